Context: an optimization exercise on an open-source flow, tuned for small area and a short achievable clock period. The choices shown serve that exercise and are no tape-out recipe. Function was checked by simulation only, so behaviour that the tests miss may differ from the original. Runs are listed by start time; runs that overlapped did not see each other's results, and the first one shown may already differ from the original design. Some runs may be left out. An edit can pass the tests and still lose a function that they never use. Power is estimated from default activity; no workload was simulated.

==> flow/design.v <==
`timescale 1ns / 1ps
module FA (
  input  X,   
  input  Y,   
  input  C,   
  output F,   
  output G,   
  output P    
);
  assign F = X ^ Y ^ C;
  assign G = X & Y;
  assign P = X + Y;
endmodule
`timescale 1ns / 1ps
module CLA4 (
  input  G3,   
  input  G2,   
  input  G1,   
  input  G0,   
  input  P3,   
  input  P2,   
  input  P1,   
  input  P0,   
  output C3,   
  output C2,   
  output C1,   
  output C0,   
  input  Cin   
);
  assign C0 = G0 + (P0 & Cin);
  assign C1 = G1 + (P1 & G0) + (P1 & P0 & Cin);
  assign C2 = G2 + (P2 & G1) + (P2 & P1 & G0) + (P2 & P1 & P0 & Cin);
  assign C3 = G3 + (P3 & G2) + (P3 & P2 & G1) + (P3 & P2 & P1 & G0) + (P3 & P3 & P1 & P0 & Cin);
endmodule
`timescale 1ns / 1ps
module Adder4 (
  input  [3:0] X,      
  input  [3:0] Y,      
  input        Cin,    
  output       Cout,   
  output [3:0] F,      
  output       Gm,
  output       Pm,
  output       C2
);
  wire [3:0] G, P, C;
  FA L3 (
    .X(X[3]),
    .Y(Y[3]),
    .C(C[2]),
    .F(F[3]),
    .G(G[3]),
    .P(P[3])
  );
  FA L2 (
    .X(X[2]),
    .Y(Y[2]),
    .C(C[1]),
    .F(F[2]),
    .G(G[2]),
    .P(P[2])
  );
  FA L1 (
    .X(X[1]),
    .Y(Y[1]),
    .C(C[0]),
    .F(F[1]),
    .G(G[1]),
    .P(P[1])
  );
  FA L0 (
    .X(X[0]),
    .Y(Y[0]),
    .C(Cin),
    .F(F[0]),
    .G(G[0]),
    .P(P[0])
  );
  CLA4 CLA (
    .G3(G[3]),
    .G2(G[2]),
    .G1(G[1]),
    .G0(G[0]),
    .P3(P[3]),
    .P2(P[2]),
    .P1(P[1]),
    .P0(P[0]),
    .C3(C[3]),
    .C2(C[2]),
    .C1(C[1]),
    .C0(C[0]),
    .Cin(Cin)
  );
  assign Cout = C[3];
  assign C2   = C[2];
  assign Gm   = G[3] + (P[3] & G[2]) + (P[3] & P[2] & G[1]) + (P[3] & P[2] & P[1] & G[0]);
  assign Pm   = P[3] & P[2] & P[1] & P[0];
endmodule
`timescale 1ns / 1ps
module Adder16 (
  input  [15:0] A,
  input  [15:0] B,
  input         Cin,
  output [15:0] F,
  output        Px,
  output        Gx,
  output        C14
);
  wire C15, C11, C7, C3;
  wire Pm3, Pm2, Pm1, Pm0;
  wire Gm3, Gm2, Gm1, Gm0;
  Adder4 U3 (
    .X(A[15:12]),
    .Y(B[15:12]),
    .Cin(C11),
    .Cout(),
    .F(F[15:12]),
    .Gm(Gm3),
    .Pm(Pm3),
    .C2(C14)
  );
  Adder4 U2 (
    .X(A[11:8]),
    .Y(B[11:8]),
    .Cin(C7),
    .Cout(),
    .F(F[11:8]),
    .Gm(Gm2),
    .Pm(Pm2),
    .C2()
  );
  Adder4 U1 (
    .X(A[7:4]),
    .Y(B[7:4]),
    .Cin(C3),
    .Cout(),
    .F(F[7:4]),
    .Gm(Gm1),
    .Pm(Pm1),
    .C2()
  );
  Adder4 U0 (
    .X(A[3:0]),
    .Y(B[3:0]),
    .Cin(Cin),
    .Cout(),
    .F(F[3:0]),
    .Gm(Gm0),
    .Pm(Pm0),
    .C2()
  );
  assign C3  = Gm0 + (Pm0 & Cin);
  assign C7  = Gm1 + (Pm1 & Gm0) + (Pm1 & Pm0 & Cin);
  assign C11 = Gm2 + (Pm2 & Gm1) + (Pm2 & Pm1 & Gm0) + (Pm2 & Pm1 & Pm0 & Cin);
  assign Px  = Pm3 & Pm2 & Pm1 & Pm0;
  assign Gx  = Gm3 + (Pm3 & Gm2) + (Pm3 & Pm2 & Gm1) + (Pm3 & Pm2 & Pm1 & Gm0);
endmodule
`timescale 1ns / 1ps
module Adder32 (
  input  [31:0] A,      
  input  [31:0] B,      
  output [31:0] F,      
  input         Cin,    
  output        Cout,   
  output        OF,     
  output        SF,     
  output        ZF,     
  output        CF      
);
  wire Gx1, Gx0, Px1, Px0;
  wire C15, C31, C30;
  Adder16 LW (
    .A(A[15:0]),
    .B(B[15:0]),
    .Cin(Cin),
    .F(F[15:0]),
    .Px(Px0),
    .Gx(Gx0),
    .C14()
  );
  Adder16 HW (
    .A(A[31:16]),
    .B(B[31:16]),
    .Cin(C15),
    .F(F[31:16]),
    .Px(Px1),
    .Gx(Gx1),
    .C14(C30)
  );
  assign C15  = Gx0 + (Px0 & Cin);
  assign C31  = Gx1 + (Px1 & Gx0) + (Px1 & Px0 & Cin);
  assign Cout = C31;
  assign OF   = C31 ^ C30;
  assign SF   = F[31];
  assign ZF   = ~|F;
  assign CF   = Cout ^ Cin;
endmodule
`timescale 1ns / 1ps
module BEXT (
  input         datain,     
  output [31:0] dataout     
);
  assign dataout = {32{datain}};
endmodule
`timescale 1ns / 1ps
module MUX1X2 (
    input X1, X0,
    input S,
    output wire Y
);
    assign Y = S ? X1 : X0;
endmodule
`timescale 1ns / 1ps
module MUX32X2 (
    input [31: 0] X1, X0,
    input S,
    output wire [31: 0] Y
);
    assign Y = S ? X1 : X0;
endmodule
`timescale 1ns / 1ps
module MUX32X4 (
    input [31: 0] X3, X2, X1, X0,
    input [1: 0] S,
    output wire [31: 0] Y
);
    assign Y = S == 2'b11 ? X3 :
               S == 2'b10 ? X2 :
               S == 2'b01 ? X1 :
                            X0;
endmodule
`timescale 1ns / 1ps
module MUX3X2 (
    input [2:0] X1, X0,
    input S,
    output wire [2:0] Y
);
    assign Y = S ? X1 : X0;
endmodule
`timescale 1ns / 1ps
module ALUCTR (
  input  [2:0] ALUctr,  
  output       SUBctr,  
  output [1:0] OPctr,   
  output       OVctr,   
  output       SIGctr   
);
  assign SUBctr  = ALUctr[2];
  assign OVctr   = !ALUctr[1] & ALUctr[0];
  assign SIGctr  = ALUctr[0];
  assign OPctr[1] = ALUctr[2] & ALUctr[1];
  assign OPctr[0] = !ALUctr[2] & ALUctr[1] & !ALUctr[0];
endmodule
`timescale 1ns / 1ps
module ALU (
    input [31: 0] A, B,
    input [2: 0] ALUctr,
    output wire [31: 0] Result,
    output wire Overflow, Z
);
    wire SUBctr, OVctr, SIGctr;
    wire [1: 0] OPctr;
    ALUCTR aluctr (
        .ALUctr(ALUctr),
        .SUBctr(SUBctr),
        .OVctr(OVctr),
        .SIGctr(SIGctr),
        .OPctr(OPctr)
    );
    wire [31: 0] ext_SUBctr;
    BEXT bext1 (
        .datain(SUBctr),
        .dataout(ext_SUBctr)
    );
    wire [31: 0] realB;
    assign realB = B ^ ext_SUBctr;
    wire [31: 0] F;
    wire OF, SF, CF;
    wire __ignore_for_adder__;
    Adder32 adder (
        .A(A),
        .B(realB),
        .F(F),
        .Cin(SUBctr),
        .Cout(__ignore_for_adder__),
        .ZF(Z),
        .OF(OF),
        .SF(SF),
        .CF(CF)
    );
    assign Overflow = OVctr & OF;
    wire [31: 0] orresult;
    assign orresult = A | B;
    wire SFxorOF;
    assign SFxorOF = SF ^ OF;
    wire x1;
    MUX1X2 mux1 (
        .X1(SFxorOF),
        .X0(CF),
        .S(SIGctr),
        .Y(x1)
    );
    wire [31: 0] _32h0, _32h1;
    assign _32h0 = 32'h0;
    assign _32h1 = 32'h1;
    wire [31: 0] out2;
    MUX32X2 mux2 (
        .X1(_32h1),
        .X0(_32h0),
        .S(x1),
        .Y(out2)
    );
    wire [31: 0] __ignore_for_mux3__;
    MUX32X4 mux3 (
        .X3(__ignore_for_mux3__),
        .X2(out2),
        .X1(orresult),
        .X0(F),
        .S(OPctr),
        .Y(Result)
    );
endmodule
`timescale 1ns / 1ps
module PC (
  input         Clk,    
  input         Clrn,   
  input  [31:0] PCin,   
  output [31:0] PCout   
);
  reg [31:0] PC;
  always @(negedge Clk) begin
    if (!Clrn) PC <= 32'h00000000;
    else PC <= PCin;
  end
  assign PCout = PC;
endmodule
`timescale 1ns / 1ps
module Ext (
  input  [15:0] imm16,   
  input         ExtOp,   
  output [31:0] Extout   
);
  assign Extout = ExtOp ? {{16{imm16[15]}}, imm16} : {16'h0000, imm16};
endmodule
`timescale 1ns / 1ps
module ControlUnit_main (
  input  [5:0] OP,      
  output       RegWr,   
  output       ALUSrc,  
  output       RegDst,  
  output       MemtoReg,  
  output       MemWr,   
  output       Branch,  
  output       Jump,    
  output       ExtOp,   
  output [2:0] ALUop,   
  output       R_type   
);
  wire ori   = !OP[5] & !OP[4] & OP[3] & OP[2] & !OP[1] & OP[0];    
  wire addiu = !OP[5] & !OP[4] & OP[3] & !OP[2] & !OP[1] & OP[0];   
  wire lw    = OP[5] & !OP[4] & !OP[3] & !OP[2] & OP[1] & OP[0];    
  wire sw    = OP[5] & !OP[4] & OP[3] & !OP[2] & OP[1] & OP[0];     
  wire beq   = !OP[5] & !OP[4] & !OP[3] & OP[2] & !OP[1] & !OP[0];  
  wire jump  = !OP[5] & !OP[4] & !OP[3] & !OP[2] & OP[1] & !OP[0];  
  assign RegWr    = R_type | ori | addiu | lw;
  assign ALUSrc   = ori | addiu | lw | sw;
  assign RegDst   = R_type;
  assign MemtoReg = lw;
  assign MemWr    = sw;
  assign Branch   = beq;
  assign Jump     = jump;
  assign ExtOp    = addiu | lw | sw;
  assign ALUop[0] = R_type;
  assign ALUop[1] = ori;
  assign ALUop[2] = beq;
  assign R_type   = !OP[5] & !OP[4] & !OP[3] & !OP[2] & !OP[1] & !OP[0];
endmodule
`timescale 1ns / 1ps
module ControlUnit_ALU (
  input  [5:0] func,    
  output [2:0] ALUctr   
);
  assign ALUctr[2] = !func[2] & func[1];
  assign ALUctr[1] = func[3] & !func[2] & func[1];
  assign ALUctr[0] = !func[3] & !func[2] & !func[0] | !func[2] & func[1] & !func[0];
endmodule
`timescale 1ns / 1ps
module ControlUnit (
  input  [5:0] OP,     
  input  [5:0] func,   
  output       RegWr,  
  output       ALUSrc,  
  output       RegDst,  
  output       MemtoReg,  
  output       MemWr,  
  output       Branch,  
  output       Jump,   
  output       ExtOp,  
  output [2:0] ALUctr  
);
  wire [2:0] ALUop;    
  wire [2:0] ALUop_R;  
  wire R_type;         
  ControlUnit_main U1 (  
    .OP(OP),
    .RegWr(RegWr),
    .ALUSrc(ALUSrc),
    .RegDst(RegDst),
    .MemtoReg(MemtoReg),
    .MemWr(MemWr),
    .Branch(Branch),
    .Jump(Jump),
    .ExtOp(ExtOp),
    .ALUop(ALUop),
    .R_type(R_type)
  );
  ControlUnit_ALU U2 (  
    .func(func),
    .ALUctr(ALUop_R)
  );
  MUX3X2 U3 (  
    .X1(ALUop_R),
    .X0(ALUop),
    .S(R_type),
    .Y(ALUctr)
  );
endmodule
`timescale 1ns / 1ps
module RegFiles (
  input        CLK,     
  input  [31:0] busW,   
  input        WE,      
  input  [4:0]  Rw,     
  input  [4:0]  Ra,     
  input  [4:0]  Rb,     
  output [31:0] busA,   
  output [31:0] busB    
);
  reg [31:0] RegFiles[31:0];  
  always @(negedge CLK) begin
    if (WE && Rw != 5'b00000) RegFiles[Rw] <= busW;  
  end
  assign busA = (Ra == 5'b00000) ? 32'h00000000 : RegFiles[Ra];
  assign busB = (Rb == 5'b00000) ? 32'h00000000 : RegFiles[Rb];
endmodule
`timescale 1ns / 1ps
module DetUnit (
    input  [4:0] E_Rs,      
    input  [4:0] E_Rt,      
    input        E_ALUSrc,  
    input  [4:0] M_Rw,      
    input  [4:0] W_Rw,      
    input        M_RegWr,   
    input        W_RegWr,   
    output [1:0] ALUSrcA,   
    output [1:0] ALUSrcB    
);
    wire C1A = M_RegWr && (M_Rw == E_Rs);
    wire C1B = M_RegWr && (M_Rw == E_Rt);
    wire C2A = W_RegWr && (W_Rw == E_Rs);
    wire C2B = W_RegWr && (W_Rw == E_Rt);
    assign ALUSrcA = C1A ? 2'b01 : C2A ? 2'b10 : 2'b00;
    assign ALUSrcB = E_ALUSrc ? 2'b11 : C1B ? 2'b01 : C2B ? 2'b10 : 2'b00;
endmodule
`timescale 1ns / 1ps
module DetUnit_load (
    input       E_MemtoReg,  
    input [4:0] Rs,          
    input [4:0] Rt,          
    input [4:0] E_Rt,        
    output      load_use     
);
    assign load_use = E_MemtoReg && ((E_Rt == Rs) || (E_Rt == Rt));
endmodule
`timescale 1ns / 1ps
module DetUnit_MEM (
    input  [4:0] M_Rt,      
    input  [4:0] W_Rw,      
    input        W_RegWr,   
    input        M_MemWr,   
    output       forward_busB  
);
    assign forward_busB = M_MemWr && W_RegWr && (W_Rw == M_Rt) && (W_Rw != 5'd0);
endmodule
`timescale 1ns / 1ps
module STAGE_IF (
    input              Clk,                     
    input              Clrn,                    
    input              stall,                   
    input              MEM_PCSrc,               
    input      [31:0]  MEM_Btarg_or_Jtarg,      
    input      [31:0]  IF_imem_data,            
    output reg [31:0]  IFout_PC,                
    output reg [31:0]  IFout_PC4,               
    output reg [31:0]  IFout_Inst               
);
    wire [31:0] pcin;
    wire [31:0] next_pc;
    MUX32X2 mux_pcin (
        .X1(MEM_Btarg_or_Jtarg),
        .X0(IFout_PC4),
        .S(MEM_PCSrc),
        .Y(next_pc)
    );
    assign pcin = stall ? IFout_PC : next_pc;
    wire [31:0] pc_wire;
    PC pc (
        .Clk(Clk),
        .Clrn(Clrn),
        .PCin(pcin),
        .PCout(pc_wire)
    );
    wire [31:0] inst_data;
    assign inst_data = IF_imem_data;
    always @(posedge Clk or negedge Clrn) begin
        if (!Clrn) begin
            IFout_PC  <= 32'd0;
            IFout_PC4 <= 32'd4;
            IFout_Inst<= 32'd0;
        end else if (!stall) begin
            IFout_PC  <= pc_wire;
            IFout_PC4 <= pc_wire + 32'd4;
            IFout_Inst<= inst_data;
        end
    end
endmodule
`timescale 1ns / 1ps
module REG_IF_ID (
    input Clk,                         
    input Clrn,                        
    input stall,                       
    input MEM_PCSrc,                   
    input [31:0] IF_PC4,               
    input [31:0] IF_PC,                
    input [31:0] IF_Inst,              
    output reg [31:0] ID_PC4,          
    output reg [31:0] ID_PC,           
    output reg [31:0] ID_Inst          
);
    always @(negedge Clk) begin
        if (!Clrn || MEM_PCSrc) begin
            ID_PC4  <= 32'h0;
            ID_PC   <= 32'h0;
            ID_Inst <= 32'h0;
        end
        else if (!stall) begin
            ID_PC4  <= IF_PC4;
            ID_PC   <= IF_PC;
            ID_Inst <= IF_Inst;
        end
    end
endmodule
`timescale 1ns / 1ps
module STAGE_ID (
    input              Clk,                     
    input      [31:0]  IDin_PC4,                
    input      [31:0]  IDin_PC,                 
    input      [31:0]  IDin_Inst,               
    input              WR_RegWE,                
    input      [4:0]   WR_Rw,                   
    input      [31:0]  WR_RegDin,               
    output     [31:0]  IDout_PC4,               
    output     [31:0]  IDout_Jtarg,             
    output     [31:0]  IDout_busA,              
    output     [31:0]  IDout_busB,              
    output     [4:0]   IDout_Rs,                
    output     [4:0]   IDout_Rt,                
    output     [4:0]   IDout_Rd,                
    output     [5:0]   IDout_func,              
    output     [15:0]  IDout_immd,              
    output             IDout_RegWr,             
    output             IDout_ALUSrc,            
    output             IDout_RegDst,            
    output             IDout_MemtoReg,          
    output             IDout_MemWr,             
    output             IDout_Branch,            
    output             IDout_Jump,              
    output             IDout_ExtOp,             
    output             IDout_R_type,            
    output     [2:0]   IDout_ALUop              
);
    wire [4:0]  ID_Rt     = IDin_Inst[20:16];
    wire [4:0]  ID_Rd     = IDin_Inst[15:11];
    wire [15:0] ID_imm16  = IDin_Inst[15:0];
    wire [5:0]  ID_func   = IDin_Inst[5:0];
    wire [5:0]  id_op     = IDin_Inst[31:26];
    wire [4:0]  id_rs     = IDin_Inst[25:21];
    ControlUnit cu (
        .OP(id_op),
        .func(ID_func),
        .RegWr(IDout_RegWr),
        .ALUSrc(IDout_ALUSrc),
        .RegDst(IDout_RegDst),
        .MemtoReg(IDout_MemtoReg),
        .MemWr(IDout_MemWr),
        .Branch(IDout_Branch),
        .Jump(IDout_Jump),
        .ExtOp(IDout_ExtOp),
        .ALUctr(IDout_ALUop)
    );
    assign IDout_R_type = id_op == 6'b000000;
    RegFiles regfiles (
        .CLK(Clk),
        .busW(WR_RegDin),
        .WE(WR_RegWE),
        .Rw(WR_Rw),
        .Ra(id_rs),
        .Rb(ID_Rt),
        .busA(IDout_busA),
        .busB(IDout_busB)
    );
    assign IDout_PC4   = IDin_PC4;
    assign IDout_Rs    = id_rs;
    assign IDout_Rt    = ID_Rt;
    assign IDout_Rd    = ID_Rd;
    assign IDout_func  = ID_func;
    assign IDout_immd  = ID_imm16;
    assign IDout_Jtarg = { IDin_PC4[31:28], IDin_Inst[25:0], 2'b00 };
endmodule
`timescale 1ns / 1ps
module REG_ID_EX (
    input Clk,                                     
    input Clrn,                                    
    input bubble,                                  
    input MEM_PCSrc,                               
    input [31:0] ID_PC4,                          
    input [31:0] ID_Jtarg,                        
    input [31:0] ID_busA,                         
    input [31:0] ID_busB,                         
    input [4:0] ID_Rs,                            
    input [4:0] ID_Rt,                            
    input [4:0] ID_Rd,                            
    input [5:0] ID_func,                          
    input [15:0] ID_immd,                         
    input ID_RegWr,                               
    input ID_ALUSrc,                              
    input ID_RegDst,                              
    input ID_MemtoReg,                            
    input ID_MemWr,                               
    input ID_Branch,                              
    input ID_Jump,                                
    input ID_ExtOp,                               
    input [2:0] ID_ALUop,                         
    input ID_R_type,                              
    output reg [31:0] EX_PC4,                     
    output reg [31:0] EX_Jtarg,                   
    output reg [31:0] EX_busA,                    
    output reg [31:0] EX_busB,                    
    output reg [4:0] EX_Rs,                       
    output reg [4:0] EX_Rt,                       
    output reg [4:0] EX_Rd,                       
    output reg [5:0] EX_func,                     
    output reg [15:0] EX_immd,                    
    output reg EX_RegWr,                          
    output reg EX_ALUSrc,                         
    output reg EX_RegDst,                         
    output reg EX_MemtoReg,                       
    output reg EX_MemWr,                          
    output reg EX_Branch,                         
    output reg EX_Jump,                           
    output reg EX_ExtOp,                          
    output reg [2:0] EX_ALUop,                    
    output reg EX_R_type                          
);
    always @(negedge Clk) begin
        if (!Clrn || MEM_PCSrc) begin
            EX_PC4     <= 32'h0;
            EX_Jtarg   <= 32'h0;
            EX_busA    <= 32'h0;
            EX_busB    <= 32'h0;
            EX_Rs      <= 5'h0;
            EX_Rt      <= 5'h0;
            EX_Rd      <= 5'h0;
            EX_func    <= 6'h0;
            EX_immd    <= 16'h0;
            EX_ALUop   <= 3'h0;
            EX_RegWr   <= 1'b0;
            EX_ALUSrc  <= 1'b0;
            EX_RegDst  <= 1'b0;
            EX_MemtoReg <= 1'b0;
            EX_MemWr   <= 1'b0;
            EX_Branch  <= 1'b0;
            EX_Jump    <= 1'b0;
            EX_ExtOp   <= 1'b0;
            EX_R_type  <= 1'b0;
        end
        else if (bubble) begin
            EX_PC4     <= ID_PC4;
            EX_Jtarg   <= ID_Jtarg;
            EX_busA    <= ID_busA;
            EX_busB    <= ID_busB;
            EX_Rs      <= ID_Rs;
            EX_Rt      <= ID_Rt;
            EX_Rd      <= ID_Rd;
            EX_func    <= ID_func;
            EX_immd    <= ID_immd;
            EX_ALUop   <= ID_ALUop;
            EX_RegWr   <= 1'b0;   
            EX_ALUSrc  <= ID_ALUSrc;
            EX_RegDst  <= ID_RegDst;
            EX_MemtoReg <= 1'b0;
            EX_MemWr   <= 1'b0;
            EX_Branch  <= 1'b0;
            EX_Jump    <= 1'b0;
            EX_ExtOp   <= ID_ExtOp;
            EX_R_type  <= ID_R_type;
        end
        else begin
            EX_PC4     <= ID_PC4;
            EX_Jtarg   <= ID_Jtarg;
            EX_busA    <= ID_busA;
            EX_busB    <= ID_busB;
            EX_Rs      <= ID_Rs;
            EX_Rt      <= ID_Rt;
            EX_Rd      <= ID_Rd;
            EX_func    <= ID_func;
            EX_immd    <= ID_immd;
            EX_ALUop   <= ID_ALUop;
            EX_RegWr   <= ID_RegWr;
            EX_ALUSrc  <= ID_ALUSrc;
            EX_RegDst  <= ID_RegDst;
            EX_MemtoReg <= ID_MemtoReg;
            EX_MemWr   <= ID_MemWr;
            EX_Branch  <= ID_Branch;
            EX_Jump    <= ID_Jump;
            EX_ExtOp   <= ID_ExtOp;
            EX_R_type  <= ID_R_type;
        end
    end
endmodule
`timescale 1ns / 1ps
module STAGE_EX (
    input              Clk,                     
    input      [31:0]  EXin_PC4,                
    input      [31:0]  EXin_Jtarg,              
    input      [31:0]  EXin_busA,               
    input      [31:0]  EXin_busB,               
    input      [4:0]   EXin_Rs,                 
    input      [4:0]   EXin_Rt,                 
    input      [4:0]   EXin_Rd,                 
    input      [5:0]   EXin_func,                
    input      [15:0]  EXin_immd,                
    input              EXin_RegWr,               
    input              EXin_ALUSrc,             
    input              EXin_RegDst,             
    input              EXin_MemtoReg,           
    input              EXin_MemWr,              
    input              EXin_Branch,             
    input              EXin_Jump,               
    input              EXin_ExtOp,              
    input              EXin_R_type,             
    input      [2:0]   EXin_ALUop,               
    input      [31:0]  MEM_ALUout,              
    input      [4:0]   MEM_Rw,                  
    input              MEM_RegWr,               
    input      [31:0]  WR_RegDin,               
    input      [4:0]   WR_Rw,                   
    input              WR_RegWr,                
    output     [31:0]  EXout_Btarg,              
    output     [31:0]  EXout_Jtarg,              
    output     [31:0]  EXout_busB,               
    output     [31:0]  EXout_ALUout,            
    output     [4:0]   EXout_Rw,                 
    output             EXout_Zero,               
    output             EXout_Overflow,           
    output             EXout_RegWr,              
    output             EXout_MemtoReg,           
    output             EXout_MemWr,              
    output             EXout_Branch,             
    output             EXout_Jump                
);
    wire [31:0] EX_ext_immd;
    Ext ext_inst (
        .imm16(EXin_immd),
        .ExtOp(EXin_ExtOp),
        .Extout(EX_ext_immd)
    );
    wire [1:0] ALUSrcA_ctrl, ALUSrcB_ctrl;
    DetUnit forward_unit (
        .E_Rs(EXin_Rs),
        .E_Rt(EXin_Rt),
        .E_ALUSrc(EXin_ALUSrc),
        .M_Rw(MEM_Rw),
        .W_Rw(WR_Rw),
        .M_RegWr(MEM_RegWr),
        .W_RegWr(WR_RegWr),
        .ALUSrcA(ALUSrcA_ctrl),
        .ALUSrcB(ALUSrcB_ctrl)
    );
    wire [31:0] ALU_A;
    assign ALU_A = (ALUSrcA_ctrl == 2'b01) ? MEM_ALUout :
                   (ALUSrcA_ctrl == 2'b10) ? WR_RegDin :
                   EXin_busA;
    wire [31:0] forwarded_busB;
    assign forwarded_busB = (ALUSrcB_ctrl == 2'b01) ? MEM_ALUout :
                            (ALUSrcB_ctrl == 2'b10) ? WR_RegDin :
                            EXin_busB;
    wire [31:0] ALU_B;
    assign ALU_B = EXin_ALUSrc ? EX_ext_immd : forwarded_busB;
    wire [31:0] ALU_result;
    wire ALU_overflow, ALU_zero;
    ALU alu_inst (
        .A(ALU_A),
        .B(ALU_B),
        .ALUctr(EXin_ALUop),
        .Result(ALU_result),
        .Overflow(ALU_overflow),
        .Z(ALU_zero)
    );
    wire [31:0] EX_shifted_immd = EX_ext_immd << 2;
    assign EXout_Btarg = EXin_PC4 + EX_shifted_immd;
    assign EXout_Jtarg    = EXin_Jtarg;
    assign EXout_busB     = forwarded_busB;   
    assign EXout_ALUout   = ALU_result;
    assign EXout_Rw       = EXin_RegDst ? EXin_Rd : EXin_Rt;
    assign EXout_Zero     = ALU_zero;
    assign EXout_Overflow = ALU_overflow;
    assign EXout_RegWr    = EXin_RegWr;
    assign EXout_MemtoReg = EXin_MemtoReg;
    assign EXout_MemWr    = EXin_MemWr;
    assign EXout_Branch   = EXin_Branch;
    assign EXout_Jump     = EXin_Jump;
endmodule
`timescale 1ns / 1ps
module REG_EX_MEM (
    input Clk,                           
    input Clrn,                          
    input MEM_PCSrc,                     
    input [31:0] EX_Btarg,               
    input [31:0] EX_Jtarg,               
    input [31:0] EX_busB,                
    input [31:0] EX_ALUout,              
    input [4:0] EX_Rw,                   
    input [4:0] EX_Rt,                   
    input EX_Zero,                       
    input EX_Overflow,                   
    input EX_RegWr,                      
    input EX_MemtoReg,                   
    input EX_MemWr,                      
    input EX_Branch,                     
    input EX_Jump,                       
    output reg [31:0] MEM_Btarg,         
    output reg [31:0] MEM_Jtarg,         
    output reg [31:0] MEM_busB,          
    output reg [31:0] MEM_ALUout,        
    output reg [4:0] MEM_Rw,             
    output reg [4:0] MEM_Rt,             
    output reg MEM_Zero,                 
    output reg MEM_Overflow,             
    output reg MEM_RegWr,                
    output reg MEM_MemtoReg,             
    output reg MEM_MemWr,                
    output reg MEM_Branch,               
    output reg MEM_Jump                  
);
    always @(negedge Clk) begin
        if (!Clrn || MEM_PCSrc) begin
            MEM_Btarg   <= 32'h0;
            MEM_Jtarg   <= 32'h0;
            MEM_busB    <= 32'h0;
            MEM_ALUout  <= 32'h0;
            MEM_Rw      <= 5'h0;
            MEM_Rt      <= 5'h0;
            MEM_Zero    <= 1'b0;
            MEM_Overflow <= 1'b0;
            MEM_RegWr   <= 1'b0;
            MEM_MemtoReg <= 1'b0;
            MEM_MemWr   <= 1'b0;
            MEM_Branch  <= 1'b0;
            MEM_Jump    <= 1'b0;
        end
        else begin
            MEM_Btarg   <= EX_Btarg;
            MEM_Jtarg   <= EX_Jtarg;
            MEM_busB    <= EX_busB;
            MEM_ALUout  <= EX_ALUout;
            MEM_Rw      <= EX_Rw;
            MEM_Rt      <= EX_Rt;
            MEM_Zero    <= EX_Zero;
            MEM_Overflow <= EX_Overflow;
            MEM_RegWr   <= EX_RegWr;
            MEM_MemtoReg <= EX_MemtoReg;
            MEM_MemWr   <= EX_MemWr;
            MEM_Branch  <= EX_Branch;
            MEM_Jump    <= EX_Jump;
        end
    end
endmodule
`timescale 1ns / 1ps
module STAGE_MEM (
    input              Clk,                     
    input      [31:0]  MEMin_Btarg,             
    input      [31:0]  MEMin_Jtarg,             
    input      [31:0]  MEMin_busB,              
    input      [31:0]  MEMin_ALUout,            
    input      [4:0]   MEMin_Rw,                
    input      [4:0]   MEMin_Rt,                
    input              MEMin_Zero,               
    input              MEMin_Overflow,          
    input              MEMin_RegWr,             
    input              MEMin_MemtoReg,          
    input              MEMin_MemWr,             
    input              MEMin_Branch,            
    input              MEMin_Jump,               
    input      [31:0]  WR_RegDin,               
    input      [4:0]   WR_Rw,                   
    input              WR_RegWr,                
    output     [31:0]  MEMout_Dout,             
    output     [31:0]  MEMout_ALUout,           
    output     [31:0]  MEMout_Btarg_or_Jtarg,   
    output     [4:0]   MEMout_Rw,               
    output             MEMout_Overflow,         
    output             MEMout_MemtoReg,         
    output             MEMout_RegWr,            
    output             MEMout_PCSrc,            
    output             MEM_dmem_we,             
    output             MEM_dmem_re,             
    output     [31:0]  MEM_dmem_addr,           
    output     [31:0]  MEM_dmem_wdata,          
    input      [31:0]  MEM_dmem_rdata           
);
    wire mem_forward_busB;
    DetUnit_MEM det_mem (
        .M_Rt(MEMin_Rt),
        .W_Rw(WR_Rw),
        .W_RegWr(WR_RegWr),
        .M_MemWr(MEMin_MemWr),
        .forward_busB(mem_forward_busB)
    );
    wire [31:0] DataIn_forward;
    assign DataIn_forward = mem_forward_busB ? WR_RegDin : MEMin_busB;
    wire [31:0] mem_dout;
    assign MEM_dmem_we    = MEMin_MemWr;
    assign MEM_dmem_re    = MEMin_MemtoReg;
    assign MEM_dmem_addr  = MEMin_ALUout;
    assign MEM_dmem_wdata = DataIn_forward;
    assign mem_dout       = MEM_dmem_rdata;
    assign MEMout_Dout       = mem_dout;
    assign MEMout_ALUout     = MEMin_ALUout;
    assign MEMout_Btarg_or_Jtarg = MEMin_Jump ? MEMin_Jtarg : MEMin_Btarg;
    assign MEMout_Rw         = MEMin_Rw;
    assign MEMout_Overflow   = MEMin_Overflow;
    assign MEMout_MemtoReg   = MEMin_MemtoReg;
    assign MEMout_RegWr      = MEMin_RegWr;
    assign MEMout_PCSrc      = MEMin_Jump | (MEMin_Branch & MEMin_Zero);
endmodule
`timescale 1ns / 1ps
module REG_MEM_WR (
    input Clk,                           
    input Clrn,                          
    input [31:0] MEM_Dout,               
    input [31:0] MEM_ALUout,             
    input [4:0] MEM_Rw,                  
    input MEM_Overflow,                  
    input MEM_MemtoReg,                  
    input MEM_RegWr,                     
    output reg [31:0] WR_Dout,           
    output reg [31:0] WR_ALUout,         
    output reg [4:0] WR_Rw,              
    output reg WR_Overflow,              
    output reg WR_MemtoReg,              
    output reg WR_RegWr                  
);
    always @(negedge Clk) begin
        if (!Clrn) begin
            WR_Dout     <= 32'h0;
            WR_ALUout   <= 32'h0;
            WR_Rw       <= 5'h0;
            WR_Overflow <= 1'b0;
            WR_MemtoReg <= 1'b0;
            WR_RegWr    <= 1'b0;
        end
        else begin
            WR_Dout     <= MEM_Dout;
            WR_ALUout   <= MEM_ALUout;
            WR_Rw       <= MEM_Rw;
            WR_Overflow <= MEM_Overflow;
            WR_MemtoReg <= MEM_MemtoReg;
            WR_RegWr    <= MEM_RegWr;
        end
    end
endmodule
`timescale 1ns / 1ps
module STAGE_WR (
    input      [31:0]  WRin_Dout,               
    input      [31:0]  WRin_ALUout,             
    input      [4:0]   WRin_Rw,                 
    input              WRin_Overflow,           
    input              WRin_MemtoReg,           
    input              WRin_RegWr,             
    output     [31:0]  WRout_RegDin,            
    output     [4:0]   WRout_Rw,                
    output             WRout_RegWE              
);
    assign WRout_RegDin = WRin_MemtoReg ? WRin_Dout : WRin_ALUout;
    assign WRout_Rw = WRin_Rw;
    assign WRout_RegWE = WRin_RegWr & (~WRin_Overflow);
endmodule
`timescale 1ns / 1ps
module PPCPU (
    input Clk,
    input Clrn,
    output [31:0] imem_addr,   
    input  [31:0] imem_data,   
    output        dmem_we,   
    output        dmem_re,   
    output [31:0] dmem_addr,   
    output [31:0] dmem_wdata,   
    input  [31:0] dmem_rdata,   
    output        wb_we,   
    output [ 4:0] wb_rw,   
    output [31:0] wb_data   
);
  wire [31:0] IFout_PC;   
  wire [31:0] IFout_PC4;   
  wire [31:0] IFout_Inst;   
  wire [31:0] ID_PC4;   
  wire [31:0] ID_PC;   
  wire [31:0] ID_Inst;   
  wire [31:0] IDout_PC4;   
  wire [31:0] IDout_Jtarg;   
  wire [31:0] IDout_busA;   
  wire [31:0] IDout_busB;   
  wire [ 4:0] IDout_Rs;   
  wire [ 4:0] IDout_Rt;   
  wire [ 4:0] IDout_Rd;   
  wire [ 5:0] IDout_func;   
  wire [15:0] IDout_immd;   
  wire        IDout_RegWr;   
  wire        IDout_ALUSrc;   
  wire        IDout_RegDst;   
  wire        IDout_MemtoReg;   
  wire        IDout_MemWr;   
  wire        IDout_Branch;   
  wire        IDout_Jump;   
  wire        IDout_ExtOp;   
  wire        IDout_R_type;   
  wire [ 2:0] IDout_ALUop;   
  wire [31:0] EX_PC4;   
  wire [31:0] EX_Jtarg;   
  wire [31:0] EX_busA;   
  wire [31:0] EX_busB;   
  wire [ 4:0] EX_Rs;   
  wire [ 4:0] EX_Rt;   
  wire [ 4:0] EX_Rd;   
  wire [ 5:0] EX_func;   
  wire [15:0] EX_immd;   
  wire        EX_RegWr;   
  wire        EX_ALUSrc;   
  wire        EX_RegDst;   
  wire        EX_MemtoReg;   
  wire        EX_MemWr;   
  wire        EX_Branch;   
  wire        EX_Jump;   
  wire        EX_ExtOp;   
  wire        EX_R_type;   
  wire [ 2:0] EX_ALUop;   
  wire [31:0] EXout_Btarg;   
  wire [31:0] EXout_Jtarg;   
  wire [31:0] EXout_busB;   
  wire [31:0] EXout_ALUout;   
  wire [ 4:0] EXout_Rw;   
  wire        EXout_Zero;   
  wire        EXout_Overflow;   
  wire        EXout_RegWr;   
  wire        EXout_MemtoReg;   
  wire        EXout_MemWr;   
  wire        EXout_Branch;   
  wire        EXout_Jump;   
  wire [31:0] MEM_Btarg;   
  wire [31:0] MEM_Jtarg;   
  wire [31:0] MEM_busB;   
  wire [31:0] MEM_ALUout;   
  wire [ 4:0] MEM_Rw;   
  wire [ 4:0] MEM_Rt;   
  wire        MEM_Overflow;   
  wire        MEM_Zero;   
  wire        MEM_RegWr;   
  wire        MEM_MemtoReg;   
  wire        MEM_MemWr;   
  wire        MEM_Branch;   
  wire        MEM_Jump;   
  wire [31:0] MEMout_Dout;   
  wire [31:0] MEMout_ALUout;   
  wire [31:0] MEMout_Btarg_or_Jtarg;   
  wire [ 4:0] MEMout_Rw;   
  wire        MEMout_Overflow;   
  wire        MEMout_MemtoReg;   
  wire        MEMout_RegWr;   
  wire        MEMout_PCSrc;   
  wire [31:0] WR_Dout;   
  wire [31:0] WR_ALUout;   
  wire [ 4:0] WR_Rw;   
  wire        WR_Overflow;   
  wire        WR_MemtoReg;   
  wire        WR_RegWr;   
  wire [31:0] WRout_RegDin;   
  wire [ 4:0] WRout_Rw;   
  wire        WRout_RegWE;   
  wire load_use_stall;   
  DetUnit_load load_hazard_detector (
      .E_MemtoReg(EX_MemtoReg),
      .Rs(ID_Inst[25:21]),
      .Rt(ID_Inst[20:16]),
      .E_Rt(EX_Rt),
      .load_use(load_use_stall)
  );
  STAGE_IF IF_Stage (
      .Clk(Clk),
      .Clrn(Clrn),
      .stall(load_use_stall),
      .MEM_PCSrc(MEMout_PCSrc),
      .MEM_Btarg_or_Jtarg(MEMout_Btarg_or_Jtarg),
      .IF_imem_data(imem_data),
      .IFout_PC(IFout_PC),
      .IFout_PC4(IFout_PC4),
      .IFout_Inst(IFout_Inst)
  );
  REG_IF_ID IF_ID_Reg (
      .Clk(Clk),
      .Clrn(Clrn),
      .stall(load_use_stall),
      .MEM_PCSrc(MEMout_PCSrc),
      .IF_PC4(IFout_PC4),
      .IF_PC(IFout_PC),
      .IF_Inst(IFout_Inst),
      .ID_PC4(ID_PC4),
      .ID_PC(ID_PC),
      .ID_Inst(ID_Inst)
  );
  STAGE_ID ID_Stage (
      .Clk(Clk),
      .IDin_PC4(ID_PC4),
      .IDin_PC(ID_PC),
      .IDin_Inst(ID_Inst),
      .WR_RegWE(WRout_RegWE),
      .WR_Rw(WRout_Rw),
      .WR_RegDin(WRout_RegDin),
      .IDout_PC4(IDout_PC4),
      .IDout_Jtarg(IDout_Jtarg),
      .IDout_busA(IDout_busA),
      .IDout_busB(IDout_busB),
      .IDout_Rs(IDout_Rs),
      .IDout_Rt(IDout_Rt),
      .IDout_Rd(IDout_Rd),
      .IDout_func(IDout_func),
      .IDout_immd(IDout_immd),
      .IDout_RegWr(IDout_RegWr),
      .IDout_ALUSrc(IDout_ALUSrc),
      .IDout_RegDst(IDout_RegDst),
      .IDout_MemtoReg(IDout_MemtoReg),
      .IDout_MemWr(IDout_MemWr),
      .IDout_Branch(IDout_Branch),
      .IDout_Jump(IDout_Jump),
      .IDout_ExtOp(IDout_ExtOp),
      .IDout_R_type(IDout_R_type),
      .IDout_ALUop(IDout_ALUop)
  );
  REG_ID_EX ID_EX_Reg (
      .Clk(Clk),
      .Clrn(Clrn),
      .bubble(load_use_stall),
      .MEM_PCSrc(MEMout_PCSrc),
      .ID_PC4(IDout_PC4),
      .ID_Jtarg(IDout_Jtarg),
      .ID_busA(IDout_busA),
      .ID_busB(IDout_busB),
      .ID_Rs(IDout_Rs),
      .ID_Rt(IDout_Rt),
      .ID_Rd(IDout_Rd),
      .ID_func(IDout_func),
      .ID_immd(IDout_immd),
      .ID_RegWr(IDout_RegWr),
      .ID_ALUSrc(IDout_ALUSrc),
      .ID_RegDst(IDout_RegDst),
      .ID_MemtoReg(IDout_MemtoReg),
      .ID_MemWr(IDout_MemWr),
      .ID_Branch(IDout_Branch),
      .ID_Jump(IDout_Jump),
      .ID_ExtOp(IDout_ExtOp),
      .ID_ALUop(IDout_ALUop),
      .ID_R_type(IDout_R_type),
      .EX_PC4(EX_PC4),
      .EX_Jtarg(EX_Jtarg),
      .EX_Rs(EX_Rs),
      .EX_Rt(EX_Rt),
      .EX_Rd(EX_Rd),
      .EX_func(EX_func),
      .EX_immd(EX_immd),
      .EX_busA(EX_busA),
      .EX_busB(EX_busB),
      .EX_RegWr(EX_RegWr),
      .EX_ALUSrc(EX_ALUSrc),
      .EX_RegDst(EX_RegDst),
      .EX_MemtoReg(EX_MemtoReg),
      .EX_MemWr(EX_MemWr),
      .EX_Branch(EX_Branch),
      .EX_Jump(EX_Jump),
      .EX_ExtOp(EX_ExtOp),
      .EX_ALUop(EX_ALUop),
      .EX_R_type(EX_R_type)
  );
  STAGE_EX EX_Stage (
      .Clk(Clk),
      .EXin_PC4(EX_PC4),
      .EXin_Jtarg(EX_Jtarg),
      .EXin_busA(EX_busA),
      .EXin_busB(EX_busB),
      .EXin_Rs(EX_Rs),
      .EXin_Rt(EX_Rt),
      .EXin_Rd(EX_Rd),
      .EXin_func(EX_func),
      .EXin_immd(EX_immd),
      .EXin_RegWr(EX_RegWr),
      .EXin_ALUSrc(EX_ALUSrc),
      .EXin_RegDst(EX_RegDst),
      .EXin_MemtoReg(EX_MemtoReg),
      .EXin_MemWr(EX_MemWr),
      .EXin_Branch(EX_Branch),
      .EXin_Jump(EX_Jump),
      .EXin_ExtOp(EX_ExtOp),
      .EXin_R_type(EX_R_type),
      .EXin_ALUop(EX_ALUop),
      .MEM_ALUout(MEM_ALUout),
      .MEM_Rw(MEM_Rw),
      .MEM_RegWr(MEM_RegWr),
      .WR_RegDin(WRout_RegDin),
      .WR_Rw(WRout_Rw),
      .WR_RegWr(WRout_RegWE),
      .EXout_Btarg(EXout_Btarg),
      .EXout_Jtarg(EXout_Jtarg),
      .EXout_busB(EXout_busB),
      .EXout_ALUout(EXout_ALUout),
      .EXout_Rw(EXout_Rw),
      .EXout_Zero(EXout_Zero),
      .EXout_Overflow(EXout_Overflow),
      .EXout_RegWr(EXout_RegWr),
      .EXout_MemtoReg(EXout_MemtoReg),
      .EXout_MemWr(EXout_MemWr),
      .EXout_Branch(EXout_Branch),
      .EXout_Jump(EXout_Jump)
  );
  REG_EX_MEM EX_MEM_Reg (
      .Clk(Clk),
      .Clrn(Clrn),
      .MEM_PCSrc(MEMout_PCSrc),
      .EX_Btarg(EXout_Btarg),
      .EX_Jtarg(EXout_Jtarg),
      .EX_busB(EXout_busB),
      .EX_ALUout(EXout_ALUout),
      .EX_Rw(EXout_Rw),
      .EX_Rt(EX_Rt),   
      .EX_Zero(EXout_Zero),
      .EX_Overflow(EXout_Overflow),
      .EX_RegWr(EXout_RegWr),
      .EX_MemtoReg(EXout_MemtoReg),
      .EX_MemWr(EXout_MemWr),
      .EX_Branch(EXout_Branch),
      .EX_Jump(EXout_Jump),
      .MEM_Btarg(MEM_Btarg),
      .MEM_Jtarg(MEM_Jtarg),
      .MEM_busB(MEM_busB),
      .MEM_ALUout(MEM_ALUout),
      .MEM_Rw(MEM_Rw),
      .MEM_Rt(MEM_Rt),   
      .MEM_Zero(MEM_Zero),
      .MEM_Overflow(MEM_Overflow),
      .MEM_RegWr(MEM_RegWr),
      .MEM_MemtoReg(MEM_MemtoReg),
      .MEM_MemWr(MEM_MemWr),
      .MEM_Branch(MEM_Branch),
      .MEM_Jump(MEM_Jump)
  );
  STAGE_MEM MEM_Stage (
      .Clk(Clk),
      .MEMin_Btarg(MEM_Btarg),
      .MEMin_Jtarg(MEM_Jtarg),
      .MEMin_busB(MEM_busB),
      .MEMin_ALUout(MEM_ALUout),
      .MEMin_Rw(MEM_Rw),
      .MEMin_Rt(MEM_Rt),   
      .MEMin_Zero(MEM_Zero),
      .MEMin_Overflow(MEM_Overflow),
      .MEMin_RegWr(MEM_RegWr),
      .MEMin_MemtoReg(MEM_MemtoReg),
      .MEMin_MemWr(MEM_MemWr),
      .MEMin_Branch(MEM_Branch),
      .MEMin_Jump(MEM_Jump),
      .WR_RegDin(WRout_RegDin),
      .WR_Rw(WRout_Rw),
      .WR_RegWr(WRout_RegWE),
      .MEMout_Dout(MEMout_Dout),
      .MEMout_ALUout(MEMout_ALUout),
      .MEMout_Btarg_or_Jtarg(MEMout_Btarg_or_Jtarg),
      .MEMout_Rw(MEMout_Rw),
      .MEMout_Overflow(MEMout_Overflow),
      .MEMout_MemtoReg(MEMout_MemtoReg),
      .MEMout_RegWr(MEMout_RegWr),
      .MEMout_PCSrc(MEMout_PCSrc),
      .MEM_dmem_we(dmem_we),
      .MEM_dmem_re(dmem_re),
      .MEM_dmem_addr(dmem_addr),
      .MEM_dmem_wdata(dmem_wdata),
      .MEM_dmem_rdata(dmem_rdata)
  );
  REG_MEM_WR MEM_WR_Reg (
      .Clk(Clk),
      .Clrn(Clrn),
      .MEM_Dout(MEMout_Dout),
      .MEM_ALUout(MEMout_ALUout),
      .MEM_Rw(MEMout_Rw),
      .MEM_Overflow(MEMout_Overflow),
      .MEM_MemtoReg(MEMout_MemtoReg),
      .MEM_RegWr(MEMout_RegWr),
      .WR_Dout(WR_Dout),
      .WR_ALUout(WR_ALUout),
      .WR_Rw(WR_Rw),
      .WR_Overflow(WR_Overflow),
      .WR_MemtoReg(WR_MemtoReg),
      .WR_RegWr(WR_RegWr)
  );
  STAGE_WR WR_Stage (
      .WRin_Dout(WR_Dout),
      .WRin_ALUout(WR_ALUout),
      .WRin_Rw(WR_Rw),
      .WRin_Overflow(WR_Overflow),
      .WRin_MemtoReg(WR_MemtoReg),
      .WRin_RegWr(WR_RegWr),
      .WRout_RegDin(WRout_RegDin),
      .WRout_Rw(WRout_Rw),
      .WRout_RegWE(WRout_RegWE)
  );
  assign imem_addr = IFout_PC;
  assign wb_we = WRout_RegWE;
  assign wb_rw = WRout_Rw;
  assign wb_data = WRout_RegDin;
endmodule
==> flow/run.sh <==
#!/bin/bash
# synth_recipe.tcl (not shown) runs the flow's synth.tcl, then flattens the netlist and writes it again
# the make line also repeats each setting of config.mk as NAME=value (left out here)
make -C /OpenROAD-flow-scripts/flow DESIGN_CONFIG=/design/flow/config.mk WORK_HOME=/design/flow/orfs CLKGATE_MAP_FILE= SYNTH_SCRIPT=/design/flow/synth_recipe.tcl finish
==> flow/config.mk <==
export PLATFORM = sky130hd
export DESIGN_NAME = PPCPU
export DESIGN_NICKNAME = PPCPU
export VERILOG_FILES = /design/flow/design.v
export SDC_FILE = /design/flow/constraint.sdc
export NUM_CORES = 4
export LEC_CHECK = 0
export CAP_MARGIN = 20
export CORE_MARGIN = 2
export CORE_UTILIZATION = 40
export SLEW_MARGIN = 20
==> flow/constraint.sdc <==
create_clock -name core_clock -period 13.0 [get_ports {Clk}]
set_input_delay 2.6000 -clock core_clock [delete_from_list [all_inputs] [get_ports {Clk}]]
set_output_delay 2.6000 -clock core_clock [all_outputs]
set_load 0.01 [all_outputs]
==> results.json, run 1 <==
{
  "setup-tns-final_ns": 0,
  "crit_required_ns": 10.40,
  "avgSynthCellArea_sq_um": 13.57,
  "start_util": 0.4017,
  "synthCells": 5208,
  "critPathLaunch": "MEM_WR_Reg.WR_Rw[2]",
  "drcViolationCount": 0,
  "synthMuxAreaShare": 0.1919,
  "io_pins": 202,
  "fin_skew_ns": 0.08634,
  "layout-drive-gt1-share": 0.1414,
  "post_cts_buffers": 0,
  "die_width_microns": 424.3,
  "path_class": "flip-flop to output pin",
  "grtUsageTotal": 0.2673,
  "grt_pass1_vias": 54320,
  "critPathBufInv": 2,
  "yosys_warnings": 39,
  "wire_per_inst_microns": 26.22,
  "yosys-top-cells-area": "edfxtp_1 44%, mux4_2 13%, dfxtp_1 12%",
  "fillCellCount": 15500,
  "clock-root-buffer": "clkbuf_16",
  "slew-limit-headroom": 0.2217,
  "grt_pass1_wl_microns": 350200,
  "synth_compound_gate_area_share": 0.07489,
  "nNetsFinal": 6985,
  "crit_slowest_cell": "or3_1",
  "largest_reg_flops": 1024,
  "synth_area_leader_cell": "edfxtp_1",
  "grt_max_degree": 127,
  "setup_viol": 0,
  "power_density_mw_per_mm2": 155.7,
  "synth_top_family_by_area": "multiplexers",
  "antenna_found_initial": 8,
  "top_register": "ID_Stage.regfiles.RegFiles",
  "worst_pin_slew_ns": 1.167,
  "ys_ff_latch": 1557,
  "h-tree-depth": 4,
  "cts_buffers": 173,
  "crit_arrival_ns": 10.10,
  "clkTransAtPathRegs_ns": 0.04,
  "clk_path_buf_depth": 3,
  "die_h_microns": 424.3,
  "coreArea_sq_mm": 0.1759,
  "grt_util_met2": 0.4123,
  "place_congestion": 0.9443,
  "vias_per_cell": 5.681,
  "synth-edff-count": 1024,
  "synthSimpleGateAreaFrac": 0.08300,
  "synth_top_area_share": 0.4351,
  "ys_types": 74,
  "drv_slew": 0,
  "cp_top_family": "simple AND/OR/NAND/NOR gates",
  "setup.worst_path.end_class": "output pin",
  "critPathMaxStageDelay_ns": 0.53,
  "syn_area_sq_mm": 0.07067,
  "firstDrtPassIters": 6,
  "globalRouteMet1Util": 0.3385,
  "synth_common_cells": "1024 x edfxtp_1, 568 x nand2_1, 439 x dfxtp_1",
  "grtUsageMet3": 0.07682,
  "num_vias": 52990,
  "dp_hpwl_microns": 142300,
  "area.growth.synth_to_final_pct": 23.49,
  "critPathMaxFanout": 33,
  "cts_tree": "built",
  "hold_viol": 0,
  "antenna_left": 0,
  "status": "complete, no violations",
  "p_leak_nw": 36.01,
  "ys.flop_type": "edfxtp_1",
  "die-area_sq_mm": 0.1801,
  "path_cells": "or3_1 -> nor2_1 -> nor3_1 -> a21oi_1 -> or3_4 -> buf_4 -> mux2_2 -> clkdlybuf4s50_1",
  "totalWireLength_microns": 244600,
  "reg2reg_from": "ID_EX_Reg.EX_Jtarg[22]",
  "cp-start-kind": "flip-flop",
  "num_rows": 154,
  "hp-class": "flip-flop to flip-flop",
  "ys_seq_area_frac": 0.5928,
  "busiest_layer": "met2",
  "rsz0062_at_grt": "false",
  "synth.most_common_cell": "edfxtp_1",
  "p_total_mw": 13.58,
  "min-delay-start": "ID_EX_Reg.EX_PC4[1]",
  "overflow": 0,
  "fin_util": 0.4961,
  "clock-sinks": 1557,
  "synth_xor_area_frac": 0.02156,
  "numPortBuffers": 201,
  "clock_latency_ns": 0.84,
  "detailedRoute.firstIterationViolations": 6222,
  "async_flop_share": 0.06037,
  "cap_violations": 0,
  "ir_drop_uv": 137.3,
  "synth_fa_ha_area_frac": 0.01296
}
==> routing by layer <==
layer / vias to the layer above / part of all wire
met4: 6 / 0.048
met5: - / 0.00013
met1: 26550 / 0.39
li1: 23030 / -
met2: 2856 / 0.47
met3: 546 / 0.10
==> power breakdown <==
group	total, mW	switching (mW)	internal (mW)
Sequential	5.56	0.114	5.44
Clock	6.86	3.33	3.53
Combinational	1.16	0.714	0.450
Total	13.6	4.16	9.43
==> path summary, 6_finish.rpt <==
| check | to | slack [ns] | cells past startpoint |
|---|---|---|---|
| worst max-delay path | dmem_wdata[7] | 0.30 | 8 |
| worst min-delay path | EX_MEM_Reg.MEM_Btarg[1] | 0.42 | 1 |
| worst max register to register | EX_MEM_Reg.MEM_Zero | 2.64 | 31 |
| worst min register to register | EX_MEM_Reg.MEM_Btarg[1] | 0.42 | 1 |
| max in group asynchronous | IF_Stage.IFout_Inst[17] | 9.43 | 3 |
| min in group asynchronous | IF_Stage.IFout_PC4[4] | 2.03 | 2 |
==> metrics by stage <==
step	cells	instance area (sq um)	hold WS, ns	setup WS [ns]
global route	9327	87260	0.4412	0.1936
finish	9328	87270	0.4158	0.2990
floorplan	5239	70790	0.4057	1.748
detailed placement	7553	75850	0.4097	0.9217
CTS	9326	87250	0.4177	0.07142
global placement	7553	75850	0.4094	0.8597
==> cell usage in the layout (no fill, tap or decap), drive strengths merged, types with 11 or more instances in the layout <==
cell and n:
clkbuf 183, nor4 11, nor3 84, clkdlybuf4s50 200, a21boi 37, nand2 568
dfrtp 93, nor2b 14, a21oi 336, xor2 83, and2 190, buf 140
mux2i 326, conb 32, bufinv 24, nor2 253, nand3 28, dfxtp 439
or3 11, o22ai 80, o221ai 78, and3 19, xnor2 91, a221o 17
a211oi 42, o21ai 241, mux4 413, mux2 88, a21o 14, edfxtp 1024
clkinvlp 33, clkinv 26, ha 62, inv 1566, nand2b 19, nand4 19
==> what timing repair did <==
| action | 4_1_cts | 5_1_grt |
|---|---|---|
| setup endpoints to repair | 0 | 6 |
| resized for setup | 0 | 1 |
| hold buffers | 0 | 0 |
==> kinds of logic after synthesis <==
group                    after synthesis
other                                  1
buffers and inverters                425
AO/OA/AOI/OAI                        887
flip-flops                          1557
adder cells (fa/ha/maj)               69
AND/OR/NAND/NOR                     1268
XOR/XNOR                             174
multiplexers                         827
==> worst reg2reg max path, delay by kind of cell, from the launching register on <==
family / cells / cell delay, ns
simple gates: 17 / 5.11
compound gates: 4 / 1.51
fa+ha+maj: 2 / 1.02
mux: 3 / 0.82
buf+inv: 2 / 0.67
xor+xnor: 3 / 0.61
flops: 1 / 0.52
==> cell type report <==
type	count	area [sq um]	area share
sequential	1557	41930	0.4805
multi-input combinational	3257	27590	0.3161
clock inverter	1591	7025	0.08051
clock buffer	183	4387	0.05027
timing repair buffer	340	3182	0.03646
tap	2340	2928	0.03355
inverter	58	220.2	0.002523
antenna	2	5.005	0.00005735
==> inputs of run 2 (changes only) <==
--- a/flow/design.v
+++ b/flow/design.v
@@ -1000,338 +1000,148 @@
 module PPCPU (
     input Clk,
     input Clrn,
-    output [31:0] imem_addr,   
-    input  [31:0] imem_data,   
-    output        dmem_we,   
-    output        dmem_re,   
-    output [31:0] dmem_addr,   
-    output [31:0] dmem_wdata,   
-    input  [31:0] dmem_rdata,   
-    output        wb_we,   
-    output [ 4:0] wb_rw,   
-    output [31:0] wb_data   
+    output [31:0] imem_addr,
+    input  [31:0] imem_data,
+    output        dmem_we,
+    output        dmem_re,
+    output [31:0] dmem_addr,
+    output [31:0] dmem_wdata,
+    input  [31:0] dmem_rdata,
+    output        wb_we,
+    output [ 4:0] wb_rw,
+    output [31:0] wb_data
 );
-  wire [31:0] IFout_PC;   
-  wire [31:0] IFout_PC4;   
-  wire [31:0] IFout_Inst;   
-  wire [31:0] ID_PC4;   
-  wire [31:0] ID_PC;   
-  wire [31:0] ID_Inst;   
-  wire [31:0] IDout_PC4;   
-  wire [31:0] IDout_Jtarg;   
-  wire [31:0] IDout_busA;   
-  wire [31:0] IDout_busB;   
-  wire [ 4:0] IDout_Rs;   
-  wire [ 4:0] IDout_Rt;   
-  wire [ 4:0] IDout_Rd;   
-  wire [ 5:0] IDout_func;   
-  wire [15:0] IDout_immd;   
-  wire        IDout_RegWr;   
-  wire        IDout_ALUSrc;   
-  wire        IDout_RegDst;   
-  wire        IDout_MemtoReg;   
-  wire        IDout_MemWr;   
-  wire        IDout_Branch;   
-  wire        IDout_Jump;   
-  wire        IDout_ExtOp;   
-  wire        IDout_R_type;   
-  wire [ 2:0] IDout_ALUop;   
-  wire [31:0] EX_PC4;   
-  wire [31:0] EX_Jtarg;   
-  wire [31:0] EX_busA;   
-  wire [31:0] EX_busB;   
-  wire [ 4:0] EX_Rs;   
-  wire [ 4:0] EX_Rt;   
-  wire [ 4:0] EX_Rd;   
-  wire [ 5:0] EX_func;   
-  wire [15:0] EX_immd;   
-  wire        EX_RegWr;   
-  wire        EX_ALUSrc;   
-  wire        EX_RegDst;   
-  wire        EX_MemtoReg;   
-  wire        EX_MemWr;   
-  wire        EX_Branch;   
-  wire        EX_Jump;   
-  wire        EX_ExtOp;   
-  wire        EX_R_type;   
-  wire [ 2:0] EX_ALUop;   
-  wire [31:0] EXout_Btarg;   
-  wire [31:0] EXout_Jtarg;   
-  wire [31:0] EXout_busB;   
-  wire [31:0] EXout_ALUout;   
-  wire [ 4:0] EXout_Rw;   
-  wire        EXout_Zero;   
-  wire        EXout_Overflow;   
-  wire        EXout_RegWr;   
-  wire        EXout_MemtoReg;   
-  wire        EXout_MemWr;   
-  wire        EXout_Branch;   
-  wire        EXout_Jump;   
-  wire [31:0] MEM_Btarg;   
-  wire [31:0] MEM_Jtarg;   
-  wire [31:0] MEM_busB;   
-  wire [31:0] MEM_ALUout;   
-  wire [ 4:0] MEM_Rw;   
-  wire [ 4:0] MEM_Rt;   
-  wire        MEM_Overflow;   
-  wire        MEM_Zero;   
-  wire        MEM_RegWr;   
-  wire        MEM_MemtoReg;   
-  wire        MEM_MemWr;   
-  wire        MEM_Branch;   
-  wire        MEM_Jump;   
-  wire [31:0] MEMout_Dout;   
-  wire [31:0] MEMout_ALUout;   
-  wire [31:0] MEMout_Btarg_or_Jtarg;   
-  wire [ 4:0] MEMout_Rw;   
-  wire        MEMout_Overflow;   
-  wire        MEMout_MemtoReg;   
-  wire        MEMout_RegWr;   
-  wire        MEMout_PCSrc;   
-  wire [31:0] WR_Dout;   
-  wire [31:0] WR_ALUout;   
-  wire [ 4:0] WR_Rw;   
-  wire        WR_Overflow;   
-  wire        WR_MemtoReg;   
-  wire        WR_RegWr;   
-  wire [31:0] WRout_RegDin;   
-  wire [ 4:0] WRout_Rw;   
-  wire        WRout_RegWE;   
-  wire load_use_stall;   
-  DetUnit_load load_hazard_detector (
-      .E_MemtoReg(EX_MemtoReg),
-      .Rs(ID_Inst[25:21]),
-      .Rt(ID_Inst[20:16]),
-      .E_Rt(EX_Rt),
-      .load_use(load_use_stall)
-  );
-  STAGE_IF IF_Stage (
-      .Clk(Clk),
-      .Clrn(Clrn),
-      .stall(load_use_stall),
-      .MEM_PCSrc(MEMout_PCSrc),
-      .MEM_Btarg_or_Jtarg(MEMout_Btarg_or_Jtarg),
-      .IF_imem_data(imem_data),
-      .IFout_PC(IFout_PC),
-      .IFout_PC4(IFout_PC4),
-      .IFout_Inst(IFout_Inst)
-  );
-  REG_IF_ID IF_ID_Reg (
-      .Clk(Clk),
-      .Clrn(Clrn),
-      .stall(load_use_stall),
-      .MEM_PCSrc(MEMout_PCSrc),
-      .IF_PC4(IFout_PC4),
-      .IF_PC(IFout_PC),
-      .IF_Inst(IFout_Inst),
-      .ID_PC4(ID_PC4),
-      .ID_PC(ID_PC),
-      .ID_Inst(ID_Inst)
-  );
-  STAGE_ID ID_Stage (
-      .Clk(Clk),
-      .IDin_PC4(ID_PC4),
-      .IDin_PC(ID_PC),
-      .IDin_Inst(ID_Inst),
-      .WR_RegWE(WRout_RegWE),
-      .WR_Rw(WRout_Rw),
-      .WR_RegDin(WRout_RegDin),
-      .IDout_PC4(IDout_PC4),
-      .IDout_Jtarg(IDout_Jtarg),
-      .IDout_busA(IDout_busA),
-      .IDout_busB(IDout_busB),
-      .IDout_Rs(IDout_Rs),
-      .IDout_Rt(IDout_Rt),
-      .IDout_Rd(IDout_Rd),
-      .IDout_func(IDout_func),
-      .IDout_immd(IDout_immd),
-      .IDout_RegWr(IDout_RegWr),
-      .IDout_ALUSrc(IDout_ALUSrc),
-      .IDout_RegDst(IDout_RegDst),
-      .IDout_MemtoReg(IDout_MemtoReg),
-      .IDout_MemWr(IDout_MemWr),
-      .IDout_Branch(IDout_Branch),
-      .IDout_Jump(IDout_Jump),
-      .IDout_ExtOp(IDout_ExtOp),
-      .IDout_R_type(IDout_R_type),
-      .IDout_ALUop(IDout_ALUop)
-  );
-  REG_ID_EX ID_EX_Reg (
-      .Clk(Clk),
-      .Clrn(Clrn),
-      .bubble(load_use_stall),
-      .MEM_PCSrc(MEMout_PCSrc),
-      .ID_PC4(IDout_PC4),
-      .ID_Jtarg(IDout_Jtarg),
-      .ID_busA(IDout_busA),
-      .ID_busB(IDout_busB),
-      .ID_Rs(IDout_Rs),
-      .ID_Rt(IDout_Rt),
-      .ID_Rd(IDout_Rd),
-      .ID_func(IDout_func),
-      .ID_immd(IDout_immd),
-      .ID_RegWr(IDout_RegWr),
-      .ID_ALUSrc(IDout_ALUSrc),
-      .ID_RegDst(IDout_RegDst),
-      .ID_MemtoReg(IDout_MemtoReg),
-      .ID_MemWr(IDout_MemWr),
-      .ID_Branch(IDout_Branch),
-      .ID_Jump(IDout_Jump),
-      .ID_ExtOp(IDout_ExtOp),
-      .ID_ALUop(IDout_ALUop),
-      .ID_R_type(IDout_R_type),
-      .EX_PC4(EX_PC4),
-      .EX_Jtarg(EX_Jtarg),
-      .EX_Rs(EX_Rs),
-      .EX_Rt(EX_Rt),
-      .EX_Rd(EX_Rd),
-      .EX_func(EX_func),
-      .EX_immd(EX_immd),
-      .EX_busA(EX_busA),
-      .EX_busB(EX_busB),
-      .EX_RegWr(EX_RegWr),
-      .EX_ALUSrc(EX_ALUSrc),
-      .EX_RegDst(EX_RegDst),
-      .EX_MemtoReg(EX_MemtoReg),
-      .EX_MemWr(EX_MemWr),
-      .EX_Branch(EX_Branch),
-      .EX_Jump(EX_Jump),
-      .EX_ExtOp(EX_ExtOp),
-      .EX_ALUop(EX_ALUop),
-      .EX_R_type(EX_R_type)
-  );
-  STAGE_EX EX_Stage (
-      .Clk(Clk),
-      .EXin_PC4(EX_PC4),
-      .EXin_Jtarg(EX_Jtarg),
-      .EXin_busA(EX_busA),
-      .EXin_busB(EX_busB),
-      .EXin_Rs(EX_Rs),
-      .EXin_Rt(EX_Rt),
-      .EXin_Rd(EX_Rd),
-      .EXin_func(EX_func),
-      .EXin_immd(EX_immd),
-      .EXin_RegWr(EX_RegWr),
-      .EXin_ALUSrc(EX_ALUSrc),
-      .EXin_RegDst(EX_RegDst),
-      .EXin_MemtoReg(EX_MemtoReg),
-      .EXin_MemWr(EX_MemWr),
-      .EXin_Branch(EX_Branch),
-      .EXin_Jump(EX_Jump),
-      .EXin_ExtOp(EX_ExtOp),
-      .EXin_R_type(EX_R_type),
-      .EXin_ALUop(EX_ALUop),
-      .MEM_ALUout(MEM_ALUout),
-      .MEM_Rw(MEM_Rw),
-      .MEM_RegWr(MEM_RegWr),
-      .WR_RegDin(WRout_RegDin),
-      .WR_Rw(WRout_Rw),
-      .WR_RegWr(WRout_RegWE),
-      .EXout_Btarg(EXout_Btarg),
-      .EXout_Jtarg(EXout_Jtarg),
-      .EXout_busB(EXout_busB),
-      .EXout_ALUout(EXout_ALUout),
-      .EXout_Rw(EXout_Rw),
-      .EXout_Zero(EXout_Zero),
-      .EXout_Overflow(EXout_Overflow),
-      .EXout_RegWr(EXout_RegWr),
-      .EXout_MemtoReg(EXout_MemtoReg),
-      .EXout_MemWr(EXout_MemWr),
-      .EXout_Branch(EXout_Branch),
-      .EXout_Jump(EXout_Jump)
-  );
-  REG_EX_MEM EX_MEM_Reg (
-      .Clk(Clk),
-      .Clrn(Clrn),
-      .MEM_PCSrc(MEMout_PCSrc),
-      .EX_Btarg(EXout_Btarg),
-      .EX_Jtarg(EXout_Jtarg),
-      .EX_busB(EXout_busB),
-      .EX_ALUout(EXout_ALUout),
-      .EX_Rw(EXout_Rw),
-      .EX_Rt(EX_Rt),   
-      .EX_Zero(EXout_Zero),
-      .EX_Overflow(EXout_Overflow),
-      .EX_RegWr(EXout_RegWr),
-      .EX_MemtoReg(EXout_MemtoReg),
-      .EX_MemWr(EXout_MemWr),
-      .EX_Branch(EXout_Branch),
-      .EX_Jump(EXout_Jump),
-      .MEM_Btarg(MEM_Btarg),
-      .MEM_Jtarg(MEM_Jtarg),
-      .MEM_busB(MEM_busB),
-      .MEM_ALUout(MEM_ALUout),
-      .MEM_Rw(MEM_Rw),
-      .MEM_Rt(MEM_Rt),   
-      .MEM_Zero(MEM_Zero),
-      .MEM_Overflow(MEM_Overflow),
-      .MEM_RegWr(MEM_RegWr),
-      .MEM_MemtoReg(MEM_MemtoReg),
-      .MEM_MemWr(MEM_MemWr),
-      .MEM_Branch(MEM_Branch),
-      .MEM_Jump(MEM_Jump)
-  );
-  STAGE_MEM MEM_Stage (
-      .Clk(Clk),
-      .MEMin_Btarg(MEM_Btarg),
-      .MEMin_Jtarg(MEM_Jtarg),
-      .MEMin_busB(MEM_busB),
-      .MEMin_ALUout(MEM_ALUout),
-      .MEMin_Rw(MEM_Rw),
-      .MEMin_Rt(MEM_Rt),   
-      .MEMin_Zero(MEM_Zero),
-      .MEMin_Overflow(MEM_Overflow),
-      .MEMin_RegWr(MEM_RegWr),
-      .MEMin_MemtoReg(MEM_MemtoReg),
-      .MEMin_MemWr(MEM_MemWr),
-      .MEMin_Branch(MEM_Branch),
-      .MEMin_Jump(MEM_Jump),
-      .WR_RegDin(WRout_RegDin),
-      .WR_Rw(WRout_Rw),
-      .WR_RegWr(WRout_RegWE),
-      .MEMout_Dout(MEMout_Dout),
-      .MEMout_ALUout(MEMout_ALUout),
-      .MEMout_Btarg_or_Jtarg(MEMout_Btarg_or_Jtarg),
-      .MEMout_Rw(MEMout_Rw),
-      .MEMout_Overflow(MEMout_Overflow),
-      .MEMout_MemtoReg(MEMout_MemtoReg),
-      .MEMout_RegWr(MEMout_RegWr),
-      .MEMout_PCSrc(MEMout_PCSrc),
-      .MEM_dmem_we(dmem_we),
-      .MEM_dmem_re(dmem_re),
-      .MEM_dmem_addr(dmem_addr),
-      .MEM_dmem_wdata(dmem_wdata),
-      .MEM_dmem_rdata(dmem_rdata)
-  );
-  REG_MEM_WR MEM_WR_Reg (
-      .Clk(Clk),
-      .Clrn(Clrn),
-      .MEM_Dout(MEMout_Dout),
-      .MEM_ALUout(MEMout_ALUout),
-      .MEM_Rw(MEMout_Rw),
-      .MEM_Overflow(MEMout_Overflow),
-      .MEM_MemtoReg(MEMout_MemtoReg),
-      .MEM_RegWr(MEMout_RegWr),
-      .WR_Dout(WR_Dout),
-      .WR_ALUout(WR_ALUout),
-      .WR_Rw(WR_Rw),
-      .WR_Overflow(WR_Overflow),
-      .WR_MemtoReg(WR_MemtoReg),
-      .WR_RegWr(WR_RegWr)
-  );
-  STAGE_WR WR_Stage (
-      .WRin_Dout(WR_Dout),
-      .WRin_ALUout(WR_ALUout),
-      .WRin_Rw(WR_Rw),
-      .WRin_Overflow(WR_Overflow),
-      .WRin_MemtoReg(WR_MemtoReg),
-      .WRin_RegWr(WR_RegWr),
-      .WRout_RegDin(WRout_RegDin),
-      .WRout_Rw(WRout_Rw),
-      .WRout_RegWE(WRout_RegWE)
-  );
-  assign imem_addr = IFout_PC;
-  assign wb_we = WRout_RegWE;
-  assign wb_rw = WRout_Rw;
-  assign wb_data = WRout_RegDin;
+  reg  [31:2] if_pc;
+  reg  [31:0] if_inst;
+  reg  [31:0] id_inst;
+  reg  [31:2] id_pc4;
+  reg         stall_r;   
+  reg  [31:0] ex_a, ex_b;
+  reg  [15:0] ex_imm;
+  reg         ex_immhi;
+  reg  [31:2] ex_tgt;
+  reg  [ 4:0] ex_rw;
+  reg ex_regwr, ex_lw, ex_sw, ex_br, ex_j;
+  reg ex_alusrc, ex_fma, ex_fmb;
+  reg ex_sub, ex_or, ex_slt, ex_sig, ex_ovc;
+  reg  [31:0] mem_alu, mem_sd;
+  reg  [31:2] mem_tgt;
+  reg  [ 4:0] mem_rw;
+  reg mem_regwr, mem_lw, mem_sw, mem_pcsrc, mem_ov;
+  reg  [31:0] wr_data;
+  reg  [ 4:0] wr_rw;
+  reg         wr_we;
+  reg  [31:0] rf [1:31];
+  wire flush = !Clrn | mem_pcsrc;
+  wire [31:0] wrdata_n = mem_lw ? dmem_rdata : mem_alu;
+  wire        mem_we_eff = mem_regwr & ~mem_ov;
+  wire [5:0] op = id_inst[31:26];
+  wire [5:0] fn = id_inst[5:0];
+  wire [4:0] id_rs = id_inst[25:21];
+  wire [4:0] id_rt = id_inst[20:16];
+  wire [4:0] id_rd = id_inst[15:11];
+  wire d_r     = op == 6'b000000;
+  wire d_ori   = op == 6'b001101;
+  wire d_addiu = op == 6'b001001;
+  wire d_lw    = op == 6'b100011;
+  wire d_sw    = op == 6'b101011;
+  wire d_beq   = op == 6'b000100;
+  wire d_j     = op == 6'b000010;
+  wire d_regwr  = d_r | d_ori | d_addiu | d_lw;
+  wire d_alusrc = d_ori | d_addiu | d_lw | d_sw;
+  wire d_extop  = d_addiu | d_lw | d_sw;
+  wire [2:0] aluctr_r = {!fn[2] & fn[1],
+                         fn[3] & !fn[2] & fn[1],
+                         !fn[3] & !fn[2] & !fn[0] | !fn[2] & fn[1] & !fn[0]};
+  wire [2:0] aluctr = d_r ? aluctr_r : {d_beq, d_ori, 1'b0};
+  wire [31:0] rf_a = (id_rs == 5'd0) ? 32'd0 : rf[id_rs];
+  wire [31:0] rf_b = (id_rt == 5'd0) ? 32'd0 : rf[id_rt];
+  wire fm_a = ex_regwr & (ex_rw == id_rs);
+  wire fm_b = ex_regwr & (ex_rw == id_rt);
+  wire fw_a = mem_we_eff & (mem_rw == id_rs);
+  wire fw_b = mem_we_eff & (mem_rw == id_rt);
+  wire [31:2] id_btgt = id_pc4 + {14'd0, id_inst[15:0]};
+  wire [31:2] id_tgt  = d_j ? {id_pc4[31:28], id_inst[25:0]} : id_btgt;
+  wire stall_n = !flush & !stall_r & d_lw &
+                 ((id_rt == if_inst[25:21]) | (id_rt == if_inst[20:16]));
+  wire [31:0] alu_a = ex_fma ? mem_alu : ex_a;
+  wire [31:0] alu_b = ex_alusrc ? {{16{ex_immhi}}, ex_imm} : ex_fmb ? mem_alu : ex_b;
+  wire [31:0] alu_bx = alu_b ^ {32{ex_sub}};
+  wire [32:0] sum_x = {alu_a, 1'b1} + {alu_bx, ex_sub};
+  wire [31:0] sum = sum_x[32:1];
+  wire        cout = (alu_a[31] & alu_bx[31]) | ((alu_a[31] ^ alu_bx[31]) & ~sum[31]);
+  wire        of = (alu_a[31] == alu_bx[31]) & (sum[31] != alu_a[31]);
+  wire        lt = ex_sig ? (sum[31] ^ of) : (cout ^ ex_sub);
+  wire [31:0] result = ex_slt ? {31'd0, lt} : ex_or ? (alu_a | alu_b) : sum;
+  wire        eq = alu_a == alu_b;
+  always @(posedge Clk or negedge Clrn) begin
+    if (!Clrn) begin
+      if_pc   <= 30'd0;
+      if_inst <= 32'd0;
+    end else begin
+      if (!(stall_n | stall_r)) if_pc <= mem_pcsrc ? mem_tgt : if_pc + 30'd1;
+      if (!stall_n) if_inst <= imem_data;
+    end
+  end
+  always @(posedge Clk) begin
+    stall_r <= stall_n;
+    if (flush) id_inst <= 32'd0;
+    else if (!stall_r) id_inst <= if_inst;
+    if (!stall_r) id_pc4 <= if_pc + 30'd1;
+    if (flush | stall_r) begin
+      ex_regwr <= 1'b0;
+      ex_lw    <= 1'b0;
+      ex_sw    <= 1'b0;
+      ex_br    <= 1'b0;
+      ex_j     <= 1'b0;
+    end else begin
+      ex_regwr <= d_regwr;
+      ex_lw    <= d_lw;
+      ex_sw    <= d_sw;
+      ex_br    <= d_beq;
+      ex_j     <= d_j;
+    end
+    ex_a      <= fw_a ? wrdata_n : rf_a;
+    ex_b      <= (fw_b & !d_alusrc) ? wrdata_n : rf_b;
+    ex_fma    <= fm_a;
+    ex_fmb    <= fm_b & !d_alusrc;
+    ex_alusrc <= d_alusrc;
+    ex_imm    <= id_inst[15:0];
+    ex_immhi  <= d_extop & id_inst[15];
+    ex_tgt    <= id_tgt;
+    ex_rw     <= d_r ? id_rd : id_rt;
+    ex_sub    <= aluctr[2];
+    ex_ovc    <= !aluctr[1] & aluctr[0];
+    ex_sig    <= aluctr[0];
+    ex_slt    <= aluctr[2] & aluctr[1];
+    ex_or     <= !aluctr[2] & aluctr[1] & !aluctr[0];
+    if (flush) begin
+      mem_regwr <= 1'b0;
+      mem_lw    <= 1'b0;
+      mem_sw    <= 1'b0;
+      mem_pcsrc <= 1'b0;
+    end else begin
+      mem_regwr <= ex_regwr;
+      mem_lw    <= ex_lw;
+      mem_sw    <= ex_sw;
+      mem_pcsrc <= ex_j | (ex_br & eq);
+    end
+    mem_alu <= result;
+    mem_ov  <= ex_ovc & of;
+    mem_tgt <= ex_tgt;
+    mem_rw  <= ex_rw;
+    mem_sd  <= (mem_we_eff & (mem_rw == ex_rw) & (mem_rw != 5'd0)) ? wrdata_n : ex_b;
+    wr_we   <= Clrn & mem_we_eff;
+    wr_rw   <= mem_rw;
+    wr_data <= wrdata_n;
+    if (wr_we && wr_rw != 5'd0) rf[wr_rw] <= wr_data;
+  end
+  assign imem_addr  = {if_pc, 2'b00};
+  assign dmem_we    = mem_sw;
+  assign dmem_re    = mem_lw;
+  assign dmem_addr  = mem_alu;
+  assign dmem_wdata = mem_sd;
+  assign wb_we      = wr_we;
+  assign wb_rw      = wr_rw;
+  assign wb_data    = wr_data;
 endmodule
==> results.json, run 2 <==
{
  "status": "complete, no violations",
  "grtUsageTotal": 0.2334,
  "num_rows": 146,
  "cp_num_cells": 1,
  "endpoint": "wb_data[0]",
  "start_util": 0.4022,
  "slew-limit-headroom": 0.1592,
  "cts_tree": "built",
  "r2r_setup_slack_ns": 8.29,
  "ys_seq_area_frac": 0.6056,
  "timing.final.crit_share": 0.4001,
  "yosys-top-cells-area": "edfxtp_1 48%, mux4_2 19%, dfxtp_1 9.9%",
  "ys.flop_type": "edfxtp_1",
  "yosys_warnings": 1,
  "path_cells": "clkdlybuf4s50_1",
  "synth_area_leader_cell": "edfxtp_1",
  "clkTransAtPathRegs_ns": 0.06,
  "final_cells": 6330,
  "cp_top_family": "flip-flops",
  "period_needed_ns": 5.201,
  "setup-tns-final_ns": 0,
  "clock-root-buffer": "clkbuf_16",
  "ys_ff_latch": 1398,
  "cts_buffers": 148,
  "antenna_left": 0,
  "r2r_cells": 16,
  "synthCells": 3949,
  "cts_hold_buf": 0,
  "async_flop_share": 0.04435,
  "critPathBufInv": 1,
  "coreArea_sq_mm": 0.1582,
  "worst_pin_slew_ns": 1.226,
  "layout-drive-gt1-share": 0.2354,
  "critPathLaunch": "wr_data[0]",
  "grt_pass1_vias": 37650,
  "clock-sinks": 1398,
  "ir_drop_uv": 97.77,
  "dp_hpwl_microns": 111300,
  "antenna_found_initial": 7,
  "power_density_mw_per_mm2": 170.0,
  "rr_endpoint": "mem_alu[0]",
  "setup.worst_path.end_class": "output pin",
  "hp-class": "flip-flop to flip-flop",
  "detailedRoute.firstIterationViolations": 4531,
  "cap_violations": 0,
  "avgSynthCellArea_sq_um": 16.11,
  "crit_arrival_ns": 2.60,
  "critPathMaxFanout": 32,
  "ys_types": 76,
  "dp.cells": 6049,
  "grt_pass1_wl_microns": 271300,
  "die_h_microns": 402.8,
  "numPortBuffers": 199,
  "overflow": 0,
  "firstDrtPassIters": 5,
  "synth-edff-count": 1022,
  "largest_reg_flops": 992,
  "clk_path_buf_depth": 3,
  "critPathMaxStageDelay_ns": 0.98,
  "cp-start-kind": "flip-flop",
  "hold_viol": 0,
  "io_pins": 202,
  "die-area_sq_mm": 0.1623,
  "vias_per_cell": 6.013,
  "drcViolationCount": 0,
  "nNetsFinal": 4277,
  "synth.most_common_cell": "edfxtp_1",
  "fmax_mhz": 192.3,
  "place_congestion": 0.8667,
  "area.growth.synth_to_final_pct": 15.11,
  "setup_viol": 0,
  "reg2reg_from": "ex_fmb",
  "num_vias": 38060,
  "h-tree-depth": 4,
  "path_class": "flip-flop to output pin",
  "layout_commonest_cell": "edfxtp_1",
  "grt_max_degree": 143,
  "rsz0062_at_grt": "false",
  "clock_latency_ns": 0.81,
  "synth_common_cells": "1022 x edfxtp_1, 550 x mux4_2, 314 x dfxtp_1",
  "fin_skew_ns": 0.04750,
  "post_cts_buffers": 0,
  "syn_area_sq_mm": 0.06362,
  "drv_slew": 0,
  "die_width_microns": 402.8,
  "synth_top_area_share": 0.4824,
  "wire_per_inst_microns": 30.18,
  "mostFrequentLayoutCells": "1022 x edfxtp_1, 550 x mux4_2, 296 x dfxtp_1, 257 x mux2i_1, 216 x nor2_1",
  "p_leak_nw": 24.35,
  "totalWireLength_microns": 191100,
  "crit_required_ns": 10.40,
  "crit_slowest_cell": "dfxtp_1",
  "cts_resized": 0,
  "fillCellCount": 13500,
  "top_register": "rf"
}
==> run 2: how the worst min path moves through the flow <==
| stage | startpoint | endpoint | slack, ns | cells past startpoint |
|---|---|---|---|---|
| after floorplan | ex_tgt[10] | mem_tgt[10] | 0.31 | 0 |
| after global placement | ex_tgt[31] | mem_tgt[31] | 0.31 | 0 |
| after detailed placement | ex_tgt[24] | mem_tgt[24] | 0.31 | 0 |
| after CTS | ex_tgt[2] | mem_tgt[2] | 0.32 | 0 |
| after global routing | ex_tgt[24] | mem_tgt[24] | 0.33 | 0 |
| final | ex_tgt[2] | mem_tgt[2] | 0.32 | 0 |
==> run 2: final cells by class <==
cell class | instances | area [sq um] | area share
inverter | 90 | 337.8 | 0.004613
sequential | 1398 | 38570 | 0.5268
clock buffer | 196 | 4093 | 0.05589
multi-input combinational | 2194 | 23960 | 0.3272
timing repair buffer | 296 | 2828 | 0.03861
clock inverter | 82 | 840.8 | 0.01148
antenna | 2 | 5.005 | 0.00006834
tap | 2072 | 2592 | 0.03540
==> run 2: power breakdown <==
| group | switching (mW) | internal (mW) | total [mW] | leakage [nW] |
|---|---|---|---|---|
| Sequential | 0.403 | 5.55 | 5.95 | 12.7 |
| Combinational | 1.33 | 0.894 | 2.23 | 9.26 |
| Clock | 1.83 | 2.44 | 4.27 | 2.42 |
| Total | 3.57 | 8.89 | 12.5 | 24.4 |
==> run 2: cells by family (layout without fill, tap and decap cells) <==
group / Yosys count / in the layout / synth area share
mux: 861 / 861 / 0.2447
flops: 1398 / 1398 / 0.6056
fa+ha+maj: 83 / 83 / 0.01656
other cells: 1 / 4 / 0.00005894
buf+inv: 358 / 664 / 0.02254
simple gates: 597 / 597 / 0.04132
xor+xnor: 149 / 149 / 0.02051
compound gates: 502 / 502 / 0.04870
==> run 2: through the flow <==
step | cell area [sq um] | hold WS, ns | utilization | power, mW | worst slack [ns]
finish | 73230 | 0.3208 | 0.4629 | 12.45 | 7.799
global route | 73230 | 0.3270 | 0.4629 | 12.94 | 7.672
CTS | 73200 | 0.3231 | 0.4627 | 12.53 | 7.710
detailed placement | 68270 | 0.3121 | 0.4315 | 8.266 | 8.276
global placement | 68220 | 0.3104 | 0.4313 | 8.247 | 8.269
floorplan | 63620 | 0.3096 | - | 7.104 | 8.785
==> run 2: layer usage <==
metal / part of all wire / track usage
met1: 0.40 / 0.3169
met2: 0.47 / 0.3666
met3: 0.10 / 0.06214
met4: 0.030 / 0.07464
met5: 0.00021 / 0
==> inputs of run 3 (changes only) <==
--- a/flow/design.v
+++ b/flow/design.v
@@ -1023,9 +1023,8 @@
   reg  [ 4:0] ex_rw;
   reg ex_regwr, ex_lw, ex_sw, ex_br, ex_j;
   reg ex_alusrc, ex_fma, ex_fmb;
-  reg ex_sub, ex_or, ex_slt, ex_sig, ex_ovc;
+  reg ex_sub, ex_or, ex_slt, ex_sig, ex_ovc, ex_sum, ex_tsel;
   reg  [31:0] mem_alu, mem_sd;
-  reg  [31:2] mem_tgt;
   reg  [ 4:0] mem_rw;
   reg mem_regwr, mem_lw, mem_sw, mem_pcsrc, mem_ov;
   reg  [31:0] wr_data;
@@ -1054,8 +1053,16 @@
                          fn[3] & !fn[2] & fn[1],
                          !fn[3] & !fn[2] & !fn[0] | !fn[2] & fn[1] & !fn[0]};
   wire [2:0] aluctr = d_r ? aluctr_r : {d_beq, d_ori, 1'b0};
-  wire [31:0] rf_a = (id_rs == 5'd0) ? 32'd0 : rf[id_rs];
-  wire [31:0] rf_b = (id_rt == 5'd0) ? 32'd0 : rf[id_rt];
+  reg [31:0] rf_a, rf_b;
+  integer ri;
+  always @* begin
+    rf_a = 32'd0;
+    rf_b = 32'd0;
+    for (ri = 1; ri < 32; ri = ri + 1) begin
+      rf_a = rf_a | ({32{id_rs == ri}} & rf[ri]);
+      rf_b = rf_b | ({32{id_rt == ri}} & rf[ri]);
+    end
+  end
   wire fm_a = ex_regwr & (ex_rw == id_rs);
   wire fm_b = ex_regwr & (ex_rw == id_rt);
   wire fw_a = mem_we_eff & (mem_rw == id_rs);
@@ -1072,14 +1079,15 @@
   wire        cout = (alu_a[31] & alu_bx[31]) | ((alu_a[31] ^ alu_bx[31]) & ~sum[31]);
   wire        of = (alu_a[31] == alu_bx[31]) & (sum[31] != alu_a[31]);
   wire        lt = ex_sig ? (sum[31] ^ of) : (cout ^ ex_sub);
-  wire [31:0] result = ex_slt ? {31'd0, lt} : ex_or ? (alu_a | alu_b) : sum;
+  wire [31:0] result = ({32{ex_sum}} & sum) | ({32{ex_or}} & (alu_a | alu_b)) |
+                       {31'd0, ex_slt & lt} | ({32{ex_tsel}} & {ex_tgt, 2'b00});
   wire        eq = alu_a == alu_b;
   always @(posedge Clk or negedge Clrn) begin
     if (!Clrn) begin
       if_pc   <= 30'd0;
       if_inst <= 32'd0;
     end else begin
-      if (!(stall_n | stall_r)) if_pc <= mem_pcsrc ? mem_tgt : if_pc + 30'd1;
+      if (!(stall_n | stall_r)) if_pc <= mem_pcsrc ? mem_alu[31:2] : if_pc + 30'd1;
       if (!stall_n) if_inst <= imem_data;
     end
   end
@@ -1115,6 +1123,8 @@
     ex_sig    <= aluctr[0];
     ex_slt    <= aluctr[2] & aluctr[1];
     ex_or     <= !aluctr[2] & aluctr[1] & !aluctr[0];
+    ex_tsel   <= d_beq | d_j;
+    ex_sum    <= !(aluctr[1] | d_beq | d_j);
     if (flush) begin
       mem_regwr <= 1'b0;
       mem_lw    <= 1'b0;
@@ -1128,7 +1138,6 @@
     end
     mem_alu <= result;
     mem_ov  <= ex_ovc & of;
-    mem_tgt <= ex_tgt;
     mem_rw  <= ex_rw;
     mem_sd  <= (mem_we_eff & (mem_rw == ex_rw) & (mem_rw != 5'd0)) ? wrdata_n : ex_b;
     wr_we   <= Clrn & mem_we_eff;
==> flow/flow/run.sh (new file) <==
#!/bin/bash
# Layout flow: the standard ORFS flow, unchanged, with a setup-slack
# margin for timing repair so that it aims well below the clock period.
# The clock period and all constraints are the standard flow's own.
cp standard.sh standard.sh.txt
export SETUP_SLACK_MARGIN=9
bash standard.sh > standard.log 2>&1
==> flow/standard.sh (new file) <==
#!/bin/bash
# synth_recipe.tcl (not shown) runs the flow's synth.tcl, then flattens the netlist and writes it again
# the make line also repeats each setting of config.mk as NAME=value (left out here)
make -C /OpenROAD-flow-scripts/flow DESIGN_CONFIG=/design/flow/config.mk WORK_HOME=/design/flow/orfs CLKGATE_MAP_FILE= SYNTH_SCRIPT=/design/flow/synth_recipe.tcl "${@:-finish}"
removed: flow/run.sh
==> results.json, run 3 <==
{
  "clkTransAtPathRegs_ns": 0.06,
  "crit_arrival_ns": 4.76,
  "finish.instance_area_sq_mm": 0.07034,
  "grt_max_degree": 65,
  "cap_violations": 0,
  "critPathMaxFanout": 4,
  "synth_area_leader_cell": "edfxtp_1",
  "die-area_sq_mm": 0.1481,
  "top_register": "rf",
  "cp-start-kind": "flip-flop",
  "largest_reg_flops": 992,
  "fin_util": 0.4890,
  "clk_path_buf_depth": 3,
  "switching_share": 0.2964,
  "pwr-share-seq": 0.441,
  "timing.final.crit_share": 0.3147,
  "totalWireLength_microns": 273900,
  "drv_slew": 0,
  "coreArea_sq_mm": 0.1438,
  "crit_slowest_cell": "dfxtp_4",
  "clock_latency_ns": 0.83,
  "numPortBuffers": 199,
  "synthCells": 4336,
  "async_flop_share": 0.04559,
  "h-tree-depth": 4,
  "grtUsageTotal": 0.3591,
  "hp-class": "flip-flop to flip-flop",
  "ir_drop_uv": 159.4,
  "p_total_mw": 13.09,
  "place_congestion": 0.9522,
  "wire_per_inst_microns": 40.54,
  "dp_hpwl_microns": 145600,
  "cp_top_family": "compound AO/OA/AOI/OAI gates",
  "layout-drive-gt1-share": 0.2107,
  "num_vias": 48630,
  "mostFrequentLayoutCells": "1022 x edfxtp_1, 411 x a22oi_1, 289 x buf_4, 243 x a22o_1, 243 x a221oi_1",
  "synth_top_area_share": 0.5289,
  "worst_pin_slew_ns": 1.272,
  "cts_tree": "built",
  "die_width_microns": 384.9,
  "antenna_found_initial": 12,
  "synth.most_common_cell": "edfxtp_1",
  "slew-limit-headroom": 0.1458,
  "critPathBufInv": 1,
  "start_util": 0.4035,
  "yosys_warnings": 1,
  "antenna_left": 0,
  "period_needed_ns": 4.091,
  "drcViolationCount": 0,
  "dp.cells": 6310,
  "ys_seq_area_frac": 0.6508,
  "final_cells": 6756,
  "grt_pass1_vias": 45670,
  "die_h_microns": 384.9,
  "setup.worst_path.end_class": "flip-flop",
  "grt_pass1_wl_microns": 368200,
  "setup-tns-final_ns": 0,
  "path_cells": "buf_6 -> mux2i_1 -> nor2_1 -> a21oi_2 -> xnor2_1 -> ha_1 -> a21oi_2 -> nand2_1 -> nand4b_1 -> nand3_2 -> nand2_4 -> a221oi_4 -> o211ai_1 -> and4_1 -> a211o_1 -> fa_2 -> xnor2_2 -> o21ai_2 -> nand2_1 -> o221ai_1",
  "rsz0062_at_grt": "true",
  "p_leak_nw": 24.53,
  "clock-sinks": 1360,
  "fmax_mhz": 244.4,
  "fin_skew_ns": 0.05674,
  "area.growth.synth_to_final_pct": 21.21,
  "switchingPower_mw": 3.880,
  "placed_cell_area_sq_mm": 0.06317,
  "nNetsFinal": 4875,
  "io_pins": 202,
  "avgSynthCellArea_sq_um": 13.38,
  "crit_required_ns": 13.67,
  "p_clk_frac": 0.321,
  "path_class": "flip-flop to flip-flop",
  "clock-root-buffer": "clkbuf_16",
  "ys.flop_type": "edfxtp_1",
  "cts_buffers": 142,
  "synth_common_cells": "1022 x edfxtp_1, 411 x a22oi_1, 276 x dfxtp_1",
  "critPathMaxStageDelay_ns": 0.38,
  "power_density_mw_per_mm2": 186.2,
  "ys_types": 78,
  "setup_viol": 0,
  "synth-edff-count": 1022,
  "syn_area_sq_mm": 0.05803,
  "firstDrtPassIters": 14,
  "yosys-top-cells-area": "edfxtp_1 53%, dfxtp_1 9.5%, a22oi_1 5.3%",
  "num_rows": 139,
  "ys_ff_latch": 1360,
  "p_comb_frac": 0.237,
  "hold_viol": 0,
  "vias_per_cell": 7.197,
  "layout_commonest_cell": "edfxtp_1",
  "internal_power_mw": 9.213,
  "cts_hold_buf": 0,
  "detailedRoute.firstIterationViolations": 11350,
  "overflow": 0,
  "status": "complete, no violations"
}
## run 3: cell types whose count changed after synthesis, moves of 62 or more
cell and change:
nand3_1 +63, a221oi_1 +242, a211oi_1 -74, a22o_1 +243
o22ai_1 -62, nor3_1 +68, mux2i_1 -149, a22oi_1 +406
nand4_1 +132, mux4_2 -550, a222oi_1 +64
## run 3: layout make-up
type | count | area (sq um)
antenna | 13 | 32.53
clock buffer | 173 | 3774
clock inverter | 86 | 938.4
fill | 12330 | 73490
inverter | 61 | 229.0
multi-input combinational | 2625 | 19870
sequential | 1360 | 38030
tap | 1903 | 2381
timing repair buffer | 535 | 5081
## run 3: path summary, 6_finish.rpt
| kind | from | end | slack (ns) | depth (start not counted) |
|---|---|---|---|---|
| setup / recovery | ex_fmb | mem_alu[0] | 8.91 | 20 |
| hold / removal | ex_rw[3] | mem_rw[3] | 0.43 | 0 |
| setup reg to reg | ex_fmb | mem_alu[0] | 8.91 | 20 |
| hold reg to reg | ex_rw[3] | mem_rw[3] | 0.43 | 0 |
| max in group asynchronous | Clrn | if_pc[8] | 10.33 | 2 |
| min in group asynchronous | Clrn | if_inst[15] | 2.04 | 2 |
## run 3: timing repair
| item | 4_1_cts | 5_1_grt |
|---|---|---|
| cloned | 21 | 0 |
| pin swaps | 25 | 12 |
| setup buffers | 147 | 6 |
| gates resized for setup | 788 | 21 |
| endpoints found under the setup margin | 158 | 43 |
## run 3: layer usage
metal / vias to the layer above / global-route usage / share of wire
li1: 18380 / - / -
met1: 23450 / 0.4334 / 0.34
met2: 5231 / 0.5113 / 0.41
met3: 1541 / 0.1810 / 0.18
met4: 24 / 0.2133 / 0.078
met5: - / 0.01007 / 0.0010
## run 3: cells by family after synthesis
| kind of cell | Yosys count | share of synthesized area |
|---|---|---|
| AOI/OAI and AO/OA | 1307 | 0.1735 |
| xor gates and xnor gates | 141 | 0.02128 |
| adders and majority gates | 84 | 0.01850 |
| buffers and inverters | 352 | 0.02488 |
| DFF | 1360 | 0.6508 |
| muxes | 198 | 0.03601 |
| other | 1 | 0.00006462 |
| and+or+nand+nor | 893 | 0.07491 |
## run 3: stage by stage
stage                     hold WS, ns  setup slack, ns
final                          0.4317            8.909
after global routing           0.4475            8.636
after CTS                      0.4313            8.744
after detailed placement       0.4194            8.023
after global placement         0.4186            7.995
after floorplan                0.3673            8.956
## run 3: worst reg2reg max path, stage by stage (launching register included)
cell and delay (ns):
dfxtp_4 0.38, buf_6 0.13, mux2i_1 0.20, nor2_1 0.07, a21oi_2 0.15, xnor2_1 0.09
ha_1 0.38, a21oi_2 0.20, nand2_1 0.09, nand4b_1 0.24, nand3_2 0.15, nand2_4 0.08
a221oi_4 0.31, o211ai_1 0.18, and4_1 0.26, a211o_1 0.25, fa_2 0.36, xnor2_2 0.19
o21ai_2 0.08, nand2_1 0.07, o221ai_1 0.09
## run 3: power groups by stage
stage	clock network, mW	registers (mW)	logic [mW]
after global routing	4.36	5.80	3.23
after floorplan	0	6.02	0.868
after CTS	4.19	5.77	2.94
after detailed placement	0	6.01	2.04
final	4.21	5.78	3.11
after global placement	0	6.00	2.03
==> inputs of run 4 (changes only) <==
--- a/flow/design.v
+++ b/flow/design.v
@@ -1014,8 +1014,8 @@
   reg  [31:2] if_pc;
   reg  [31:0] if_inst;
   reg  [31:0] id_inst;
-  reg  [31:2] id_pc4;
   reg         stall_r;   
+  reg         stall_rr;  
   reg  [31:0] ex_a, ex_b;
   reg  [15:0] ex_imm;
   reg         ex_immhi;
@@ -1023,6 +1023,7 @@
   reg  [ 4:0] ex_rw;
   reg ex_regwr, ex_lw, ex_sw, ex_br, ex_j;
   reg ex_alusrc, ex_fma, ex_fmb;
+  reg ex_alusrc_h, ex_fma_h, ex_fmb_h, ex_sub_h, ex_sum_h, ex_or_h, ex_tsel_h;
   reg ex_sub, ex_or, ex_slt, ex_sig, ex_ovc, ex_sum, ex_tsel;
   reg  [31:0] mem_alu, mem_sd;
   reg  [ 4:0] mem_rw;
@@ -1053,35 +1054,52 @@
                          fn[3] & !fn[2] & fn[1],
                          !fn[3] & !fn[2] & !fn[0] | !fn[2] & fn[1] & !fn[0]};
   wire [2:0] aluctr = d_r ? aluctr_r : {d_beq, d_ori, 1'b0};
-  reg [31:0] rf_a, rf_b;
-  integer ri;
-  always @* begin
-    rf_a = 32'd0;
-    rf_b = 32'd0;
-    for (ri = 1; ri < 32; ri = ri + 1) begin
-      rf_a = rf_a | ({32{id_rs == ri}} & rf[ri]);
-      rf_b = rf_b | ({32{id_rt == ri}} & rf[ri]);
+  wire [31:1] sel_a, sel_b;
+  wire [31:0] rf_a, rf_b;
+  genvar gr, gb;
+  generate
+    for (gr = 1; gr < 32; gr = gr + 1) begin : g_dec
+      assign sel_a[gr] = id_rs == gr;
+      assign sel_b[gr] = id_rt == gr;
     end
-  end
+    for (gb = 0; gb < 32; gb = gb + 1) begin : g_rd
+      wire [31:1] col;
+      for (gr = 1; gr < 32; gr = gr + 1) begin : g_col
+        assign col[gr] = rf[gr][gb];
+      end
+      pp_rdmux u_a (.s(sel_a), .d(col), .y(rf_a[gb]));
+      pp_rdmux u_b (.s(sel_b), .d(col), .y(rf_b[gb]));
+    end
+  endgenerate
   wire fm_a = ex_regwr & (ex_rw == id_rs);
   wire fm_b = ex_regwr & (ex_rw == id_rt);
   wire fw_a = mem_we_eff & (mem_rw == id_rs);
   wire fw_b = mem_we_eff & (mem_rw == id_rt);
-  wire [31:2] id_btgt = id_pc4 + {14'd0, id_inst[15:0]};
-  wire [31:2] id_tgt  = d_j ? {id_pc4[31:28], id_inst[25:0]} : id_btgt;
+  wire        held = stall_r | stall_rr;
+  wire [32:2] id_btgt_x = {if_pc, held} + {14'd0, id_inst[15:0], held};
+  wire [31:2] id_btgt = id_btgt_x[32:3];
+  wire [31:28] id_pc4_hi = if_pc[31:28] + {3'd0, held & (&if_pc[27:2])};
+  wire [31:2] id_tgt  = d_j ? {id_pc4_hi, id_inst[25:0]} : id_btgt;
   wire stall_n = !flush & !stall_r & d_lw &
                  ((id_rt == if_inst[25:21]) | (id_rt == if_inst[20:16]));
-  wire [31:0] alu_a = ex_fma ? mem_alu : ex_a;
-  wire [31:0] alu_b = ex_alusrc ? {{16{ex_immhi}}, ex_imm} : ex_fmb ? mem_alu : ex_b;
-  wire [31:0] alu_bx = alu_b ^ {32{ex_sub}};
+  wire [31:0] alu_a;
+  wire [31:0] alu_bx;
+  assign alu_a[15:0]  = ex_fma ? mem_alu[15:0] : ex_a[15:0];
+  assign alu_a[31:16] = ex_fma_h ? mem_alu[31:16] : ex_a[31:16];
+  assign alu_bx[15:0]  = ex_alusrc ? ex_imm :
+                         ex_fmb ? (mem_alu[15:0] ^ {16{ex_sub}}) : ex_b[15:0];
+  assign alu_bx[31:16] = ex_alusrc_h ? {16{ex_immhi}} :
+                         ex_fmb_h ? (mem_alu[31:16] ^ {16{ex_sub_h}}) : ex_b[31:16];
   wire [32:0] sum_x = {alu_a, 1'b1} + {alu_bx, ex_sub};
   wire [31:0] sum = sum_x[32:1];
-  wire        cout = (alu_a[31] & alu_bx[31]) | ((alu_a[31] ^ alu_bx[31]) & ~sum[31]);
   wire        of = (alu_a[31] == alu_bx[31]) & (sum[31] != alu_a[31]);
-  wire        lt = ex_sig ? (sum[31] ^ of) : (cout ^ ex_sub);
-  wire [31:0] result = ({32{ex_sum}} & sum) | ({32{ex_or}} & (alu_a | alu_b)) |
-                       {31'd0, ex_slt & lt} | ({32{ex_tsel}} & {ex_tgt, 2'b00});
-  wire        eq = alu_a == alu_b;
+  wire        lt = (alu_a[31] ^ ~alu_bx[31]) ? (ex_sig ? alu_a[31] : ~alu_bx[31]) : sum[31];
+  wire [31:0] sel_sum = {{16{ex_sum_h}}, {16{ex_sum}}};
+  wire [31:0] sel_or  = {{16{ex_or_h}}, {16{ex_or}}};
+  wire [31:0] sel_tgt = {{16{ex_tsel_h}}, {16{ex_tsel}}};
+  wire [31:0] result = (sel_sum & sum) | (sel_or & (alu_a | alu_bx)) |
+                       {31'd0, ex_slt & lt} | (sel_tgt & {ex_tgt, 2'b00});
+  wire        eq = &(alu_a ^ alu_bx);   
   always @(posedge Clk or negedge Clrn) begin
     if (!Clrn) begin
       if_pc   <= 30'd0;
@@ -1093,9 +1111,8 @@
   end
   always @(posedge Clk) begin
     stall_r <= stall_n;
-    if (flush) id_inst <= 32'd0;
-    else if (!stall_r) id_inst <= if_inst;
-    if (!stall_r) id_pc4 <= if_pc + 30'd1;
+    id_inst <= flush ? 32'd0 : if_inst;
+    stall_rr <= stall_r;
     if (flush | stall_r) begin
       ex_regwr <= 1'b0;
       ex_lw    <= 1'b0;
@@ -1110,10 +1127,17 @@
       ex_j     <= d_j;
     end
     ex_a      <= fw_a ? wrdata_n : rf_a;
-    ex_b      <= (fw_b & !d_alusrc) ? wrdata_n : rf_b;
+    ex_b      <= ((fw_b & !d_alusrc) ? wrdata_n : rf_b) ^ {32{aluctr[2]}};
     ex_fma    <= fm_a;
     ex_fmb    <= fm_b & !d_alusrc;
     ex_alusrc <= d_alusrc;
+    ex_fma_h    <= fm_a & !stall_r;
+    ex_fmb_h    <= fm_b & !d_alusrc & !stall_r;
+    ex_alusrc_h <= d_alusrc & !stall_r;
+    ex_sub_h    <= aluctr[2] & !stall_r;
+    ex_or_h     <= !aluctr[2] & aluctr[1] & !aluctr[0] & !stall_r;
+    ex_tsel_h   <= (d_beq | d_j) & !stall_r;
+    ex_sum_h    <= !(aluctr[1] | d_beq | d_j) & !stall_r;
     ex_imm    <= id_inst[15:0];
     ex_immhi  <= d_extop & id_inst[15];
     ex_tgt    <= id_tgt;
@@ -1154,3 +1178,38 @@
   assign wb_rw      = wr_rw;
   assign wb_data    = wr_data;
 endmodule
+module pp_rdmux (
+    input  [31:1] s,
+    input  [31:1] d,
+    output        y
+);
+  wire [10:0] t;
+  wire [ 2:0] p;
+  genvar g;
+  generate
+    for (g = 0; g < 10; g = g + 1) begin : g_aoi
+      pp_aoi222 u (.a1(s[3*g+1]), .b1(d[3*g+1]), .a2(s[3*g+2]), .b2(d[3*g+2]),
+                   .a3(s[3*g+3]), .b3(d[3*g+3]), .y(t[g]));
+    end
+  endgenerate
+  pp_nand2 u_t10 (.a(s[31]), .b(d[31]), .y(t[10]));
+  pp_nand4 u_p0 (.a(t[0]), .b(t[1]), .c(t[2]), .d(t[3]), .y(p[0]));
+  pp_nand4 u_p1 (.a(t[4]), .b(t[5]), .c(t[6]), .d(t[7]), .y(p[1]));
+  pp_nand3 u_p2 (.a(t[8]), .b(t[9]), .c(t[10]), .y(p[2]));
+  pp_or3   u_y  (.a(p[0]), .b(p[1]), .c(p[2]), .y(y));
+endmodule
+module pp_aoi222 (input a1, b1, a2, b2, a3, b3, output y);
+  assign y = ~((a1 & b1) | (a2 & b2) | (a3 & b3));
+endmodule
+module pp_nand2 (input a, b, output y);
+  assign y = ~(a & b);
+endmodule
+module pp_nand3 (input a, b, c, output y);
+  assign y = ~(a & b & c);
+endmodule
+module pp_nand4 (input a, b, c, d, output y);
+  assign y = ~(a & b & c & d);
+endmodule
+module pp_or3 (input a, b, c, output y);
+  assign y = a | b | c;
+endmodule
==> flow/flow/run.sh (replaced) <==
#!/bin/bash
# Layout flow: the standard ORFS flow (standard.sh, synthesis unchanged)
# with a setup-slack margin so that timing repair aims below the clock
# period, and plain buf_2 cells as the port buffers. The clock period and
# all constraints are the standard flow's own.
export SETUP_SLACK_MARGIN=9
export BUFFER_PORTS_ARGS="-buffer_cell sky130_fd_sc_hd__buf_2"
bash standard.sh > standard.log 2>&1
--- a/flow/config.mk
+++ b/flow/config.mk
@@ -7,5 +7,9 @@
 export LEC_CHECK = 0
 export CAP_MARGIN = 20
 export CORE_MARGIN = 2
-export CORE_UTILIZATION = 40
+export CORE_UTILIZATION = 45
+export CTS_BUF_LIST = sky130_fd_sc_hd__clkbuf_16
+export CTS_CLUSTER_DIAMETER = 100
+export CTS_CLUSTER_SIZE = 24
 export SLEW_MARGIN = 20
+export SYNTH_HIERARCHICAL = 1
==> results.json, run 4 <==
{
  "status": "complete, no violations",
  "antenna_left": 0,
  "setup_viol": 0,
  "yosys-top-cells-area": "edfxtp_1 53%, a222oi_1 11%, dfxtp_1 10%",
  "critPathBufInv": 2,
  "ir_drop_uv": 118.4,
  "firstDrtPassIters": 14,
  "yosys_warnings": 7,
  "internal_power_mw": 7.486,
  "critPathLaunch": "wr_data[21]",
  "grt_pass1_vias": 41050,
  "num_rows": 129,
  "nNetsFinal": 4670,
  "power_density_mw_per_mm2": 171.9,
  "clock-sinks": 1338,
  "hold_viol": 0,
  "setup_slack_ns": 9.022,
  "die_h_microns": 356.5,
  "syn_area_sq_mm": 0.05591,
  "critPathMaxStageDelay_ns": 0.37,
  "overflow": 0,
  "grt_pass1_wl_microns": 295100,
  "r2r_cells": 9,
  "p_total_mw": 10.99,
  "grtUsageTotal": 0.3212,
  "timing.final.crit_share": 0.3060,
  "min_path_cells": 0,
  "fin_skew_ns": 0.02315,
  "switching_share": 0.3187,
  "synth_top_area_share": 0.5328,
  "h-tree-depth": 2,
  "coreArea_sq_mm": 0.1235,
  "cp_top_family": "flip-flops",
  "totalWireLength_microns": 211100,
  "r2r_setup_slack_ns": 9.18,
  "die_width_microns": 356.5,
  "avgSynthCellArea_sq_um": 13.52,
  "clock-root-buffer": "clkbuf_16",
  "pwr-share-seq": 0.521,
  "worst_pin_slew_ns": 1.046,
  "path_cells": "buf_12 -> buf_8",
  "fmax_mhz": 251.4,
  "ys_seq_area_frac": 0.6622,
  "top_register": "rf",
  "largest_reg_flops": 992,
  "setup-tns-final_ns": 0,
  "synth_common_cells": "992 x edfxtp_1, 640 x a222oi_1, 327 x nand2_1",
  "p_leak_nw": 22.29,
  "wire_per_inst_microns": 34.03,
  "antenna_found_initial": 16,
  "die-area_sq_mm": 0.1271,
  "cts_buffers": 61,
  "synth-edff-count": 992,
  "cp_num_cells": 2,
  "rr_endpoint": "ex_b[17]",
  "layout_commonest_cell": "edfxtp_1",
  "mostFrequentLayoutCells": "992 x edfxtp_1, 640 x a222oi_1, 325 x nand2_1, 212 x dfxtp_1, 202 x buf_4",
  "vias_per_cell": 7.002,
  "placed_cell_area_sq_mm": 0.06004,
  "clkTransAtPathRegs_ns": 0.10,
  "drcViolationCount": 0,
  "slew-limit-headroom": 0.3024,
  "cts_tree": "built",
  "final_cells": 6203,
  "p_comb_frac": 0.277,
  "fillCellCount": 10520,
  "detailedRoute.firstIterationViolations": 9182,
  "ys_types": 82,
  "finalHoldWorstSlack_ns": 0.4407,
  "crit_arrival_ns": 1.38,
  "critPathMaxFanout": 2,
  "ys_ff_latch": 1338,
  "area.growth.synth_to_final_pct": 14.32,
  "pre_cts_ws_ns": 8.141,
  "endpoint": "wb_data[21]",
  "cap_violations": 0,
  "crit_required_ns": 10.40,
  "layout-drive-gt1-share": 0.1706,
  "cp-start-kind": "flip-flop",
  "io_pins": 202,
  "clock_latency_ns": 0.74,
  "synth.most_common_cell": "edfxtp_1",
  "switchingPower_mw": 3.502,
  "period_needed_ns": 3.978,
  "numPortBuffers": 199,
  "reg2reg_from": "id_inst[18]",
  "setup.worst_path.end_class": "output pin",
  "synth_area_leader_cell": "edfxtp_1",
  "ys.flop_type": "edfxtp_1",
  "finish.instance_area_sq_mm": 0.06392,
  "synthCells": 4136,
  "p_clk_frac": 0.202,
  "clk_path_buf_depth": 3,
  "crit_slowest_cell": "dfxtp_4",
  "place_congestion": 0.9482,
  "grt_max_degree": 83,
  "num_vias": 43430,
  "async_flop_share": 0.04634,
  "drv_slew": 0,
  "dp.cells": 5986,
  "fin_util": 0.5176,
  "hp-class": "flip-flop to flip-flop",
  "rsz0062_at_grt": "false",
  "start_util": 0.4528,
  "dp_hpwl_microns": 125100,
  "path_class": "flip-flop to output pin"
}
[run 4: worst reg2reg max path, cell delays in order, from the launching register on]
cell and delay, ns:
dfxtp_1 0.72, nand2b_1 0.71, nor2_2 0.06, buf_4 0.36, a222oi_1 0.52, nand4_1 0.45
or3_1 0.54, nor2_1 0.12, a21oi_1 0.07, xor2_1 0.17
[run 4: power groups by stage]
stage / clock, mW / combinational (mW) / sequential (mW)
floorplan: 0 / 0.925 / 5.90
global placement: 0 / 2.04 / 5.84
detailed placement: 0 / 2.06 / 5.84
CTS: 2.23 / 2.92 / 5.72
global route: 2.37 / 3.21 / 5.75
finish: 2.22 / 3.05 / 5.72
[run 4: timing repair]
action                                  CTS  global route
resized for setup                       246            14
setup buffers                            72            10
hold buffers                              0             0
gates cloned                             24             1
endpoints found under the setup margin  122            48
pin swaps                                 0             0
[run 4: kinds of logic (layout without fill, tap and decap cells)]
| logic type | count (synthesis) | in the layout | share of synthesized area |
|---|---|---|---|
| simple gates | 1060 | 1060 | 0.09240 |
| flops | 1338 | 1338 | 0.6622 |
| buf+inv | 270 | 693 | 0.01911 |
| xor+xnor | 140 | 140 | 0.02193 |
| mux | 81 | 81 | 0.01537 |
| fa+ha+maj | 84 | 84 | 0.01907 |
| compound gates | 1162 | 1162 | 0.1698 |
| other cells | 1 | 8 | 0.00006707 |
[run 4: worst min-delay path by stage]
stage / start / endpoint / slack, ns
finish: ex_rw[3] / mem_rw[3] / 0.44
global placement: ex_rw[3] / mem_rw[3] / 0.42
CTS: ex_rw[3] / mem_rw[3] / 0.44
global route: id_inst[10] / ex_imm[10] / 0.44
detailed placement: ex_rw[3] / mem_rw[3] / 0.42
floorplan: id_inst[5] / ex_imm[5] / 0.35
[run 4: per-module statistics from Yosys, one instance, submodules excluded, excerpt]
module | times used | cells | flops+latches
PPCPU | 1 | 3176 | 1338
pp_aoi222 | 640 | 1 | 0
pp_nand2 | 64 | 1 | 0
pp_nand3 | 64 | 1 | 0
pp_nand4 | 128 | 1 | 0
pp_or3 | 64 | 1 | 0
[run 4: final cells by class]
class	count	area, sq um	area share
Clock buffer	63	1577	0.02467
Timing Repair Buffer	452	3986	0.06237
Sequential cell	1338	37240	0.5827
Multi-Input combinational cell	2529	18370	0.2874
Timing Repair inverter	1	5.005	0.00007830
Inverter	137	518.0	0.008104
Antenna cell	6	15.01	0.0002349
Tap cell	1637	2048	0.03205
Clock inverter	40	156.4	0.002447
[run 4: metal layers]
| layer | routed length, microns | track usage | vias to the layer above |
|---|---|---|---|
| met5 | 366 | 0.01444 | - |
| met4 | 9983 | 0.1395 | 20 |
| met3 | 30050 | 0.08808 | 599 |
| met2 | 93880 | 0.4966 | 3400 |
| met1 | 76790 | 0.4240 | 21310 |
| li1 | - | - | 18110 |
==> inputs of run 5 (changes only) <==
--- a/flow/design.v
+++ b/flow/design.v
@@ -1014,6 +1014,8 @@
   reg  [31:2] if_pc;
   reg  [31:0] if_inst;
   reg  [31:0] id_inst;
+  reg  [3:0]  id_rsh, id_rth;
+  reg  [7:0]  id_rsl, id_rtl;
   reg         stall_r;   
   reg         stall_rr;  
   reg  [31:0] ex_a, ex_b;
@@ -1059,8 +1061,8 @@
   genvar gr, gb;
   generate
     for (gr = 1; gr < 32; gr = gr + 1) begin : g_dec
-      assign sel_a[gr] = id_rs == gr;
-      assign sel_b[gr] = id_rt == gr;
+      assign sel_a[gr] = id_rsh[gr / 8] & id_rsl[gr % 8];
+      assign sel_b[gr] = id_rth[gr / 8] & id_rtl[gr % 8];
     end
     for (gb = 0; gb < 32; gb = gb + 1) begin : g_rd
       wire [31:1] col;
@@ -1112,6 +1114,10 @@
   always @(posedge Clk) begin
     stall_r <= stall_n;
     id_inst <= flush ? 32'd0 : if_inst;
+    id_rsh  <= flush ? 4'd1 : (4'd1 << if_inst[25:24]);
+    id_rsl  <= flush ? 8'd1 : (8'd1 << if_inst[23:21]);
+    id_rth  <= flush ? 4'd1 : (4'd1 << if_inst[20:19]);
+    id_rtl  <= flush ? 8'd1 : (8'd1 << if_inst[18:16]);
     stall_rr <= stall_r;
     if (flush | stall_r) begin
       ex_regwr <= 1'b0;
==> results.json, run 5 <==
{
  "status": "complete, no violations",
  "mostFrequentLayoutCells": "992 x edfxtp_1, 641 x a222oi_1, 345 x nand2_1, 240 x dfxtp_1, 193 x buf_2",
  "worst_pin_slew_ns": 1.187,
  "die-area_sq_mm": 0.1276,
  "die_h_microns": 357.2,
  "synth.most_common_cell": "edfxtp_1",
  "synth_common_cells": "992 x edfxtp_1, 641 x a222oi_1, 347 x nand2_1",
  "ys_types": 80,
  "num_vias": 43420,
  "drcViolationCount": 0,
  "clkTransAtPathRegs_ns": 0.09,
  "final_cells": 6128,
  "hp-class": "flip-flop to flip-flop",
  "yosys-top-cells-area": "edfxtp_1 53%, a222oi_1 11%, dfxtp_1 11%",
  "timing.final.crit_share": 0.3075,
  "hold_viol": 0,
  "p_leak_nw": 22.40,
  "crit_slowest_cell": "dfxtp_1",
  "critPathBufInv": 1,
  "synth_fa_ha_area_frac": 0.01899,
  "grt_max_degree": 67,
  "ys_ff_latch": 1362,
  "rsz0062_at_grt": "true",
  "vias_per_cell": 7.086,
  "r2r_cells": 13,
  "antenna_left": 0,
  "ir_drop_uv": 87.82,
  "synthSimpleGateAreaFrac": 0.09278,
  "cts_buffers": 67,
  "setup.worst_path.end_class": "output pin",
  "start_util": 0.4534,
  "synth-edff-count": 992,
  "num_rows": 129,
  "min-delay-start": "id_inst[6]",
  "place_congestion": 0.9301,
  "yosys_warnings": 7,
  "cap_violations": 0,
  "grtUsageTotal": 0.3324,
  "fillCellCount": 10510,
  "clock_latency_ns": 0.69,
  "layout_commonest_cell": "edfxtp_1",
  "h-tree-depth": 3,
  "path_cells": "buf_2",
  "cp_num_cells": 1,
  "detailedRoute.firstIterationViolations": 9451,
  "firstDrtPassIters": 31,
  "slew-limit-headroom": 0.2065,
  "synth_compound_gate_area_share": 0.1652,
  "cp-start-kind": "flip-flop",
  "synth_area_leader_cell": "edfxtp_1",
  "largest_reg_flops": 992,
  "area.growth.synth_to_final_pct": 13.53,
  "synth_xor_area_frac": 0.02387,
  "numPortBuffers": 199,
  "cts_tree": "built",
  "setup_viol": 0,
  "avgSynthCellArea_sq_um": 13.71,
  "critPathMaxStageDelay_ns": 0.52,
  "min_path_cells": 0,
  "hold_end": "ex_imm[6]",
  "cp_top_family": "flip-flops",
  "synth_top_area_share": 0.5307,
  "fmax_mhz": 250.2,
  "rr_endpoint": "mem_alu[31]",
  "syn_area_sq_mm": 0.05613,
  "critPathMaxFanout": 5,
  "die_width_microns": 357.2,
  "fin_skew_ns": 0.03400,
  "crit_arrival_ns": 1.40,
  "wire_per_inst_microns": 35.67,
  "path_class": "flip-flop to output pin",
  "crit_required_ns": 10.40,
  "grt_pass1_vias": 40850,
  "reg2reg_from": "ex_fmb",
  "dp_hpwl_microns": 126700,
  "top_register": "rf",
  "setup-tns-final_ns": 0,
  "totalWireLength_microns": 218600,
  "synth_top_family_by_area": "compound AO/OA/AOI/OAI gates",
  "grt_pass1_wl_microns": 301500,
  "drv_slew": 0,
  "synthMuxAreaShare": 0.01349,
  "synthCells": 4095,
  "power_density_mw_per_mm2": 170.5,
  "antenna_found_initial": 20,
  "ys_seq_area_frac": 0.6682,
  "dp.cells": 5952,
  "clock-root-buffer": "clkbuf_16",
  "clk_path_buf_depth": 3,
  "async_flop_share": 0.04552,
  "r2r_setup_slack_ns": 9.02,
  "cts_hold_buf": 0,
  "finalHoldWorstSlack_ns": 0.4232,
  "ys.flop_type": "edfxtp_1",
  "period_needed_ns": 3.997,
  "nNetsFinal": 4594,
  "fin_util": 0.5147,
  "multiInputGateArea_sq_mm": 0.01796,
  "layout-drive-gt1-share": 0.1447,
  "clock-sinks": 1362,
  "overflow": 0,
  "coreArea_sq_mm": 0.1238,
  "regArea_sq_mm": 0.03769,
  "io_pins": 202,
  "p_total_mw": 10.86
}
-- run 5: cell types whose count changed after synthesis, moves of 13 or more --
cell	delta
and2_1	+64
nor2_1	-51
dfxtp_1	+24
nand2_1	+20
nand3_1	-18
nor3_1	-15
o21ai_0	-13
-- run 5: modules after synthesis (local to each module, per instance), excerpt --
module	area, sq um	flops+latches	cells	times used
pp_nand3	5.005	0	1	64
pp_nand2	3.754	0	1	64
PPCPU	47960	1362	3135	1
pp_nand4	6.256	0	1	128
pp_aoi222	10.01	0	1	640
pp_or3	6.256	0	1	64
-- run 5: cell type report --
| class | count | area share |
|---|---|---|
| Clock buffer | 71 | 0.02788 |
| Tap cell | 1637 | 0.03214 |
| Antenna cell | 6 | 0.0002356 |
| Sequential cell | 1362 | 0.5915 |
| Clock inverter | 39 | 0.003436 |
| Inverter | 130 | 0.007716 |
| Timing Repair inverter | 1 | 0.0001178 |
| Multi-Input combinational cell | 2488 | 0.2819 |
| Timing Repair Buffer | 394 | 0.05513 |
-- run 5: cells by family after synthesis --
| logic type | Yosys count |
|---|---|
| buffers and inverters | 248 |
| multiplexers | 72 |
| adder cells (fa/ha/maj) | 84 |
| other | 1 |
| AO/OA/AOI/OAI | 1122 |
| flip-flops | 1362 |
| XOR/XNOR | 153 |
| AND/OR/NAND/NOR | 1053 |
-- run 5: what timing repair did --
action,CTS,global route
resized for setup,192,18
buffers inserted,28,2
endpoints found under the setup margin,142,24
cloned,28,1
-- run 5: power breakdown --
group	switching, mW	internal [mW]
clock	1.39	1.04
sequential	0.437	5.41
combinational	1.53	1.05
total	3.36	7.50
-- run 5: worst max path at each step --
| stage | startpoint | endpoint | slack (ns) |
|---|---|---|---|
| final | mem_alu[21] | dmem_addr[21] | 9.00 |
| after global routing | ex_fmb_h | mem_alu[31] | 8.94 |
| after CTS | wr_data[23] | wb_data[23] | 8.88 |
| after detailed placement | Clrn | if_inst[15] | 7.68 |
| after global placement | Clrn | if_pc[31] | 7.47 |
| after floorplan | Clrn | if_pc[27] | 8.94 |
-- run 5: through the flow --
stage | worst slack (ns) | area, sq um
after CTS | 8.885 | 63630
after global placement | 7.466 | 60000
after global routing | 8.936 | 63710
final | 9.003 | 63720
after floorplan | 8.935 | 56180
after detailed placement | 7.683 | 60020
-- run 5: metal layers --
layer  vias to the layer above  track usage  part of all wire
met3                       624      0.08750              0.15
li1                      17840            -                 -
met4                         2       0.1534             0.053
met5                         -            0          0.000050
met2                      3599       0.5108              0.44
met1                     21360       0.4418              0.36
==> inputs of run 6 (changes only) <==
--- a/flow/design.v
+++ b/flow/design.v
@@ -1024,8 +1024,9 @@
   reg  [31:2] ex_tgt;
   reg  [ 4:0] ex_rw;
   reg ex_regwr, ex_lw, ex_sw, ex_br, ex_j;
-  reg ex_alusrc, ex_fma, ex_fmb;
-  reg ex_alusrc_h, ex_fma_h, ex_fmb_h, ex_sub_h, ex_sum_h, ex_or_h, ex_tsel_h;
+  reg ex_alusrc, ex_fma;
+  reg ex_alusrc_h, ex_fma_h, ex_sum_h, ex_or_h, ex_tsel_h;
+  reg ex_bm, ex_bmi, ex_bsr, ex_bm_h, ex_bmi_h, ex_br_h;
   reg ex_sub, ex_or, ex_slt, ex_sig, ex_ovc, ex_sum, ex_tsel;
   reg  [31:0] mem_alu, mem_sd;
   reg  [ 4:0] mem_rw;
@@ -1088,20 +1089,49 @@
   wire [31:0] alu_bx;
   assign alu_a[15:0]  = ex_fma ? mem_alu[15:0] : ex_a[15:0];
   assign alu_a[31:16] = ex_fma_h ? mem_alu[31:16] : ex_a[31:16];
-  assign alu_bx[15:0]  = ex_alusrc ? ex_imm :
-                         ex_fmb ? (mem_alu[15:0] ^ {16{ex_sub}}) : ex_b[15:0];
-  assign alu_bx[31:16] = ex_alusrc_h ? {16{ex_immhi}} :
-                         ex_fmb_h ? (mem_alu[31:16] ^ {16{ex_sub_h}}) : ex_b[31:16];
-  wire [32:0] sum_x = {alu_a, 1'b1} + {alu_bx, ex_sub};
-  wire [31:0] sum = sum_x[32:1];
-  wire        of = (alu_a[31] == alu_bx[31]) & (sum[31] != alu_a[31]);
-  wire        lt = (alu_a[31] ^ ~alu_bx[31]) ? (ex_sig ? alu_a[31] : ~alu_bx[31]) : sum[31];
+  wire [31:0] bs_imm = {{16{ex_alusrc_h}}, {16{ex_alusrc}}};
+  wire [31:0] bs_m   = {{16{ex_bm_h}}, {16{ex_bm}}};
+  wire [31:0] bs_mi  = {{16{ex_bmi_h}}, {16{ex_bmi}}};
+  wire [31:0] bs_r   = {{16{ex_br_h}}, {16{ex_bsr}}};
+  assign alu_bx = (bs_imm & {{16{ex_immhi}}, ex_imm}) | (bs_m & mem_alu) |
+                  (bs_mi & ~mem_alu) | (bs_r & ex_b);
+  wire [31:0] pr, gn, gn_n;
+  genvar ga;
+  generate
+    for (ga = 0; ga < 32; ga = ga + 1) begin : g_pg
+      pp_xor2 u_p (.a(alu_a[ga]), .b(alu_bx[ga]), .y(pr[ga]));
+      pp_nand2 u_g (.a(alu_a[ga]), .b(alu_bx[ga]), .y(gn_n[ga]));
+      assign gn[ga] = ~gn_n[ga];
+    end
+  endgenerate
+  wire [31:0] cg [0:5];
+  wire [31:0] cp [0:5];
+  assign cg[0] = {gn[31:1], gn[0] | (pr[0] & ex_sub)};
+  assign cp[0] = pr;
+  genvar gl, gi;
+  generate
+    for (gl = 0; gl < 5; gl = gl + 1) begin : g_lvl
+      for (gi = 0; gi < 32; gi = gi + 1) begin : g_bit
+        if (gi >= (1 << gl)) begin : g_op
+          assign cg[gl+1][gi] = cg[gl][gi] | (cp[gl][gi] & cg[gl][gi - (1 << gl)]);
+          assign cp[gl+1][gi] = cp[gl][gi] & cp[gl][gi - (1 << gl)];
+        end else begin : g_pass
+          assign cg[gl+1][gi] = cg[gl][gi];
+          assign cp[gl+1][gi] = cp[gl][gi];
+        end
+      end
+    end
+  endgenerate
+  wire [31:0] carry = {cg[5][30:0], ex_sub};
+  wire [31:0] sum = pr ^ carry;
+  wire        of = !pr[31] & (sum[31] ^ alu_a[31]);
+  wire        lt = !pr[31] ? (ex_sig ? alu_a[31] : ~alu_bx[31]) : sum[31];
   wire [31:0] sel_sum = {{16{ex_sum_h}}, {16{ex_sum}}};
   wire [31:0] sel_or  = {{16{ex_or_h}}, {16{ex_or}}};
   wire [31:0] sel_tgt = {{16{ex_tsel_h}}, {16{ex_tsel}}};
-  wire [31:0] result = (sel_sum & sum) | (sel_or & (alu_a | alu_bx)) |
+  wire [31:0] result = (sel_sum & sum) | (sel_or & (pr | gn)) |
                        {31'd0, ex_slt & lt} | (sel_tgt & {ex_tgt, 2'b00});
-  wire        eq = &(alu_a ^ alu_bx);   
+  wire        eq = &pr;   
   always @(posedge Clk or negedge Clrn) begin
     if (!Clrn) begin
       if_pc   <= 30'd0;
@@ -1135,12 +1165,15 @@
     ex_a      <= fw_a ? wrdata_n : rf_a;
     ex_b      <= ((fw_b & !d_alusrc) ? wrdata_n : rf_b) ^ {32{aluctr[2]}};
     ex_fma    <= fm_a;
-    ex_fmb    <= fm_b & !d_alusrc;
     ex_alusrc <= d_alusrc;
     ex_fma_h    <= fm_a & !stall_r;
-    ex_fmb_h    <= fm_b & !d_alusrc & !stall_r;
     ex_alusrc_h <= d_alusrc & !stall_r;
-    ex_sub_h    <= aluctr[2] & !stall_r;
+    ex_bm       <= fm_b & !d_alusrc & !aluctr[2];
+    ex_bmi      <= fm_b & !d_alusrc & aluctr[2];
+    ex_bsr      <= !fm_b & !d_alusrc;
+    ex_bm_h     <= fm_b & !d_alusrc & !aluctr[2] & !stall_r;
+    ex_bmi_h    <= fm_b & !d_alusrc & aluctr[2] & !stall_r;
+    ex_br_h     <= !fm_b & !d_alusrc & !stall_r;
     ex_or_h     <= !aluctr[2] & aluctr[1] & !aluctr[0] & !stall_r;
     ex_tsel_h   <= (d_beq | d_j) & !stall_r;
     ex_sum_h    <= !(aluctr[1] | d_beq | d_j) & !stall_r;
@@ -1219,3 +1252,6 @@
 module pp_or3 (input a, b, c, output y);
   assign y = a | b | c;
 endmodule
+module pp_xor2 (input a, b, output y);
+  assign y = a ^ b;
+endmodule
==> results.json, run 6 <==
{
  "p_leak_nw": 22.52,
  "area.growth.synth_to_final_pct": 14.96,
  "avgSynthCellArea_sq_um": 14.10,
  "setup.worst_path.end_class": "output pin",
  "layout_commonest_cell": "edfxtp_1",
  "grt_max_degree": 65,
  "synth_common_cells": "992 x edfxtp_1, 657 x a222oi_1, 311 x dfxtp_1",
  "largest_reg_flops": 992,
  "syn_area_sq_mm": 0.05544,
  "clk_path_buf_depth": 3,
  "totalWireLength_microns": 226200,
  "drv_slew": 0,
  "timing.final.crit_share": 0.3063,
  "cp_top_family": "flip-flops",
  "placed_cell_area_sq_mm": 0.05944,
  "worst_pin_slew_ns": 1.078,
  "ys_ff_latch": 1365,
  "ys.flop_type": "edfxtp_1",
  "async_flop_share": 0.04542,
  "fmax_mhz": 251.2,
  "clock-root-buffer": "clkbuf_16",
  "critPathMaxStageDelay_ns": 0.37,
  "start_util": 0.4543,
  "layout-drive-gt1-share": 0.1761,
  "grtUsageTotal": 0.3469,
  "synth_area_leader_cell": "edfxtp_1",
  "clock-sinks": 1365,
  "fin_skew_ns": 0.03123,
  "io_pins": 202,
  "hold_viol": 0,
  "coreArea_sq_mm": 0.1220,
  "cts_buffers": 68,
  "cp-start-kind": "flip-flop",
  "num_rows": 128,
  "ys_seq_area_frac": 0.6777,
  "grt_pass1_wl_microns": 309900,
  "die_width_microns": 355.0,
  "wire_per_inst_microns": 37.58,
  "num_vias": 43430,
  "synthCells": 3933,
  "critPathBufInv": 2,
  "h-tree-depth": 3,
  "nNetsFinal": 4432,
  "cap_violations": 0,
  "slew-limit-headroom": 0.2606,
  "numPortBuffers": 199,
  "place_congestion": 0.9363,
  "finalHoldWorstSlack_ns": 0.4059,
  "grt_pass1_vias": 40330,
  "antenna_found_initial": 22,
  "path_class": "flip-flop to output pin",
  "path_cells": "buf_12 -> buf_2",
  "antenna_left": 0,
  "ys_types": 76,
  "critPathMaxFanout": 3,
  "synth_top_area_share": 0.5374,
  "vias_per_cell": 7.217,
  "setup-tns-final_ns": 0,
  "setup_viol": 0,
  "synth-edff-count": 992,
  "dp_hpwl_microns": 132200,
  "firstDrtPassIters": 13,
  "overflow": 0,
  "crit_arrival_ns": 1.38,
  "cts_hold_buf": 0,
  "finish.instance_area_sq_mm": 0.06373,
  "die_h_microns": 355.0,
  "fin_util": 0.5222,
  "status": "complete, no violations",
  "fillCellCount": 10390,
  "yosys-top-cells-area": "edfxtp_1 54%, a222oi_1 12%, dfxtp_1 11%",
  "hp-class": "flip-flop to flip-flop",
  "top_register": "rf",
  "synth.most_common_cell": "edfxtp_1",
  "final_cells": 6018,
  "mostFrequentLayoutCells": "992 x edfxtp_1, 657 x a222oi_1, 276 x nand2_1, 231 x dfxtp_1, 185 x buf_2",
  "clock_latency_ns": 0.72,
  "rsz0062_at_grt": "false",
  "die-area_sq_mm": 0.1260,
  "crit_required_ns": 10.40,
  "ir_drop_uv": 117.8,
  "period_needed_ns": 3.981,
  "detailedRoute.firstIterationViolations": 9838,
  "drcViolationCount": 0,
  "cts_tree": "built",
  "clkTransAtPathRegs_ns": 0.10,
  "yosys_warnings": 7,
  "crit_slowest_cell": "dfxtp_4",
  "power_density_mw_per_mm2": 174.2,
  "dp.cells": 5802
}
[run 6: cell families (layout without fill, tap and decap cells)]
family / count (synthesis) / after routing / synth area share
AO/OA/AOI/OAI: 1065 / 1065 / 0.1631
XOR/XNOR: 148 / 148 / 0.02338
adder cells (fa/ha/maj): 22 / 22 / 0.005101
buffers and inverters: 189 / 638 / 0.01307
flip-flops: 1365 / 1365 / 0.6777
multiplexers: 137 / 137 / 0.02634
other: 1 / 10 / 0.00006765
AND/OR/NAND/NOR: 1006 / 1008 / 0.09132
[run 6: worst paths after layout]
| path | cells past startpoint | slack, ns | from | end |
|---|---|---|---|---|
| max reg2reg | 12 | 9.13 | stall_r | ex_tgt[23] |
| min | 0 | 0.41 | id_inst[6] | ex_imm[6] |
| min reg2reg | 0 | 0.41 | id_inst[6] | ex_imm[6] |
| max in group asynchronous | 2 | 10.30 | Clrn | if_pc[29] |
| min in group asynchronous | 1 | 1.72 | Clrn | if_pc[8] |
| max | 2 | 9.02 | wr_data[20] | wb_data[20] |
[run 6: what timing repair did]
item                                    4_1_cts  5_1_grt
setup buffers                                52       15
pin swaps                                     2        3
endpoints found under the setup margin      157       78
hold endpoints to repair                      0        0
resized for setup                           235       32
gates cloned                                 29        1
[run 6: through the flow]
step | setup WS, ns | power [mW]
after floorplan | 8.964 | 6.674
after global placement | 7.595 | 7.702
after detailed placement | 7.503 | 7.718
after CTS | 8.846 | 10.95
after global routing | 9.000 | 11.37
final | 9.019 | 11.10
[run 6: power breakdown]
group | leakage [nW] | total (mW) | internal (mW) | switching (mW)
combinational | 9.12 | 2.80 | 1.13 | 1.67
sequential | 12.3 | 5.81 | 5.41 | 0.395
clock | 1.13 | 2.49 | 1.06 | 1.44
total | 22.5 | 11.1 | 7.60 | 3.50
[run 6: cell type report]
cell class	instances	area, sq um	share of cell area
Inverter	91	341.6	0.005360
Clock buffer	73	1827	0.02866
Sequential cell	1365	37800	0.5931
Tap cell	1625	2033	0.03190
Clock inverter	38	247.7	0.003887
Timing Repair Buffer	436	3926	0.06161
Multi-Input combinational cell	2382	17540	0.2752
Antenna cell	8	20.02	0.0003141
[run 6: worst register-to-register path: cells and delay by family, from the launching register on]
family,cells,cell delay (ns)
compound gates,6,1.74
fa+ha+maj,1,0.41
flops,1,0.31
simple gates,3,0.66
buf+inv,1,0.22
xor+xnor,1,0.39
[run 6: Yosys stat by module (local to each module, per instance), excerpt]
module	copies in the design	flops+latches	cell area (sq um)	cells inside
PPCPU	1	1365	46870	2909
pp_aoi222	640	0	10.01	1
pp_xor2	32	0	8.758	1
pp_nand4	128	0	6.256	1
pp_or3	64	0	6.256	1
pp_nand3	64	0	5.005	1
pp_nand2	96	0	3.754	1
[run 6: per-layer routing]
metal | wire length, microns | vias up | GRT usage
met4 | 11690 | 18 | 0.1494
li1 | - | 17530 | -
met5 | 248 | - | 0.005660
met1 | 82980 | 21590 | 0.4692
met2 | 96020 | 3662 | 0.5062
met3 | 35230 | 626 | 0.1198
==> inputs of run 7 (changes only) <==
--- a/flow/design.v
+++ b/flow/design.v
@@ -1083,7 +1083,7 @@
   wire [31:2] id_btgt = id_btgt_x[32:3];
   wire [31:28] id_pc4_hi = if_pc[31:28] + {3'd0, held & (&if_pc[27:2])};
   wire [31:2] id_tgt  = d_j ? {id_pc4_hi, id_inst[25:0]} : id_btgt;
-  wire stall_n = !flush & !stall_r & d_lw &
+  wire stall_n = !mem_pcsrc & !stall_r & d_lw &
                  ((id_rt == if_inst[25:21]) | (id_rt == if_inst[20:16]));
   wire [31:0] alu_a;
   wire [31:0] alu_bx;
@@ -1142,7 +1142,7 @@
     end
   end
   always @(posedge Clk) begin
-    stall_r <= stall_n;
+    stall_r <= Clrn & stall_n;
     id_inst <= flush ? 32'd0 : if_inst;
     id_rsh  <= flush ? 4'd1 : (4'd1 << if_inst[25:24]);
     id_rsl  <= flush ? 8'd1 : (8'd1 << if_inst[23:21]);
==> flow/flow/run.sh (replaced) <==
#!/bin/bash
# Layout flow: the standard ORFS flow (standard.sh, synthesis unchanged)
# with a setup-slack margin so that timing repair aims below the clock
# period, and plain buf_2 cells as the port buffers. The clock period and
# all constraints are the standard flow's own.
export SETUP_SLACK_MARGIN=9.5
export BUFFER_PORTS_ARGS="-buffer_cell sky130_fd_sc_hd__buf_2"
bash standard.sh > standard.log 2>&1
==> results.json, run 7 <==
{
  "clock-root-buffer": "clkbuf_16",
  "die_width_microns": 354.6,
  "status": "complete, no violations",
  "cp-start-kind": "flip-flop",
  "reg2reg_from": "ex_fma",
  "ys_ff_latch": 1365,
  "ys_types": 68,
  "slew-limit-headroom": 0.1759,
  "start_util": 0.4537,
  "power_density_mw_per_mm2": 173.0,
  "cts_buffers": 67,
  "rsz0062_at_grt": "true",
  "synth_common_cells": "992 x edfxtp_1, 653 x a222oi_1, 311 x dfxtp_1",
  "finish.instance_area_sq_mm": 0.06540,
  "area.growth.synth_to_final_pct": 18.26,
  "clock-sinks": 1365,
  "layout-drive-gt1-share": 0.2079,
  "setup.worst_path.end_class": "output pin",
  "synth_area_leader_cell": "edfxtp_1",
  "synth_top_area_share": 0.5387,
  "crit_slowest_cell": "dfxtp_4",
  "numPortBuffers": 199,
  "dp_hpwl_microns": 132900,
  "placed_cell_area_sq_mm": 0.05923,
  "path_class": "flip-flop to output pin",
  "critPathMaxFanout": 2,
  "crit_required_ns": 10.40,
  "yosys-top-cells-area": "edfxtp_1 54%, a222oi_1 12%, dfxtp_1 11%",
  "top_register": "rf",
  "place_congestion": 0.9459,
  "p_total_mw": 11.31,
  "drcViolationCount": 0,
  "clk_path_buf_depth": 3,
  "ir_drop_uv": 141.6,
  "cts_tree": "built",
  "synth.most_common_cell": "edfxtp_1",
  "setup-tns-final_ns": 0,
  "setup_viol": 0,
  "fillCellCount": 10020,
  "path_cells": "buf_12 -> buf_8",
  "antenna_found_initial": 18,
  "grt_max_degree": 65,
  "syn_area_sq_mm": 0.05530,
  "avgSynthCellArea_sq_um": 14.13,
  "die_h_microns": 354.6,
  "wire_per_inst_microns": 37.16,
  "cap_violations": 0,
  "multiInputGateArea_sq_mm": 0.01778,
  "overflow": 0,
  "fmax_mhz": 253.8,
  "antenna_left": 0,
  "grt_pass1_vias": 41030,
  "min-delay-start": "id_inst[5]",
  "totalWireLength_microns": 226900,
  "fin_skew_ns": 0.02859,
  "synth-edff-count": 992,
  "crit_arrival_ns": 1.34,
  "ys.flop_type": "edfxtp_1",
  "largest_reg_flops": 992,
  "clock_latency_ns": 0.69,
  "hold_viol": 0,
  "vias_per_cell": 7.124,
  "regArea_sq_mm": 0.03792,
  "timing.final.crit_share": 0.3031,
  "grt_pass1_wl_microns": 311000,
  "layout_commonest_cell": "edfxtp_1",
  "mostFrequentLayoutCells": "992 x edfxtp_1, 653 x a222oi_1, 278 x buf_4, 259 x nand2_1, 208 x dfxtp_1",
  "detailedRoute.firstIterationViolations": 10420,
  "p_leak_nw": 23.28,
  "critPathLaunch": "wr_data[0]",
  "critPathMaxStageDelay_ns": 0.37,
  "num_rows": 128,
  "nNetsFinal": 4521,
  "synthCells": 3914,
  "num_vias": 43490,
  "ys_seq_area_frac": 0.6793,
  "period_needed_ns": 3.940,
  "coreArea_sq_mm": 0.1219,
  "grtUsageTotal": 0.3496,
  "io_pins": 202,
  "hp-class": "flip-flop to flip-flop",
  "clkTransAtPathRegs_ns": 0.10,
  "yosys_warnings": 7,
  "firstDrtPassIters": 13,
  "h-tree-depth": 3,
  "drv_slew": 0,
  "worst_pin_slew_ns": 1.236,
  "die-area_sq_mm": 0.1257,
  "async_flop_share": 0.04542
}
-- run 7: cell types whose count changed after synthesis, moves of 7 or more --
cell	delta
nand3_1	+12
nand2_1	-8
o22ai_1	+8
a21oi_1	-7
o21ai_0	-9
-- run 7: worst paths after layout --
| check | depth (start not counted) | slack, ns | endpoint |
|---|---|---|---|
| setup reg to reg | 13 | 9.43 | mem_alu[28] |
| max in group asynchronous | 2 | 10.41 | if_pc[24] |
| min in group asynchronous | 1 | 1.81 | if_pc[6] |
| hold reg to reg | 0 | 0.40 | ex_imm[5] |
| hold / removal | 0 | 0.40 | ex_imm[5] |
| setup / recovery | 2 | 9.06 | wb_data[0] |
-- run 7: power by group --
| group | switching, mW | total (mW) | internal, mW |
|---|---|---|---|
| Sequential | 0.251 | 5.68 | 5.43 |
| Clock | 1.41 | 2.38 | 0.969 |
| Combinational | 1.86 | 3.25 | 1.39 |
-- run 7: cells by family after synthesis --
family / count (synthesis) / share of synthesized area
muxes: 139 / 0.02668
and+or+nand+nor: 996 / 0.09019
AOI/OAI and AO/OA: 1055 / 0.1623
DFF: 1365 / 0.6793
adders and majority gates: 22 / 0.005114
buffers and inverters: 188 / 0.01290
other: 1 / 0.00006781
xor gates and xnor gates: 148 / 0.02344
-- run 7: worst max-delay path, delay by kind of cell (launching register included) --
| family | cells | cell delay [ns] |
|---|---|---|
| DFF | 1 | 0.37 |
| buffers and inverters | 2 | 0.27 |
-- run 7: per-module statistics from Yosys, one instance, submodules excluded, excerpt --
module | times used | cells inside | cell area, sq um
PPCPU | 1 | 2890 | 46730
pp_aoi222 | 640 | 1 | 10.01
pp_nand2 | 96 | 1 | 3.754
pp_nand3 | 64 | 1 | 5.005
pp_nand4 | 128 | 1 | 6.256
pp_or3 | 64 | 1 | 6.256
pp_xor2 | 32 | 1 | 8.758
-- run 7: cell type report --
class	count	area share
Sequential cell	1365	0.5799
Multi-Input combinational cell	2362	0.2719
Inverter	90	0.005166
Antenna cell	6	0.0002296
Tap cell	1625	0.03109
Timing Repair Buffer	547	0.08252
Clock inverter	42	0.003233
Clock buffer	68	0.02602
-- run 7: repair_timing --
item,4_1_cts,5_1_grt
pin swaps,8,35
buffers inserted,153,37
setup endpoints to repair,170,173
hold buffers,0,0
cloned,24,0
gates resized for setup,439,83
-- run 7: through the flow --
step	setup slack, ns	std cells	hold slack, ns	util
after global routing	9.038	6099	0.4148	0.5364
after floorplan	9.562	3915	0.3545	-
after detailed placement	8.577	5774	0.3844	0.4860
after global placement	8.622	5774	0.3816	0.4860
after CTS	9.036	6061	0.3984	0.5308
final	9.060	6105	0.3983	0.5366
-- run 7: routing by layer --
layer	vias to the layer above	global-route usage	wire, microns
li1	17680	-	-
met1	21520	0.4644	82500
met2	3659	0.5207	97670
met3	619	0.1170	34490
met4	12	0.1575	12110
met5	-	0	90
==> inputs of run 8 (changes only) <==
==> flow/flow/run.sh (replaced) <==
#!/bin/bash
# Layout flow: the standard ORFS flow (standard.sh, synthesis unchanged)
# with a setup-slack margin so that timing repair aims below the clock
# period, and plain buf_2 cells as the port buffers. The clock period and
# all constraints are the standard flow's own.
export SETUP_SLACK_MARGIN=9
export BUFFER_PORTS_ARGS="-buffer_cell sky130_fd_sc_hd__buf_2"
bash standard.sh > standard.log 2>&1
--- a/flow/config.mk
+++ b/flow/config.mk
@@ -5,11 +5,11 @@
 export SDC_FILE = /design/flow/constraint.sdc
 export NUM_CORES = 4
 export LEC_CHECK = 0
-export CAP_MARGIN = 20
+export CAP_MARGIN = 5
 export CORE_MARGIN = 2
 export CORE_UTILIZATION = 45
 export CTS_BUF_LIST = sky130_fd_sc_hd__clkbuf_16
 export CTS_CLUSTER_DIAMETER = 100
 export CTS_CLUSTER_SIZE = 24
-export SLEW_MARGIN = 20
+export SLEW_MARGIN = 5
 export SYNTH_HIERARCHICAL = 1
==> results.json, run 8 <==
{
  "status": "complete, no violations",
  "mostFrequentLayoutCells": "992 x edfxtp_1, 653 x a222oi_1, 270 x nand2_1, 232 x dfxtp_1, 190 x buf_2",
  "rr_endpoint": "mem_alu[31]",
  "pwr-share-seq": 0.547,
  "clk_path_buf_depth": 3,
  "firstDrtPassIters": 14,
  "clock-root-buffer": "clkbuf_16",
  "dp.cells": 5791,
  "detailedRoute.firstIterationViolations": 9976,
  "p_leak_nw": 22.33,
  "hp-class": "flip-flop to flip-flop",
  "setup_viol": 0,
  "cts_tree": "built",
  "timing.final.crit_share": 0.3067,
  "ys_seq_area_frac": 0.6793,
  "synth_area_leader_cell": "edfxtp_1",
  "layout-drive-gt1-share": 0.1648,
  "p_comb_frac": 0.228,
  "start_util": 0.4537,
  "final_cells": 5974,
  "numPortBuffers": 199,
  "vias_per_cell": 7.202,
  "cp-start-kind": "flip-flop",
  "nNetsFinal": 4390,
  "internal_power_mw": 7.404,
  "place_congestion": 0.9476,
  "yosys-top-cells-area": "edfxtp_1 54%, a222oi_1 12%, dfxtp_1 11%",
  "crit_required_ns": 10.40,
  "ir_drop_uv": 112.0,
  "wire_per_inst_microns": 37.34,
  "grt_pass1_wl_microns": 305600,
  "dp_hpwl_microns": 132600,
  "setup.worst_path.end_class": "output pin",
  "critPathMaxFanout": 2,
  "synth_top_area_share": 0.5387,
  "finalHoldWorstSlack_ns": 0.3940,
  "num_vias": 43030,
  "switching_share": 0.3102,
  "die_h_microns": 354.6,
  "overflow": 0,
  "avgSynthCellArea_sq_um": 14.13,
  "top_register": "rf",
  "largest_reg_flops": 992,
  "path_class": "flip-flop to output pin",
  "num_rows": 128,
  "switchingPower_mw": 3.330,
  "syn_area_sq_mm": 0.05530,
  "ys_types": 68,
  "clkTransAtPathRegs_ns": 0.09,
  "r2r_setup_slack_ns": 9.18,
  "hold_end": "ex_imm[4]",
  "ys_ff_latch": 1365,
  "reg2reg_from": "ex_fma",
  "period_needed_ns": 3.987,
  "grtUsageTotal": 0.3432,
  "drcViolationCount": 0,
  "r2r_cells": 11,
  "power_density_mw_per_mm2": 170.4,
  "die-area_sq_mm": 0.1257,
  "crit_arrival_ns": 1.39,
  "drv_slew": 0,
  "io_pins": 202,
  "die_width_microns": 354.6,
  "area.growth.synth_to_final_pct": 13.91,
  "fmax_mhz": 250.8,
  "clock_latency_ns": 0.69,
  "setup-tns-final_ns": 0,
  "synth.most_common_cell": "edfxtp_1",
  "fin_skew_ns": 0.04431,
  "clock-sinks": 1365,
  "hold_viol": 0,
  "coreArea_sq_mm": 0.1219,
  "rsz0062_at_grt": "true",
  "grt_max_degree": 65,
  "antenna_found_initial": 20,
  "p_total_mw": 10.73,
  "cap_violations": 0,
  "h-tree-depth": 3,
  "fillCellCount": 10300,
  "synth-edff-count": 992,
  "crit_slowest_cell": "dfxtp_4",
  "async_flop_share": 0.04542,
  "slew-limit-headroom": 0.1749,
  "grt_pass1_vias": 40520,
  "yosys_warnings": 7,
  "critPathMaxStageDelay_ns": 0.42,
  "cts_hold_buf": 0,
  "ys.flop_type": "edfxtp_1",
  "cts_buffers": 68,
  "worst_pin_slew_ns": 1.238,
  "antenna_left": 0,
  "synth_common_cells": "992 x edfxtp_1, 653 x a222oi_1, 311 x dfxtp_1",
  "p_clk_frac": 0.225,
  "path_cells": "buf_12 -> buf_2",
  "layout_commonest_cell": "edfxtp_1",
  "synthCells": 3914,
  "totalWireLength_microns": 223100,
  "min_path_cells": 0,
  "min-delay-start": "id_inst[4]"
}
run 8: cell counts after synthesis:
Identical to the previous run, type by type.
run 8: per-stage QoR:
step / setup WS [ns] / cell area [sq um] / utilization
final: 9.013 / 62990 / 0.5168
after global routing: 8.948 / 62980 / 0.5167
after CTS: 8.936 / 62850 / 0.5157
after detailed placement: 8.596 / 59340 / 0.4869
after global placement: 8.677 / 59340 / 0.4869
after floorplan: 9.257 / 55300 / -
run 8: worst max-delay path by stage:
stage | start | to | slack [ns] | cells after the start
floorplan | ex_fma | mem_alu[28] | 9.26 | 13
global placement | Clrn | id_rtl[4] | 8.68 | 4
detailed placement | Clrn | id_rtl[4] | 8.60 | 4
CTS | wr_data[30] | wb_data[30] | 8.94 | 1
global route | ex_fma | mem_alu[31] | 8.95 | 12
finish | wr_data[27] | wb_data[27] | 9.01 | 2
run 8: cell families (layout without fill, tap and decap cells):
kind of cell	Yosys count	in the layout	synth area share
flip-flops	1365	1365	0.6793
AO/OA/AOI/OAI	1055	1055	0.1623
AND/OR/NAND/NOR	996	996	0.09019
buffers and inverters	188	617	0.01290
XOR/XNOR	148	148	0.02344
multiplexers	139	139	0.02668
adder cells (fa/ha/maj)	22	22	0.005114
other	1	7	0.00006781
run 8: worst max-delay path, delay by kind of cell, from the launching register on:
| family | cells | cell delay (ns) |
|---|---|---|
| buffers and inverters | 2 | 0.28 |
| DFF | 1 | 0.42 |
run 8: power by group through the flow:
| stage | combinational [mW] | clock [mW] | sequential, mW |
|---|---|---|---|
| 6_report | 2.45 | 2.42 | 5.87 |
| 4_1_cts | 2.33 | 2.43 | 5.86 |
| 3_5_place_dp | 1.72 | 0 | 5.91 |
| 2_1_floorplan | 0.741 | 0 | 5.93 |
| 5_1_grt | 2.55 | 2.57 | 5.89 |
| 3_3_place_gp | 1.71 | 0 | 5.91 |
run 8: per-layer routing:
metal	global-route usage	wire length, microns
met5	0.009811	398
met4	0.1606	11380
met3	0.1119	34560
met2	0.5113	96330
met1	0.4542	80410
run 8: final cells by class:
type                    instances  area (sq um)  area share
clock buffers                  71          1777     0.02821
repair buffers                415          3533     0.05610
inverters                      90         337.8    0.005363
diodes                          5         12.51   0.0001986
well taps                    1625          2033     0.03228
flip-flops and latches       1365         37790      0.5999
multi-input cells            2362         17310      0.2749
clock inverters                41         197.7    0.003138
run 8: per-module statistics from Yosys (local to each module, per instance), excerpt:
module	area (sq um)	cells inside
pp_nand3	5.005	1
pp_nand2	3.754	1
pp_xor2	8.758	1
pp_aoi222	10.01	1
PPCPU	46730	2890
pp_or3	6.256	1
pp_nand4	6.256	1
run 8: what timing repair did:
action	in CTS	in global routing
gates resized for setup	199	22
cloned	23	0
setup endpoints to repair	91	26
buffers inserted	35	8
==> inputs of run 9 (changes only) <==
--- a/flow/design.v
+++ b/flow/design.v
@@ -1034,7 +1034,7 @@
   reg  [31:0] wr_data;
   reg  [ 4:0] wr_rw;
   reg         wr_we;
-  reg  [31:0] rf [1:31];
+  wire [31:0] rf [1:31];
   wire flush = !Clrn | mem_pcsrc;
   wire [31:0] wrdata_n = mem_lw ? dmem_rdata : mem_alu;
   wire        mem_we_eff = mem_regwr & ~mem_ov;
@@ -1206,8 +1206,21 @@
     wr_we   <= Clrn & mem_we_eff;
     wr_rw   <= mem_rw;
     wr_data <= wrdata_n;
-    if (wr_we && wr_rw != 5'd0) rf[wr_rw] <= wr_data;
   end
+  genvar gw, gwb;
+  generate
+    for (gw = 1; gw < 32; gw = gw + 1) begin : g_rf
+      reg  [31:0] row;
+      wire [31:0] row_n;
+      wire        we   = wr_we & (wr_rw == gw);
+      wire        we_n = ~we;
+      for (gwb = 0; gwb < 32; gwb = gwb + 1) begin : g_bit
+        pp_a22o u (.a1(we), .b1(wr_data[gwb]), .a2(we_n), .b2(row[gwb]), .y(row_n[gwb]));
+      end
+      always @(posedge Clk) row <= row_n;
+      assign rf[gw] = row;
+    end
+  endgenerate
   assign imem_addr  = {if_pc, 2'b00};
   assign dmem_we    = mem_sw;
   assign dmem_re    = mem_lw;
@@ -1255,3 +1268,6 @@
 module pp_xor2 (input a, b, output y);
   assign y = a ^ b;
 endmodule
+module pp_a22o (input a1, b1, a2, b2, output y);
+  assign y = (a1 & b1) | (a2 & b2);
+endmodule
--- a/flow/config.mk
+++ b/flow/config.mk
@@ -5,11 +5,11 @@
 export SDC_FILE = /design/flow/constraint.sdc
 export NUM_CORES = 4
 export LEC_CHECK = 0
-export CAP_MARGIN = 5
+export CAP_MARGIN = 20
 export CORE_MARGIN = 2
 export CORE_UTILIZATION = 45
 export CTS_BUF_LIST = sky130_fd_sc_hd__clkbuf_16
 export CTS_CLUSTER_DIAMETER = 100
 export CTS_CLUSTER_SIZE = 24
-export SLEW_MARGIN = 5
+export SLEW_MARGIN = 20
 export SYNTH_HIERARCHICAL = 1
==> results.json, run 9 <==
{
  "synthCells": 4953,
  "ys_ff_latch": 1365,
  "path_class": "flip-flop to output pin",
  "pwr-share-seq": 0.573,
  "ir_drop_uv": 102.5,
  "setup.worst_path.end_class": "output pin",
  "r2r_cells": 15,
  "hold_viol": 0,
  "switching_share": 0.2817,
  "area.growth.synth_to_final_pct": 13.85,
  "worst_pin_slew_ns": 1.098,
  "die_width_microns": 351.3,
  "rsz0062_at_grt": "true",
  "mostFrequentLayoutCells": "1235 x dfxtp_1, 994 x a22o_1, 651 x a222oi_1, 303 x nand2_1, 196 x buf_2",
  "firstDrtPassIters": 15,
  "place_congestion": 0.9791,
  "clk_path_buf_depth": 3,
  "totalWireLength_microns": 259700,
  "yosys-top-cells-area": "dfxtp_1 48%, a22o_1 16%, a222oi_1 12%",
  "fin_skew_ns": 0.04952,
  "min_path_cells": 0,
  "syn_area_sq_mm": 0.05427,
  "power_density_mw_per_mm2": 128.6,
  "vias_per_cell": 7.438,
  "largest_reg_flops": 992,
  "fillCellCount": 10950,
  "critPathMaxFanout": 2,
  "yosys_warnings": 7,
  "nNetsFinal": 5448,
  "clock_latency_ns": 0.71,
  "num_vias": 52110,
  "clkTransAtPathRegs_ns": 0.09,
  "slew-limit-headroom": 0.2494,
  "setup_viol": 0,
  "fmax_mhz": 250.8,
  "clock-root-buffer": "clkbuf_16",
  "switchingPower_mw": 2.238,
  "avgSynthCellArea_sq_um": 10.96,
  "grt_pass1_wl_microns": 360000,
  "crit_required_ns": 10.40,
  "start_util": 0.4530,
  "die_h_microns": 351.3,
  "async_flop_share": 0.04542,
  "dp_hpwl_microns": 149100,
  "internal_power_mw": 5.707,
  "period_needed_ns": 3.987,
  "h-tree-depth": 3,
  "p_total_mw": 7.945,
  "synth_top_area_share": 0.4806,
  "critPathMaxStageDelay_ns": 0.42,
  "cp-start-kind": "flip-flop",
  "ys.flop_type": "dfxtp_1",
  "overflow": 0,
  "hp-class": "flip-flop to flip-flop",
  "detailedRoute.firstIterationViolations": 10890,
  "cap_violations": 0,
  "ys_seq_area_frac": 0.5092,
  "wire_per_inst_microns": 37.07,
  "synth.most_common_cell": "dfxtp_1",
  "grtUsageTotal": 0.4027,
  "synth_area_leader_cell": "dfxtp_1",
  "p_clk_frac": 0.310,
  "ys_types": 76,
  "p_comb_frac": 0.117,
  "status": "complete, no violations",
  "top_register": "g_rf.row",
  "layout_commonest_cell": "dfxtp_1",
  "layout-drive-gt1-share": 0.1307,
  "antenna_left": 0,
  "crit_arrival_ns": 1.39,
  "grt_max_degree": 65,
  "io_pins": 202,
  "setup-tns-final_ns": 0,
  "drv_slew": 0,
  "drcViolationCount": 0,
  "grt_pass1_vias": 47000,
  "die-area_sq_mm": 0.1234,
  "p_leak_nw": 24.26,
  "path_cells": "buf_12 -> buf_2",
  "timing.final.crit_share": 0.3067,
  "synth_common_cells": "1303 x dfxtp_1, 994 x a22o_1, 651 x a222oi_1",
  "num_rows": 127,
  "cts_tree": "built",
  "synth-edff-count": 0,
  "clock-sinks": 1365,
  "crit_slowest_cell": "dfxtp_4",
  "antenna_found_initial": 43,
  "coreArea_sq_mm": 0.1198,
  "numPortBuffers": 199,
  "cts_buffers": 68
}
run 9: cell types whose count changed after synthesis, moves of 33 or more:
cell / previous run / this run
and2_1: 71 / 104
dfxtp_1: 311 / 1303
nor2_1: 167 / 124
edfxtp_1: 992 / 0
inv_1: 88 / 122
a22o_1: 1 / 994
run 9: kinds of logic (layout without fill, tap and decap cells):
group | after synthesis | after routing | share of synthesized area
buffers and inverters | 230 | 654 | 0.01625
XOR/XNOR | 146 | 146 | 0.02356
other | 1 | 18 | 0.00006909
AND/OR/NAND/NOR | 989 | 989 | 0.09104
adder cells (fa/ha/maj) | 22 | 22 | 0.005210
AO/OA/AOI/OAI | 2064 | 2064 | 0.3280
flip-flops | 1365 | 1365 | 0.5092
multiplexers | 136 | 136 | 0.02667
run 9: path summary, 6_finish.rpt:
| check | from | endpoint | slack (ns) |
|---|---|---|---|
| hold reg to reg | ex_rw[1] | mem_rw[1] | 0.43 |
| max in group asynchronous | Clrn | if_pc[18] | 10.09 |
| min in group asynchronous | Clrn | if_pc[31] | 1.87 |
| hold / removal | ex_rw[1] | mem_rw[1] | 0.43 |
| setup reg to reg | ex_alusrc | mem_alu[30] | 9.15 |
| setup / recovery | wr_data[11] | wb_data[11] | 9.01 |
run 9: worst max-delay path: cells and delay by family, from the launching register on:
kind | cells | cell delay (ns)
buf+inv | 2 | 0.28
flops | 1 | 0.42
run 9: what timing repair did:
action	CTS	global route
gates resized for setup	179	13
hold buffers	0	0
gates cloned	24	1
endpoints found under the setup margin	80	28
setup buffers	33	16
hold endpoints to repair	0	0
pin swaps	0	0
run 9: final cells by class:
cell class,instances,area [sq um],share of cell area
diodes,16,40.04,0.0006480
clock buffers,70,1752,0.02835
clock inverters,18,170.2,0.002754
inverters,124,465.4,0.007532
multi-input cells,3359,25770,0.4170
flip-flops and latches,1365,27810,0.4501
well taps,1612,2017,0.03264
repair buffers,442,3766,0.06095
run 9: power by group through the flow:
stage / clock network [mW] / registers [mW] / logic, mW
after floorplan: 0 / 4.62 / 0.336
after global placement: 0 / 4.62 / 0.710
after detailed placement: 0 / 4.62 / 0.714
after CTS: 2.46 / 4.55 / 0.876
after global routing: 2.60 / 4.57 / 0.964
final: 2.47 / 4.55 / 0.927
run 9: per-stage QoR:
step	hold WS [ns]	util	instance area (sq um)	worst slack, ns	cells
floorplan	0.3545	-	54280	9.557	4954
global placement	0.4119	0.4854	58150	8.869	6828
detailed placement	0.4136	0.4854	58150	8.816	6828
CTS	0.4279	0.5140	61580	8.899	6973
global route	0.4420	0.5155	61760	8.966	6995
finish	0.4277	0.5157	61790	9.013	7006
run 9: modules after synthesis, one instance, submodules excluded, a selection:
module / cells / times used / cell area, sq um / flops+latches
pp_a22o: 1 / 992 / 8.758 / 0
pp_xor2: 1 / 32 / 8.758 / 0
pp_nand2: 1 / 96 / 3.754 / 0
pp_or3: 1 / 64 / 6.256 / 0
pp_nand4: 1 / 128 / 6.256 / 0
PPCPU: 2937 / 1 / 37020 / 1365
pp_nand3: 1 / 64 / 5.005 / 0
run 9: metal layers:
layer	global-route usage	wire (microns)	up-vias
li1	-	-	21540
met5	0.01020	514	-
met4	0.1970	16170	52
met3	0.1752	41500	855
met1	0.5112	95180	25330
met2	0.5802	106400	4336
==> inputs of run 10 (changes only) <==
--- a/flow/config.mk
+++ b/flow/config.mk
@@ -5,11 +5,11 @@
 export SDC_FILE = /design/flow/constraint.sdc
 export NUM_CORES = 4
 export LEC_CHECK = 0
-export CAP_MARGIN = 20
+export CAP_MARGIN = 5
 export CORE_MARGIN = 2
 export CORE_UTILIZATION = 45
 export CTS_BUF_LIST = sky130_fd_sc_hd__clkbuf_16
 export CTS_CLUSTER_DIAMETER = 100
 export CTS_CLUSTER_SIZE = 24
-export SLEW_MARGIN = 20
+export SLEW_MARGIN = 5
 export SYNTH_HIERARCHICAL = 1
==> results.json, run 10 <==
{
  "crit_required_ns": 10.40,
  "totalWireLength_microns": 259700,
  "synth_compound_gate_area_share": 0.3280,
  "num_vias": 52110,
  "avgSynthCellArea_sq_um": 10.96,
  "grt_max_degree": 65,
  "syn_area_sq_mm": 0.05427,
  "fillCellCount": 10950,
  "synthCells": 4953,
  "ys.flop_type": "dfxtp_1",
  "top_register": "g_rf.row",
  "overflow": 0,
  "start_util": 0.4530,
  "antenna_found_initial": 43,
  "fmax_mhz": 250.8,
  "clock-sinks": 1365,
  "synth_xor_area_frac": 0.02356,
  "setup_slack_ns": 9.013,
  "power_density_mw_per_mm2": 128.6,
  "slew-limit-headroom": 0.2494,
  "h-tree-depth": 3,
  "synth.most_common_cell": "dfxtp_1",
  "synth_top_area_share": 0.4806,
  "clkTransAtPathRegs_ns": 0.09,
  "grt_pass1_wl_microns": 360000,
  "cp-start-kind": "flip-flop",
  "synthSimpleGateAreaFrac": 0.09104,
  "r2r_setup_slack_ns": 9.15,
  "synth-edff-count": 0,
  "synth_fa_ha_area_frac": 0.005210,
  "hp-class": "flip-flop to flip-flop",
  "ys_seq_area_frac": 0.5092,
  "rr_endpoint": "mem_alu[30]",
  "yosys-top-cells-area": "dfxtp_1 48%, a22o_1 16%, a222oi_1 12%",
  "firstDrtPassIters": 15,
  "io_pins": 202,
  "clock_latency_ns": 0.71,
  "dp_hpwl_microns": 149100,
  "layout_commonest_cell": "dfxtp_1",
  "clock-root-buffer": "clkbuf_16",
  "ys_types": 76,
  "cts_buffers": 68,
  "fin_util": 0.5157,
  "dp.cells": 6828,
  "grtUsageTotal": 0.4027,
  "grt_pass1_vias": 47000,
  "finalHoldWorstSlack_ns": 0.4277,
  "critPathMaxFanout": 2,
  "p_total_mw": 7.945,
  "p_leak_nw": 24.26,
  "rsz0062_at_grt": "true",
  "worst_pin_slew_ns": 1.098,
  "layout-drive-gt1-share": 0.1307,
  "synth_common_cells": "1303 x dfxtp_1, 994 x a22o_1, 651 x a222oi_1",
  "die_width_microns": 351.3,
  "setup.worst_path.end_class": "output pin",
  "setup-tns-final_ns": 0,
  "die-area_sq_mm": 0.1234,
  "clk_path_buf_depth": 3,
  "status": "complete, no violations",
  "cap_violations": 0,
  "synth_area_leader_cell": "dfxtp_1",
  "cts_tree": "built",
  "drv_slew": 0,
  "drcViolationCount": 0,
  "mostFrequentLayoutCells": "1235 x dfxtp_1, 994 x a22o_1, 651 x a222oi_1, 303 x nand2_1, 196 x buf_2",
  "path_class": "flip-flop to output pin",
  "place_congestion": 0.9791,
  "area.growth.synth_to_final_pct": 13.85,
  "ir_drop_uv": 102.5,
  "setup_viol": 0,
  "async_flop_share": 0.04542,
  "numPortBuffers": 199,
  "placed_cell_area_sq_mm": 0.05815,
  "vias_per_cell": 7.438,
  "min-delay-start": "ex_rw[1]",
  "wire_per_inst_microns": 37.07,
  "finish.instance_area_sq_mm": 0.06179,
  "r2r_cells": 15,
  "period_needed_ns": 3.987,
  "synth_top_family_by_area": "compound AO/OA/AOI/OAI gates",
  "fin_skew_ns": 0.04952,
  "num_rows": 127,
  "reg2reg_from": "ex_alusrc",
  "hold_end": "mem_rw[1]",
  "nNetsFinal": 5448,
  "hold_viol": 0,
  "crit_arrival_ns": 1.39,
  "pre_cts_ws_ns": 8.816,
  "min_path_cells": 0,
  "antenna_left": 0,
  "detailedRoute.firstIterationViolations": 10890,
  "ys_ff_latch": 1365,
  "final_cells": 7006,
  "synthMuxAreaShare": 0.02667,
  "largest_reg_flops": 992,
  "die_h_microns": 351.3,
  "yosys_warnings": 7,
  "timing.final.crit_share": 0.3067,
  "coreArea_sq_mm": 0.1198
}
run 10: cell counts after synthesis:
No cell type changed its count.
run 10: repair_timing:
| item | 4_1_cts | 5_1_grt |
|---|---|---|
| endpoints found under the setup margin | 80 | 28 |
| hold buffers | 0 | 0 |
| hold endpoints to repair | 0 | 0 |
| buffers inserted | 33 | 16 |
| gates resized for setup | 179 | 13 |
| gates cloned | 24 | 1 |
run 10: report_power, final:
part           internal, mW  total (mW)  switching, mW
sequential             4.34        4.55          0.211
clock                  1.01        2.47           1.46
combinational         0.355       0.927          0.572
total                  5.71        7.95           2.24
run 10: cells by family after synthesis:
group | after synthesis
AO/OA/AOI/OAI | 2064
XOR/XNOR | 146
adder cells (fa/ha/maj) | 22
buffers and inverters | 230
flip-flops | 1365
multiplexers | 136
other | 1
AND/OR/NAND/NOR | 989
run 10: metal layers:
metal  GRT usage  vias up  routed length, microns
li1            -    21540                       -
met1      0.5112    25330                   95180
met2      0.5802     4336                  106400
met3      0.1752      855                   41500
met4      0.1970       52                   16170
met5     0.01020        -                     514
run 10: cell type report:
class                      instances  area [sq um]  share of cell area
clock buffer                      70          1752             0.02835
multi-input combinational       3359         25770              0.4170
clock inverter                    18         170.2            0.002754
antenna                           16         40.04           0.0006480
inverter                         124         465.4            0.007532
sequential                      1365         27810              0.4501
timing repair buffer             442          3766             0.06095
tap                             1612          2017             0.03264
run 10: worst max-delay path by stage:
| stage | start | endpoint | slack [ns] | cells after the start |
|---|---|---|---|---|
| 5_1_grt | ex_alusrc | mem_alu[30] | 8.97 | 15 |
| 6_report | wr_data[11] | wb_data[11] | 9.01 | 2 |
| 4_1_cts | mem_lw | dmem_re | 8.90 | 2 |
| 3_3_place_gp | Clrn | id_rsl[5] | 8.87 | 6 |
| 2_1_floorplan | Clrn | id_rsl[0] | 9.56 | 4 |
| 3_5_place_dp | Clrn | id_rsl[4] | 8.82 | 5 |
run 10: per-module statistics from Yosys (local to each module, per instance), a selection:
| module | cells | copies in the design | cell area [sq um] |
|---|---|---|---|
| pp_aoi222 | 1 | 640 | 10.01 |
| pp_nand4 | 1 | 128 | 6.256 |
| pp_a22o | 1 | 992 | 8.758 |
| pp_nand2 | 1 | 96 | 3.754 |
| pp_nand3 | 1 | 64 | 5.005 |
| pp_or3 | 1 | 64 | 6.256 |
| pp_xor2 | 1 | 32 | 8.758 |
| PPCPU | 2937 | 1 | 37020 |
run 10: worst max-delay path, stage by stage (launching register included):
cell and delay [ns]:
dfxtp_4 0.42, buf_12 0.15, buf_2 0.13
==> inputs of run 11 (changes only) <==
--- a/flow/config.mk
+++ b/flow/config.mk
@@ -7,7 +7,7 @@
 export LEC_CHECK = 0
 export CAP_MARGIN = 5
 export CORE_MARGIN = 2
-export CORE_UTILIZATION = 45
+export CORE_UTILIZATION = 55
 export CTS_BUF_LIST = sky130_fd_sc_hd__clkbuf_16
 export CTS_CLUSTER_DIAMETER = 100
 export CTS_CLUSTER_SIZE = 24
==> results.json, run 11 <==
{
  "status": "complete, no violations",
  "synth.most_common_cell": "dfxtp_1",
  "numPortBuffers": 199,
  "fillCellCount": 8205,
  "clock-root-buffer": "clkbuf_16",
  "h-tree-depth": 3,
  "critPathMaxFanout": 3,
  "die_width_microns": 318.1,
  "fin_skew_ns": 0.04110,
  "nNetsFinal": 5430,
  "fin_util": 0.6216,
  "antenna_left": 0,
  "crit_slowest_cell": "dfxtp_2",
  "grt_pass1_wl_microns": 347700,
  "critPathBufInv": 1,
  "mostFrequentLayoutCells": "1235 x dfxtp_1, 994 x a22o_1, 651 x a222oi_1, 303 x nand2_1, 196 x buf_2",
  "syn_area_sq_mm": 0.05427,
  "setup_viol": 0,
  "yosys-top-cells-area": "dfxtp_1 48%, a22o_1 16%, a222oi_1 12%",
  "grtUsageTotal": 0.4665,
  "ys.flop_type": "dfxtp_1",
  "setup_slack_ns": 8.988,
  "multiInputGateArea_sq_mm": 0.02577,
  "hold_viol": 0,
  "path_cells": "buf_2",
  "detailedRoute.firstIterationViolations": 11310,
  "synth-edff-count": 0,
  "worst_pin_slew_ns": 0.9692,
  "drv_slew": 0,
  "grt_pass1_vias": 47120,
  "largest_reg_flops": 992,
  "antenna_found_initial": 45,
  "firstDrtPassIters": 11,
  "path_class": "flip-flop to output pin",
  "hp-class": "flip-flop to flip-flop",
  "fmax_mhz": 249.3,
  "wire_per_inst_microns": 37.35,
  "clock-sinks": 1365,
  "p_total_mw": 7.791,
  "min-delay-start": "id_inst[7]",
  "cp_top_family": "flip-flops",
  "clkTransAtPathRegs_ns": 0.10,
  "clock_latency_ns": 0.69,
  "overflow": 0,
  "start_util": 0.5531,
  "ys_ff_latch": 1365,
  "yosys_warnings": 7,
  "synthCells": 4953,
  "cts_tree": "built",
  "ir_drop_uv": 94.40,
  "crit_arrival_ns": 1.41,
  "cts_buffers": 66,
  "area.growth.synth_to_final_pct": 12.40,
  "avgSynthCellArea_sq_um": 10.96,
  "rsz0062_at_grt": "false",
  "crit_required_ns": 10.40,
  "slew-limit-headroom": 0.3532,
  "cap_violations": 0,
  "synth_top_area_share": 0.4806,
  "power_density_mw_per_mm2": 127.7,
  "final_cells": 6650,
  "critPathMaxStageDelay_ns": 0.53,
  "synth_area_leader_cell": "dfxtp_1",
  "die_h_microns": 318.1,
  "ys_types": 76,
  "async_flop_share": 0.04542,
  "place_congestion": 0.9770,
  "regArea_sq_mm": 0.02780,
  "dp_hpwl_microns": 146300,
  "die-area_sq_mm": 0.1012,
  "totalWireLength_microns": 248400,
  "timing.final.crit_share": 0.3086,
  "coreArea_sq_mm": 0.09813,
  "drcViolationCount": 0,
  "setup-tns-final_ns": 0,
  "r2r_setup_slack_ns": 9.22,
  "clk_path_buf_depth": 3,
  "layout_commonest_cell": "dfxtp_1",
  "pre_cts_ws_ns": 8.378,
  "dp.cells": 6507,
  "num_rows": 115,
  "ys_seq_area_frac": 0.5092,
  "cts_hold_buf": 0,
  "cp-start-kind": "flip-flop",
  "setup.worst_path.end_class": "output pin",
  "layout-drive-gt1-share": 0.1256,
  "period_needed_ns": 4.012,
  "num_vias": 52090,
  "vias_per_cell": 7.832,
  "p_leak_nw": 24.08,
  "io_pins": 202,
  "grt_max_degree": 65,
  "top_register": "g_rf.row",
  "critPathLaunch": "wr_data[19]",
  "reg2reg_from": "ex_fma",
  "synth_common_cells": "1303 x dfxtp_1, 994 x a22o_1, 651 x a222oi_1"
}
-- run 11: final cells by class --
cell class / count / share of cell area
clock buffer: 68 / 0.02789
antenna: 11 / 0.0004512
multi-input combinational: 3359 / 0.4225
sequential: 1365 / 0.4557
clock inverter: 10 / 0.0009025
inverter: 124 / 0.007630
timing repair buffer: 426 / 0.05848
tap: 1287 / 0.02640
-- run 11: cells by family (layout without fill, tap and decap cells) --
logic type,Yosys count,after routing,share of synthesized area
XOR/XNOR,146,146,0.02356
flip-flops,1365,1365,0.5092
AO/OA/AOI/OAI,2064,2064,0.3280
other,1,13,0.00006909
adder cells (fa/ha/maj),22,22,0.005210
multiplexers,136,136,0.02667
buffers and inverters,230,628,0.01625
AND/OR/NAND/NOR,989,989,0.09104
-- run 11: timing repair --
item                                    4_1_cts  5_1_grt
pin swaps                                     0        0
endpoints found under the setup margin       71       35
cloned                                       22        1
buffers inserted                             24        7
gates resized for setup                     160       22
-- run 11: per-layer routing --
layer | GRT usage | up-vias | share of wire | wire length, microns
met5 | 0.02033 | - | 0.0024 | 607
met4 | 0.2686 | 56 | 0.074 | 18280
met3 | 0.1836 | 939 | 0.16 | 39870
met2 | 0.6648 | 4384 | 0.40 | 100300
met1 | 0.5968 | 25230 | 0.36 | 89350
li1 | - | 21480 | - | -
-- run 11: worst paths after layout --
kind                          endpoint  cells after the start
min reg2reg                  ex_imm[7]                      0
max in group asynchronous     if_pc[9]                      3
max                        wb_data[19]                      1
max reg2reg                mem_alu[30]                     14
min                          ex_imm[7]                      0
min in group asynchronous     if_pc[3]                      2
-- run 11: power breakdown --
group	leakage, nW	switching, mW	internal (mW)	total, mW
registers	11.3	0.213	4.34	4.55
clock network	0.888	1.40	0.948	2.35
logic	11.9	0.552	0.338	0.890
total	24.1	2.16	5.63	7.79
-- run 11: modules after synthesis (local to each module, per instance), excerpt --
module	copies in the design	cells
pp_nand2	96	1
pp_nand3	64	1
pp_xor2	32	1
pp_or3	64	1
pp_a22o	992	1
pp_nand4	128	1
pp_aoi222	640	1
PPCPU	1	2937
-- run 11: through the flow --
stage / hold slack, ns / area, sq um
after floorplan: 0.3545 / 54280
after global placement: 0.4169 / 57780
after detailed placement: 0.4077 / 57780
after CTS: 0.4171 / 60860
after global routing: 0.4273 / 60980
final: 0.4209 / 61000
==> inputs of run 12 (changes only) <==
--- a/flow/design.v
+++ b/flow/design.v
@@ -1014,8 +1014,6 @@
   reg  [31:2] if_pc;
   reg  [31:0] if_inst;
   reg  [31:0] id_inst;
-  reg  [3:0]  id_rsh, id_rth;
-  reg  [7:0]  id_rsl, id_rtl;
   reg         stall_r;   
   reg         stall_rr;  
   reg  [31:0] ex_a, ex_b;
@@ -1062,8 +1060,8 @@
   genvar gr, gb;
   generate
     for (gr = 1; gr < 32; gr = gr + 1) begin : g_dec
-      assign sel_a[gr] = id_rsh[gr / 8] & id_rsl[gr % 8];
-      assign sel_b[gr] = id_rth[gr / 8] & id_rtl[gr % 8];
+      assign sel_a[gr] = id_rs == gr;
+      assign sel_b[gr] = id_rt == gr;
     end
     for (gb = 0; gb < 32; gb = gb + 1) begin : g_rd
       wire [31:1] col;
@@ -1144,10 +1142,6 @@
   always @(posedge Clk) begin
     stall_r <= Clrn & stall_n;
     id_inst <= flush ? 32'd0 : if_inst;
-    id_rsh  <= flush ? 4'd1 : (4'd1 << if_inst[25:24]);
-    id_rsl  <= flush ? 8'd1 : (8'd1 << if_inst[23:21]);
-    id_rth  <= flush ? 4'd1 : (4'd1 << if_inst[20:19]);
-    id_rtl  <= flush ? 8'd1 : (8'd1 << if_inst[18:16]);
     stall_rr <= stall_r;
     if (flush | stall_r) begin
       ex_regwr <= 1'b0;
--- a/flow/config.mk
+++ b/flow/config.mk
@@ -7,7 +7,7 @@
 export LEC_CHECK = 0
 export CAP_MARGIN = 5
 export CORE_MARGIN = 2
-export CORE_UTILIZATION = 55
+export CORE_UTILIZATION = 45
 export CTS_BUF_LIST = sky130_fd_sc_hd__clkbuf_16
 export CTS_CLUSTER_DIAMETER = 100
 export CTS_CLUSTER_SIZE = 24
==> results.json, run 12 <==
{
  "worst_pin_slew_ns": 1.442,
  "cts_buffers": 66,
  "clkTransAtPathRegs_ns": 0.10,
  "setup-tns-final_ns": 0,
  "synth_common_cells": "1279 x dfxtp_1, 995 x a22o_1, 652 x a222oi_1",
  "fin_util": 0.5232,
  "yosys-top-cells-area": "dfxtp_1 48%, a22o_1 16%, a222oi_1 12%",
  "cp-start-kind": "flip-flop",
  "power_density_mw_per_mm2": 127.1,
  "firstDrtPassIters": 13,
  "async_flop_share": 0.04623,
  "ys.flop_type": "dfxtp_1",
  "fin_skew_ns": 0.03645,
  "place_congestion": 0.9855,
  "final_cells": 6993,
  "synth_top_area_share": 0.4758,
  "globalRouteMet1Util": 0.5177,
  "grtUsageTotal": 0.4066,
  "cts_tree": "built",
  "setup_viol": 0,
  "ir_drop_uv": 94.55,
  "top_register": "g_rf.row",
  "path_class": "flip-flop to flip-flop",
  "timing.final.crit_share": 0.3125,
  "cts_hold_buf": 0,
  "layout_commonest_cell": "dfxtp_1",
  "layout-drive-gt1-share": 0.1448,
  "clock-root-buffer": "clkbuf_16",
  "totalWireLength_microns": 260200,
  "mostFrequentLayoutCells": "1206 x dfxtp_1, 995 x a22o_1, 652 x a222oi_1, 313 x nand2_1, 199 x buf_4",
  "synth_fa_ha_area_frac": 0.005255,
  "yosys_warnings": 7,
  "detailedRoute.firstIterationViolations": 11410,
  "hold_viol": 0,
  "cap_violations": 0,
  "coreArea_sq_mm": 0.1184,
  "r2r_setup_slack_ns": 8.94,
  "h-tree-depth": 3,
  "synth-edff-count": 0,
  "largest_reg_flops": 992,
  "die_width_microns": 349.8,
  "synthSimpleGateAreaFrac": 0.09196,
  "area.growth.synth_to_final_pct": 15.12,
  "numPortBuffers": 199,
  "fmax_mhz": 246.2,
  "overflow": 0,
  "antenna_left": 0,
  "setup_slack_ns": 8.938,
  "crit_arrival_ns": 4.61,
  "pre_cts_ws_ns": 8.811,
  "critPathLaunch": "id_inst[20]",
  "endpoint": "ex_b[11]",
  "synth.most_common_cell": "dfxtp_1",
  "drv_slew": 0,
  "reg2reg_from": "id_inst[20]",
  "vias_per_cell": 7.443,
  "grt_pass1_wl_microns": 360800,
  "start_util": 0.4545,
  "synthMuxAreaShare": 0.02730,
  "dp.cells": 6817,
  "grtUsageMet3": 0.1086,
  "wire_per_inst_microns": 37.21,
  "grt_max_degree": 65,
  "ys_seq_area_frac": 0.5047,
  "slew-limit-headroom": 0.03636,
  "syn_area_sq_mm": 0.05381,
  "rsz0062_at_grt": "false",
  "hp-class": "flip-flop to flip-flop",
  "synthCells": 4957,
  "io_pins": 202,
  "period_needed_ns": 4.062,
  "num_vias": 52050,
  "critPathMaxFanout": 32,
  "grt_pass1_vias": 48000,
  "die-area_sq_mm": 0.1224,
  "clk_path_buf_depth": 3,
  "nNetsFinal": 5455,
  "p_leak_nw": 24.29,
  "num_rows": 126,
  "busiest_layer": "met2",
  "avgSynthCellArea_sq_um": 10.86,
  "synth_xor_area_frac": 0.02425,
  "synth_top_family_by_area": "compound AO/OA/AOI/OAI gates",
  "synth_compound_gate_area_share": 0.3301,
  "antenna_found_initial": 16,
  "crit_required_ns": 13.55,
  "finish.instance_area_sq_mm": 0.06195,
  "ys_ff_latch": 1341,
  "dp_hpwl_microns": 149000,
  "rr_endpoint": "ex_b[11]",
  "r2r_cells": 9,
  "die_h_microns": 349.8,
  "drcViolationCount": 0,
  "synth_area_leader_cell": "dfxtp_1",
  "status": "complete, no violations",
  "placed_cell_area_sq_mm": 0.05808,
  "clock_latency_ns": 0.71,
  "grt_util_met2": 0.5951,
  "ys_types": 85,
  "clock-sinks": 1341,
  "setup.worst_path.end_class": "flip-flop"
}
-- run 12: changes by cell type in the layout (fill, tap and decap cells not counted), sizes merged, moves of 14 or more --
cell   delta
a21oi    +14
xor2     +20
nor2     +81
nand3    -14
and2     -64
dfxtp    -24
buf      +22
xnor2    -17
-- run 12: critical path, stage by stage, from the launching register on --
cell      delay, ns
dfxtp_1        0.90
nand3b_1       0.46
nor2_4         0.06
buf_4          0.35
a222oi_1       0.46
nand4_1        0.57
or3_1          0.67
nor2_1         0.16
a21oi_1        0.07
xor2_1         0.17
-- run 12: area by class of cell --
cell class,instances,area [sq um]
Antenna cell,13,32.53
Clock buffer,69,1727
Clock inverter,12,73.82
Fill cell,10570,56450
Inverter,115,431.7
Multi-Input combinational cell,3386,26190
Sequential cell,1341,27360
Tap cell,1600,2002
Timing Repair Buffer,457,4139
-- run 12: worst min path at each step --
| stage | from | to | slack, ns | cells after the start |
|---|---|---|---|---|
| finish | mem_rw[2] | wr_rw[2] | 0.43 | 0 |
| global route | ex_rw[1] | mem_rw[1] | 0.44 | 0 |
| CTS | ex_rw[1] | mem_rw[1] | 0.43 | 0 |
| detailed placement | ex_rw[1] | mem_rw[1] | 0.42 | 0 |
| global placement | ex_lw | mem_lw | 0.42 | 1 |
| floorplan | stall_r | stall_rr | 0.33 | 0 |
-- run 12: report_power, final --
part | internal, mW | total [mW] | switching, mW
clock | 0.965 | 2.37 | 1.40
sequential | 4.27 | 4.46 | 0.195
combinational | 0.403 | 1.04 | 0.636
-- run 12: through the flow --
stage	total power [mW]	hold slack, ns
final	7.872	0.4309
after global routing	8.053	0.4390
after CTS	7.813	0.4329
after detailed placement	5.293	0.4156
after global placement	5.290	0.4208
after floorplan	4.890	0.3290
-- run 12: layer usage --
layer,share of wire,vias up,wire (microns)
met3,0.13,974,33790
met2,0.41,4280,107900
met5,0.00021,-,54
li1,-,21580,-
met4,0.088,8,22830
met1,0.37,25210,95610
-- run 12: logic make-up after synthesis --
group / count (synthesis)
compound gates: 2057
xor+xnor: 149
fa+ha+maj: 22
buf+inv: 231
flops: 1341
mux: 138
other cells: 1
simple gates: 1018
-- run 12: Yosys stat by module (local to each module, per instance), a selection --
module / area, sq um / flip-flops and latches / copies in the design
pp_xor2: 8.758 / 0 / 32
pp_nand2: 3.754 / 0 / 96
PPCPU: 36560 / 1341 / 1
pp_nand4: 6.256 / 0 / 128
pp_a22o: 8.758 / 0 / 992
pp_or3: 6.256 / 0 / 64
pp_aoi222: 10.01 / 0 / 640
pp_nand3: 5.005 / 0 / 64
-- run 12: what timing repair did --
item	4_1_cts	5_1_grt
setup buffers	43	7
cloned	31	1
endpoints found under the setup margin	77	49
gates resized for setup	204	25
==> inputs of run 13 (changes only) <==
--- a/flow/design.v
+++ b/flow/design.v
@@ -1014,6 +1014,8 @@
   reg  [31:2] if_pc;
   reg  [31:0] if_inst;
   reg  [31:0] id_inst;
+  reg  [3:0]  id_rsh, id_rth;
+  reg  [7:0]  id_rsl, id_rtl;
   reg         stall_r;   
   reg         stall_rr;  
   reg  [31:0] ex_a, ex_b;
@@ -1060,8 +1062,8 @@
   genvar gr, gb;
   generate
     for (gr = 1; gr < 32; gr = gr + 1) begin : g_dec
-      assign sel_a[gr] = id_rs == gr;
-      assign sel_b[gr] = id_rt == gr;
+      assign sel_a[gr] = id_rsh[gr / 8] & id_rsl[gr % 8];
+      assign sel_b[gr] = id_rth[gr / 8] & id_rtl[gr % 8];
     end
     for (gb = 0; gb < 32; gb = gb + 1) begin : g_rd
       wire [31:1] col;
@@ -1142,6 +1144,10 @@
   always @(posedge Clk) begin
     stall_r <= Clrn & stall_n;
     id_inst <= flush ? 32'd0 : if_inst;
+    id_rsh  <= flush ? 4'd1 : (4'd1 << if_inst[25:24]);
+    id_rsl  <= flush ? 8'd1 : (8'd1 << if_inst[23:21]);
+    id_rth  <= flush ? 4'd1 : (4'd1 << if_inst[20:19]);
+    id_rtl  <= flush ? 8'd1 : (8'd1 << if_inst[18:16]);
     stall_rr <= stall_r;
     if (flush | stall_r) begin
       ex_regwr <= 1'b0;
--- a/flow/config.mk
+++ b/flow/config.mk
@@ -5,11 +5,12 @@
 export SDC_FILE = /design/flow/constraint.sdc
 export NUM_CORES = 4
 export LEC_CHECK = 0
-export CAP_MARGIN = 5
+export CAP_MARGIN = 20
 export CORE_MARGIN = 2
 export CORE_UTILIZATION = 45
 export CTS_BUF_LIST = sky130_fd_sc_hd__clkbuf_16
 export CTS_CLUSTER_DIAMETER = 100
 export CTS_CLUSTER_SIZE = 24
-export SLEW_MARGIN = 5
+export GPL_TIMING_DRIVEN = 0
+export SLEW_MARGIN = 20
 export SYNTH_HIERARCHICAL = 1
==> results.json, run 13 <==
{
  "status": "complete, no violations",
  "overflow": 0,
  "synth_area_leader_cell": "dfxtp_1",
  "wl_met3_microns": 38000,
  "wire_per_inst_microns": 35.39,
  "setup.worst_path.end_class": "output pin",
  "min-delay-start": "id_inst[1]",
  "internal_power_mw": 5.667,
  "critPathMaxFanout": 2,
  "antenna_found_initial": 45,
  "vias_per_cell": 7.372,
  "place_congestion": 1.009,
  "drv_slew": 0,
  "synth.most_common_cell": "dfxtp_1",
  "power_density_mw_per_mm2": 123.3,
  "fmax_mhz": 251.4,
  "multiInputGateArea_sq_mm": 0.02596,
  "cp_top_family": "flip-flops",
  "clock-sinks": 1365,
  "path_cells": "buf_16 -> buf_2",
  "pwr-share-seq": 0.578,
  "critPathMaxStageDelay_ns": 0.38,
  "fillCellCount": 10560,
  "cts_tree": "built",
  "worst_pin_slew_ns": 1.088,
  "r2r_setup_slack_ns": 9.27,
  "grt_pass1_wl_microns": 350600,
  "clkTransAtPathRegs_ns": 0.10,
  "coreArea_sq_mm": 0.1198,
  "slew-limit-headroom": 0.2538,
  "synth-edff-count": 0,
  "ys.flop_type": "dfxtp_1",
  "cp-start-kind": "flip-flop",
  "num_vias": 52180,
  "dr_wl_met2_microns": 101300,
  "async_flop_share": 0.04542,
  "cap_violations": 0,
  "dp_hpwl_microns": 167500,
  "numPortBuffers": 199,
  "drt-met1-wl_microns": 94170,
  "totalWireLength_microns": 250500,
  "clk_path_buf_depth": 3,
  "critPathLaunch": "wr_data[23]",
  "clock_latency_ns": 0.71,
  "yosys_warnings": 7,
  "crit_required_ns": 10.40,
  "detailedRoute.firstIterationViolations": 10890,
  "regArea_sq_mm": 0.02783,
  "grt_max_degree": 47,
  "synth_top_area_share": 0.4806,
  "hold_viol": 0,
  "min_path_cells": 0,
  "rr_endpoint": "mem_ov",
  "die_h_microns": 351.3,
  "switching_share": 0.2783,
  "layout_commonest_cell": "dfxtp_1",
  "p_clk_frac": 0.309,
  "ys_seq_area_frac": 0.5092,
  "synth_common_cells": "1303 x dfxtp_1, 994 x a22o_1, 651 x a222oi_1",
  "setup_viol": 0,
  "layout-drive-gt1-share": 0.1482,
  "crit_slowest_cell": "dfxtp_4",
  "timing.final.crit_share": 0.3060,
  "synthCells": 4953,
  "rsz0062_at_grt": "false",
  "clock-root-buffer": "clkbuf_16",
  "mostFrequentLayoutCells": "1233 x dfxtp_1, 994 x a22o_1, 651 x a222oi_1, 272 x nand2_1, 202 x buf_2",
  "antenna_left": 0,
  "num_rows": 127,
  "area.growth.synth_to_final_pct": 17.34,
  "period_needed_ns": 3.978,
  "hp-class": "flip-flop to flip-flop",
  "top_register": "g_rf.row",
  "die-area_sq_mm": 0.1234,
  "io_pins": 202,
  "grt_pass1_vias": 48170,
  "yosys-top-cells-area": "dfxtp_1 48%, a22o_1 16%, a222oi_1 12%",
  "crit_arrival_ns": 1.38,
  "placed_cell_area_sq_mm": 0.06104,
  "p_leak_nw": 24.73,
  "avgSynthCellArea_sq_um": 10.96,
  "r2r_cells": 13,
  "cts_hold_buf": 0,
  "grtUsageTotal": 0.3896,
  "dp.cells": 6920,
  "ys_ff_latch": 1365,
  "syn_area_sq_mm": 0.05427,
  "switchingPower_mw": 2.185,
  "start_util": 0.4530,
  "setup-tns-final_ns": 0,
  "fin_skew_ns": 0.04910,
  "finish.instance_area_sq_mm": 0.06368,
  "firstDrtPassIters": 13,
  "p_comb_frac": 0.113,
  "final_cells": 7078,
  "critPathBufInv": 2,
  "path_class": "flip-flop to output pin",
  "die_width_microns": 351.3,
  "ir_drop_uv": 117.5,
  "h-tree-depth": 3,
  "nNetsFinal": 5516,
  "routed.top_layer": "met5",
  "hold_end": "ex_imm[1]",
  "drcViolationCount": 0,
  "cts_buffers": 67,
  "largest_reg_flops": 992,
  "ys_types": 76,
  "reg2reg_from": "ex_fma"
}
[run 13: logic make-up (layout without fill, tap and decap cells)]
family	after synthesis	count (layout)	synth area share
compound gates	2064	2064	0.3280
xor+xnor	146	146	0.02356
fa+ha+maj	22	22	0.005210
buf+inv	230	723	0.01625
flops	1365	1365	0.5092
mux	136	136	0.02667
other cells	1	21	0.00006909
simple gates	989	989	0.09104
[run 13: layout make-up]
type                       instances  area share
antenna                           19   0.0007466
buffer                           106    0.006719
clock buffer                      69     0.02711
clock inverter                    19    0.002318
inverter                         124    0.007309
multi-input combinational       3359      0.4077
sequential                      1365      0.4371
tap                             1612     0.03167
timing repair buffer             405     0.07937
[run 13: per-stage QoR]
stage                     setup slack (ns)  utilization  total power [mW]  hold WS, ns
final                                9.022       0.5315             7.852       0.4235
after detailed placement             8.287       0.5095             5.420       0.4040
after floorplan                      9.557            -             4.956       0.3545
after global placement               7.645       0.4782             5.324       0.4043
after global routing                 9.000       0.5312             8.060       0.4256
after CTS                            8.968       0.5302             7.815       0.4201
[run 13: routing by layer]
metal  GRT usage  up-vias
met5    0.003925        -
met4      0.2166       36
met3      0.1554      866
met2      0.5470     4162
met1      0.5059    25430
li1            -    21690
[run 13: worst max path at each step]
stage                  endpoint  depth (start not counted)
floorplan             id_rsl[0]                          4
global route        wb_data[15]                          2
detailed placement    id_rth[2]                          6
CTS                 wb_data[17]                          2
global placement      id_rth[2]                          5
finish              wb_data[23]                          2
[run 13: power by group through the flow]
stage | Clock [mW] | Sequential, mW | Combinational [mW]
final | 2.42 | 4.54 | 0.890
after global routing | 2.57 | 4.55 | 0.936
after CTS | 2.43 | 4.53 | 0.854
after detailed placement | 0 | 4.68 | 0.742
after global placement | 0 | 4.76 | 0.567
after floorplan | 0 | 4.62 | 0.336
[run 13: per-module statistics from Yosys (local to each module, per instance), excerpt]
module     area (sq um)  cells inside
pp_nand4          6.256             1
pp_aoi222         10.01             1
pp_a22o           8.758             1
pp_nand3          5.005             1
pp_xor2           8.758             1
pp_or3            6.256             1
PPCPU             37020          2937
pp_nand2          3.754             1
[run 13: timing repair]
action / 4_1_cts / 5_1_grt
endpoints found under the setup margin: 84 / 22
setup buffers: 44 / 3
gates cloned: 4 / 0
gates resized for setup: 86 / 33

## port drivers added, routing unchanged
In the flow no input, the clock included, has a driving cell. The finished layouts below were timed again as built, in two steps.
Step 1 sets driving cells, clkbuf_16 on the clock port and buf_2 on the other inputs (assumed; they add their load-dependent delay and slew).
Step 2 moves the port delays by t, midway between the first and last clock arrival at a register: inputs arrive t later, outputs are due t later. That takes back most of the time a late clock gives input paths.
Three values: no drivers, after step 1, after step 2; two values: the first two.
run | shift t [ns] | setup slack, ns | clock arrival spread, ns | slew at the worst register clock pin (ns)
run 2 | 0.878 | 7.799 / 7.707 / 8.274 | 0.048 / 0.048 | 0.07 / 0.07
run 3 | 0.881 | 8.909 / 8.879 / 8.447 | 0.064 / 0.064 | 0.07 / 0.07
run 4 | 0.803 | 9.022 / 8.944 / 8.422 | 0.026 / 0.027 | 0.11 / 0.11
run 5 | 0.742 | 9.003 / 8.928 / 8.344 | 0.037 / 0.037 | 0.10 / 0.10
run 6 | 0.778 | 9.019 / 8.948 / 8.349 | 0.035 / 0.035 | 0.11 / 0.11
run 7 | 0.758 | 9.060 / 8.983 / 8.999 | 0.037 / 0.037 | 0.11 / 0.11
run 8 | 0.746 | 9.013 / 8.941 / 8.627 | 0.050 / 0.050 | 0.11 / 0.11
run 9 | 0.762 | 9.013 / 8.939 / 8.806 | 0.053 / 0.053 | 0.11 / 0.11
run 10 | 0.762 | 9.013 / 8.939 / 8.806 | 0.053 / 0.053 | 0.11 / 0.11
run 11 | 0.754 | 8.988 / 8.907 / 8.566 | 0.044 / 0.044 | 0.10 / 0.10
run 12 | 0.764 | 8.938 / 8.938 / 8.931 | 0.045 / 0.045 | 0.11 / 0.11
run 13 | 0.761 | 9.022 / 8.943 / 8.464 | 0.052 / 0.052 | 0.11 / 0.11
After both steps setup and hold are still met in every run listed. The setup slack of run 6, which loses most, moves by -0.071 ns with the drivers and by -0.670 ns with both steps.
